From an optimization exercise on the open Yosys and OpenROAD flow, aimed at small area and a short achievable clock period; shortcuts taken in it are not production practice.
RTL that was checked went through simulation tests only; none was proved equivalent to the original.
Runs are listed by start time; runs that overlapped did not see each other's results, and the first one shown may already differ from the original design.
The series may have gaps, and a smaller design here may also do less where the tests do not look.
No functional check of the RTL was part of runs 2 to 10, 13 to 16, 27 and 28.

## design.v

```verilog
`default_nettype none
module sync_fifo
#(
    parameter DATA_WIDTH = 8,
    parameter DATA_DEPTH = 64,
    parameter ADDR_WIDTH = 6
)
(
	input   wire                      clk,
	input   wire                      rst_n,
	input   wire  [DATA_WIDTH-1:0]    wr_data,
	input   wire                      rq,   
	input   wire                      wq,   
	output  reg   [DATA_WIDTH-1:0]    rd_data,
	output  wire                      full,
	output  wire                      empty
);
reg [DATA_WIDTH-1:0] fifo_mem [DATA_DEPTH-1:0];
reg[ADDR_WIDTH:0]  counter;  
reg[ADDR_WIDTH-1:0] rd_ptr;
reg[ADDR_WIDTH-1:0] wr_ptr;
wire wr_en;
wire rd_en;
assign   full  = (counter==DATA_DEPTH) ? 1'b1 : 1'b0;
assign   empty = (counter==0) ? 1'b1 : 1'b0;
assign   wr_en = wq && !full;
assign   rd_en = rq && !empty;
always @(posedge clk or negedge rst_n)
begin
	if(!rst_n)
		counter<=0;
	else if(wr_en && !rd_en)
		counter <= counter + 1;
	else if(rd_en && !wr_en)
		counter <= counter - 1;
	else
		counter <= counter;    
end
always @(posedge clk or negedge rst_n )
begin
	if(!rst_n) begin
		rd_data <= 0;
	end
	else if(rd_en)
		rd_data <= fifo_mem[rd_ptr];
end
always @(posedge clk)
begin
	if(wr_en)
		fifo_mem[wr_ptr] <= wr_data;
end
always @(posedge clk or negedge rst_n)
begin
	if(!rst_n)
        begin
            wr_ptr <= 0;
            rd_ptr <= 0;
        end
	else
        begin
            if(wr_en)
                wr_ptr <= wr_ptr + 1;
            if(rd_en)
                rd_ptr <= rd_ptr + 1;
        end
end
endmodule
`default_nettype wire
```

## run.sh

```bash
#!/bin/bash
# synth_recipe.tcl (not shown) runs the flow's synth.tcl, then flattens the netlist and writes it again
# the make line also repeats each setting of config.mk as NAME=value (left out here)
make -C /OpenROAD-flow-scripts/flow DESIGN_CONFIG=/design/flow/config.mk WORK_HOME=/design/flow/orfs CLKGATE_MAP_FILE= SYNTH_SCRIPT=/design/flow/synth_recipe.tcl finish
```

## config.mk

```make
export PLATFORM = sky130hd
export DESIGN_NAME = sync_fifo
export DESIGN_NICKNAME = sync_fifo
export VERILOG_FILES = /design/flow/design.v
export SDC_FILE = /design/flow/constraint.sdc
export NUM_CORES = 4
export LEC_CHECK = 0
export CAP_MARGIN = 20
export CORE_MARGIN = 2
export CORE_UTILIZATION = 40
export SLEW_MARGIN = 20
```

## constraint.sdc

```tcl
create_clock -name core_clock -period 4.0 [get_ports {clk}]
set_input_delay 0.8000 -clock core_clock [delete_from_list [all_inputs] [get_ports {clk}]]
set_output_delay 0.8000 -clock core_clock [all_outputs]
set_load 0.01 [all_outputs]
```

==> flow_metrics.py, run 1 <==
metrics = {
    "outcome": {
        "status": "finished clean",
    },
    "critical_path": {
        "end_kind": "flop",
        "critPathLaunchType": "flop",
        "rr_worst_depth": 11,
        "crit_arrival_ns": 3.91,
        "rr_startpoint": "counter[1]$_DFFE_PN0P_",
        "worstPathRequired_ns": 4.47,
        "r2r_slack_ns": 0.56,
        "cp_max_fo": 6,
        "crit_type": "flop to flop",
        "r2r-end": "counter[5]$_DFFE_PN0P_",
    },
    "global_routing": {
        "grt_start_max_net_pins": 45,
        "grt_pass1_wl_mm": 75.4,
        "grt_pass1_vias": 11415,
        "overflow": 0,
        "grt.total_usage": 0.184,
        "antenna_found_initial": 0,
    },
    "cts": {
        "ctsHtreeMaxLevel": 2,
        "insertion_delay_ns": 0.59,
        "clkTransAtPathRegs_ns": 0.06,
        "cts-root-buf": "clkbuf_16",
        "cts_buffers": 54,
        "postCtsSetupBuffers": 0,
        "cts_max_path_buffers": 3,
        "cts_hold_buf": 0,
        "post_cts_resized": 0,
        "cts_tree": "yes",
        "cts.sink_count": 539,
    },
    "route": {
        "drtIter0Drc": 909,
        "detail_route.vias_per_cell": 5.59,
        "drc": 0,
        "dr.pass1.iters": 5,
        "num_vias": 11152,
        "finalWirelength_mm": 50.6,
        "antenna_left": 0,
        "post_drt_wl_per_cell_um": 25.4,
    },
    "layout": {
        "mostFrequentLayoutCell": "edfxtp_1",
        "syn_to_final_growth_pct": 13.5,
        "final_cell_mix": "512 x edfxtp_1, 120 x mux2i_1, 106 x nor2_1",
        "drive_above_1_share": 0.175,
        "fin_nets": 1282,
        "stdcell_count": 1994,
        "antenna_cells": 0,
    },
    "floorplan": {
        "core.rowCount": 84,
        "dieHeight_um": 236,
        "dieArea_um2": 55700,
        "ioPinCount": 22,
        "core_area_um2": 52900,
        "die_w_um": 236,
        "start_util": 0.407,
    },
    "synthesis": {
        "synth_edf_count": 512,
        "ys_warn_count": 1,
        "muxShareOfSynthArea": 0.130,
        "post_synth_num_cell_types": 54,
        "synthesis.nets": 1192,
        "synth_flop_cell": "edfxtp_1",
        "async_flop_share": 0.0501,
        "synth_top_family_by_area": "multiplexers",
        "netlist_area_um2": 21500,
        "synthXorXnorAreaFrac": 0.00611,
        "synth_seq_cells": 539,
        "yosys.area_share.simple": 0.0482,
        "synth_fa_ha_area_frac": 0.00558,
        "synth_compound_area_frac": 0.0409,
        "postSynthAreaPerCell_um2": 18.4,
        "seq_area_frac_synth": 0.746,
        "synthCells": 1171,
    },
    "sta": {
        "whs_ns": 0.489,
        "slew_headroom": 0.286,
        "period_needed_ns": 3.44,
        "setup_viol": 0,
        "tns_ns": 0,
        "finClkSkew_ns": 0.0134,
        "tightest_slew_ns": 1.07,
        "fin_crit_sh": 0.861,
        "max_freq_ghz": 0.290,
        "rsz0062_at_grt": "false",
        "slew_viol_final": 0,
        "hold_violations": 0,
    },
    "min_path": {
        "holdPathStages": 2,
        "hp-start": "rd_data[4]$_DFFE_PN0P_",
        "hold_end": "rd_data[4]$_DFFE_PN0P_",
        "hold_class": "flop to flop",
    },
    "flow_run": {
        "cap_violations": 0,
    },
    "place": {
        "dp_hpwl_mm": 32.2,
        "io_buffers": 21,
        "dp.cells": 1893,
        "gp_congestion": 0.809,
    },
}
-- state kept, by name, indices dropped and copies added (netlist names) --
| name | flops |
|---|---|
| wr_ptr | 6 |
| rd_ptr | 6 |
| counter | 7 |
| rd_data | 8 |
| fifo_mem | 512 |
-- cells by family (layout without fill, tap and decap cells) --
group / count (synthesis) / count (layout)
compound gates: 122 / 122
xor+xnor: 15 / 15
fa+ha+maj: 9 / 9
buf+inv: 71 / 206
flops: 539 / 539
mux: 190 / 190
simple gates: 225 / 225
-- cell usage after synthesis, drive strengths merged, types with 3 or more instances --
master	number	area, um2
a21o	3	22.5
nand3b	4	33.8
nor2b	12	75.1
o22ai	22	138
mux2i	120	1200
o21ai	26	130
or3b	4	35.0
a311o	6	60.1
ha	8	100
clkbuf	11	41.3
dfrtp	27	676
nor2	106	398
and2	3	18.8
a211o	3	26.3
nor3	7	35.0
xor2	5	43.8
xnor2	10	87.6
edfxtp	512	15400
inv	6	22.5
a221oi	8	70.1
a31oi	8	50.1
nand2	46	175
nor4	19	125
nand3	13	65.1
mux4	68	1580
a211oi	18	135
o221ai	10	87.6
buf	54	428
a22o	10	87.6
-- how the worst max path moves through the flow --
stage                                start  depth (start not counted)                      to  slack, ns
floorplan           counter[1]$_DFFE_PN0P_                         12  counter[5]$_DFFE_PN0P_       0.63
global placement                        wq                         11  counter[5]$_DFFE_PN0P_       0.54
detailed placement                      wq                         11  counter[5]$_DFFE_PN0P_       0.54
CTS                 counter[1]$_DFFE_PN0P_                         11  counter[5]$_DFFE_PN0P_       0.56
global route        counter[1]$_DFFE_PN0P_                         11  counter[5]$_DFFE_PN0P_       0.28
finish              counter[1]$_DFFE_PN0P_                         11  counter[5]$_DFFE_PN0P_       0.56
-- routing by layer --
layer / GRT usage / vias to the layer above / wire (um)
met1: 0.265 / 5864 / 22800
met3: 0.0314 / 73 / 3000
met5: 0 / - / 0
li1: - / 4880 / -
met4: 0.0596 / 0 / 1320
met2: 0.286 / 335 / 23500
-- critical path: stages, from the launching register on --
cell and delay, ns:
dfrtp_1 0.43, or4_4 0.57, o41a_4 0.37, inv_1 0.12, ha_1 0.26, inv_1 0.17, ha_1 0.30, a21o_1 0.18
a21o_1 0.20, a21oi_1 0.22, nor4_1 0.06, or3b_2 0.45
-- through the flow --
step	util	worst slack, ns	instance area [um2]
2_1_floorplan	-	0.630	21500
3_3_place_gp	0.429	0.539	22700
3_5_place_dp	0.429	0.537	22700
4_1_cts	0.462	0.563	24400
5_1_grt	0.462	0.284	24400
6_report	0.462	0.555	24400
-- final cells by class --
| class | count | area [um2] |
|---|---|---|
| multi-input combinational | 561 | 4970 |
| inverter | 6 | 22.5 |
| clock buffer | 71 | 1480 |
| timing repair buffer | 99 | 781 |
| clock inverter | 30 | 238 |
| tap | 688 | 861 |
| fill | 4481 | 28500 |
| sequential | 539 | 16100 |
Power of run 1 is not shown: the default activity estimate is doubtful for this run.
==> inputs of run 2 (changes only) <==
==> design.v (replaced) <==
`default_nettype none
module sync_fifo
#(
    parameter DATA_WIDTH = 8,
    parameter DATA_DEPTH = 64,
    parameter ADDR_WIDTH = 6
)
(
	input   wire                      clk,
	input   wire                      rst_n,
	input   wire  [DATA_WIDTH-1:0]    wr_data,
	input   wire                      rq,   
	input   wire                      wq,   
	output  reg   [DATA_WIDTH-1:0]    rd_data,
	output  wire                      full,
	output  wire                      empty
);
reg [DATA_WIDTH-1:0] mem [DATA_DEPTH-1:0];
reg [ADDR_WIDTH-1:0] rd_ptr;
reg [ADDR_WIDTH-1:0] wr_ptr;
reg full_r;
reg empty_r;
assign full  = full_r;
assign empty = empty_r;
wire wr_en = wq & ~full_r;
wire rd_en = rq & ~empty_r;
wire [ADDR_WIDTH-1:0] rd_ptr_inc = rd_ptr + 1'b1;
wire [ADDR_WIDTH-1:0] wr_ptr_inc = wr_ptr + 1'b1;
wire one_left  = (rd_ptr_inc == wr_ptr);    
wire one_free  = (wr_ptr_inc == rd_ptr);    
always @(posedge clk or negedge rst_n)
begin
	if (!rst_n) begin
		rd_ptr  <= 0;
		wr_ptr  <= 0;
		full_r  <= 1'b0;
		empty_r <= 1'b1;
	end else begin
		if (wr_en)
			wr_ptr <= wr_ptr_inc;
		if (rd_en)
			rd_ptr <= rd_ptr_inc;
		empty_r <= ~wr_en & (empty_r | (rd_en & one_left));
		full_r  <= ~rd_en & (full_r | (wr_en & one_free));
	end
end
always @(posedge clk or negedge rst_n)
begin
	if (!rst_n)
		rd_data <= 0;
	else if (rd_en)
		rd_data <= mem[rd_ptr];
end
genvar i;
generate
	for (i = 0; i < DATA_DEPTH; i = i + 1) begin : row
		wire ld = (wr_ptr == i) & ~full_r;
		always @(posedge clk)
			mem[i] <= ({DATA_WIDTH{ld}} & wr_data) | ({DATA_WIDTH{~ld}} & mem[i]);
	end
endgenerate
endmodule
`default_nettype wire
--- a/config.mk
+++ b/config.mk
@@ -8,4 +8,5 @@
 export CAP_MARGIN = 20
 export CORE_MARGIN = 2
-export CORE_UTILIZATION = 40
+export CORE_UTILIZATION = 65
+export PLACE_DENSITY = 0.75
 export SLEW_MARGIN = 20
==> flow_metrics.py, run 2 <==
metrics = {
    "outcome": {
        "status": "finished clean",
    },
    "cts": {
        "cts_hold_buf": 0,
        "post_cts_resized": 0,
        "cts_tree": "yes",
        "postCtsSetupBuffers": 0,
        "cts_max_path_buffers": 3,
        "cts_buffers": 51,
        "ctsHtreeMaxLevel": 2,
        "clkTransAtPathRegs_ns": 0.06,
        "cts.sink_count": 534,
        "cts-root-buf": "clkbuf_16",
        "insertion_delay_ns": 0.59,
    },
    "synthesis": {
        "synthTopCellsByArea": "edfxtp_1 73%, a22oi_1 4.6%, dfrtp_1 2.5%",
        "synthesis.nets": 1347,
        "seq_area_frac_synth": 0.758,
        "yosysMostFrequentCell": "edfxtp_1",
        "ys_warn_count": 2,
        "postSynthAreaPerCell_um2": 15.8,
        "synthXorXnorAreaFrac": 0.0104,
        "synth_flop_cell": "edfxtp_1",
        "synth_top_family_by_area": "compound AO/OA/AOI/OAI gates",
        "synthCells": 1327,
        "muxShareOfSynthArea": 0.0140,
        "post_synth_num_cell_types": 71,
        "synth_seq_cells": 534,
        "netlist_area_um2": 21000,
        "synth_top_area_frac": 0.731,
        "async_flop_share": 0.0412,
        "yosys.area_share.simple": 0.0888,
        "synth_fa_ha_area_frac": 0.00476,
        "synth_edf_count": 512,
        "synth_compound_area_frac": 0.109,
        "synth_top_cell_by_area": "edfxtp_1",
        "yosys-top-cells-count": "512 x edfxtp_1, 139 x nor2_1, 130 x a22oi_1, 59 x nand2_1, 33 x nand4_1",
    },
    "layout": {
        "mostFrequentLayoutCell": "edfxtp_1",
        "fill_cells": 1919,
        "fin_nets": 1453,
        "antenna_cells": 0,
        "final_cell_mix": "512 x edfxtp_1, 136 x nor2_1, 130 x a22oi_1",
        "syn_to_final_growth_pct": 13.0,
        "stdcell_count": 1874,
        "drive_above_1_share": 0.144,
        "final_area_um2": 23700,
    },
    "critical_path": {
        "crit_arrival_ns": 4.24,
        "crit_type": "flop to flop",
        "path_delay_family": "simple AND/OR/NAND/NOR gates",
        "crit_buf_inv": 2,
        "max_stage_delay_ns": 0.76,
        "worstPathRequired_ns": 4.42,
        "critPathLaunchType": "flop",
        "cp_max_fo": 21,
        "slowest_stage": "nor4_1",
        "end_kind": "flop",
        "crit_chain": "inv_1 > ha_1 > buf_4 > nor3b_1 > and3_1 > a2111oi_2 > nand3_1 > or4_1 > nor4_1 > o21ai_0",
    },
    "floorplan": {
        "dieArea_um2": 33800,
        "die_w_um": 184,
        "core.rowCount": 65,
        "start_util": 0.663,
        "core_area_um2": 31700,
        "ioPinCount": 22,
        "dieHeight_um": 184,
    },
    "global_routing": {
        "overflow": 0,
        "antenna_found_initial": 0,
        "grt.total_usage": 0.412,
        "grt_start_max_net_pins": 49,
        "grt_util_met3": 0.108,
        "met2_usage": 0.604,
        "grt.met1_usage": 0.581,
        "grt_busiest_layer": "met2",
        "grt_pass1_wl_mm": 95.0,
        "grt_pass1_vias": 12969,
    },
    "route": {
        "drc": 0,
        "post_drt_wl_per_cell_um": 36.4,
        "antenna_left": 0,
        "detail_route.vias_per_cell": 7.43,
        "finalWirelength_mm": 68.2,
        "dr.pass1.iters": 6,
        "num_vias": 13916,
        "drtIter0Drc": 2704,
    },
    "flow_run": {
        "cap_violations": 0,
    },
    "sta": {
        "hold_violations": 0,
        "period_needed_ns": 3.82,
        "rsz0062_at_grt": "false",
        "setup_viol": 0,
        "fin_crit_sh": 0.954,
        "max_freq_ghz": 0.262,
        "tightest_slew_ns": 1.26,
        "slew_viol_final": 0,
        "tns_ns": 0,
        "slew_headroom": 0.154,
        "finClkSkew_ns": 0.0203,
    },
    "min_path": {
        "hold_class": "flop to flop",
    },
    "place": {
        "dp_hpwl_mm": 47.5,
        "io_buffers": 21,
        "gp_congestion": 1.03,
        "dp.cells": 1781,
        "dpl_cell_area_um2": 22100,
    },
}
run 2: cell count changes in the layout (fill, tap and decap cells not counted), moves of 16 or more:
cell	previous run	this run
nand4_1	2	33
o22ai_1	22	4
nor2_1	106	136
nand3_1	13	29
and3_1	1	19
mux2i_1	120	26
mux4_2	56	0
a22o_1	10	26
a22oi_1	2	130
run 2: kinds of logic (layout without fill, tap and decap cells):
family / after synthesis / in the layout
adders and majority gates: 8 / 8
buffers and inverters: 69 / 214
AOI/OAI and AO/OA: 291 / 291
muxes: 29 / 29
DFF: 534 / 534
and+or+nand+nor: 371 / 371
xor gates and xnor gates: 25 / 25
run 2: per-layer routing:
layer | up-vias | part of all wire
li1 | 5573 | -
met1 | 6816 | 0.35
met2 | 1295 | 0.44
met3 | 232 | 0.15
met4 | 0 | 0.060
met5 | - | 0
run 2: cell type report:
type / count / area, um2 / area share
clock buffers: 57 / 1300 / 0.0547
repair buffers: 113 / 865 / 0.0364
multi-input cells: 724 / 4780 / 0.201
inverters: 9 / 33.8 / 0.00142
flip-flops and latches: 534 / 15900 / 0.671
clock inverters: 35 / 334 / 0.0141
well taps: 402 / 503 / 0.0212
run 2: worst paths after layout:
kind                                              from                endpoint  slack, ns  cells after the start
worst min-delay path            rd_data[1]$_DFFE_PN0P_  rd_data[1]$_DFFE_PN0P_       0.50                      2
min in group asynchronous                        rst_n   rd_ptr[4]$_DFFE_PN0P_       0.55                      1
worst max-delay path             rd_ptr[0]$_DFFE_PN0P_  rd_data[4]$_DFFE_PN0P_       0.18                     10
worst min register to register  rd_data[1]$_DFFE_PN0P_  rd_data[1]$_DFFE_PN0P_       0.50                      2
worst max register to register   rd_ptr[0]$_DFFE_PN0P_  rd_data[4]$_DFFE_PN0P_       0.18                     10
max in group asynchronous                        rst_n       empty_r$_DFF_PN1_       2.77                      2
run 2: per-stage QoR:
stage / utilization / hold WS, ns / worst slack (ns)
after floorplan: - / 0.504 / 1.51
after global placement: 0.697 / 0.488 / 0.334
after detailed placement: 0.697 / 0.496 / 0.275
after CTS: 0.748 / 0.509 / 0.273
after global routing: 0.749 / 0.541 / 0.162
final: 0.749 / 0.502 / 0.182
run 2: tightest hold or removal path, cell delays in order, from the launching register on:
cell and delay [ns]:
dfrtp_1 0.34, a2bb2oi_1 0.07, o21ai_0 0.06
Power of run 2 is not shown: the default activity estimate is doubtful for this run.
==> inputs of run 3 (changes only) <==
--- a/config.mk
+++ b/config.mk
@@ -8,5 +8,4 @@
 export CAP_MARGIN = 20
 export CORE_MARGIN = 2
-export CORE_UTILIZATION = 65
-export PLACE_DENSITY = 0.75
+export CORE_UTILIZATION = 40
 export SLEW_MARGIN = 20
==> flow_metrics.py, run 3 <==
metrics = {
    "sta": {
        "slew_headroom": 0.0960,
        "fin_crit_sh": 0.933,
        "whs_ns": 0.157,
        "rsz0062_at_grt": "false",
        "hold_violations": 0,
        "tightest_slew_ns": 1.35,
        "setup_viol": 0,
        "tns_ns": 0,
        "max_freq_ghz": 0.268,
        "slew_viol_final": 0,
        "finClkSkew_ns": 0.0351,
        "period_needed_ns": 3.73,
    },
    "cts": {
        "cts_max_path_buffers": 3,
        "cts-root-buf": "clkbuf_16",
        "cts_buffers": 54,
        "cts.sink_count": 534,
        "insertion_delay_ns": 0.63,
        "clkTransAtPathRegs_ns": 0.07,
        "postCtsSetupBuffers": 0,
        "post_cts_resized": 0,
        "cts_hold_buf": 0,
        "ctsHtreeMaxLevel": 2,
        "cts_tree": "yes",
    },
    "route": {
        "dr.pass1.iters": 6,
        "drtIter0Drc": 2080,
        "detail_route.vias_per_cell": 6.28,
        "finalWirelength_mm": 73.6,
        "drc": 0,
        "num_vias": 13642,
        "antenna_left": 0,
        "post_drt_wl_per_cell_um": 33.9,
    },
    "synthesis": {
        "netlist_area_um2": 21000,
        "muxShareOfSynthArea": 0.0140,
        "post_synth_num_cell_types": 71,
        "synth_top_cell_by_area": "edfxtp_1",
        "synth_edf_count": 512,
        "synth_flop_cell": "edfxtp_1",
        "synth_compound_area_frac": 0.109,
        "synth_top_family_by_area": "compound AO/OA/AOI/OAI gates",
        "yosysMostFrequentCell": "edfxtp_1",
        "ys_warn_count": 2,
        "synth_fa_ha_area_frac": 0.00476,
        "synthTopCellsByArea": "edfxtp_1 73%, a22oi_1 4.6%, dfrtp_1 2.5%",
        "synthXorXnorAreaFrac": 0.0104,
        "synthCells": 1327,
        "yosys.area_share.simple": 0.0888,
        "synth_seq_cells": 534,
        "yosys-top-cells-count": "512 x edfxtp_1, 139 x nor2_1, 130 x a22oi_1, 59 x nand2_1, 33 x nand4_1",
        "postSynthAreaPerCell_um2": 15.8,
        "synth_top_area_frac": 0.731,
        "seq_area_frac_synth": 0.758,
        "async_flop_share": 0.0412,
        "synthesis.nets": 1347,
    },
    "place": {
        "dpl_cell_area_um2": 22500,
        "dp.cells": 2077,
        "gp_congestion": 1.03,
        "io_buffers": 21,
        "dp_hpwl_mm": 51.3,
    },
    "critical_path": {
        "crit_type": "flop to flop",
        "slowest_stage": "a2111oi_2",
        "worstPathRequired_ns": 4.49,
        "critPathLaunchType": "flop",
        "crit_chain": "buf_4 > or2_2 > nor2_1 > a2111oi_2 > nand3_1 > or4_1 > nor4_1 > o21ai_0",
        "crit_arrival_ns": 4.22,
        "cp_max_fo": 14,
        "end_kind": "flop",
        "max_stage_delay_ns": 0.62,
    },
    "global_routing": {
        "antenna_found_initial": 0,
        "grt.total_usage": 0.273,
        "grt_pass1_vias": 13037,
        "overflow": 0,
        "grt_pass1_wl_mm": 102,
        "grt_start_max_net_pins": 50,
    },
    "layout": {
        "fin_nets": 1465,
        "final_cell_mix": "512 x edfxtp_1, 132 x nor2_1, 130 x a22oi_1",
        "mostFrequentLayoutCell": "edfxtp_1",
        "antenna_cells": 0,
        "drive_above_1_share": 0.148,
        "stdcell_count": 2172,
        "syn_to_final_growth_pct": 15.0,
        "final_area_um2": 24200,
    },
    "floorplan": {
        "die_w_um": 233,
        "dieArea_um2": 54400,
        "core.rowCount": 84,
        "ioPinCount": 22,
        "core_area_um2": 52200,
        "start_util": 0.402,
        "dieHeight_um": 233,
    },
    "outcome": {
        "status": "finished clean",
    },
    "min_path": {
        "hold_class": "input pin to async pin",
    },
    "flow_run": {
        "cap_violations": 0,
    },
}
==> run 3: cell counts after synthesis <==
Identical to the previous run, type by type.
==> run 3: area by class of cell <==
cell class	count	area, um2
inverter	9	33.8
timing repair buffer	122	928
fill	4510	28100
clock inverter	29	210
sequential	534	15900
tap	688	861
clock buffer	66	1420
multi-input combinational	724	4790
==> run 3: worst paths after layout <==
kind / to / cells past startpoint / startpoint / slack [ns]
worst max-delay path: rd_data[4]$_DFFE_PN0P_ / 8 / rd_ptr[5]$_DFFE_PN0P_ / 0.27
worst min-delay path: rd_ptr[0]$_DFFE_PN0P_ / 1 / rst_n / 0.16
worst max register to register: rd_data[4]$_DFFE_PN0P_ / 8 / rd_ptr[5]$_DFFE_PN0P_ / 0.27
worst min register to register: rd_data[0]$_DFFE_PN0P_ / 2 / rd_data[0]$_DFFE_PN0P_ / 0.50
max in group asynchronous: rd_ptr[2]$_DFFE_PN0P_ / 1 / rst_n / 3.43
min in group core_clock: rd_data[0]$_DFFE_PN0P_ / 2 / rd_data[0]$_DFFE_PN0P_ / 0.50
==> run 3: through the flow <==
step                      setup slack (ns)  utilization
after CTS                            0.423        0.463
after detailed placement             0.441        0.431
after global routing                 0.302        0.463
final                                0.266        0.463
after global placement               0.430        0.431
after floorplan                       1.51            -
==> run 3: critical path, delay by kind of cell, from the launching register on <==
family                 cells  cell delay, ns
AND/OR/NAND/NOR            5            1.92
AO/OA/AOI/OAI              2            0.77
flip-flops                 1            0.59
buffers and inverters      1            0.29
==> run 3: cells by family after synthesis <==
group           Yosys count
flops                   534
buf+inv                  69
simple gates            371
fa+ha+maj                 8
compound gates          291
mux                      29
xor+xnor                 25
==> run 3: routing by layer <==
layer / track usage / up-vias / wire (um) / share of wire
met5: 0 / - / 0 / 0
met4: 0.150 / 0 / 4560 / 0.062
met3: 0.0670 / 209 / 8430 / 0.11
met2: 0.400 / 967 / 31800 / 0.43
met1: 0.373 / 6868 / 28800 / 0.39
li1: - / 5598 / - / -
Power of run 3 is not shown: the default activity estimate is doubtful for this run.
==> inputs of run 4 (changes only) <==
--- a/config.mk
+++ b/config.mk
@@ -8,4 +8,5 @@
 export CAP_MARGIN = 20
 export CORE_MARGIN = 2
-export CORE_UTILIZATION = 40
+export CORE_UTILIZATION = 60
+export SETUP_SLACK_MARGIN = 2.0
 export SLEW_MARGIN = 20
==> flow_metrics.py, run 4 <==
metrics = {
    "layout": {
        "fin_nets": 1529,
        "fill_cells": 2161,
        "seq_area_um2": 16000,
        "final_cell_mix": "512 x edfxtp_1, 131 x buf_4, 122 x a22oi_1",
        "drive_above_1_share": 0.285,
        "syn_to_final_growth_pct": 21.8,
        "mostFrequentLayoutCell": "edfxtp_1",
        "fin_util": 0.741,
        "antenna_cells": 0,
        "multiInputGateArea_um2": 5620,
    },
    "critical_path": {
        "cp_max_fo": 6,
        "rr_startpoint": "rd_ptr[0]$_DFFE_PN0P_",
        "end_kind": "flop",
        "crit_start": "rd_ptr[0]$_DFFE_PN0P_",
        "crit_arrival_ns": 3.48,
        "worstPathRequired_ns": 4.48,
        "critPathLaunchType": "flop",
        "crit_type": "flop to flop",
    },
    "synthesis": {
        "postSynthAreaPerCell_um2": 15.8,
        "synthesis.nets": 1347,
        "synth_top_cell_by_area": "edfxtp_1",
        "yosysMostFrequentCell": "edfxtp_1",
        "yosys-top-cells-count": "512 x edfxtp_1, 139 x nor2_1, 130 x a22oi_1, 59 x nand2_1, 33 x nand4_1",
        "seq_area_frac_synth": 0.758,
        "synth_edf_count": 512,
        "synth_top_area_frac": 0.731,
        "synth_flop_cell": "edfxtp_1",
        "synth_seq_cells": 534,
        "synthTopCellsByArea": "edfxtp_1 73%, a22oi_1 4.6%, dfrtp_1 2.5%",
        "async_flop_share": 0.0412,
        "post_synth_num_cell_types": 71,
        "ys_warn_count": 2,
        "netlist_area_um2": 21000,
        "synthCells": 1327,
    },
    "cts": {
        "clkTransAtPathRegs_ns": 0.07,
        "cts_max_path_buffers": 3,
        "ctsHtreeMaxLevel": 2,
        "cts_tree": "yes",
        "cts-root-buf": "clkbuf_16",
        "insertion_delay_ns": 0.62,
        "cts_hold_buf": 0,
        "cts_buffers": 51,
        "cts.sink_count": 534,
    },
    "place": {
        "io_buffers": 21,
        "dp_hpwl_mm": 51.2,
        "gp_congestion": 1.10,
    },
    "route": {
        "finalWirelength_mm": 76.2,
        "drtIter0Drc": 2458,
        "drc": 0,
        "dr.pass1.iters": 6,
        "detail_route.vias_per_cell": 7.20,
        "post_drt_wl_per_cell_um": 38.0,
        "antenna_left": 0,
        "num_vias": 14433,
    },
    "sta": {
        "setup_viol": 0,
        "hold_violations": 0,
        "rsz0062_at_grt": "true",
        "max_freq_ghz": 0.333,
        "slew_headroom": 0.257,
        "whs_ns": 0.232,
        "finClkSkew_ns": 0.0185,
        "tightest_slew_ns": 1.11,
        "period_needed_ns": 3.00,
        "slew_viol_final": 0,
        "fin_crit_sh": 0.750,
        "tns_ns": 0,
    },
    "floorplan": {
        "core_area_um2": 34500,
        "dieArea_um2": 36600,
        "ioPinCount": 22,
        "die_w_um": 191,
        "dieHeight_um": 191,
        "core.rowCount": 68,
        "start_util": 0.609,
    },
    "global_routing": {
        "grt.total_usage": 0.429,
        "grt_pass1_vias": 13693,
        "overflow": 0,
        "antenna_found_initial": 0,
        "grt_pass1_wl_mm": 105,
        "grt_start_max_net_pins": 52,
    },
    "outcome": {
        "status": "finished clean",
    },
    "min_path": {
        "hold_class": "input pin to async pin",
    },
    "flow_run": {
        "cap_violations": 0,
    },
}
==> run 4: cell counts after synthesis <==
No cell type changed its count.
==> run 4: routing by layer <==
metal / GRT usage / up-vias / wire [um]
met1: 0.581 / 7147 / 26500
met4: 0.241 / 0 / 5140
met3: 0.104 / 272 / 10400
met2: 0.644 / 1274 / 34200
met5: 0 / - / 0
li1: - / 5740 / -
==> run 4: logic make-up after synthesis <==
family | Yosys count | share of synthesized area
flip-flops | 534 | 0.758
AND/OR/NAND/NOR | 371 | 0.0888
AO/OA/AOI/OAI | 291 | 0.109
buffers and inverters | 69 | 0.0157
multiplexers | 29 | 0.0140
XOR/XNOR | 25 | 0.0104
adder cells (fa/ha/maj) | 8 | 0.00476
==> run 4: worst max-delay path: stages (launching register included) <==
cell and delay [ns]:
dfrtp_2 0.45, inv_2 0.09, ha_4 0.21, nor3b_2 0.20, and3_4 0.20, a2111oi_4 0.42, nand3_2 0.17, or4_4 0.58
nor4_4 0.45, o21ai_1 0.10
==> run 4: worst paths after layout <==
kind,end,slack [ns],cells past startpoint
worst max-delay path,rd_data[4]$_DFFE_PN0P_,1.00,9
max in group asynchronous,rd_ptr[3]$_DFFE_PN0P_,3.24,1
worst min-delay path,rd_data[6]$_DFFE_PN0P_,0.23,1
worst max register to register,rd_data[4]$_DFFE_PN0P_,1.00,9
min in group core_clock,rd_data[4]$_DFFE_PN0P_,0.50,2
worst min register to register,rd_data[4]$_DFFE_PN0P_,0.50,2
==> run 4: cell type report <==
type                       instances  share of cell area
sequential                       534               0.623
multi-input combinational        724               0.220
timing repair buffer             189              0.0665
clock buffer                      57              0.0507
tap                              455              0.0222
clock inverter                    36              0.0164
inverter                           9             0.00147
==> run 4: stage by stage <==
step | setup slack, ns | cell area [um2] | cells
3_3_place_gp | 0.239 | 22300 | 1831
2_1_floorplan | 1.65 | 21200 | 1327
6_report | 1.00 | 25600 | 2004
3_5_place_dp | 0.314 | 22300 | 1831
4_1_cts | 1.17 | 25200 | 1984
5_1_grt | 1.00 | 25600 | 2004
==> run 4: timing repair <==
action	4_1_cts	5_1_grt
resized for setup	208	57
buffers inserted	60	20
endpoints found under the setup margin	383	170
pin swaps	31	21
Power of run 4 is not shown: the default activity estimate is doubtful for this run.
==> inputs of run 5 (changes only) <==
--- a/design.v
+++ b/design.v
@@ -17,6 +17,7 @@
 );
 reg [DATA_WIDTH-1:0] mem [DATA_DEPTH-1:0];
-reg [ADDR_WIDTH-1:0] rd_ptr;
 reg [ADDR_WIDTH-1:0] wr_ptr;
+reg [7:0]            rd_lo;      
+reg [2:0]            rd_hi;      
 reg full_r;
 reg empty_r;
@@ -25,13 +26,14 @@
 wire wr_en = wq & ~full_r;
 wire rd_en = rq & ~empty_r;
-wire [ADDR_WIDTH-1:0] rd_ptr_inc = rd_ptr + 1'b1;
 wire [ADDR_WIDTH-1:0] wr_ptr_inc = wr_ptr + 1'b1;
-wire one_left  = (rd_ptr_inc == wr_ptr);    
-wire one_free  = (wr_ptr_inc == rd_ptr);    
+wire [ADDR_WIDTH-1:0] wr_ptr_dec = wr_ptr - 1'b1;
+wire one_left = rd_lo[wr_ptr_dec[2:0]] & (rd_hi == wr_ptr_dec[5:3]);
+wire one_free = rd_lo[wr_ptr_inc[2:0]] & (rd_hi == wr_ptr_inc[5:3]);
 always @(posedge clk or negedge rst_n)
 begin
 	if (!rst_n) begin
-		rd_ptr  <= 0;
 		wr_ptr  <= 0;
+		rd_lo   <= 8'b0000_0001;
+		rd_hi   <= 0;
 		full_r  <= 1'b0;
 		empty_r <= 1'b1;
@@ -39,9 +41,25 @@
 		if (wr_en)
 			wr_ptr <= wr_ptr_inc;
-		if (rd_en)
-			rd_ptr <= rd_ptr_inc;
+		if (rd_en) begin
+			rd_lo <= {rd_lo[6:0], rd_lo[7]};
+			if (rd_lo[7])
+				rd_hi <= rd_hi + 1'b1;
+		end
 		empty_r <= ~wr_en & (empty_r | (rd_en & one_left));
 		full_r  <= ~rd_en & (full_r | (wr_en & one_free));
 	end
+end
+reg [DATA_WIDTH-1:0] grp [7:0];
+reg [DATA_WIDTH-1:0] rd_next;
+integer j, k;
+always @(*) begin
+	for (j = 0; j < 8; j = j + 1) begin
+		grp[j] = {DATA_WIDTH{1'b0}};
+		for (k = 0; k < 8; k = k + 1)
+			grp[j] = grp[j] | ({DATA_WIDTH{rd_lo[k]}} & mem[8*j+k]);
+	end
+	rd_next = {DATA_WIDTH{1'b0}};
+	for (j = 0; j < 8; j = j + 1)
+		rd_next = rd_next | ({DATA_WIDTH{rd_hi == j}} & grp[j]);
 end
 always @(posedge clk or negedge rst_n)
@@ -50,12 +68,12 @@
 		rd_data <= 0;
 	else if (rd_en)
-		rd_data <= mem[rd_ptr];
+		rd_data <= rd_next;
 end
 genvar i;
 generate
 	for (i = 0; i < DATA_DEPTH; i = i + 1) begin : row
-		wire ld = (wr_ptr == i) & ~full_r;
 		always @(posedge clk)
-			mem[i] <= ({DATA_WIDTH{ld}} & wr_data) | ({DATA_WIDTH{~ld}} & mem[i]);
+			if ((wr_ptr == i) && !full_r)
+				mem[i] <= wr_data;
 	end
 endgenerate
==> flow_metrics.py, run 5 <==
metrics = {
    "outcome": {
        "status": "finished clean",
    },
    "floorplan": {
        "start_util": 0.606,
        "ioPinCount": 22,
        "dieHeight_um": 188,
        "dieArea_um2": 35300,
        "die_w_um": 188,
        "core.rowCount": 67,
        "core_area_um2": 33400,
    },
    "synthesis": {
        "synthesis.nets": 1199,
        "ys_warn_count": 3,
        "yosys-top-cells-count": "512 x edfxtp_1, 254 x a22oi_1, 76 x nor2_1, 48 x nand2_1, 42 x clkbuf_1",
        "synthCells": 1176,
        "synth_seq_cells": 539,
        "async_flop_share": 0.0501,
        "synth_top_area_frac": 0.758,
        "synth_top_cell_by_area": "edfxtp_1",
        "post_synth_num_cell_types": 46,
        "seq_area_frac_synth": 0.791,
        "synth_edf_count": 512,
        "yosysMostFrequentCell": "edfxtp_1",
        "synth_flop_cell": "edfxtp_1",
        "netlist_area_um2": 20300,
        "postSynthAreaPerCell_um2": 17.2,
        "synthTopCellsByArea": "edfxtp_1 76%, a22oi_1 9.4%, dfrtp_1 3.1%",
    },
    "cts": {
        "cts_max_path_buffers": 3,
        "cts_hold_buf": 0,
        "clkTransAtPathRegs_ns": 0.07,
        "ctsHtreeMaxLevel": 2,
        "cts_buffers": 52,
        "cts_tree": "yes",
        "cts-root-buf": "clkbuf_16",
        "insertion_delay_ns": 0.61,
        "cts.sink_count": 539,
    },
    "place": {
        "gp_congestion": 0.902,
        "io_buffers": 21,
        "dp_slack_ns": 1.31,
        "dp_hpwl_mm": 31.2,
    },
    "critical_path": {
        "crit_type": "flop to flop",
        "path_common_cell": "buf_12",
        "crit_chain": "buf_12 > buf_12 > a22oi_1 > nand4_1 > a221oi_2 > nor2_2 > o22a_1",
        "crit_start": "rd_lo[1]$_DFFE_PN0P_",
        "slowest_stage": "dfrtp_4",
        "worstPathRequired_ns": 4.48,
        "crit_end": "rd_data[1]$_DFFE_PN0P_",
        "max_stage_delay_ns": 0.57,
        "crit_arrival_ns": 2.64,
        "rr_startpoint": "rd_lo[1]$_DFFE_PN0P_",
        "r2r_slack_ns": 1.84,
        "cp_max_fo": 19,
        "r2r-end": "rd_data[1]$_DFFE_PN0P_",
        "critPathLaunchType": "flop",
        "end_kind": "flop",
        "rr_worst_depth": 7,
    },
    "global_routing": {
        "grt_start_max_net_pins": 65,
        "overflow": 0,
        "grt_pass1_vias": 11800,
        "grt_pass1_wl_mm": 81.8,
        "antenna_found_initial": 0,
        "grt.total_usage": 0.325,
    },
    "route": {
        "detail_route.vias_per_cell": 6.98,
        "dr.pass1.iters": 6,
        "drtIter0Drc": 1655,
        "post_drt_wl_per_cell_um": 33.0,
        "num_vias": 12584,
        "finalWirelength_mm": 59.5,
        "drc": 0,
        "antenna_left": 0,
    },
    "sta": {
        "fin_crit_sh": 0.541,
        "hold_violations": 0,
        "tightest_slew_ns": 1.02,
        "slew_viol_final": 0,
        "finClkSkew_ns": 0.0229,
        "setup_viol": 0,
        "rsz0062_at_grt": "true",
        "slew_headroom": 0.321,
        "max_freq_ghz": 0.462,
        "tns_ns": 0,
        "period_needed_ns": 2.16,
        "setup_slack_ns": 1.84,
    },
    "layout": {
        "fill_cells": 1834,
        "largest-register": "mem",
        "syn_to_final_growth_pct": 24.9,
        "antenna_cells": 0,
        "drive_above_1_share": 0.306,
        "final_cell_mix": "512 x edfxtp_1, 219 x a22oi_1, 64 x nor2_4, 64 x buf_12",
        "largest_registers": "mem: 512 flops, rd_data: 8 flops, rd_lo: 8 flops",
        "fin_nets": 1336,
        "multiInputGateArea_um2": 4770,
        "largest_reg_flops": 512,
        "mostFrequentLayoutCell": "edfxtp_1",
        "seq_area_um2": 16100,
    },
    "flow_run": {
        "cap_violations": 0,
    },
    "min_path": {
        "hold_class": "input pin to async pin",
    },
}
run 5: layout make-up:
| type | instances | area share |
|---|---|---|
| flip-flops and latches | 539 | 0.635 |
| repair buffers | 167 | 0.0897 |
| multi-input cells | 548 | 0.188 |
| well taps | 448 | 0.0221 |
| clock inverters | 30 | 0.00934 |
| clock buffers | 65 | 0.0542 |
| inverters | 5 | 0.000889 |
run 5: timing repair:
item | 4_1_cts | 5_1_grt
gates resized for setup | 239 | 89
setup buffers | 90 | 23
endpoints found under the setup margin | 531 | 491
cloned | 0 | 6
pin swaps | 60 | 44
run 5: cells by family after synthesis:
group | synth area share
AND/OR/NAND/NOR | 0.0423
flip-flops | 0.791
buffers and inverters | 0.0230
XOR/XNOR | 0.00648
multiplexers | 0.00654
AO/OA/AOI/OAI | 0.123
adder cells (fa/ha/maj) | 0.00679
run 5: metal layers:
| metal | vias to the layer above | global-route usage | share of wire | routed length (um) |
|---|---|---|---|---|
| met3 | 151 | 0.0530 | 0.11 | 6350 |
| met4 | 0 | 0.126 | 0.040 | 2400 |
| met1 | 6452 | 0.474 | 0.38 | 22800 |
| met5 | - | 0 | 0 | 0 |
| met2 | 870 | 0.500 | 0.47 | 27900 |
| li1 | 5111 | - | - | - |
run 5: worst min path at each step:
stage	slack (ns)	endpoint	cells past startpoint	start
6_report	0.58	wr_ptr[4]$_DFFE_PN0P_	2	rst_n
2_1_floorplan	0.50	full_r$_DFF_PN0_	0	rst_n
3_5_place_dp	0.57	empty_r$_DFF_PN1_	1	empty_r$_DFF_PN1_
3_3_place_gp	0.58	rd_data[1]$_DFFE_PN0P_	1	rd_data[1]$_DFFE_PN0P_
5_1_grt	0.61	rd_data[4]$_DFFE_PN0P_	1	rd_data[4]$_DFFE_PN0P_
4_1_cts	0.58	wr_ptr[4]$_DFFE_PN0P_	2	rst_n
run 5: critical path, delay by kind of cell (launching register included):
kind / cells / cell delay [ns]
flip-flops: 1 / 0.57
AO/OA/AOI/OAI: 3 / 0.77
AND/OR/NAND/NOR: 2 / 0.37
buffers and inverters: 2 / 0.31
run 5: through the flow:
step	hold slack (ns)	cell area [um2]	utilization	std cells
global route	0.609	25300	0.757	1802
finish	0.584	25300	0.757	1802
CTS	0.585	24500	0.732	1773
global placement	0.579	20800	0.622	1586
detailed placement	0.575	20800	0.623	1588
floorplan	0.504	20300	-	1176
Power of run 5 is not shown: the default activity estimate is doubtful for this run.
==> inputs of run 6 (changes only) <==
--- a/design.v
+++ b/design.v
@@ -18,6 +18,7 @@
 reg [DATA_WIDTH-1:0] mem [DATA_DEPTH-1:0];
 reg [ADDR_WIDTH-1:0] wr_ptr;
-reg [7:0]            rd_lo;      
-reg [2:0]            rd_hi;      
+reg [7:0]            rd_lo_a;
+reg [7:0]            rd_lo_b;
+reg [3:0]            rd_hi;
 reg full_r;
 reg empty_r;
@@ -26,14 +27,14 @@
 wire wr_en = wq & ~full_r;
 wire rd_en = rq & ~empty_r;
+wire [7:0] rd_lo = rd_lo_a | rd_lo_b;    
+wire       rd_p5 = |rd_lo_b;             
 wire [ADDR_WIDTH-1:0] wr_ptr_inc = wr_ptr + 1'b1;
 wire [ADDR_WIDTH-1:0] wr_ptr_dec = wr_ptr - 1'b1;
-wire one_left = rd_lo[wr_ptr_dec[2:0]] & (rd_hi == wr_ptr_dec[5:3]);
-wire one_free = rd_lo[wr_ptr_inc[2:0]] & (rd_hi == wr_ptr_inc[5:3]);
+wire one_left = rd_lo[wr_ptr_dec[2:0]] & rd_hi[wr_ptr_dec[4:3]] & (rd_p5 == wr_ptr_dec[5]);
+wire one_free = rd_lo[wr_ptr_inc[2:0]] & rd_hi[wr_ptr_inc[4:3]] & (rd_p5 == wr_ptr_inc[5]);
 always @(posedge clk or negedge rst_n)
 begin
 	if (!rst_n) begin
 		wr_ptr  <= 0;
-		rd_lo   <= 8'b0000_0001;
-		rd_hi   <= 0;
 		full_r  <= 1'b0;
 		empty_r <= 1'b1;
@@ -41,11 +42,28 @@
 		if (wr_en)
 			wr_ptr <= wr_ptr_inc;
-		if (rd_en) begin
-			rd_lo <= {rd_lo[6:0], rd_lo[7]};
-			if (rd_lo[7])
-				rd_hi <= rd_hi + 1'b1;
-		end
 		empty_r <= ~wr_en & (empty_r | (rd_en & one_left));
-		full_r  <= ~rd_en & (full_r | (wr_en & one_free));
+		full_r  <= ~rd_en & (full_r | (wr_en & ~empty_r & one_free));
+	end
+end
+reg [7:0] lo_n;
+reg [3:0] hi_n;
+reg       p5_n;
+always @(*) begin
+	if (empty_r) begin
+		lo_n = 8'd1 << wr_ptr[2:0];
+		hi_n = 4'd1 << wr_ptr[4:3];
+		p5_n = wr_ptr[5];
+	end else begin
+		lo_n = {rd_lo[6:0], rd_lo[7]};
+		hi_n = rd_lo[7] ? {rd_hi[2:0], rd_hi[3]} : rd_hi;
+		p5_n = rd_p5 ^ (rd_lo[7] & rd_hi[3]);
+	end
+end
+always @(posedge clk)
+begin
+	if (empty_r || rq) begin
+		rd_lo_a <= lo_n & {8{~p5_n}};
+		rd_lo_b <= lo_n & {8{p5_n}};
+		rd_hi   <= hi_n;
 	end
 end
@@ -57,9 +75,9 @@
 		grp[j] = {DATA_WIDTH{1'b0}};
 		for (k = 0; k < 8; k = k + 1)
-			grp[j] = grp[j] | ({DATA_WIDTH{rd_lo[k]}} & mem[8*j+k]);
+			grp[j] = grp[j] | ({DATA_WIDTH{(j < 4) ? rd_lo_a[k] : rd_lo_b[k]}} & mem[8*j+k]);
 	end
 	rd_next = {DATA_WIDTH{1'b0}};
-	for (j = 0; j < 8; j = j + 1)
-		rd_next = rd_next | ({DATA_WIDTH{rd_hi == j}} & grp[j]);
+	for (j = 0; j < 4; j = j + 1)
+		rd_next = rd_next | ({DATA_WIDTH{rd_hi[j]}} & (grp[j] | grp[j+4]));
 end
 always @(posedge clk or negedge rst_n)
==> flow_metrics.py, run 6 <==
metrics = {
    "synthesis": {
        "synth_flop_cell": "edfxtp_1",
        "synthTopCellsByArea": "edfxtp_1 78%, a221oi_1 5.5%, a22o_1 5.5%",
        "synth_top_area_frac": 0.777,
        "synthesis.nets": 1179,
        "synth_top_cell_by_area": "edfxtp_1",
        "post_synth_num_cell_types": 42,
        "synth_seq_cells": 548,
        "synth_fa_ha_area_frac": 0.00487,
        "ys_warn_count": 3,
        "synthCells": 1159,
        "synthXorXnorAreaFrac": 0.00505,
        "yosys.area_share.simple": 0.0425,
        "synth_top_family_by_area": "compound AO/OA/AOI/OAI gates",
        "async_flop_share": 0.0292,
        "postSynthAreaPerCell_um2": 17.7,
        "yosys-top-cells-count": "532 x edfxtp_1, 128 x a221oi_1, 128 x a22o_1, 104 x nor2_1, 59 x clkbuf_1",
        "muxShareOfSynthArea": 0.00816,
        "yosysMostFrequentCell": "edfxtp_1",
        "synth_edf_count": 532,
        "synth_compound_area_frac": 0.123,
        "netlist_area_um2": 20600,
        "seq_area_frac_synth": 0.797,
    },
    "sta": {
        "tns_ns": 0,
        "slew_headroom": 0.331,
        "finClkSkew_ns": 0.0160,
        "hold_violations": 0,
        "period_needed_ns": 2.23,
        "whs_ns": 0.567,
        "tightest_slew_ns": 1.00,
        "slew_viol_final": 0,
        "rsz0062_at_grt": "true",
        "max_freq_ghz": 0.449,
        "setup_viol": 0,
        "fin_crit_sh": 0.556,
    },
    "critical_path": {
        "r2r_slack_ns": 1.77,
        "rr_startpoint": "rd_lo_b[6]$_DFFE_PP_",
        "rr_worst_depth": 7,
        "crit_start": "rd_lo_b[6]$_DFFE_PP_",
        "critPathLaunchType": "flop",
        "cp_max_fo": 13,
        "crit_arrival_ns": 2.63,
        "crit_chain": "buf_4 > bufbuf_16 > a22o_1 > a221oi_2 > nand4_1 > a22oi_2 > a31oi_1",
        "r2r-end": "rd_data[4]$_DFFE_PN0P_",
        "slowest_stage": "edfxtp_1",
        "worstPathRequired_ns": 4.40,
        "max_stage_delay_ns": 0.47,
        "end_kind": "flop",
        "crit_type": "flop to flop",
    },
    "global_routing": {
        "antenna_found_initial": 1,
        "grt_pass1_wl_mm": 87.7,
        "grt.total_usage": 0.354,
        "overflow": 0,
        "grt_start_max_net_pins": 50,
        "grt_pass1_vias": 11996,
    },
    "cts": {
        "clkTransAtPathRegs_ns": 0.06,
        "cts_max_path_buffers": 3,
        "cts-root-buf": "clkbuf_16",
        "insertion_delay_ns": 0.58,
        "cts_buffers": 54,
        "cts_tree": "yes",
        "ctsHtreeMaxLevel": 2,
        "cts_hold_buf": 0,
        "cts.sink_count": 548,
    },
    "layout": {
        "largest_reg_flops": 512,
        "drive_above_1_share": 0.354,
        "fill_cells": 1806,
        "largest-register": "mem",
        "syn_to_final_growth_pct": 26.8,
        "final_cell_mix": "532 x edfxtp_1, 125 x a22o_1, 85 x buf_4",
        "mostFrequentLayoutCell": "edfxtp_1",
        "seq_area_um2": 16400,
        "stdcell_count": 1802,
        "antenna_cells": 0,
        "fin_nets": 1334,
        "multiInputGateArea_um2": 5180,
        "fin_util": 0.775,
    },
    "floorplan": {
        "ioPinCount": 22,
        "die_w_um": 189,
        "start_util": 0.611,
        "core_area_um2": 33600,
        "dieArea_um2": 35800,
        "dieHeight_um": 189,
        "core.rowCount": 67,
    },
    "route": {
        "num_vias": 12783,
        "antenna_left": 0,
        "dr.pass1.iters": 6,
        "detail_route.vias_per_cell": 7.09,
        "post_drt_wl_per_cell_um": 35.5,
        "drtIter0Drc": 1720,
        "finalWirelength_mm": 64.0,
        "drc": 0,
    },
    "min_path": {
        "hold_end": "rd_data[7]$_DFFE_PN0P_",
        "hold_class": "flop to flop",
        "hp-start": "rd_data[7]$_DFFE_PN0P_",
        "holdPathStages": 2,
    },
    "flow_run": {
        "cap_violations": 0,
    },
    "place": {
        "gp_congestion": 0.887,
        "dp.cells": 1579,
        "dp_hpwl_mm": 34.7,
        "io_buffers": 21,
    },
    "outcome": {
        "status": "finished clean",
    },
}
run 6: final cells by class:
cell class | instances | area share
multi-input combinational | 517 | 0.199
inverter | 8 | 0.00115
tap | 448 | 0.0215
clock inverter | 26 | 0.00668
timing repair buffer | 185 | 0.0860
sequential | 548 | 0.629
clock buffer | 70 | 0.0566
run 6: worst max-delay path by stage:
stage               slack, ns                     end  cells past startpoint
global route             1.75  rd_data[4]$_DFFE_PN0P_                      7
detailed placement       1.25    rd_lo_b[3]$_DFFE_PP_                      6
CTS                      1.84    mem[26][6]$_DFFE_PP_                      4
global placement         1.20        full_r$_DFF_PN0_                      4
finish                   1.77  rd_data[4]$_DFFE_PN0P_                      7
floorplan                1.91    mem[16][0]$_DFFE_PP_                      5
run 6: what timing repair did:
action / CTS / global route
buffers inserted: 74 / 43
cloned: 9 / 1
resized for setup: 320 / 71
endpoints found under the setup margin: 511 / 412
pin swaps: 58 / 52
endpoints found under the hold margin: 0 / 0
run 6: logic make-up after synthesis:
family / Yosys count
fa+ha+maj: 8
flops: 548
compound gates: 298
xor+xnor: 11
mux: 12
simple gates: 188
buf+inv: 94
run 6: per-stage QoR:
step | worst slack (ns) | cell area (um2)
detailed placement | 1.25 | 21200
floorplan | 1.91 | 20600
global route | 1.75 | 26100
finish | 1.77 | 26100
global placement | 1.20 | 21200
CTS | 1.84 | 25200
run 6: metal layers:
| layer | up-vias | GRT usage | wire [um] |
|---|---|---|---|
| met2 | 909 | 0.529 | 29200 |
| met4 | 0 | 0.0974 | 2420 |
| met1 | 6559 | 0.519 | 24300 |
| met5 | - | 0 | 0 |
| met3 | 166 | 0.0979 | 8050 |
| li1 | 5149 | - | - |
run 6: critical path: cells and delay by family (launching register included):
kind	cells	cell delay (ns)
AO/OA/AOI/OAI	4	0.91
flip-flops	1	0.47
buffers and inverters	2	0.51
AND/OR/NAND/NOR	1	0.16
Power of run 6 is not shown: the default activity estimate is doubtful for this run.
==> inputs of run 7 (changes only) <==
--- a/design.v
+++ b/design.v
@@ -22,5 +22,6 @@
 reg [3:0]            rd_hi;
 reg full_r;
-reg empty_r;
+reg nempty_r;                    
+wire empty_r = ~nempty_r;
 assign full  = full_r;
 assign empty = empty_r;
@@ -38,9 +39,9 @@
 		wr_ptr  <= 0;
 		full_r  <= 1'b0;
-		empty_r <= 1'b1;
+		nempty_r <= 1'b0;
 	end else begin
 		if (wr_en)
 			wr_ptr <= wr_ptr_inc;
-		empty_r <= ~wr_en & (empty_r | (rd_en & one_left));
+		nempty_r <= wr_en | (nempty_r & ~(rd_en & one_left));
 		full_r  <= ~rd_en & (full_r | (wr_en & ~empty_r & one_free));
 	end
@@ -54,17 +55,19 @@
 		hi_n = 4'd1 << wr_ptr[4:3];
 		p5_n = wr_ptr[5];
-	end else begin
+	end else if (rq) begin
 		lo_n = {rd_lo[6:0], rd_lo[7]};
 		hi_n = rd_lo[7] ? {rd_hi[2:0], rd_hi[3]} : rd_hi;
 		p5_n = rd_p5 ^ (rd_lo[7] & rd_hi[3]);
+	end else begin
+		lo_n = rd_lo;
+		hi_n = rd_hi;
+		p5_n = rd_p5;
 	end
 end
 always @(posedge clk)
 begin
-	if (empty_r || rq) begin
-		rd_lo_a <= lo_n & {8{~p5_n}};
-		rd_lo_b <= lo_n & {8{p5_n}};
-		rd_hi   <= hi_n;
-	end
+	rd_lo_a <= lo_n & {8{~p5_n}};
+	rd_lo_b <= lo_n & {8{p5_n}};
+	rd_hi   <= hi_n;
 end
 reg [DATA_WIDTH-1:0] grp [7:0];
--- a/config.mk
+++ b/config.mk
@@ -8,5 +8,7 @@
 export CAP_MARGIN = 20
 export CORE_MARGIN = 2
-export CORE_UTILIZATION = 60
-export SETUP_SLACK_MARGIN = 2.0
+export CORE_UTILIZATION = 70
+export CTS_CLUSTER_DIAMETER = 60
+export CTS_CLUSTER_SIZE = 30
+export SETUP_SLACK_MARGIN = 2.2
 export SLEW_MARGIN = 20
==> flow_metrics.py, run 7 <==
metrics = {
    "global_routing": {
        "grt_pass1_vias": 13082,
        "antenna_found_initial": 0,
        "grt_start_max_net_pins": 65,
        "overflow": 0,
        "grt_pass1_wl_mm": 91.4,
        "grt.total_usage": 0.426,
    },
    "sta": {
        "tightest_slew_ns": 1.06,
        "fin_crit_sh": 0.574,
        "setup_viol": 0,
        "rsz0062_at_grt": "true",
        "slew_headroom": 0.291,
        "hold_violations": 0,
        "max_freq_ghz": 0.435,
        "slew_viol_final": 0,
        "finClkSkew_ns": 0.0290,
        "tns_ns": 0,
        "period_needed_ns": 2.30,
    },
    "critical_path": {
        "cp_max_fo": 6,
        "end_kind": "flop",
        "rr_startpoint": "rd_lo_a[0]$_DFF_P_",
        "r2r-end": "rd_data[1]$_DFFE_PN0P_",
        "crit_arrival_ns": 2.69,
        "worstPathRequired_ns": 4.40,
        "r2r_slack_ns": 1.70,
        "rr_worst_depth": 7,
        "critPathLaunchType": "flop",
        "crit_type": "flop to flop",
    },
    "synthesis": {
        "yosys-top-cells-count": "516 x edfxtp_1, 128 x a221oi_1, 128 x a22o_1, 102 x nor2_1, 45 x buf_2",
        "synthXorXnorAreaFrac": 0.00514,
        "seq_area_frac_synth": 0.793,
        "synth_fa_ha_area_frac": 0.00428,
        "synth_edf_count": 516,
        "muxShareOfSynthArea": 0.00764,
        "yosys.area_share.simple": 0.0427,
        "postSynthAreaPerCell_um2": 17.5,
        "yosysMostFrequentCell": "edfxtp_1",
        "netlist_area_um2": 20500,
        "synth_top_family_by_area": "compound AO/OA/AOI/OAI gates",
        "ys_warn_count": 3,
        "synthCells": 1168,
        "synth_top_cell_by_area": "edfxtp_1",
        "synth_top_area_frac": 0.757,
        "synthTopCellsByArea": "edfxtp_1 76%, a221oi_1 5.5%, a22o_1 5.5%",
        "post_synth_num_cell_types": 39,
        "synth_flop_cell": "edfxtp_1",
        "async_flop_share": 0.0292,
        "synth_seq_cells": 548,
        "synthesis.nets": 1187,
        "synth_compound_area_frac": 0.127,
    },
    "route": {
        "antenna_left": 0,
        "drc": 0,
        "finalWirelength_mm": 73.2,
        "detail_route.vias_per_cell": 8.28,
        "num_vias": 14336,
        "post_drt_wl_per_cell_um": 42.3,
        "drtIter0Drc": 3036,
        "dr.pass1.iters": 7,
    },
    "cts": {
        "clkTransAtPathRegs_ns": 0.10,
        "insertion_delay_ns": 0.56,
        "cts_tree": "yes",
        "cts.sink_count": 548,
        "cts-root-buf": "clkbuf_16",
        "cts_max_path_buffers": 3,
        "ctsHtreeMaxLevel": 2,
        "cts_buffers": 36,
    },
    "flow_run": {
        "cap_violations": 0,
    },
    "layout": {
        "fin_nets": 1342,
        "final_cell_mix": "516 x edfxtp_1, 125 x a22o_1, 86 x buf_4",
        "fill_cells": 866,
        "largest-register": "mem",
        "largest_reg_flops": 512,
        "drive_above_1_share": 0.369,
        "antenna_cells": 0,
        "syn_to_final_growth_pct": 26.9,
        "mostFrequentLayoutCell": "edfxtp_1",
    },
    "floorplan": {
        "start_util": 0.711,
        "ioPinCount": 22,
        "core.rowCount": 62,
        "die_w_um": 175,
        "core_area_um2": 28800,
        "dieArea_um2": 30600,
        "dieHeight_um": 175,
    },
    "place": {
        "gp_congestion": 0.950,
        "dp_hpwl_mm": 32.4,
        "io_buffers": 21,
    },
    "outcome": {
        "status": "finished clean",
    },
    "min_path": {
        "hp-start": "rd_data[7]$_DFFE_PN0P_",
        "hold_class": "flop to flop",
        "holdPathStages": 2,
        "hold_end": "rd_data[7]$_DFFE_PN0P_",
    },
}
run 7: changes by cell type after synthesis, sizes merged, moves of 4 or more:
| cell | delta |
|---|---|
| clkbuf | -30 |
| buf | +28 |
| dfxtp | +16 |
| edfxtp | -16 |
| o21ai | +8 |
| a21oi | +7 |
| nand2 | +6 |
| a22oi | +4 |
| a31oi | -4 |
| nor3 | +4 |
| or2 | -4 |
run 7: worst max path at each step:
stage                          start                      to  slack, ns  cells after the start
6_report          rd_lo_a[0]$_DFF_P_  rd_data[1]$_DFFE_PN0P_       1.70                      7
2_1_floorplan  wr_ptr[3]$_DFFE_PN0P_    mem[24][0]$_DFFE_PP_       2.07                      5
5_1_grt           rd_lo_b[2]$_DFF_P_  rd_data[2]$_DFFE_PN0P_       1.77                      8
3_3_place_gp                      rq      rd_lo_a[1]$_DFF_P_       1.33                      6
3_5_place_dp                      rq      rd_lo_a[1]$_DFF_P_       1.29                      6
4_1_cts           nempty_r$_DFF_PN0_                   empty       1.98                      2
run 7: cell type report:
cell class / count / area, um2 / area share
clock buffer: 38 / 930 / 0.0358
clock inverter: 25 / 322 / 0.0124
inverter: 6 / 33.8 / 0.00130
multi-input combinational: 530 / 5370 / 0.207
sequential: 548 / 16300 / 0.627
tap: 384 / 480 / 0.0185
timing repair buffer: 201 / 2560 / 0.0984
run 7: metal layers:
metal	GRT usage	vias to the layer above	part of all wire
met5	0	-	0.00075
met4	0.170	2	0.083
met3	0.132	487	0.17
met2	0.649	1798	0.44
met1	0.585	6891	0.30
li1	-	5158	-
run 7: cells by family (layout without fill, tap and decap cells):
group,Yosys count,in the layout
buffers and inverters,90,270
adder cells (fa/ha/maj),7,7
flip-flops,548,548
AND/OR/NAND/NOR,189,189
multiplexers,10,10
AO/OA/AOI/OAI,312,312
XOR/XNOR,12,12
run 7: timing repair:
item / in CTS / in global routing
gates cloned: 5 / 1
buffers inserted: 114 / 28
pin swaps: 107 / 64
endpoints found under the hold margin: 0 / 0
hold buffers: 0 / 0
gates resized for setup: 321 / 79
setup endpoints to repair: 546 / 426
run 7: critical path, cell delays in order, from the launching register on:
cell      delay, ns
dfxtp_4        0.39
buf_12         0.16
buf_8          0.14
a22o_1         0.25
a221oi_2       0.34
nand4_1        0.41
a22oi_2        0.32
a31oi_1        0.13
run 7: per-stage QoR:
stage | hold WS (ns) | setup slack (ns) | utilization | std cells | area (um2)
floorplan | 0.504 | 2.07 | - | 1168 | 20600
global placement | 0.560 | 1.33 | 0.733 | 1521 | 21100
detailed placement | 0.562 | 1.29 | 0.733 | 1521 | 21100
CTS | 0.613 | 1.98 | 0.876 | 1703 | 25200
global route | 0.682 | 1.77 | 0.902 | 1732 | 26000
finish | 0.658 | 1.70 | 0.902 | 1732 | 26000
Power of run 7 is not shown: the default activity estimate is doubtful for this run.
==> inputs of run 8 (changes only) <==
--- a/config.mk
+++ b/config.mk
@@ -8,7 +8,5 @@
 export CAP_MARGIN = 20
 export CORE_MARGIN = 2
-export CORE_UTILIZATION = 70
-export CTS_CLUSTER_DIAMETER = 60
-export CTS_CLUSTER_SIZE = 30
+export CORE_UTILIZATION = 60
 export SETUP_SLACK_MARGIN = 2.2
 export SLEW_MARGIN = 20
==> flow_metrics.py, run 8 <==
metrics = {
    "floorplan": {
        "dieHeight_um": 189,
        "dieArea_um2": 35600,
        "core.rowCount": 67,
        "core_area_um2": 33500,
        "die_w_um": 189,
        "start_util": 0.610,
        "ioPinCount": 22,
    },
    "synthesis": {
        "postSynthAreaPerCell_um2": 17.5,
        "synth_flop_cell": "edfxtp_1",
        "synth_top_area_frac": 0.757,
        "synth_seq_cells": 548,
        "synth_edf_count": 516,
        "synthesis.nets": 1187,
        "seq_area_frac_synth": 0.793,
        "synthCells": 1168,
        "netlist_area_um2": 20500,
        "synthTopCellsByArea": "edfxtp_1 76%, a221oi_1 5.5%, a22o_1 5.5%",
        "async_flop_share": 0.0292,
        "synth_top_cell_by_area": "edfxtp_1",
        "yosys-top-cells-count": "516 x edfxtp_1, 128 x a221oi_1, 128 x a22o_1, 102 x nor2_1, 45 x buf_2",
        "post_synth_num_cell_types": 39,
        "ys_warn_count": 3,
        "yosysMostFrequentCell": "edfxtp_1",
    },
    "cts": {
        "cts_hold_buf": 0,
        "cts-root-buf": "clkbuf_16",
        "cts.sink_count": 548,
        "clkTransAtPathRegs_ns": 0.06,
        "cts_buffers": 52,
        "insertion_delay_ns": 0.59,
        "cts_tree": "yes",
        "cts_max_path_buffers": 3,
        "ctsHtreeMaxLevel": 2,
    },
    "place": {
        "dp.cells": 1587,
        "dp_hpwl_mm": 35.0,
        "dp_slack_ns": 1.48,
        "dpl_cell_area_um2": 21200,
        "io_buffers": 21,
        "gp_congestion": 0.970,
    },
    "layout": {
        "fill_cells": 1599,
        "largest-register": "mem",
        "drive_above_1_share": 0.391,
        "stdcell_count": 1859,
        "final_area_um2": 27000,
        "largest_reg_flops": 512,
        "final_cell_mix": "516 x edfxtp_1, 123 x a22o_1, 100 x buf_4",
        "fin_nets": 1392,
        "mostFrequentLayoutCell": "edfxtp_1",
        "syn_to_final_growth_pct": 31.9,
    },
    "sta": {
        "slew_headroom": 0.264,
        "fin_crit_sh": 0.537,
        "max_freq_ghz": 0.465,
        "finClkSkew_ns": 0.0166,
        "period_needed_ns": 2.15,
        "setup_viol": 0,
        "tns_ns": 0,
        "setup_slack_ns": 1.85,
        "hold_violations": 0,
        "slew_viol_final": 0,
        "tightest_slew_ns": 1.10,
        "rsz0062_at_grt": "true",
    },
    "critical_path": {
        "crit_start": "wq",
        "max_stage_delay_ns": 0.60,
        "crit_type": "input pin to flop",
        "critPathLaunchType": "input pin",
        "worstPathRequired_ns": 4.45,
        "r2r-end": "rd_data[6]$_DFFE_PN0P_",
        "rr_startpoint": "rd_lo_b[7]$_DFF_P_",
        "r2r_slack_ns": 1.91,
        "crit_arrival_ns": 2.60,
        "slowest_stage": "clkdlybuf4s50_1",
        "end_kind": "flop",
        "cp_max_fo": 9,
        "crit_chain": "clkdlybuf4s50_1 > nand2_1 > or3_1 > o32ai_1",
        "rr_worst_depth": 6,
        "crit_end": "full_r$_DFF_PN0_",
    },
    "route": {
        "dr.pass1.iters": 7,
        "drc": 0,
        "drtIter0Drc": 2184,
        "post_drt_wl_per_cell_um": 37.4,
        "antenna_left": 0,
        "detail_route.vias_per_cell": 7.31,
        "num_vias": 13587,
        "finalWirelength_mm": 69.6,
    },
    "global_routing": {
        "overflow": 0,
        "grt.met1_usage": 0.521,
        "grt_start_max_net_pins": 65,
        "antenna_found_initial": 1,
        "grt_pass1_vias": 12805,
        "grt_util_met3": 0.0812,
        "grt.total_usage": 0.381,
        "grt_busiest_layer": "met2",
        "met2_usage": 0.590,
        "grt_pass1_wl_mm": 94.2,
    },
    "min_path": {
        "hold_class": "flop to flop",
    },
    "outcome": {
        "status": "finished clean",
    },
    "flow_run": {
        "cap_violations": 0,
    },
}
==> run 8: repair_timing <==
item | CTS | global route
resized for setup | 365 | 67
setup endpoints to repair | 552 | 527
pin swaps | 115 | 56
gates cloned | 10 | 2
setup buffers | 133 | 35
==> run 8: layer usage <==
layer  vias up  share of wire  routed length (um)
met5         -              0                   0
met4         0          0.068                4730
met3       284           0.12                8580
met2      1142           0.46               31700
met1      6874           0.35               24600
li1       5287              -                   -
==> run 8: cell families after synthesis <==
family	count (synthesis)	synth area share
AOI/OAI and AO/OA	312	0.127
xor gates and xnor gates	12	0.00514
adders and majority gates	7	0.00428
buffers and inverters	90	0.0207
DFF	548	0.793
muxes	10	0.00764
and+or+nand+nor	189	0.0427
==> run 8: through the flow <==
stage / hold slack (ns) / utilization
2_1_floorplan: 0.504 / -
3_3_place_gp: 0.610 / 0.632
3_5_place_dp: 0.610 / 0.632
4_1_cts: 0.607 / 0.781
5_1_grt: 0.648 / 0.805
6_report: 0.637 / 0.805
==> run 8: worst max-delay path: cells and delay by family <==
| family | cells | cell delay (ns) |
|---|---|---|
| AND/OR/NAND/NOR | 2 | 0.83 |
| buffers and inverters | 1 | 0.60 |
| AO/OA/AOI/OAI | 1 | 0.36 |
==> run 8: layout make-up <==
type / count / area [um2] / area share
Clock buffer: 72 / 1440 / 0.0533
Timing Repair Buffer: 235 / 3160 / 0.117
Multi-Input combinational cell: 530 / 5430 / 0.201
Sequential cell: 548 / 16300 / 0.604
Inverter: 6 / 25.0 / 0.000927
Clock inverter: 19 / 86.3 / 0.00320
Antenna cell: 1 / 2.50 / 0.0000927
Tap cell: 448 / 561 / 0.0208
==> run 8: worst min-delay path by stage <==
stage	startpoint	endpoint	slack [ns]	depth (start not counted)
floorplan	rst_n	full_r$_DFF_PN0_	0.50	0
global placement	rd_data[1]$_DFFE_PN0P_	rd_data[1]$_DFFE_PN0P_	0.61	2
detailed placement	rd_data[7]$_DFFE_PN0P_	rd_data[7]$_DFFE_PN0P_	0.61	2
CTS	wr_ptr[4]$_DFFE_PN0P_	wr_ptr[4]$_DFFE_PN0P_	0.61	2
global route	wr_ptr[4]$_DFFE_PN0P_	wr_ptr[4]$_DFFE_PN0P_	0.65	2
finish	wr_ptr[4]$_DFFE_PN0P_	wr_ptr[4]$_DFFE_PN0P_	0.64	2
Power of run 8 is not shown: the default activity estimate is doubtful for this run.
==> inputs of run 9 (changes only) <==
==> design.v (replaced) <==
`default_nettype none
module sync_fifo
#(
    parameter DATA_WIDTH = 8,
    parameter DATA_DEPTH = 64,
    parameter ADDR_WIDTH = 6
)
(
	input   wire                      clk,
	input   wire                      rst_n,
	input   wire  [DATA_WIDTH-1:0]    wr_data,
	input   wire                      rq,   
	input   wire                      wq,   
	output  reg   [DATA_WIDTH-1:0]    rd_data,
	output  wire                      full,
	output  wire                      empty
);
reg [DATA_WIDTH-1:0] mem [DATA_DEPTH-1:0];
reg [ADDR_WIDTH-1:0] wr_ptr;
reg [7:0]            rd_lo;      
reg [7:0]            rd_hi;      
reg full_r;
reg nempty_r;
assign full  = full_r;
assign empty = ~nempty_r;
wire wr_en = wq & ~full_r;
wire rd_en = rq & nempty_r;
wire [ADDR_WIDTH-1:0] wr_ptr_inc = wr_ptr + 1'b1;
wire [ADDR_WIDTH-1:0] wr_ptr_dec = wr_ptr - 1'b1;
wire one_left = rd_lo[wr_ptr_dec[2:0]] & rd_hi[wr_ptr_dec[5:3]];
wire one_free = rd_lo[wr_ptr_inc[2:0]] & rd_hi[wr_ptr_inc[5:3]] & nempty_r;
always @(posedge clk or negedge rst_n)
begin
	if (!rst_n) begin
		wr_ptr   <= 0;
		full_r   <= 1'b0;
		nempty_r <= 1'b0;
	end else begin
		if (wr_en)
			wr_ptr <= wr_ptr_inc;
		full_r   <= ~rq & (full_r | (wq & one_free));
		nempty_r <= nempty_r ? ~(rq & ~wq & one_left) : wq;
	end
end
always @(posedge clk)
begin
	if (!nempty_r) begin
		rd_lo <= 8'd1 << wr_ptr[2:0];
		rd_hi <= 8'd1 << wr_ptr[5:3];
	end else if (rq) begin
		rd_lo <= {rd_lo[6:0], rd_lo[7]};
		if (rd_lo[7])
			rd_hi <= {rd_hi[6:0], rd_hi[7]};
	end
end
reg [DATA_WIDTH-1:0] rd_next;
integer r;
always @(*) begin
	rd_next = {DATA_WIDTH{1'b0}};
	for (r = 0; r < DATA_DEPTH; r = r + 1)
		rd_next = rd_next | ({DATA_WIDTH{rd_lo[r % 8] & rd_hi[r / 8]}} & mem[r]);
end
always @(posedge clk or negedge rst_n)
begin
	if (!rst_n)
		rd_data <= 0;
	else if (rd_en)
		rd_data <= rd_next;
end
genvar i;
generate
	for (i = 0; i < DATA_DEPTH; i = i + 1) begin : row
		always @(posedge clk)
			if ((wr_ptr == i) && !full_r)
				mem[i] <= wr_data;
	end
endgenerate
endmodule
`default_nettype wire
==> flow_metrics.py, run 9 <==
metrics = {
    "global_routing": {
        "antenna_found_initial": 3,
        "overflow": 0,
        "grt_pass1_wl_mm": 109,
        "grt.total_usage": 0.446,
        "grt_start_max_net_pins": 65,
        "grt_pass1_vias": 14119,
    },
    "sta": {
        "max_freq_ghz": 0.393,
        "fin_crit_sh": 0.637,
        "finClkSkew_ns": 0.0343,
        "period_needed_ns": 2.55,
        "tns_ns": 0,
        "hold_violations": 0,
        "tightest_slew_ns": 1.06,
        "whs_ns": 0.570,
        "slew_headroom": 0.295,
        "setup_viol": 0,
        "rsz0062_at_grt": "true",
        "slew_viol_final": 0,
    },
    "route": {
        "drc": 0,
        "post_drt_wl_per_cell_um": 39.2,
        "detail_route.vias_per_cell": 7.42,
        "drtIter0Drc": 3097,
        "finalWirelength_mm": 80.3,
        "num_vias": 15212,
        "antenna_left": 0,
        "dr.pass1.iters": 8,
    },
    "synthesis": {
        "synth_flop_cell": "edfxtp_1",
        "yosysMostFrequentCell": "edfxtp_1",
        "async_flop_share": 0.0294,
        "postSynthAreaPerCell_um2": 16.0,
        "ys_warn_count": 2,
        "yosys-top-cells-count": "528 x edfxtp_1, 145 x a22oi_1, 96 x nor2_1, 76 x nand3_1, 52 x clkbuf_1",
        "muxShareOfSynthArea": 0.00932,
        "synthXorXnorAreaFrac": 0.00418,
        "yosys.area_share.simple": 0.0638,
        "seq_area_frac_synth": 0.776,
        "synth_seq_cells": 544,
        "synth_top_cell_by_area": "edfxtp_1",
        "netlist_area_um2": 20900,
        "synth_fa_ha_area_frac": 0.00418,
        "synth_edf_count": 528,
        "synth_top_area_frac": 0.757,
        "synth_top_family_by_area": "compound AO/OA/AOI/OAI gates",
        "synthesis.nets": 1328,
        "synth_compound_area_frac": 0.121,
        "synthCells": 1309,
        "post_synth_num_cell_types": 55,
        "synthTopCellsByArea": "edfxtp_1 76%, a22oi_1 5.2%, dfrtp_1 1.9%",
    },
    "layout": {
        "final_area_um2": 27000,
        "mostFrequentLayoutCell": "edfxtp_1",
        "antenna_cells": 0,
        "fin_util": 0.783,
        "fin_nets": 1572,
        "largest_reg_flops": 512,
        "syn_to_final_growth_pct": 28.9,
        "largest-register": "mem",
        "final_cell_mix": "528 x edfxtp_1, 151 x buf_4, 143 x a22oi_1",
        "drive_above_1_share": 0.321,
    },
    "cts": {
        "cts-root-buf": "clkbuf_16",
        "cts_tree": "yes",
        "ctsHtreeMaxLevel": 2,
        "cts_buffers": 53,
        "cts_max_path_buffers": 3,
        "cts.sink_count": 544,
        "insertion_delay_ns": 0.62,
        "clkTransAtPathRegs_ns": 0.07,
    },
    "min_path": {
        "hold_class": "input pin to async pin",
    },
    "floorplan": {
        "dieHeight_um": 191,
        "core_area_um2": 34500,
        "die_w_um": 191,
        "start_util": 0.608,
        "ioPinCount": 22,
        "dieArea_um2": 36400,
        "core.rowCount": 68,
    },
    "critical_path": {
        "max_stage_delay_ns": 0.75,
        "end_kind": "flop",
        "slowest_stage": "a222oi_1",
        "crit_chain": "buf_6 > a222oi_1 > o22ai_2 > or4_1 > o22a_1",
        "critPathLaunchType": "flop",
        "crit_arrival_ns": 3.06,
        "worstPathRequired_ns": 4.51,
        "cp_max_fo": 21,
        "crit_type": "flop to flop",
    },
    "place": {
        "dpl_cell_area_um2": 22100,
        "gp_congestion": 0.989,
        "dp_hpwl_mm": 45.7,
        "io_buffers": 21,
    },
    "outcome": {
        "status": "finished clean",
    },
    "flow_run": {
        "cap_violations": 0,
    },
}
==> run 9: cell types whose count changed after synthesis, moves of 36 or more <==
cell	before	now
a221oi_1	128	4
a222oi_1	0	39
a22o_1	128	23
a22oi_1	20	145
buf_2	45	9
nand3_1	7	76
==> run 9: path summary, 6_finish.rpt <==
path                                        start                     end  slack [ns]  cells after the start
setup / recovery               rd_lo[6]$_DFFE_PP_  rd_data[3]$_DFFE_PN0P_        1.45                      5
hold / removal                              rst_n   wr_ptr[1]$_DFFE_PN0P_        0.57                      1
setup reg to reg               rd_lo[6]$_DFFE_PP_  rd_data[3]$_DFFE_PN0P_        1.45                      5
hold reg to reg            rd_data[5]$_DFFE_PN0P_  rd_data[5]$_DFFE_PN0P_        0.60                      2
max in group asynchronous                   rst_n  rd_data[4]$_DFFE_PN0P_        2.89                      2
min in group core_clock    rd_data[5]$_DFFE_PN0P_  rd_data[5]$_DFFE_PN0P_        0.60                      2
==> run 9: kinds of logic (layout without fill, tap and decap cells) <==
logic type      after synthesis  after routing
compound gates              338            338
simple gates                285            286
fa+ha+maj                     7              7
buf+inv                     111            395
xor+xnor                     10             10
mux                          14             14
flops                       544            544
==> run 9: final cells by class <==
type | count | area, um2
inverter | 18 | 93.8
sequential | 544 | 16300
tap | 455 | 569
timing repair buffer | 281 | 3170
multi-input combinational | 655 | 5230
fill | 1886 | 7480
clock buffer | 65 | 1410
clock inverter | 31 | 233
==> run 9: timing repair <==
item	in CTS	in global routing
hold endpoints to repair	0	0
setup buffers	172	29
gates cloned	5	0
setup endpoints to repair	543	477
pin swaps	82	37
hold buffers	0	0
resized for setup	201	50
==> run 9: stage by stage <==
step	setup WS [ns]	std cells
after floorplan	2.10	1309
after global placement	1.01	1746
after detailed placement	1.01	1746
after CTS	1.67	2019
after global routing	1.56	2049
final	1.45	2049
==> run 9: metal layers <==
metal,routed length [um],vias to the layer above,share of wire,GRT usage
met5,8,-,0.00010,0
met3,12800,345,0.16,0.122
met1,27000,7495,0.34,0.616
met4,5820,2,0.073,0.246
li1,-,5824,-,-
met2,34600,1546,0.43,0.647
==> run 9: worst max-delay path, delay by kind of cell (launching register included) <==
family	cells	cell delay [ns]
compound gates	3	1.24
simple gates	1	0.54
flops	1	0.44
buf+inv	1	0.22
Power of run 9 is not shown: the default activity estimate is doubtful for this run.
==> inputs of run 10 (changes only) <==
--- a/config.mk
+++ b/config.mk
@@ -9,4 +9,4 @@
 export CORE_MARGIN = 2
 export CORE_UTILIZATION = 60
-export SETUP_SLACK_MARGIN = 2.2
+export SETUP_SLACK_MARGIN = 1.9
 export SLEW_MARGIN = 20
==> flow_metrics.py, run 10 <==
metrics = {
    "outcome": {
        "status": "finished clean",
    },
    "floorplan": {
        "core_area_um2": 34500,
        "die_w_um": 191,
        "dieHeight_um": 191,
        "dieArea_um2": 36400,
        "core.rowCount": 68,
        "start_util": 0.608,
        "ioPinCount": 22,
    },
    "synthesis": {
        "seq_area_frac_synth": 0.776,
        "synth_seq_cells": 544,
        "ys_warn_count": 2,
        "yosys-top-cells-count": "528 x edfxtp_1, 145 x a22oi_1, 96 x nor2_1, 76 x nand3_1, 52 x clkbuf_1",
        "synth_top_cell_by_area": "edfxtp_1",
        "synthCells": 1309,
        "synth_flop_cell": "edfxtp_1",
        "async_flop_share": 0.0294,
        "synthTopCellsByArea": "edfxtp_1 76%, a22oi_1 5.2%, dfrtp_1 1.9%",
        "post_synth_num_cell_types": 55,
        "synth_edf_count": 528,
        "yosysMostFrequentCell": "edfxtp_1",
        "postSynthAreaPerCell_um2": 16.0,
        "synthesis.nets": 1328,
        "netlist_area_um2": 20900,
        "synth_top_area_frac": 0.757,
    },
    "layout": {
        "largest-register": "mem",
        "mostFrequentLayoutCell": "edfxtp_1",
        "fin_nets": 1494,
        "final_cell_mix": "528 x edfxtp_1, 149 x buf_4, 140 x a22oi_1",
        "largest_reg_flops": 512,
        "drive_above_1_share": 0.257,
        "syn_to_final_growth_pct": 19.9,
        "fill_cells": 2190,
    },
    "route": {
        "antenna_left": 0,
        "detail_route.vias_per_cell": 7.35,
        "drtIter0Drc": 2834,
        "finalWirelength_mm": 73.9,
        "post_drt_wl_per_cell_um": 37.5,
        "num_vias": 14480,
        "drc": 0,
        "dr.pass1.iters": 8,
    },
    "cts": {
        "cts_buffers": 53,
        "cts-root-buf": "clkbuf_16",
        "cts_max_path_buffers": 3,
        "cts.sink_count": 544,
        "cts_tree": "yes",
        "insertion_delay_ns": 0.60,
        "ctsHtreeMaxLevel": 2,
        "clkTransAtPathRegs_ns": 0.07,
    },
    "global_routing": {
        "grt.total_usage": 0.417,
        "met2_usage": 0.625,
        "grt_busiest_layer": "met2",
        "antenna_found_initial": 2,
        "grt_pass1_wl_mm": 103,
        "grt_start_max_net_pins": 55,
        "overflow": 0,
        "grt_util_met3": 0.120,
        "grt.met1_usage": 0.580,
        "grt_pass1_vias": 13453,
    },
    "sta": {
        "rsz0062_at_grt": "true",
        "period_needed_ns": 2.42,
        "hold_violations": 0,
        "slew_viol_final": 0,
        "fin_crit_sh": 0.604,
        "tightest_slew_ns": 1.18,
        "whs_ns": 0.609,
        "max_freq_ghz": 0.414,
        "slew_headroom": 0.215,
        "setup_viol": 0,
        "finClkSkew_ns": 0.0301,
        "tns_ns": 0,
    },
    "critical_path": {
        "cp_max_fo": 12,
        "worstPathRequired_ns": 4.49,
        "crit_arrival_ns": 2.91,
        "critPathLaunchType": "flop",
        "crit_type": "flop to flop",
        "path_delay_family": "compound AO/OA/AOI/OAI gates",
        "end_kind": "flop",
        "max_stage_delay_ns": 0.61,
        "rr_worst_depth": 5,
        "slowest_stage": "a222oi_1",
        "crit_chain": "buf_6 > a222oi_1 > o221ai_1 > or4_1 > o22a_1",
        "crit_buf_inv": 1,
        "cp.depth": 5,
    },
    "place": {
        "gp_congestion": 1.02,
        "dp_hpwl_mm": 46.7,
        "io_buffers": 21,
    },
    "flow_run": {
        "cap_violations": 0,
    },
    "min_path": {
        "holdPathStages": 1,
        "hold_class": "flop to flop",
    },
}
run 10: final cells by class:
cell class / count / area (um2) / area share
sequential: 544 / 16300 / 0.648
multi-input combinational: 654 / 4780 / 0.190
timing repair buffer: 204 / 1760 / 0.0700
clock buffer: 75 / 1470 / 0.0586
tap: 455 / 569 / 0.0227
clock inverter: 19 / 158 / 0.00628
inverter: 18 / 92.6 / 0.00369
antenna: 1 / 2.50 / 0.0000997
run 10: cells by family after synthesis:
family,Yosys count,share of synthesized area
AO/OA/AOI/OAI,338,0.121
adder cells (fa/ha/maj),7,0.00418
flip-flops,544,0.776
multiplexers,14,0.00932
XOR/XNOR,10,0.00418
AND/OR/NAND/NOR,285,0.0638
buffers and inverters,111,0.0213
run 10: through the flow:
stage          area, um2  instances  utilization  setup WS (ns)
3_5_place_dp       22200       1801        0.643           1.12
4_1_cts            24800       1955        0.720           1.65
2_1_floorplan      20900       1309            -           1.91
6_report           25100       1970        0.728           1.58
5_1_grt            25100       1970        0.728           1.56
3_3_place_gp       22200       1801        0.643           1.14
run 10: path summary, 6_finish.rpt:
path,startpoint,to,slack [ns]
worst min register to register,rd_data[3]$_DFFE_PN0P_,rd_data[3]$_DFFE_PN0P_,0.61
worst max-delay path,rd_lo[7]$_DFFE_PP_,rd_data[3]$_DFFE_PN0P_,1.58
min in group asynchronous,rst_n,rd_data[3]$_DFFE_PN0P_,0.82
max in group asynchronous,rst_n,wr_ptr[3]$_DFFE_PN0P_,2.35
worst min-delay path,rd_data[3]$_DFFE_PN0P_,rd_data[3]$_DFFE_PN0P_,0.61
worst max register to register,rd_lo[7]$_DFFE_PP_,rd_data[3]$_DFFE_PN0P_,1.58
run 10: worst reg2reg max path: cells and delay by family (launching register included):
family                 cells  cell delay, ns
AO/OA/AOI/OAI              3            1.01
AND/OR/NAND/NOR            1            0.57
flip-flops                 1            0.51
buffers and inverters      1            0.23
run 10: metal layers:
layer	vias to the layer above	part of all wire
met5	-	0
met4	0	0.057
met1	7138	0.34
met2	1410	0.44
met3	272	0.16
li1	5660	-
run 10: timing repair:
| item | CTS | global route |
|---|---|---|
| pin swaps | 34 | 23 |
| cloned | 1 | 0 |
| setup endpoints to repair | 456 | 103 |
| buffers inserted | 59 | 14 |
| resized for setup | 156 | 46 |
| hold buffers | 0 | 0 |
Power of run 10 is not shown: the default activity estimate is doubtful for this run.
==> inputs of run 11 (changes only) <==
--- a/design.v
+++ b/design.v
@@ -43,37 +43,141 @@
 	end
 end
+wire [7:0] rd_lo_nx;
+wire [7:0] rd_hi_nx;
+sync_fifo_rdptr u_rdptr (
+	.load(~nempty_r), .step(rq), .wr_ptr(wr_ptr),
+	.lo(rd_lo), .hi(rd_hi), .lo_nx(rd_lo_nx), .hi_nx(rd_hi_nx)
+);
 always @(posedge clk)
 begin
-	if (!nempty_r) begin
-		rd_lo <= 8'd1 << wr_ptr[2:0];
-		rd_hi <= 8'd1 << wr_ptr[5:3];
-	end else if (rq) begin
-		rd_lo <= {rd_lo[6:0], rd_lo[7]};
-		if (rd_lo[7])
-			rd_hi <= {rd_hi[6:0], rd_hi[7]};
+	rd_lo <= rd_lo_nx;
+	rd_hi <= rd_hi_nx;
+end
+wire [DATA_DEPTH-1:0] rsel_n;
+genvar r, b, g;
+generate
+	for (r = 0; r < DATA_DEPTH; r = r + 1) begin : rs
+		sync_fifo_nand2 u_sel (.a(rd_lo[r % 8]), .b(rd_hi[r / 8]), .y(rsel_n[r]));
 	end
-end
-reg [DATA_WIDTH-1:0] rd_next;
-integer r;
-always @(*) begin
-	rd_next = {DATA_WIDTH{1'b0}};
-	for (r = 0; r < DATA_DEPTH; r = r + 1)
-		rd_next = rd_next | ({DATA_WIDTH{rd_lo[r % 8] & rd_hi[r / 8]}} & mem[r]);
-end
+endgenerate
+wire [DATA_WIDTH-1:0] rd_mux;
+wire [DATA_WIDTH-1:0] rd_nx;
+generate
+	for (b = 0; b < DATA_WIDTH; b = b + 1) begin : rm
+		wire [31:0] t;
+		wire [15:0] u;
+		wire [3:0]  v;
+		for (g = 0; g < 32; g = g + 1) begin : l1
+			sync_fifo_oai22 u_t (.a1(rsel_n[2*g]), .a2(mem[2*g][b]), .b1(rsel_n[2*g+1]), .b2(mem[2*g+1][b]), .y(t[g]));
+		end
+		for (g = 0; g < 16; g = g + 1) begin : l2
+			sync_fifo_nor2 u_u (.a(t[2*g]), .b(t[2*g+1]), .y(u[g]));
+		end
+		for (g = 0; g < 4; g = g + 1) begin : l3
+			sync_fifo_nand4 u_v (.a(u[4*g]), .b(u[4*g+1]), .c(u[4*g+2]), .d(u[4*g+3]), .y(v[g]));
+		end
+		sync_fifo_nor4 u_w (.a(v[0]), .b(v[1]), .c(v[2]), .d(v[3]), .y(rd_mux[b]));
+		sync_fifo_mux2 u_m (.s(rd_en), .a0(rd_data[b]), .a1(rd_mux[b]), .x(rd_nx[b]));
+	end
+endgenerate
 always @(posedge clk or negedge rst_n)
 begin
 	if (!rst_n)
 		rd_data <= 0;
-	else if (rd_en)
-		rd_data <= rd_next;
+	else
+		rd_data <= rd_nx;
 end
-genvar i;
 generate
-	for (i = 0; i < DATA_DEPTH; i = i + 1) begin : row
+	for (r = 0; r < DATA_DEPTH; r = r + 1) begin : row
+		wire ld   = (wr_ptr == r) & ~full_r;
+		wire hold = ~ld;
+		wire [DATA_WIDTH-1:0] d;
+		for (b = 0; b < DATA_WIDTH; b = b + 1) begin : col
+			sync_fifo_ao22 u_ao (.a1(wr_data[b]), .a2(ld), .b1(mem[r][b]), .b2(hold), .x(d[b]));
+		end
 		always @(posedge clk)
-			if ((wr_ptr == i) && !full_r)
-				mem[i] <= wr_data;
+			mem[r] <= d;
 	end
 endgenerate
 endmodule
+module sync_fifo_rdptr (
+	input  wire       load,
+	input  wire       step,
+	input  wire [5:0] wr_ptr,
+	input  wire [7:0] lo,
+	input  wire [7:0] hi,
+	output reg  [7:0] lo_nx,
+	output reg  [7:0] hi_nx
+);
+always @(*) begin
+	if (load) begin
+		lo_nx = 8'd1 << wr_ptr[2:0];
+		hi_nx = 8'd1 << wr_ptr[5:3];
+	end else if (step) begin
+		lo_nx = {lo[6:0], lo[7]};
+		hi_nx = lo[7] ? {hi[6:0], hi[7]} : hi;
+	end else begin
+		lo_nx = lo;
+		hi_nx = hi;
+	end
+end
+endmodule
+module sync_fifo_ao22 (
+	input  wire a1,
+	input  wire a2,
+	input  wire b1,
+	input  wire b2,
+	output wire x
+);
+assign x = (a1 & a2) | (b1 & b2);
+endmodule
+module sync_fifo_oai22 (
+	input  wire a1,
+	input  wire a2,
+	input  wire b1,
+	input  wire b2,
+	output wire y
+);
+assign y = ~((a1 | a2) & (b1 | b2));
+endmodule
+module sync_fifo_nand4 (
+	input  wire a,
+	input  wire b,
+	input  wire c,
+	input  wire d,
+	output wire y
+);
+assign y = ~(a & b & c & d);
+endmodule
+module sync_fifo_nor2 (
+	input  wire a,
+	input  wire b,
+	output wire y
+);
+assign y = ~(a | b);
+endmodule
+module sync_fifo_nand2 (
+	input  wire a,
+	input  wire b,
+	output wire y
+);
+assign y = ~(a & b);
+endmodule
+module sync_fifo_nor4 (
+	input  wire a,
+	input  wire b,
+	input  wire c,
+	input  wire d,
+	output wire y
+);
+assign y = ~(a | b | c | d);
+endmodule
+module sync_fifo_mux2 (
+	input  wire s,
+	input  wire a0,
+	input  wire a1,
+	output wire x
+);
+assign x = s ? a1 : a0;
+endmodule
 `default_nettype wire
--- a/config.mk
+++ b/config.mk
@@ -9,4 +9,5 @@
 export CORE_MARGIN = 2
 export CORE_UTILIZATION = 60
-export SETUP_SLACK_MARGIN = 1.9
+export SETUP_SLACK_MARGIN = 2.3
 export SLEW_MARGIN = 20
+export SYNTH_HIERARCHICAL = 1
==> flow_metrics.py, run 11 <==
metrics = {
    "outcome": {
        "status": "finished clean",
    },
    "floorplan": {
        "core_area_um2": 32600,
        "start_util": 0.610,
        "ioPinCount": 22,
        "die_w_um": 186,
        "dieHeight_um": 186,
        "core.rowCount": 66,
        "dieArea_um2": 34600,
    },
    "sta": {
        "setup_viol": 0,
        "slew_viol_final": 0,
        "tightest_slew_ns": 1.01,
        "rsz0062_at_grt": "true",
        "hold_violations": 0,
        "period_needed_ns": 2.07,
        "slew_headroom": 0.323,
        "fin_crit_sh": 0.518,
        "max_freq_ghz": 0.483,
        "finClkSkew_ns": 0.0289,
        "tns_ns": 0,
    },
    "layout": {
        "final_cell_mix": "512 x a22o_1, 512 x dfxtp_1, 235 x o22ai_1",
        "fin_util": 0.826,
        "antenna_cells": 0,
        "largest-register": "mem",
        "drive_above_1_share": 0.297,
        "final_area_um2": 26900,
        "largest_reg_flops": 512,
        "fin_nets": 2118,
        "syn_to_final_growth_pct": 35.3,
    },
    "route": {
        "antenna_left": 0,
        "drc": 0,
        "finalWirelength_mm": 73.2,
        "drtIter0Drc": 2820,
        "dr.pass1.iters": 8,
        "detail_route.vias_per_cell": 7.24,
        "post_drt_wl_per_cell_um": 28.3,
        "num_vias": 18689,
    },
    "critical_path": {
        "worstPathRequired_ns": 4.51,
        "cp_max_fo": 14,
        "crit_type": "flop to flop",
        "crit_arrival_ns": 2.58,
        "end_kind": "flop",
        "critPathLaunchType": "flop",
    },
    "place": {
        "io_buffers": 21,
        "dp_hpwl_mm": 39.1,
        "gp_congestion": 0.943,
        "dpl_cell_area_um2": 20800,
    },
    "min_path": {
        "hold_class": "flop to flop",
    },
    "synthesis": {
        "synth_top_cell_by_area": "dfxtp_1",
        "synthesis.nets": 1851,
        "synth_flop_cell": "dfxtp_1",
        "netlist_area_um2": 19900,
        "yosysMostFrequentCell": "dfxtp_1",
        "synthTopCellsByArea": "dfxtp_1 53%, a22o_1 23%, o22ai_1 8.3%",
        "post_synth_num_cell_types": 46,
        "synth_edf_count": 0,
        "ys_warn_count": 10,
        "synth_top_area_frac": 0.531,
        "synth_seq_cells": 544,
        "yosys-top-cells-count": "528 x dfxtp_1, 512 x a22o_1, 263 x o22ai_1, 130 x nor2_1, 122 x nand2_1",
        "async_flop_share": 0.0294,
        "seq_area_frac_synth": 0.551,
        "synthCells": 1834,
        "postSynthAreaPerCell_um2": 10.9,
    },
    "global_routing": {
        "grt_pass1_vias": 16337,
        "overflow": 0,
        "grt_pass1_wl_mm": 100,
        "grt_start_max_net_pins": 65,
        "antenna_found_initial": 0,
        "grt.total_usage": 0.380,
    },
    "cts": {
        "ctsHtreeMaxLevel": 2,
        "cts-root-buf": "clkbuf_16",
        "cts_tree": "yes",
        "cts_max_path_buffers": 3,
        "cts.sink_count": 544,
        "clkTransAtPathRegs_ns": 0.08,
        "insertion_delay_ns": 0.59,
        "cts_buffers": 52,
    },
    "flow_run": {
        "cap_violations": 0,
    },
}
[run 11: changes by cell type after synthesis, sizes merged, moves of 54 or more]
cell and change:
inv +54, edfxtp -528, nand3 -56, a22o +489, o22ai +233, a22oi -146, dfxtp +528, nand2 +73
[run 11: stage by stage]
stage	std cells	hold slack [ns]	setup slack, ns
2_1_floorplan	1834	0.443	2.15
3_3_place_gp	2292	0.456	1.12
3_5_place_dp	2292	0.455	1.12
4_1_cts	2496	0.475	1.99
5_1_grt	2583	0.488	1.85
6_report	2583	0.474	1.93
[run 11: cells by family after synthesis]
family / synth area share
AO/OA/AOI/OAI: 0.314
XOR/XNOR: 0.00648
adder cells (fa/ha/maj): 0.00314
buffers and inverters: 0.0171
flip-flops: 0.551
multiplexers: 0.0246
AND/OR/NAND/NOR: 0.0836
[run 11: area by class of cell]
class	count	area [um2]
timing repair inverter	1	5.00
tap	442	553
inverter	67	470
timing repair buffer	210	2360
multi-input combinational	1225	10800
sequential	544	11100
fill	1743	5690
clock buffer	82	1520
clock inverter	12	163
[run 11: routing by layer]
| metal | global-route usage | up-vias | share of wire |
|---|---|---|---|
| met4 | 0.188 | 0 | 0.062 |
| met1 | 0.538 | 9140 | 0.39 |
| met2 | 0.556 | 1359 | 0.44 |
| met3 | 0.0734 | 292 | 0.12 |
| met5 | 0 | - | 0 |
| li1 | - | 7898 | - |
[run 11: repair_timing]
item | 4_1_cts | 5_1_grt
endpoints found under the setup margin | 536 | 522
hold buffers | 0 | 0
cloned | 2 | 21
pin swaps | 75 | 71
buffers inserted | 108 | 66
gates resized for setup | 441 | 234
[run 11: per-module statistics from Yosys (local to each module, per instance)]
| module | area, um2 | times used | flops+latches |
|---|---|---|---|
| sync_fifo | 12300 | 1 | 544 |
| sync_fifo_ao22 | 8.76 | 512 | 0 |
| sync_fifo_mux2 | 15.0 | 8 | 0 |
| sync_fifo_nand2 | 3.75 | 64 | 0 |
| sync_fifo_nand4 | 6.26 | 32 | 0 |
| sync_fifo_nor2 | 3.75 | 128 | 0 |
| sync_fifo_nor4 | 12.5 | 8 | 0 |
| sync_fifo_oai22 | 6.26 | 256 | 0 |
| sync_fifo_rdptr | 394 | 1 | 0 |
[run 11: path summary, 6_finish.rpt]
check / depth (start not counted) / slack, ns / to / start
max: 7 / 1.93 / nempty_r$_DFF_PN0_ / wr_ptr[3]$_DFFE_PN0P_
min: 1 / 0.47 / mem[33][0]$_DFF_P_ / mem[33][0]$_DFF_P_
max reg2reg: 7 / 1.93 / nempty_r$_DFF_PN0_ / wr_ptr[3]$_DFFE_PN0P_
min reg2reg: 1 / 0.47 / mem[33][0]$_DFF_P_ / mem[33][0]$_DFF_P_
max in group asynchronous: 1 / 2.50 / wr_ptr[0]$_DFFE_PN0P_ / rst_n
min in group asynchronous: 1 / 0.77 / rd_data[3]$_DFF_PN0_ / rst_n
[run 11: critical path, cell delays in order, from the launching register on]
cell	delay [ns]
dfrtp_4	0.54
nor2_4	0.17
buf_12	0.23
nand2_1	0.14
xor2_1	0.27
mux4_2	0.36
nor3_2	0.17
a211o_1	0.11
Power of run 11 is not shown: the default activity estimate is doubtful for this run.
==> inputs of run 12 (changes only) <==
--- a/config.mk
+++ b/config.mk
@@ -9,5 +9,5 @@
 export CORE_MARGIN = 2
 export CORE_UTILIZATION = 60
-export SETUP_SLACK_MARGIN = 2.3
+export SETUP_SLACK_MARGIN = 2.0
 export SLEW_MARGIN = 20
 export SYNTH_HIERARCHICAL = 1
==> flow_metrics.py, run 12 <==
metrics = {
    "floorplan": {
        "core.rowCount": 66,
        "start_util": 0.610,
        "dieArea_um2": 34600,
        "dieHeight_um": 186,
        "die_w_um": 186,
        "ioPinCount": 22,
        "core_area_um2": 32600,
    },
    "place": {
        "dp_hpwl_mm": 38.8,
        "io_buffers": 21,
        "dp_slack_ns": 1.23,
        "dpl_cell_area_um2": 20700,
        "gp_congestion": 0.914,
    },
    "global_routing": {
        "grt_start_max_net_pins": 65,
        "antenna_found_initial": 0,
        "grt.total_usage": 0.357,
        "grt_pass1_wl_mm": 94.5,
        "grt_pass1_vias": 15713,
        "overflow": 0,
    },
    "synthesis": {
        "synth_fa_ha_area_frac": 0.00314,
        "synthXorXnorAreaFrac": 0.00648,
        "muxShareOfSynthArea": 0.0246,
        "synth_top_area_frac": 0.531,
        "synth_seq_cells": 544,
        "yosys-top-cells-count": "528 x dfxtp_1, 512 x a22o_1, 263 x o22ai_1, 130 x nor2_1, 122 x nand2_1",
        "synthCells": 1834,
        "synth_flop_cell": "dfxtp_1",
        "seq_area_frac_synth": 0.551,
        "synth_top_cell_by_area": "dfxtp_1",
        "yosys.area_share.simple": 0.0836,
        "post_synth_num_cell_types": 46,
        "synth_edf_count": 0,
        "synth_compound_area_frac": 0.314,
        "yosysMostFrequentCell": "dfxtp_1",
        "async_flop_share": 0.0294,
        "netlist_area_um2": 19900,
        "ys_warn_count": 10,
        "synthTopCellsByArea": "dfxtp_1 53%, a22o_1 23%, o22ai_1 8.3%",
        "postSynthAreaPerCell_um2": 10.9,
        "synth_top_family_by_area": "compound AO/OA/AOI/OAI gates",
        "synthesis.nets": 1851,
    },
    "flow_run": {
        "cap_violations": 0,
    },
    "route": {
        "highest_layer": "met4",
        "post_drt_wl_per_cell_um": 25.8,
        "antenna_left": 0,
        "dr.pass1.iters": 7,
        "drc": 0,
        "wl_met1_mm": 26.7,
        "detail_route.vias_per_cell": 6.86,
        "wl_met2_mm": 27.3,
        "drtIter0Drc": 1971,
        "finalWirelength_mm": 62.4,
        "num_vias": 16612,
        "wl_met3_mm": 6.03,
    },
    "outcome": {
        "status": "finished clean",
    },
    "cts": {
        "cts_hold_buf": 0,
        "cts.sink_count": 544,
        "cts_max_path_buffers": 3,
        "clkTransAtPathRegs_ns": 0.06,
        "ctsHtreeMaxLevel": 2,
        "insertion_delay_ns": 0.59,
        "cts_tree": "yes",
        "cts_buffers": 52,
        "cts-root-buf": "clkbuf_16",
    },
    "sta": {
        "rsz0062_at_grt": "true",
        "setup_viol": 0,
        "finClkSkew_ns": 0.0275,
        "max_freq_ghz": 0.478,
        "fin_crit_sh": 0.523,
        "tightest_slew_ns": 1.04,
        "period_needed_ns": 2.09,
        "tns_ns": 0,
        "hold_violations": 0,
        "slew_headroom": 0.308,
        "slew_viol_final": 0,
        "setup_slack_ns": 1.91,
    },
    "critical_path": {
        "r2r_slack_ns": 1.91,
        "end_kind": "flop",
        "cp_max_fo": 9,
        "critPathLaunchType": "flop",
        "crit_arrival_ns": 2.61,
        "crit_type": "flop to flop",
        "worstPathRequired_ns": 4.51,
    },
    "layout": {
        "antenna_cells": 0,
        "largest-register": "mem",
        "final_area_um2": 23000,
        "fin_util": 0.707,
        "largest_reg_flops": 512,
        "fin_nets": 1951,
        "syn_to_final_growth_pct": 15.8,
        "drive_above_1_share": 0.173,
        "final_cell_mix": "512 x a22o_1, 512 x dfxtp_1, 263 x o22ai_1",
    },
    "min_path": {
        "hold_class": "flop to flop",
    },
}
run 12: cell counts after synthesis:
No cell type changed its count.
run 12: path summary, 6_finish.rpt:
path	start	endpoint	depth (start not counted)
max	wr_ptr[0]$_DFFE_PN0P_	mem[46][7]$_DFF_P_	6
min	mem[50][3]$_DFF_P_	mem[50][3]$_DFF_P_	1
max reg2reg	wr_ptr[0]$_DFFE_PN0P_	mem[46][7]$_DFF_P_	6
min reg2reg	mem[50][3]$_DFF_P_	mem[50][3]$_DFF_P_	1
max in group asynchronous	rst_n	wr_ptr[3]$_DFFE_PN0P_	1
min in group asynchronous	rst_n	rd_data[5]$_DFF_PN0_	1
run 12: per-module statistics from Yosys, one instance, submodules excluded:
module           copies in the design  cell area (um2)  flip-flops and latches
sync_fifo_nor4                      8             12.5                       0
sync_fifo_nand2                    64             3.75                       0
sync_fifo_mux2                      8             15.0                       0
sync_fifo                           1            12300                     544
sync_fifo_ao22                    512             8.76                       0
sync_fifo_oai22                   256             6.26                       0
sync_fifo_nand4                    32             6.26                       0
sync_fifo_rdptr                     1              394                       0
sync_fifo_nor2                    128             3.75                       0
run 12: area by class of cell:
class,instances,area (um2)
clock buffers,82,1580
flip-flops and latches,544,11000
multi-input cells,1205,8910
repair buffers,64,554
fillers,2470,9570
inverters,67,255
well taps,442,553
clock inverters,16,169
run 12: stage by stage:
| step | cells | hold slack (ns) |
|---|---|---|
| after floorplan | 1834 | 0.443 |
| after global placement | 2298 | 0.456 |
| after detailed placement | 2298 | 0.454 |
| after CTS | 2411 | 0.475 |
| after global routing | 2420 | 0.482 |
| final | 2420 | 0.474 |
run 12: worst max-delay path, cell delays in order, from the launching register on:
cell	delay (ns)
dfrtp_2	0.44
inv_1	0.20
ha_2	0.33
and3_2	0.40
nand2_1	0.28
inv_2	0.20
a22o_1	0.16
run 12: logic make-up after synthesis:
logic type / count (synthesis)
muxes: 37
buffers and inverters: 85
adders and majority gates: 5
DFF: 544
AOI/OAI and AO/OA: 795
and+or+nand+nor: 355
xor gates and xnor gates: 13
run 12: routing by layer:
metal,vias to the layer above,track usage
li1,7501,-
met1,8086,0.506
met2,874,0.542
met3,151,0.0680
met4,0,0.139
met5,-,0
run 12: what timing repair did:
action | in CTS | in global routing
setup buffers | 14 | 9
endpoints found under the hold margin | 0 | 0
endpoints found under the setup margin | 532 | 451
pin swaps | 6 | 8
resized for setup | 125 | 118
cloned | 1 | 0
Power of run 12 is not shown: the default activity estimate is doubtful for this run.
==> inputs of run 13 (changes only) <==
--- a/design.v
+++ b/design.v
@@ -23,5 +23,5 @@
 reg nempty_r;
 assign full  = full_r;
-assign empty = ~nempty_r;
+sync_fifo_inv u_empty (.a(nempty_r), .y(empty));
 wire wr_en = wq & ~full_r;
 wire rd_en = rq & nempty_r;
@@ -88,14 +88,34 @@
 		rd_data <= rd_nx;
 end
+wire [DATA_DEPTH-1:0] ld;
+wire [DATA_DEPTH-1:0] hold;
+sync_fifo_wdec u_wdec (.wr_ptr(wr_ptr), .full(full_r), .ld(ld), .hold(hold));
 generate
 	for (r = 0; r < DATA_DEPTH; r = r + 1) begin : row
-		wire ld   = (wr_ptr == r) & ~full_r;
-		wire hold = ~ld;
 		wire [DATA_WIDTH-1:0] d;
 		for (b = 0; b < DATA_WIDTH; b = b + 1) begin : col
-			sync_fifo_ao22 u_ao (.a1(wr_data[b]), .a2(ld), .b1(mem[r][b]), .b2(hold), .x(d[b]));
+			sync_fifo_ao22 u_ao (.a1(wr_data[b]), .a2(ld[r]), .b1(mem[r][b]), .b2(hold[r]), .x(d[b]));
 		end
 		always @(posedge clk)
 			mem[r] <= d;
+	end
+endgenerate
+endmodule
+module sync_fifo_wdec (
+	input  wire [5:0]  wr_ptr,
+	input  wire        full,
+	output wire [63:0] ld,
+	output wire [63:0] hold
+);
+wire [7:0] lo_n, hi_n;    
+genvar i;
+generate
+	for (i = 0; i < 8; i = i + 1) begin : pre
+		assign lo_n[i] = ~(wr_ptr[2:0] == i);
+		assign hi_n[i] = ~((wr_ptr[5:3] == i) & ~full);
+	end
+	for (i = 0; i < 64; i = i + 1) begin : dec
+		sync_fifo_nor2 u_ld (.a(lo_n[i % 8]), .b(hi_n[i / 8]), .y(ld[i]));
+		sync_fifo_inv  u_hd (.a(ld[i]), .y(hold[i]));
 	end
 endgenerate
@@ -157,4 +177,10 @@
 assign y = ~(a | b);
 endmodule
+module sync_fifo_inv (
+	input  wire a,
+	output wire y
+);
+assign y = ~a;
+endmodule
 module sync_fifo_nand2 (
 	input  wire a,
==> flow_metrics.py, run 13 <==
metrics = {
    "sta": {
        "rsz0062_at_grt": "true",
        "tightest_slew_ns": 1.01,
        "period_needed_ns": 2.10,
        "slew_viol_final": 0,
        "hold_violations": 0,
        "slew_headroom": 0.328,
        "setup_viol": 0,
        "max_freq_ghz": 0.476,
        "tns_ns": 0,
        "finClkSkew_ns": 0.0221,
        "fin_crit_sh": 0.525,
    },
    "cts": {
        "cts_tree": "yes",
        "insertion_delay_ns": 0.59,
        "cts_max_path_buffers": 3,
        "cts.sink_count": 544,
        "cts_buffers": 55,
        "ctsHtreeMaxLevel": 2,
        "cts-root-buf": "clkbuf_16",
        "clkTransAtPathRegs_ns": 0.06,
        "cts_hold_buf": 0,
    },
    "global_routing": {
        "overflow": 0,
        "grt_pass1_wl_mm": 92.4,
        "grt_pass1_vias": 15645,
        "grt_start_max_net_pins": 65,
        "antenna_found_initial": 0,
        "grt.total_usage": 0.348,
    },
    "synthesis": {
        "postSynthAreaPerCell_um2": 10.9,
        "synth_top_cell_by_area": "dfxtp_1",
        "synth_edf_count": 0,
        "seq_area_frac_synth": 0.553,
        "synth_flop_cell": "dfxtp_1",
        "ys_warn_count": 10,
        "synthesis.nets": 1829,
        "synth_seq_cells": 544,
        "yosys-top-cells-count": "528 x dfxtp_1, 512 x a22o_1, 263 x o22ai_1, 198 x nor2_1",
        "synthTopCellsByArea": "dfxtp_1 53%, a22o_1 23%, o22ai_1 8.3%",
        "yosysMostFrequentCell": "dfxtp_1",
        "synthCells": 1815,
        "netlist_area_um2": 19900,
        "post_synth_num_cell_types": 48,
        "async_flop_share": 0.0294,
        "synth_top_area_frac": 0.532,
    },
    "critical_path": {
        "cp_max_fo": 3,
        "r2r-end": "mem[38][4]$_DFF_P_",
        "crit_start": "full_r$_DFF_PN0_",
        "rr_startpoint": "full_r$_DFF_PN0_",
        "crit_arrival_ns": 1.30,
        "crit_end": "full",
        "crit_type": "flop to primary output",
        "rr_worst_depth": 6,
        "end_kind": "primary output",
        "worstPathRequired_ns": 3.20,
        "r2r_slack_ns": 1.92,
        "critPathLaunchType": "flop",
    },
    "flow_run": {
        "cap_violations": 0,
    },
    "floorplan": {
        "dieHeight_um": 186,
        "start_util": 0.610,
        "dieArea_um2": 34600,
        "ioPinCount": 22,
        "core.rowCount": 66,
        "die_w_um": 186,
        "core_area_um2": 32500,
    },
    "route": {
        "antenna_left": 0,
        "detail_route.vias_per_cell": 6.77,
        "num_vias": 17036,
        "finalWirelength_mm": 62.1,
        "dr.pass1.iters": 7,
        "drtIter0Drc": 1752,
        "post_drt_wl_per_cell_um": 24.7,
        "drc": 0,
    },
    "layout": {
        "drive_above_1_share": 0.194,
        "antenna_cells": 0,
        "final_cell_mix": "512 x a22o_1, 512 x dfxtp_1, 263 x o22ai_1",
        "syn_to_final_growth_pct": 22.2,
        "largest_reg_flops": 512,
        "largest-register": "mem",
        "fill_cells": 2259,
        "fin_nets": 2044,
    },
    "place": {
        "dp_hpwl_mm": 37.7,
        "io_buffers": 21,
        "gp_congestion": 0.946,
    },
    "min_path": {
        "hp-start": "mem[43][5]$_DFF_P_",
        "hold_class": "flop to flop",
    },
    "outcome": {
        "status": "finished clean",
    },
}
## run 13: cell count changes after synthesis, sizes merged, moves of 4 or more
cell	previous run	this run
nor3	5	1
nand3	21	6
nand2	123	70
nand3b	1	7
and2	11	1
nor2	131	198
clkbuf	10	0
## run 13: stage by stage
stage	instances	setup slack [ns]	utilization	instance area [um2]	hold slack, ns
global route	2516	1.88	0.745	24300	0.479
global placement	2301	1.20	0.639	20800	0.456
floorplan	1815	1.92	-	19900	0.443
finish	2516	1.90	0.745	24300	0.474
CTS	2444	1.91	0.721	23400	0.475
detailed placement	2301	1.10	0.639	20800	0.455
## run 13: area by class of cell
cell class	instances	area, um2	share of cell area
Inverter	69	297	0.0122
Clock inverter	18	269	0.0111
Multi-Input combinational cell	1194	9060	0.373
Clock buffer	83	1680	0.0694
Sequential cell	544	11000	0.455
Tap cell	442	553	0.0228
Timing Repair Buffer	166	1360	0.0560
## run 13: how the worst min path moves through the flow
stage	end	slack, ns	cells after the start
global route	mem[43][5]$_DFF_P_	0.48	1
global placement	mem[10][3]$_DFF_P_	0.46	1
finish	mem[43][5]$_DFF_P_	0.47	1
floorplan	mem[0][0]$_DFF_P_	0.44	1
detailed placement	mem[56][2]$_DFF_P_	0.45	1
CTS	mem[38][6]$_DFF_P_	0.48	1
## run 13: modules after synthesis (local to each module, per instance), a selection
| module | flip-flops and latches | cells inside | cell area, um2 | copies in the design |
|---|---|---|---|---|
| sync_fifo_wdec | 0 | 16 | 140 | 1 |
| sync_fifo_rdptr | 0 | 50 | 394 | 1 |
| sync_fifo_nand4 | 0 | 1 | 6.26 | 32 |
| sync_fifo_oai22 | 0 | 1 | 6.26 | 256 |
| sync_fifo_mux2 | 0 | 1 | 15.0 | 8 |
| sync_fifo_nand2 | 0 | 1 | 3.75 | 64 |
| sync_fifo_inv | 0 | 1 | 3.75 | 65 |
## run 13: per-layer routing
metal,GRT usage,up-vias,share of wire
met3,0.0610,171,0.092
met4,0.151,0,0.043
met2,0.531,962,0.44
li1,-,7701,-
met5,0,-,0
met1,0.484,8202,0.43
## run 13: logic make-up after synthesis
group,share of synthesized area
buf+inv,0.0166
flops,0.553
xor+xnor,0.00662
simple gates,0.0836
mux,0.0246
fa+ha+maj,0.00126
compound gates,0.315
## run 13: critical path: stages (launching register included)
cell	delay, ns
dfrtp_2	0.44
buf_4	0.15
buf_6	0.12
## run 13: repair_timing
action | in CTS | in global routing
setup endpoints to repair | 532 | 416
setup buffers | 42 | 72
pin swaps | 23 | 31
gates cloned | 0 | 0
endpoints found under the hold margin | 0 | 0
resized for setup | 170 | 72
Power of run 13 is not shown: the default activity estimate is doubtful for this run.
==> inputs of run 14 (changes only) <==
==> flow/run.sh (new file) <==
#!/bin/bash
# Layout flow: the standard ORFS flow, with the port buffers made of
# sky130_fd_sc_hd__buf_4 cells instead of the default choice.
# All tool output goes to logs in this folder (standard.log, orfs/logs/).
set -euo pipefail
bash standard.sh "BUFFER_PORTS_ARGS=-buffer_cell sky130_fd_sc_hd__buf_4" finish > standard.log 2>&1
==> standard.sh (new file) <==
#!/bin/bash
# synth_recipe.tcl (not shown) runs the flow's synth.tcl, then flattens the netlist and writes it again
# the make line also repeats each setting of config.mk as NAME=value (left out here)
make -C /OpenROAD-flow-scripts/flow DESIGN_CONFIG=/design/flow/config.mk WORK_HOME=/design/flow/orfs CLKGATE_MAP_FILE= SYNTH_SCRIPT=/design/flow/synth_recipe.tcl "${@:-finish}"
removed: run.sh
==> flow_metrics.py, run 14 <==
metrics = {
    "outcome": {
        "status": "finished clean",
    },
    "synthesis": {
        "netlist_area_um2": 19900,
        "synthesis.nets": 1829,
        "synth_top_cell_by_area": "dfxtp_1",
        "seq_area_frac_synth": 0.553,
        "synthTopCellsByArea": "dfxtp_1 53%, a22o_1 23%, o22ai_1 8.3%",
        "post_synth_num_cell_types": 48,
        "synth_seq_cells": 544,
        "synth_flop_cell": "dfxtp_1",
        "async_flop_share": 0.0294,
        "ys_warn_count": 10,
        "synthCells": 1815,
        "synth_top_area_frac": 0.532,
        "postSynthAreaPerCell_um2": 10.9,
        "synth_edf_count": 0,
        "yosys-top-cells-count": "528 x dfxtp_1, 512 x a22o_1, 263 x o22ai_1, 198 x nor2_1",
        "yosysMostFrequentCell": "dfxtp_1",
    },
    "route": {
        "wl_met3_mm": 6.13,
        "drc": 0,
        "highest_layer": "met4",
        "wl_met1_mm": 27.2,
        "detail_route.vias_per_cell": 6.90,
        "antenna_left": 0,
        "finalWirelength_mm": 62.7,
        "post_drt_wl_per_cell_um": 25.1,
        "dr.pass1.iters": 6,
        "drtIter0Drc": 2304,
        "wl_met2_mm": 26.7,
        "num_vias": 17213,
    },
    "critical_path": {
        "crit_buf_inv": 2,
        "crit_type": "flop to primary output",
        "critPathLaunchType": "flop",
        "crit_arrival_ns": 1.29,
        "slowest_stage": "dfrtp_2",
        "end_kind": "primary output",
        "worstPathRequired_ns": 3.20,
        "max_stage_delay_ns": 0.45,
        "cp_max_fo": 4,
        "crit_chain": "buf_6 > buf_6",
        "path_delay_family": "flip-flops",
        "path_common_cell": "buf_6",
    },
    "sta": {
        "tightest_slew_ns": 1.09,
        "max_freq_ghz": 0.479,
        "period_needed_ns": 2.09,
        "setup_viol": 0,
        "fin_crit_sh": 0.521,
        "rsz0062_at_grt": "true",
        "hold_violations": 0,
        "tns_ns": 0,
        "finClkSkew_ns": 0.0139,
        "slew_headroom": 0.275,
        "slew_viol_final": 0,
    },
    "cts": {
        "cts.sink_count": 544,
        "cts-root-buf": "clkbuf_16",
        "cts_max_path_buffers": 3,
        "ctsHtreeMaxLevel": 2,
        "clkTransAtPathRegs_ns": 0.06,
        "cts_buffers": 54,
        "cts_tree": "yes",
        "insertion_delay_ns": 0.60,
    },
    "layout": {
        "drive_above_1_share": 0.203,
        "syn_to_final_growth_pct": 21.7,
        "antenna_cells": 0,
        "seq_area_um2": 11000,
        "largest-register": "mem",
        "fill_cells": 2295,
        "multiInputGateArea_um2": 9230,
        "largest_reg_flops": 512,
        "final_cell_mix": "512 x a22o_1, 512 x dfxtp_1, 262 x o22ai_1",
        "fin_nets": 2021,
    },
    "global_routing": {
        "grt_start_max_net_pins": 65,
        "grt_pass1_wl_mm": 92.7,
        "grt_pass1_vias": 15497,
        "overflow": 0,
        "grt.total_usage": 0.354,
        "antenna_found_initial": 0,
    },
    "place": {
        "io_buffers": 21,
        "dp_hpwl_mm": 36.2,
        "gp_congestion": 0.878,
    },
    "flow_run": {
        "cap_violations": 0,
    },
    "floorplan": {
        "core_area_um2": 32500,
        "start_util": 0.610,
        "dieHeight_um": 186,
        "ioPinCount": 22,
        "die_w_um": 186,
        "dieArea_um2": 34600,
        "core.rowCount": 66,
    },
    "min_path": {
        "hold_class": "input pin to async pin",
    },
}
==> run 14: logic make-up (layout without fill, tap and decap cells) <==
family | count (synthesis) | after routing | share of synthesized area
AOI/OAI and AO/OA | 793 | 793 | 0.315
DFF | 544 | 544 | 0.553
and+or+nand+nor | 349 | 349 | 0.0836
buffers and inverters | 77 | 313 | 0.0166
muxes | 38 | 38 | 0.0246
xor gates and xnor gates | 12 | 12 | 0.00662
adders and majority gates | 2 | 2 | 0.00126
==> run 14: area by class of cell <==
| cell class | instances | area share |
|---|---|---|
| clock buffers | 77 | 0.0667 |
| clock inverters | 23 | 0.0105 |
| inverters | 69 | 0.0113 |
| multi-input cells | 1194 | 0.382 |
| flip-flops and latches | 544 | 0.457 |
| well taps | 442 | 0.0229 |
| repair buffers | 144 | 0.0500 |
==> run 14: path summary, 6_finish.rpt <==
kind / cells after the start / from / slack, ns / endpoint
max: 2 / full_r$_DFF_PN0_ / 1.91 / full
min in group core_clock: 1 / mem[23][4]$_DFF_P_ / 0.47 / mem[23][4]$_DFF_P_
min reg2reg: 1 / mem[23][4]$_DFF_P_ / 0.47 / mem[23][4]$_DFF_P_
max reg2reg: 7 / full_r$_DFF_PN0_ / 1.96 / mem[2][3]$_DFF_P_
min: 1 / rst_n / 0.06 / rd_data[5]$_DFF_PN0_
max in group asynchronous: 1 / rst_n / 3.70 / wr_ptr[2]$_DFFE_PN0P_
==> run 14: layer usage <==
metal / vias to the layer above / global-route usage
li1: 7665 / -
met1: 8364 / 0.515
met2: 1010 / 0.517
met3: 174 / 0.0501
met4: 0 / 0.170
met5: - / 0
==> run 14: what timing repair did <==
| action | CTS | global route |
|---|---|---|
| setup endpoints to repair | 524 | 404 |
| hold buffers | 0 | 0 |
| pin swaps | 34 | 30 |
| buffers inserted | 46 | 69 |
| endpoints found under the hold margin | 0 | 0 |
| gates resized for setup | 167 | 80 |
==> run 14: metrics by stage <==
| step | setup slack [ns] | cell area (um2) | utilization | hold WS (ns) | instances |
|---|---|---|---|---|---|
| 3_3_place_gp | 1.15 | 20600 | 0.632 | 0.456 | 2278 |
| 5_1_grt | 1.88 | 24200 | 0.742 | 0.0641 | 2493 |
| 3_5_place_dp | 1.11 | 20600 | 0.632 | 0.455 | 2278 |
| 2_1_floorplan | 1.92 | 19900 | - | 0.443 | 1815 |
| 4_1_cts | 1.96 | 23400 | 0.718 | 0.0579 | 2424 |
| 6_report | 1.91 | 24200 | 0.742 | 0.0632 | 2493 |
==> run 14: per-module statistics from Yosys, one instance, submodules excluded, a selection <==
module | cells inside | copies in the design
sync_fifo_ao22 | 1 | 512
sync_fifo_nor4 | 1 | 8
sync_fifo_rdptr | 50 | 1
sync_fifo_oai22 | 1 | 256
sync_fifo | 612 | 1
sync_fifo_inv | 1 | 65
sync_fifo_wdec | 16 | 1
Power of run 14 is not shown: the default activity estimate is doubtful for this run.
==> inputs of run 15 (changes only) <==
--- a/design.v
+++ b/design.v
@@ -17,28 +17,52 @@
 );
 reg [DATA_WIDTH-1:0] mem [DATA_DEPTH-1:0];
-reg [ADDR_WIDTH-1:0] wr_ptr;
+reg [7:0]            wr_lo;      
+reg [7:0]            wr_hi;      
 reg [7:0]            rd_lo;      
 reg [7:0]            rd_hi;      
-reg full_r;
-reg nempty_r;
-assign full  = full_r;
-sync_fifo_inv u_empty (.a(nempty_r), .y(empty));
+reg full_r;                      
+reg nempty_r;                    
+reg full_o;                      
+reg nempty_o;                    
+assign full = full_o;
+sync_fifo_inv u_empty (.a(nempty_o), .y(empty));
 wire wr_en = wq & ~full_r;
 wire rd_en = rq & nempty_r;
-wire [ADDR_WIDTH-1:0] wr_ptr_inc = wr_ptr + 1'b1;
-wire [ADDR_WIDTH-1:0] wr_ptr_dec = wr_ptr - 1'b1;
-wire one_left = rd_lo[wr_ptr_dec[2:0]] & rd_hi[wr_ptr_dec[5:3]];
-wire one_free = rd_lo[wr_ptr_inc[2:0]] & rd_hi[wr_ptr_inc[5:3]] & nempty_r;
+wire [7:0] wr_hi_dec = wr_lo[0] ? {wr_hi[0], wr_hi[7:1]} : wr_hi;
+wire [7:0] wr_hi_inc = wr_lo[7] ? {wr_hi[6:0], wr_hi[7]} : wr_hi;
+wire one_left = (|(rd_lo & {wr_lo[0], wr_lo[7:1]})) & (|(rd_hi & wr_hi_dec));
+wire one_free = (|(rd_lo & {wr_lo[6:0], wr_lo[7]})) & (|(rd_hi & wr_hi_inc)) & nempty_r;
 always @(posedge clk or negedge rst_n)
 begin
 	if (!rst_n) begin
-		wr_ptr   <= 0;
+		wr_lo <= 8'd1;
+		wr_hi <= 8'd1;
+	end else if (wr_en) begin
+		wr_lo <= {wr_lo[6:0], wr_lo[7]};
+		if (wr_lo[7])
+			wr_hi <= {wr_hi[6:0], wr_hi[7]};
+	end
+end
+wire full_nx, nempty_nx, full_o_nx, nempty_o_nx;
+sync_fifo_flags u_flags (
+	.rq(rq), .wq(wq), .full(full_r), .nempty(nempty_r), .one_left(one_left), .one_free(one_free),
+	.full_nx(full_nx), .nempty_nx(nempty_nx)
+);
+sync_fifo_flags u_flags_o (
+	.rq(rq), .wq(wq), .full(full_r), .nempty(nempty_r), .one_left(one_left), .one_free(one_free),
+	.full_nx(full_o_nx), .nempty_nx(nempty_o_nx)
+);
+always @(posedge clk or negedge rst_n)
+begin
+	if (!rst_n) begin
 		full_r   <= 1'b0;
 		nempty_r <= 1'b0;
+		full_o   <= 1'b0;
+		nempty_o <= 1'b0;
 	end else begin
-		if (wr_en)
-			wr_ptr <= wr_ptr_inc;
-		full_r   <= ~rq & (full_r | (wq & one_free));
-		nempty_r <= nempty_r ? ~(rq & ~wq & one_left) : wq;
+		full_r   <= full_nx;
+		nempty_r <= nempty_nx;
+		full_o   <= full_o_nx;
+		nempty_o <= nempty_o_nx;
 	end
 end
@@ -46,5 +70,5 @@
 wire [7:0] rd_hi_nx;
 sync_fifo_rdptr u_rdptr (
-	.load(~nempty_r), .step(rq), .wr_ptr(wr_ptr),
+	.load(~nempty_r), .step(rq), .wr_lo(wr_lo), .wr_hi(wr_hi),
 	.lo(rd_lo), .hi(rd_hi), .lo_nx(rd_lo_nx), .hi_nx(rd_hi_nx)
 );
@@ -90,5 +114,5 @@
 wire [DATA_DEPTH-1:0] ld;
 wire [DATA_DEPTH-1:0] hold;
-sync_fifo_wdec u_wdec (.wr_ptr(wr_ptr), .full(full_r), .ld(ld), .hold(hold));
+sync_fifo_wdec u_wdec (.wr_lo(wr_lo), .wr_hi(wr_hi), .full(full_r), .ld(ld), .hold(hold));
 generate
 	for (r = 0; r < DATA_DEPTH; r = r + 1) begin : row
@@ -102,6 +126,20 @@
 endgenerate
 endmodule
+module sync_fifo_flags (
+	input  wire rq,
+	input  wire wq,
+	input  wire full,
+	input  wire nempty,
+	input  wire one_left,
+	input  wire one_free,
+	output wire full_nx,
+	output wire nempty_nx
+);
+assign full_nx   = ~rq & (full | (wq & one_free));
+assign nempty_nx = nempty ? ~(rq & ~wq & one_left) : wq;
+endmodule
 module sync_fifo_wdec (
-	input  wire [5:0]  wr_ptr,
+	input  wire [7:0]  wr_lo,
+	input  wire [7:0]  wr_hi,
 	input  wire        full,
 	output wire [63:0] ld,
@@ -112,6 +150,6 @@
 generate
 	for (i = 0; i < 8; i = i + 1) begin : pre
-		assign lo_n[i] = ~(wr_ptr[2:0] == i);
-		assign hi_n[i] = ~((wr_ptr[5:3] == i) & ~full);
+		assign lo_n[i] = ~wr_lo[i];
+		assign hi_n[i] = ~(wr_hi[i] & ~full);
 	end
 	for (i = 0; i < 64; i = i + 1) begin : dec
@@ -124,5 +162,6 @@
 	input  wire       load,
 	input  wire       step,
-	input  wire [5:0] wr_ptr,
+	input  wire [7:0] wr_lo,
+	input  wire [7:0] wr_hi,
 	input  wire [7:0] lo,
 	input  wire [7:0] hi,
@@ -132,6 +171,6 @@
 always @(*) begin
 	if (load) begin
-		lo_nx = 8'd1 << wr_ptr[2:0];
-		hi_nx = 8'd1 << wr_ptr[5:3];
+		lo_nx = wr_lo;
+		hi_nx = wr_hi;
 	end else if (step) begin
 		lo_nx = {lo[6:0], lo[7]};
==> run.sh (new file) <==
#!/bin/bash
# synth_recipe.tcl (not shown) runs the flow's synth.tcl, then flattens the netlist and writes it again
# the make line also repeats each setting of config.mk as NAME=value (left out here)
make -C /OpenROAD-flow-scripts/flow DESIGN_CONFIG=/design/flow/config.mk WORK_HOME=/design/flow/orfs CLKGATE_MAP_FILE= SYNTH_SCRIPT=/design/flow/synth_recipe.tcl finish
removed: flow/run.sh
removed: standard.sh
==> flow_metrics.py, run 15 <==
metrics = {
    "floorplan": {
        "core.rowCount": 66,
        "dieHeight_um": 187,
        "start_util": 0.614,
        "dieArea_um2": 34900,
        "core_area_um2": 32700,
        "ioPinCount": 22,
        "die_w_um": 187,
    },
    "sta": {
        "slew_viol_final": 0,
        "slew_headroom": 0.267,
        "tightest_slew_ns": 1.10,
        "hold_violations": 0,
        "period_needed_ns": 2.06,
        "finClkSkew_ns": 0.0251,
        "fin_crit_sh": 0.516,
        "max_freq_ghz": 0.484,
        "rsz0062_at_grt": "true",
        "setup_viol": 0,
        "tns_ns": 0,
    },
    "cts": {
        "cts.sink_count": 556,
        "cts_buffers": 55,
        "clkTransAtPathRegs_ns": 0.06,
        "ctsHtreeMaxLevel": 2,
        "insertion_delay_ns": 0.62,
        "cts-root-buf": "clkbuf_16",
        "cts_tree": "yes",
        "cts_max_path_buffers": 3,
    },
    "critical_path": {
        "r2r_slack_ns": 1.94,
        "slowest_stage": "inv_1",
        "critPathLaunchType": "flop",
        "crit_type": "flop to flop",
        "rr_worst_depth": 4,
        "crit_chain": "inv_1 > nor2_2 > inv_1 > a22o_1",
        "worstPathRequired_ns": 4.48,
        "cp_max_fo": 9,
        "path_common_cell": "inv_1",
        "r2r-end": "mem[27][2]$_DFF_P_",
        "max_stage_delay_ns": 0.52,
        "rr_startpoint": "wr_lo[3]$_DFFE_PN0P_",
        "end_kind": "flop",
        "crit_arrival_ns": 2.55,
    },
    "global_routing": {
        "grt_pass1_wl_mm": 96.6,
        "grt_pass1_vias": 15782,
        "grt_start_max_net_pins": 65,
        "grt_util_met3": 0.0576,
        "overflow": 0,
        "grt_busiest_layer": "met2",
        "met2_usage": 0.541,
        "antenna_found_initial": 0,
        "grt.met1_usage": 0.496,
        "grt.total_usage": 0.355,
    },
    "place": {
        "io_buffers": 21,
        "gp_congestion": 0.942,
        "dp_hpwl_mm": 39.5,
    },
    "synthesis": {
        "yosysMostFrequentCell": "dfxtp_1",
        "synthTopCellsByArea": "dfxtp_1 53%, a22o_1 22%, o22ai_1 8.0%",
        "synth_edf_count": 0,
        "netlist_area_um2": 20100,
        "synthesis.nets": 1854,
        "synth_seq_cells": 556,
        "synthCells": 1842,
        "async_flop_share": 0.0504,
        "post_synth_num_cell_types": 37,
        "postSynthAreaPerCell_um2": 10.9,
        "synth_flop_cell": "dfxtp_1",
        "ys_warn_count": 10,
        "seq_area_frac_synth": 0.562,
        "synth_top_cell_by_area": "dfxtp_1",
        "yosys-top-cells-count": "528 x dfxtp_1, 513 x a22o_1, 256 x o22ai_1, 195 x nor2_1, 87 x nand2_1",
        "synth_top_area_frac": 0.527,
    },
    "layout": {
        "mostFrequentLayoutCell": "dfxtp_1",
        "largest-register": "mem",
        "syn_to_final_growth_pct": 15.8,
        "largest_reg_flops": 512,
        "final_cell_mix": "514 x dfxtp_1, 513 x a22o_1, 256 x o22ai_1",
        "fill_cells": 2454,
        "multiInputGateArea_um2": 8830,
        "antenna_cells": 0,
        "seq_area_um2": 11300,
        "fin_nets": 1948,
        "drive_above_1_share": 0.148,
    },
    "min_path": {
        "hp-start": "mem[46][7]$_DFF_P_",
        "hold_class": "flop to flop",
        "hold_end": "mem[46][7]$_DFF_P_",
        "holdPathStages": 1,
    },
    "flow_run": {
        "cap_violations": 0,
    },
    "outcome": {
        "status": "finished clean",
    },
    "route": {
        "detail_route.vias_per_cell": 6.97,
        "dr.pass1.iters": 6,
        "antenna_left": 0,
        "drtIter0Drc": 2029,
        "finalWirelength_mm": 63.6,
        "post_drt_wl_per_cell_um": 26.3,
        "num_vias": 16887,
        "drc": 0,
    },
}
==> run 15: cell count changes after synthesis, sizes merged, moves of 8 or more <==
cell / before / now
mux2: 10 / 27
nand2: 70 / 87
mux2i: 23 / 9
nand2b: 4 / 17
dfrtp: 16 / 26
a22oi: 1 / 9
o211ai: 0 / 8
o22ai: 264 / 256
==> run 15: final cells by class <==
type | count | share of cell area
Inverter | 74 | 0.0128
Tap cell | 442 | 0.0238
Timing Repair Buffer | 48 | 0.0169
Sequential cell | 556 | 0.486
Clock buffer | 85 | 0.0727
Multi-Input combinational cell | 1201 | 0.380
Clock inverter | 16 | 0.00748
==> run 15: how the worst max path moves through the flow <==
| stage | start | end | slack [ns] |
|---|---|---|---|
| floorplan | rq | rd_data[0]$_DFF_PN0_ | 2.38 |
| global placement | rq | rd_data[1]$_DFF_PN0_ | 1.48 |
| detailed placement | rq | rd_data[6]$_DFF_PN0_ | 1.48 |
| CTS | rd_data[0]$_DFF_PN0_ | rd_data[0] | 1.85 |
| global route | full_r$_DFF_PN0_ | mem[38][3]$_DFF_P_ | 1.90 |
| finish | wr_lo[3]$_DFFE_PN0P_ | mem[27][2]$_DFF_P_ | 1.94 |
==> run 15: per-stage QoR <==
| step | cell area (um2) | instances | hold WS, ns | utilization | setup slack (ns) |
|---|---|---|---|---|---|
| final | 23200 | 2422 | 0.471 | 0.711 | 1.94 |
| after global placement | 20900 | 2309 | 0.455 | 0.638 | 1.48 |
| after detailed placement | 20900 | 2309 | 0.457 | 0.638 | 1.48 |
| after floorplan | 20100 | 1842 | 0.443 | - | 2.38 |
| after global routing | 23200 | 2422 | 0.480 | 0.711 | 1.90 |
| after CTS | 22900 | 2417 | 0.475 | 0.701 | 1.85 |
==> run 15: worst max-delay path, delay by kind of cell, from the launching register on <==
family          cells  cell delay, ns
buf+inv             2            0.76
simple gates        1            0.51
flops               1            0.45
compound gates      1            0.23
==> run 15: timing repair <==
item	4_1_cts	5_1_grt
endpoints found under the setup margin	513	405
gates resized for setup	118	66
pin swaps	0	1
hold buffers	0	0
setup buffers	7	5
==> run 15: cell families (layout without fill, tap and decap cells) <==
family,after synthesis,in the layout,share of synthesized area
AOI/OAI and AO/OA,810,810,0.320
DFF,556,556,0.562
and+or+nand+nor,355,355,0.0794
buffers and inverters,85,223,0.0175
muxes,36,36,0.0211
==> run 15: per-layer routing <==
layer / wire length, um / part of all wire / up-vias
li1: - / - / 7505
met1: 26800 / 0.42 / 8189
met2: 27800 / 0.44 / 1013
met3: 6010 / 0.094 / 180
met4: 3010 / 0.047 / 0
met5: 0 / 0 / -
==> run 15: Yosys stat by module (local to each module, per instance), excerpt <==
module,flip-flops and latches,cells,times used,area (um2)
sync_fifo_flags,0,4,2,20.0
sync_fifo_nand2,0,1,64,3.75
sync_fifo,556,616,1,11800
sync_fifo_nand4,0,1,32,6.26
sync_fifo_rdptr,0,65,1,468
sync_fifo_ao22,0,1,512,8.76
sync_fifo_wdec,0,16,1,80.1
Power of run 15 is not shown: the default activity estimate is doubtful for this run.
==> inputs of run 16 (changes only) <==
--- a/config.mk
+++ b/config.mk
@@ -9,4 +9,7 @@
 export CORE_MARGIN = 2
 export CORE_UTILIZATION = 60
+export CTS_BUF_LIST = sky130_fd_sc_hd__clkbuf_8
+export CTS_CLUSTER_DIAMETER = 60
+export CTS_CLUSTER_SIZE = 20
 export SETUP_SLACK_MARGIN = 2.0
 export SLEW_MARGIN = 20
==> flow_metrics.py, run 16 <==
metrics = {
    "outcome": {
        "status": "finished clean",
    },
    "synthesis": {
        "muxShareOfSynthArea": 0.0211,
        "ys_warn_count": 10,
        "synthXorXnorAreaFrac": 0,
        "yosys-top-cells-count": "528 x dfxtp_1, 513 x a22o_1, 256 x o22ai_1, 195 x nor2_1, 87 x nand2_1",
        "synth_compound_area_frac": 0.320,
        "synth_top_area_frac": 0.527,
        "yosysMostFrequentCell": "dfxtp_1",
        "netlist_area_um2": 20100,
        "synth_edf_count": 0,
        "seq_area_frac_synth": 0.562,
        "post_synth_num_cell_types": 37,
        "synth_top_cell_by_area": "dfxtp_1",
        "synth_top_family_by_area": "compound AO/OA/AOI/OAI gates",
        "synth_flop_cell": "dfxtp_1",
        "synth_fa_ha_area_frac": 0,
        "async_flop_share": 0.0504,
        "synth_seq_cells": 556,
        "yosys.area_share.simple": 0.0794,
        "synthTopCellsByArea": "dfxtp_1 53%, a22o_1 22%, o22ai_1 8.0%",
        "synthesis.nets": 1854,
        "postSynthAreaPerCell_um2": 10.9,
        "synthCells": 1842,
    },
    "sta": {
        "slew_viol_final": 0,
        "tns_ns": 0,
        "whs_ns": 0.486,
        "setup_viol": 0,
        "finClkSkew_ns": 0.0425,
        "rsz0062_at_grt": "true",
        "setup_slack_ns": 1.96,
        "tightest_slew_ns": 1.06,
        "fin_crit_sh": 0.510,
        "period_needed_ns": 2.04,
        "slew_headroom": 0.292,
        "max_freq_ghz": 0.491,
        "hold_violations": 0,
    },
    "layout": {
        "drive_above_1_share": 0.140,
        "largest_reg_flops": 512,
        "final_cell_mix": "514 x dfxtp_1, 513 x a22o_1, 256 x o22ai_1",
        "multiInputGateArea_um2": 8830,
        "fin_nets": 1938,
        "fill_cells": 2580,
        "antenna_cells": 0,
        "largest-register": "mem",
        "mostFrequentLayoutCell": "dfxtp_1",
        "seq_area_um2": 11300,
        "syn_to_final_growth_pct": 10.6,
    },
    "route": {
        "antenna_left": 0,
        "num_vias": 16608,
        "detail_route.vias_per_cell": 6.96,
        "dr.pass1.iters": 6,
        "drc": 0,
        "post_drt_wl_per_cell_um": 26.2,
        "drtIter0Drc": 1992,
        "finalWirelength_mm": 62.5,
    },
    "cts": {
        "cts_max_path_buffers": 3,
        "cts_tree": "yes",
        "cts-root-buf": "clkbuf_8",
        "insertion_delay_ns": 0.62,
        "cts_buffers": 37,
        "ctsHtreeMaxLevel": 2,
        "cts_hold_buf": 0,
        "cts.sink_count": 556,
        "clkTransAtPathRegs_ns": 0.12,
    },
    "floorplan": {
        "dieArea_um2": 34900,
        "die_w_um": 187,
        "ioPinCount": 22,
        "core_area_um2": 32700,
        "dieHeight_um": 187,
        "start_util": 0.614,
        "core.rowCount": 66,
    },
    "critical_path": {
        "crit_buf_inv": 2,
        "crit_chain": "inv_1 > nor2_2 > inv_1 > a22o_1",
        "path_common_cell": "inv_1",
        "crit_type": "flop to flop",
        "path_delay_family": "buffers and inverters",
        "critPathLaunchType": "flop",
        "slowest_stage": "nor2_2",
        "cp_max_fo": 9,
        "end_kind": "flop",
        "crit_arrival_ns": 2.53,
        "worstPathRequired_ns": 4.49,
        "max_stage_delay_ns": 0.49,
    },
    "min_path": {
        "hold_class": "flop to flop",
    },
    "global_routing": {
        "grt_pass1_wl_mm": 94.5,
        "grt_pass1_vias": 15503,
        "antenna_found_initial": 0,
        "grt.total_usage": 0.345,
        "overflow": 0,
        "grt_start_max_net_pins": 65,
    },
    "place": {
        "dp_slack_ns": 1.48,
        "dp_hpwl_mm": 39.5,
        "gp_congestion": 0.942,
        "io_buffers": 21,
    },
    "flow_run": {
        "cap_violations": 0,
    },
}
run 16: timing repair:
action | in CTS | in global routing
pin swaps | 0 | 3
setup endpoints to repair | 524 | 474
setup buffers | 8 | 12
resized for setup | 109 | 84
run 16: final timing paths:
check / startpoint / endpoint / slack (ns) / cells past startpoint
max: wr_lo[3]$_DFFE_PN0P_ / mem[43][3]$_DFF_P_ / 1.96 / 4
min: mem[46][7]$_DFF_P_ / mem[46][7]$_DFF_P_ / 0.49 / 1
max reg2reg: wr_lo[3]$_DFFE_PN0P_ / mem[43][3]$_DFF_P_ / 1.96 / 4
min reg2reg: mem[46][7]$_DFF_P_ / mem[46][7]$_DFF_P_ / 0.49 / 1
max in group asynchronous: rst_n / wr_lo[0]$_DFFE_PN1P_ / 3.09 / 2
min in group asynchronous: rst_n / wr_hi[7]$_DFFE_PN0P_ / 0.58 / 2
run 16: worst reg2reg max path, delay by kind of cell, from the launching register on:
kind                   cells  cell delay (ns)
buffers and inverters      2             0.72
AND/OR/NAND/NOR            1             0.50
flip-flops                 1             0.47
AO/OA/AOI/OAI              1             0.24
run 16: cell families (layout without fill, tap and decap cells):
logic type,Yosys count,after routing
AOI/OAI and AO/OA,810,810
buffers and inverters,85,188
DFF,556,556
muxes,36,36
and+or+nand+nor,355,355
run 16: Yosys stat by module (local to each module, per instance), a selection:
module / cells inside / times used / flip-flops and latches
sync_fifo: 616 / 1 / 556
sync_fifo_ao22: 1 / 512 / 0
sync_fifo_flags: 4 / 2 / 0
sync_fifo_inv: 1 / 65 / 0
sync_fifo_mux2: 1 / 8 / 0
sync_fifo_nand4: 1 / 32 / 0
sync_fifo_nor2: 1 / 192 / 0
sync_fifo_nor4: 1 / 8 / 0
sync_fifo_oai22: 1 / 256 / 0
sync_fifo_rdptr: 65 / 1 / 0
sync_fifo_wdec: 16 / 1 / 0
run 16: per-layer routing:
metal	GRT usage	wire (um)	vias to the layer above
li1	-	-	7455
met1	0.482	26100	8024
met2	0.531	27900	969
met3	0.0565	5920	160
met4	0.153	2650	0
met5	0	0	-
run 16: area by class of cell:
type	count	area share
clock buffers	39	0.0242
clock inverters	19	0.00772
inverters	74	0.0137
multi-input cells	1201	0.398
flip-flops and latches	556	0.509
well taps	442	0.0249
repair buffers	56	0.0223
run 16: metrics by stage:
stage | instance area, um2 | instances | utilization
6_report | 22200 | 2387 | 0.679
2_1_floorplan | 20100 | 1842 | -
5_1_grt | 22200 | 2387 | 0.679
3_5_place_dp | 20900 | 2309 | 0.638
3_3_place_gp | 20900 | 2309 | 0.638
4_1_cts | 21700 | 2375 | 0.665
Power of run 16 is not shown: the default activity estimate is doubtful for this run.
==> inputs of run 17 (changes only) <==
--- a/design.v
+++ b/design.v
@@ -17,5 +17,5 @@
 );
 reg [DATA_WIDTH-1:0] mem [DATA_DEPTH-1:0];
-reg [7:0]            wr_lo;      
+reg [7:0]            wr_lo_n;    
 reg [7:0]            wr_hi;      
 reg [7:0]            rd_lo;      
@@ -29,4 +29,5 @@
 wire wr_en = wq & ~full_r;
 wire rd_en = rq & nempty_r;
+wire [7:0] wr_lo = ~wr_lo_n;
 wire [7:0] wr_hi_dec = wr_lo[0] ? {wr_hi[0], wr_hi[7:1]} : wr_hi;
 wire [7:0] wr_hi_inc = wr_lo[7] ? {wr_hi[6:0], wr_hi[7]} : wr_hi;
@@ -36,8 +37,8 @@
 begin
 	if (!rst_n) begin
-		wr_lo <= 8'd1;
-		wr_hi <= 8'd1;
+		wr_lo_n <= 8'b1111_1110;
+		wr_hi   <= 8'd1;
 	end else if (wr_en) begin
-		wr_lo <= {wr_lo[6:0], wr_lo[7]};
+		wr_lo_n <= {wr_lo_n[6:0], wr_lo_n[7]};
 		if (wr_lo[7])
 			wr_hi <= {wr_hi[6:0], wr_hi[7]};
@@ -114,5 +115,5 @@
 wire [DATA_DEPTH-1:0] ld;
 wire [DATA_DEPTH-1:0] hold;
-sync_fifo_wdec u_wdec (.wr_lo(wr_lo), .wr_hi(wr_hi), .full(full_r), .ld(ld), .hold(hold));
+sync_fifo_wdec u_wdec (.wr_lo_n(wr_lo_n), .wr_hi(wr_hi), .full(full_r), .ld(ld), .hold(hold));
 generate
 	for (r = 0; r < DATA_DEPTH; r = r + 1) begin : row
@@ -140,5 +141,5 @@
 endmodule
 module sync_fifo_wdec (
-	input  wire [7:0]  wr_lo,
+	input  wire [7:0]  wr_lo_n,
 	input  wire [7:0]  wr_hi,
 	input  wire        full,
@@ -146,14 +147,13 @@
 	output wire [63:0] hold
 );
-wire [7:0] lo_n, hi_n;    
+wire [7:0] hi_n;    
 genvar i;
 generate
 	for (i = 0; i < 8; i = i + 1) begin : pre
-		assign lo_n[i] = ~wr_lo[i];
 		assign hi_n[i] = ~(wr_hi[i] & ~full);
 	end
 	for (i = 0; i < 64; i = i + 1) begin : dec
-		sync_fifo_nor2 u_ld (.a(lo_n[i % 8]), .b(hi_n[i / 8]), .y(ld[i]));
-		sync_fifo_inv  u_hd (.a(ld[i]), .y(hold[i]));
+		sync_fifo_nor2 u_ld (.a(wr_lo_n[i % 8]), .b(hi_n[i / 8]), .y(ld[i]));
+		sync_fifo_or2  u_hd (.a(wr_lo_n[i % 8]), .b(hi_n[i / 8]), .x(hold[i]));
 	end
 endgenerate
@@ -222,4 +222,11 @@
 assign y = ~a;
 endmodule
+module sync_fifo_or2 (
+	input  wire a,
+	input  wire b,
+	output wire x
+);
+assign x = a | b;
+endmodule
 module sync_fifo_nand2 (
 	input  wire a,
--- a/config.mk
+++ b/config.mk
@@ -9,5 +9,5 @@
 export CORE_MARGIN = 2
 export CORE_UTILIZATION = 60
-export CTS_BUF_LIST = sky130_fd_sc_hd__clkbuf_8
+export CTS_BUF_LIST = sky130_fd_sc_hd__clkbuf_8 sky130_fd_sc_hd__clkbuf_16
 export CTS_CLUSTER_DIAMETER = 60
 export CTS_CLUSTER_SIZE = 20
==> flow_metrics.py, run 17 <==
metrics = {
    "outcome": {
        "status": "finished clean",
    },
    "layout": {
        "antenna_cells": 0,
        "fin_nets": 1940,
        "syn_to_final_growth_pct": 10.1,
        "largest_reg_flops": 512,
        "final_area_um2": 22300,
        "largest-register": "mem",
        "mostFrequentLayoutCell": "a22o_1",
        "stdcell_count": 2393,
        "fill_cells": 2654,
        "final_cell_mix": "513 x a22o_1, 512 x dfxtp_1, 264 x o22ai_1",
        "drive_above_1_share": 0.0977,
    },
    "sta": {
        "fin_crit_sh": 0.499,
        "tightest_slew_ns": 1.02,
        "slew_headroom": 0.319,
        "period_needed_ns": 2.00,
        "finClkSkew_ns": 0.0205,
        "tns_ns": 0,
        "slew_viol_final": 0,
        "max_freq_ghz": 0.501,
        "hold_violations": 0,
        "rsz0062_at_grt": "true",
        "setup_viol": 0,
    },
    "synthesis": {
        "seq_area_frac_synth": 0.557,
        "muxShareOfSynthArea": 0.0178,
        "synth_top_area_frac": 0.522,
        "synth_seq_cells": 556,
        "yosys.area_share.simple": 0.0990,
        "netlist_area_um2": 20300,
        "synth_top_cell_by_area": "dfxtp_1",
        "synth_top_family_by_area": "compound AO/OA/AOI/OAI gates",
        "synthCells": 1860,
        "synth_fa_ha_area_frac": 0,
        "post_synth_num_cell_types": 35,
        "synthesis.nets": 1872,
        "async_flop_share": 0.0504,
        "yosys-top-cells-count": "528 x dfxtp_1, 513 x a22o_1, 264 x o22ai_1, 194 x nor2_1, 94 x nand2_1",
        "synth_flop_cell": "dfxtp_1",
        "yosysMostFrequentCell": "dfxtp_1",
        "postSynthAreaPerCell_um2": 10.9,
        "synthTopCellsByArea": "dfxtp_1 52%, a22o_1 22%, o22ai_1 8.2%",
        "ys_warn_count": 10,
        "synthXorXnorAreaFrac": 0,
        "synth_compound_area_frac": 0.319,
        "synth_edf_count": 0,
    },
    "route": {
        "num_vias": 16698,
        "post_drt_wl_per_cell_um": 25.7,
        "drc": 0,
        "dr.pass1.iters": 6,
        "drtIter0Drc": 1939,
        "antenna_left": 0,
        "finalWirelength_mm": 61.5,
        "detail_route.vias_per_cell": 6.98,
    },
    "global_routing": {
        "grt_pass1_wl_mm": 94.1,
        "grt_pass1_vias": 15416,
        "overflow": 0,
        "grt.total_usage": 0.340,
        "grt_start_max_net_pins": 65,
        "antenna_found_initial": 0,
    },
    "cts": {
        "cts_buffers": 37,
        "clkTransAtPathRegs_ns": 0.08,
        "cts-root-buf": "clkbuf_16",
        "cts_hold_buf": 0,
        "insertion_delay_ns": 0.55,
        "cts_tree": "yes",
        "cts_max_path_buffers": 3,
        "ctsHtreeMaxLevel": 2,
        "cts.sink_count": 556,
    },
    "floorplan": {
        "start_util": 0.607,
        "dieArea_um2": 35300,
        "core_area_um2": 33400,
        "die_w_um": 188,
        "ioPinCount": 22,
        "core.rowCount": 67,
        "dieHeight_um": 188,
    },
    "min_path": {
        "hold_class": "input pin to async pin",
    },
    "place": {
        "dp_hpwl_mm": 39.0,
        "io_buffers": 21,
        "gp_congestion": 0.900,
        "dpl_cell_area_um2": 21100,
        "dp.cells": 2334,
    },
    "critical_path": {
        "critPathLaunchType": "flop",
        "worstPathRequired_ns": 4.48,
        "end_kind": "flop",
        "crit_arrival_ns": 2.48,
        "crit_type": "flop to flop",
        "cp_max_fo": 16,
    },
    "flow_run": {
        "cap_violations": 0,
    },
}
[run 17: final timing paths]
path / from / end / slack, ns / cells after the start
min: rst_n / nempty_o$_DFF_PN0_ / 0.24 / 1
max: full_r$_DFF_PN0_ / mem[0][5]$_DFF_P_ / 2.00 / 3
min reg2reg: mem[36][1]$_DFF_P_ / mem[36][1]$_DFF_P_ / 0.48 / 1
max in group asynchronous: rst_n / wr_lo_n[5]$_DFFE_PN1P_ / 3.16 / 2
max reg2reg: full_r$_DFF_PN0_ / mem[0][5]$_DFF_P_ / 2.00 / 3
min in group core_clock: mem[36][1]$_DFF_P_ / mem[36][1]$_DFF_P_ / 0.48 / 1
[run 17: worst max-delay path, stage by stage (launching register included)]
cell      delay (ns)
dfrtp_1         0.52
nand2b_1        0.55
nor2_1          0.60
a22o_1          0.24
[run 17: layout make-up]
type | instances | area [um2] | area share
multi-input cells | 1273 | 8890 | 0.398
inverters | 18 | 67.6 | 0.00303
well taps | 448 | 561 | 0.0251
repair buffers | 42 | 310 | 0.0139
clock inverters | 15 | 133 | 0.00595
flip-flops and latches | 556 | 11400 | 0.509
clock buffers | 41 | 992 | 0.0445
[run 17: timing repair]
action                                  in CTS  in global routing
setup buffers                                3                  0
endpoints found under the setup margin      26                385
pin swaps                                    1                  4
gates cloned                                 0                  0
gates resized for setup                     68                 35
[run 17: kinds of logic after synthesis]
logic type | count (synthesis)
AO/OA/AOI/OAI | 818
flip-flops | 556
AND/OR/NAND/NOR | 425
buffers and inverters | 31
multiplexers | 30
[run 17: modules after synthesis (local to each module, per instance), excerpt]
module,copies in the design,cells,flip-flops and latches
sync_fifo_rdptr,1,65,0
sync_fifo_nand2,64,1,0
sync_fifo_oai22,256,1,0
sync_fifo_wdec,1,8,0
sync_fifo_nor2,192,1,0
sync_fifo,1,642,556
sync_fifo_flags,2,4,0
sync_fifo_ao22,512,1,0
sync_fifo_mux2,8,1,0
sync_fifo_nor4,8,1,0
sync_fifo_or2,64,1,0
[run 17: through the flow]
step	setup WS, ns	hold slack [ns]	utilization
2_1_floorplan	2.20	0.443	-
3_3_place_gp	1.43	0.456	0.631
3_5_place_dp	1.42	0.454	0.631
4_1_cts	1.95	0.242	0.666
5_1_grt	1.92	0.256	0.668
6_report	2.00	0.235	0.668
[run 17: layer usage]
layer,vias to the layer above,part of all wire,track usage
met2,855,0.44,0.525
li1,7552,-,-
met1,8145,0.45,0.496
met5,-,0,0
met4,0,0.037,0.118
met3,146,0.077,0.0393
Power of run 17 is not shown: the default activity estimate is doubtful for this run.
==> inputs of run 18 (changes only) <==
--- a/config.mk
+++ b/config.mk
@@ -9,7 +9,7 @@
 export CORE_MARGIN = 2
 export CORE_UTILIZATION = 60
-export CTS_BUF_LIST = sky130_fd_sc_hd__clkbuf_8 sky130_fd_sc_hd__clkbuf_16
-export CTS_CLUSTER_DIAMETER = 60
-export CTS_CLUSTER_SIZE = 20
+export CTS_BUF_LIST = sky130_fd_sc_hd__clkbuf_8
+export CTS_CLUSTER_DIAMETER = 50
+export CTS_CLUSTER_SIZE = 16
 export SETUP_SLACK_MARGIN = 2.0
 export SLEW_MARGIN = 20
==> flow_metrics.py, run 18 <==
metrics = {
    "place": {
        "dp_hpwl_mm": 39.0,
        "gp_congestion": 0.900,
        "io_buffers": 21,
        "dp.cells": 2334,
    },
    "global_routing": {
        "antenna_found_initial": 1,
        "overflow": 0,
        "grt_start_max_net_pins": 65,
        "grt_pass1_vias": 15510,
        "grt_pass1_wl_mm": 93.7,
        "grt.total_usage": 0.340,
    },
    "sta": {
        "tightest_slew_ns": 1.02,
        "rsz0062_at_grt": "true",
        "hold_violations": 0,
        "tns_ns": 0,
        "slew_viol_final": 0,
        "fin_crit_sh": 0.519,
        "setup_viol": 0,
        "slew_headroom": 0.322,
        "max_freq_ghz": 0.481,
        "finClkSkew_ns": 0.0407,
        "period_needed_ns": 2.08,
    },
    "layout": {
        "antenna_cells": 0,
        "largest-register": "mem",
        "stdcell_count": 2415,
        "drive_above_1_share": 0.107,
        "final_cell_mix": "513 x a22o_1, 512 x dfxtp_1, 264 x o22ai_1",
        "mostFrequentLayoutCell": "a22o_1",
        "fill_cells": 2701,
        "syn_to_final_growth_pct": 9.03,
        "fin_nets": 1948,
        "largest_reg_flops": 512,
    },
    "synthesis": {
        "synthCells": 1860,
        "synth_flop_cell": "dfxtp_1",
        "seq_area_frac_synth": 0.557,
        "synth_edf_count": 0,
        "async_flop_share": 0.0504,
        "synth_top_area_frac": 0.522,
        "synth_seq_cells": 556,
        "netlist_area_um2": 20300,
        "yosys-top-cells-count": "528 x dfxtp_1, 513 x a22o_1, 264 x o22ai_1, 194 x nor2_1, 94 x nand2_1",
        "synth_top_cell_by_area": "dfxtp_1",
        "synthesis.nets": 1872,
        "yosysMostFrequentCell": "dfxtp_1",
        "postSynthAreaPerCell_um2": 10.9,
        "ys_warn_count": 10,
        "synthTopCellsByArea": "dfxtp_1 52%, a22o_1 22%, o22ai_1 8.2%",
        "post_synth_num_cell_types": 35,
    },
    "critical_path": {
        "rr_startpoint": "rd_lo[2]$_DFF_P_",
        "worstPathRequired_ns": 3.20,
        "crit_start": "rd_data[3]$_DFF_PN0_",
        "crit_chain": "buf_6",
        "slowest_stage": "dfrtp_2",
        "rr_worst_depth": 6,
        "cp_max_fo": 2,
        "crit_buf_inv": 1,
        "path_delay_family": "flip-flops",
        "crit_type": "flop to primary output",
        "max_stage_delay_ns": 0.49,
        "crit_arrival_ns": 1.28,
        "critPathLaunchType": "flop",
        "cp.depth": 1,
        "end_kind": "primary output",
    },
    "route": {
        "dr.pass1.iters": 6,
        "drtIter0Drc": 1889,
        "finalWirelength_mm": 61.3,
        "detail_route.vias_per_cell": 6.91,
        "drc": 0,
        "num_vias": 16699,
        "post_drt_wl_per_cell_um": 25.4,
        "antenna_left": 0,
    },
    "cts": {
        "ctsHtreeMaxLevel": 2,
        "cts_tree": "yes",
        "cts_hold_buf": 0,
        "insertion_delay_ns": 0.66,
        "cts_buffers": 45,
        "clkTransAtPathRegs_ns": 0.10,
        "cts-root-buf": "clkbuf_8",
        "cts_max_path_buffers": 3,
        "cts.sink_count": 556,
    },
    "floorplan": {
        "core_area_um2": 33400,
        "dieArea_um2": 35300,
        "ioPinCount": 22,
        "die_w_um": 188,
        "dieHeight_um": 188,
        "core.rowCount": 67,
        "start_util": 0.607,
    },
    "flow_run": {
        "cap_violations": 0,
    },
    "min_path": {
        "hold_class": "input pin to async pin",
    },
    "outcome": {
        "status": "finished clean",
    },
}
run 18: cell counts after synthesis:
Identical to the previous run, type by type.
run 18: worst paths after layout:
path                       slack, ns                      to
max                             1.92              rd_data[3]
min                             0.12        full_r$_DFF_PN0_
max reg2reg                     2.01    rd_data[5]$_DFF_PN0_
min reg2reg                     0.48      mem[15][0]$_DFF_P_
max in group asynchronous       3.25  wr_lo_n[6]$_DFFE_PN1P_
min in group core_clock         0.48      mem[15][0]$_DFF_P_
run 18: stage by stage:
step	setup WS [ns]	hold slack [ns]	utilization	instance area (um2)
2_1_floorplan	2.20	0.443	-	20300
3_3_place_gp	1.43	0.456	0.631	21100
3_5_place_dp	1.42	0.454	0.631	21100
4_1_cts	1.78	0.105	0.658	22000
5_1_grt	1.89	0.128	0.662	22100
6_report	1.92	0.121	0.662	22100
run 18: modules after synthesis, one instance, submodules excluded:
module / cells / flops+latches
sync_fifo_rdptr: 65 / 0
sync_fifo_wdec: 8 / 0
sync_fifo_oai22: 1 / 0
sync_fifo_mux2: 1 / 0
sync_fifo_flags: 4 / 0
sync_fifo: 642 / 556
sync_fifo_or2: 1 / 0
sync_fifo_nand2: 1 / 0
sync_fifo_nor4: 1 / 0
sync_fifo_inv: 1 / 0
sync_fifo_ao22: 1 / 0
sync_fifo_nand4: 1 / 0
sync_fifo_nor2: 1 / 0
run 18: layout make-up:
type | count | area (um2) | share of cell area
Clock buffer | 51 | 702 | 0.0318
Clock inverter | 27 | 173 | 0.00782
Inverter | 18 | 67.6 | 0.00306
Multi-Input combinational cell | 1273 | 8900 | 0.403
Sequential cell | 556 | 11300 | 0.514
Tap cell | 448 | 561 | 0.0254
Timing Repair Buffer | 42 | 343 | 0.0155
run 18: timing repair:
action	CTS	global route
pin swaps	0	2
resized for setup	69	43
hold endpoints to repair	0	0
setup endpoints to repair	22	454
buffers inserted	1	2
run 18: layer usage:
| layer | part of all wire | routed length [um] | GRT usage |
|---|---|---|---|
| met5 | 0 | 0 | 0 |
| met2 | 0.43 | 26600 | 0.523 |
| met1 | 0.45 | 27500 | 0.496 |
| met3 | 0.078 | 4770 | 0.0391 |
| met4 | 0.038 | 2320 | 0.123 |
run 18: logic make-up after synthesis:
logic type / after synthesis / share of synthesized area
buffers and inverters: 31 / 0.00784
AND/OR/NAND/NOR: 425 / 0.0990
flip-flops: 556 / 0.557
AO/OA/AOI/OAI: 818 / 0.319
multiplexers: 30 / 0.0178
Power of run 18 is not shown: the default activity estimate is doubtful for this run.
==> inputs of run 19 (changes only) <==
--- a/config.mk
+++ b/config.mk
@@ -12,5 +12,5 @@
 export CTS_CLUSTER_DIAMETER = 50
 export CTS_CLUSTER_SIZE = 16
-export SETUP_SLACK_MARGIN = 2.0
+export SETUP_SLACK_MARGIN = 2.25
 export SLEW_MARGIN = 20
 export SYNTH_HIERARCHICAL = 1
==> flow_metrics.py, run 19 <==
metrics = {
    "floorplan": {
        "start_util": 0.607,
        "dieArea_um2": 35300,
        "dieHeight_um": 188,
        "ioPinCount": 22,
        "core_area_um2": 33400,
        "die_w_um": 188,
        "core.rowCount": 67,
    },
    "sta": {
        "slew_headroom": 0.280,
        "hold_violations": 0,
        "max_freq_ghz": 0.482,
        "setup_viol": 0,
        "finClkSkew_ns": 0.0258,
        "tns_ns": 0,
        "rsz0062_at_grt": "true",
        "period_needed_ns": 2.08,
        "tightest_slew_ns": 1.08,
        "fin_crit_sh": 0.519,
        "slew_viol_final": 0,
    },
    "route": {
        "antenna_left": 0,
        "detail_route.vias_per_cell": 7.17,
        "dr.pass1.iters": 6,
        "finalWirelength_mm": 70.4,
        "drtIter0Drc": 2385,
        "post_drt_wl_per_cell_um": 28.2,
        "num_vias": 17916,
        "drc": 0,
    },
    "global_routing": {
        "overflow": 0,
        "grt_start_max_net_pins": 65,
        "grt_pass1_wl_mm": 101,
        "grt.total_usage": 0.371,
        "antenna_found_initial": 1,
        "grt_pass1_vias": 16002,
    },
    "cts": {
        "insertion_delay_ns": 0.67,
        "clkTransAtPathRegs_ns": 0.10,
        "cts_buffers": 47,
        "cts_hold_buf": 0,
        "cts-root-buf": "clkbuf_8",
        "cts_max_path_buffers": 3,
        "cts_tree": "yes",
        "ctsHtreeMaxLevel": 2,
        "cts.sink_count": 556,
    },
    "synthesis": {
        "synthesis.nets": 1872,
        "synth_flop_cell": "dfxtp_1",
        "post_synth_num_cell_types": 35,
        "synth_seq_cells": 556,
        "postSynthAreaPerCell_um2": 10.9,
        "synthCells": 1860,
        "synth_top_area_frac": 0.522,
        "async_flop_share": 0.0504,
        "synthTopCellsByArea": "dfxtp_1 52%, a22o_1 22%, o22ai_1 8.2%",
        "netlist_area_um2": 20300,
        "ys_warn_count": 10,
        "synth_edf_count": 0,
        "yosysMostFrequentCell": "dfxtp_1",
        "yosys-top-cells-count": "528 x dfxtp_1, 513 x a22o_1, 264 x o22ai_1, 194 x nor2_1, 94 x nand2_1",
        "synth_top_cell_by_area": "dfxtp_1",
        "seq_area_frac_synth": 0.557,
    },
    "layout": {
        "seq_area_um2": 11400,
        "mostFrequentLayoutCell": "a22o_1",
        "largest-register": "mem",
        "fill_cells": 2421,
        "multiInputGateArea_um2": 9960,
        "drive_above_1_share": 0.209,
        "final_cell_mix": "513 x a22o_1, 512 x dfxtp_1, 229 x o22ai_1",
        "largest_reg_flops": 512,
        "fin_nets": 2030,
        "syn_to_final_growth_pct": 19.7,
    },
    "critical_path": {
        "critPathLaunchType": "flop",
        "slowest_stage": "dfrtp_2",
        "worstPathRequired_ns": 3.20,
        "max_stage_delay_ns": 0.48,
        "end_kind": "primary output",
        "crit_type": "flop to primary output",
        "cp_max_fo": 2,
        "r2r_slack_ns": 2.13,
        "crit_arrival_ns": 1.28,
        "crit_buf_inv": 1,
        "path_delay_family": "flip-flops",
        "crit_chain": "buf_6",
    },
    "outcome": {
        "status": "finished clean",
    },
    "place": {
        "io_buffers": 21,
        "gp_congestion": 0.967,
        "dp_hpwl_mm": 41.1,
    },
    "flow_run": {
        "cap_violations": 0,
    },
    "min_path": {
        "hold_class": "input pin to async pin",
    },
}
run 19: cell counts after synthesis:
Identical to the previous run, type by type.
run 19: final cells by class:
type / instances / share of cell area
Multi-Input combinational cell: 1273 / 0.411
Clock buffer: 52 / 0.0295
Clock inverter: 27 / 0.0120
Antenna cell: 4 / 0.000413
Inverter: 18 / 0.00294
Timing Repair Buffer: 121 / 0.0517
Sequential cell: 556 / 0.469
Tap cell: 448 / 0.0231
Timing Repair inverter: 1 / 0.000310
run 19: cell families after synthesis:
logic type / count (synthesis) / synth area share
AOI/OAI and AO/OA: 818 / 0.319
buffers and inverters: 31 / 0.00784
DFF: 556 / 0.557
muxes: 30 / 0.0178
and+or+nand+nor: 425 / 0.0990
run 19: metal layers:
metal  GRT usage  vias up  part of all wire
met5           0        -                 0
met3      0.0786      275              0.11
met2       0.551     1247              0.42
met1       0.526     8636              0.41
li1            -     7758                 -
met4       0.157        0             0.055
run 19: repair_timing:
item | 4_1_cts | 5_1_grt
endpoints found under the setup margin | 542 | 479
gates resized for setup | 183 | 191
setup buffers | 33 | 51
gates cloned | 0 | 1
pin swaps | 27 | 80
run 19: modules after synthesis, one instance, submodules excluded:
| module | cell area, um2 | copies in the design | flops+latches | cells |
|---|---|---|---|---|
| sync_fifo_flags | 20.0 | 2 | 0 | 4 |
| sync_fifo_rdptr | 468 | 1 | 0 | 65 |
| sync_fifo_nand2 | 3.75 | 64 | 0 | 1 |
| sync_fifo_nor4 | 12.5 | 8 | 0 | 1 |
| sync_fifo_nand4 | 6.26 | 32 | 0 | 1 |
| sync_fifo_oai22 | 6.26 | 256 | 0 | 1 |
| sync_fifo_wdec | 50.0 | 1 | 0 | 8 |
| sync_fifo_inv | 3.75 | 1 | 0 | 1 |
| sync_fifo_nor2 | 3.75 | 192 | 0 | 1 |
| sync_fifo | 11800 | 1 | 556 | 642 |
| sync_fifo_mux2 | 15.0 | 8 | 0 | 1 |
| sync_fifo_or2 | 6.26 | 64 | 0 | 1 |
| sync_fifo_ao22 | 8.76 | 512 | 0 | 1 |
run 19: per-stage QoR:
step	area, um2	worst slack (ns)	util	cells	hold slack, ns
global route	24200	1.90	0.726	2497	0.152
floorplan	20300	2.25	-	1860	0.443
global placement	21100	1.53	0.632	2332	0.456
CTS	22800	1.91	0.683	2444	0.123
finish	24200	1.92	0.727	2500	0.129
detailed placement	21100	1.57	0.632	2332	0.454
run 19: worst paths after layout:
path	start	cells past startpoint	endpoint
setup / recovery	rd_data[4]$_DFF_PN0_	1	rd_data[4]
hold / removal	rst_n	1	wr_hi[1]$_DFFE_PN0P_
setup reg to reg	rd_lo[5]$_DFF_P_	7	rd_data[5]$_DFF_PN0_
hold reg to reg	mem[15][6]$_DFF_P_	1	mem[15][6]$_DFF_P_
max in group asynchronous	rst_n	2	wr_lo_n[6]$_DFFE_PN1P_
min in group core_clock	wq	2	nempty_r$_DFF_PN0_
Power of run 19 is not shown: the default activity estimate is doubtful for this run.
==> inputs of run 20 (changes only) <==
--- a/design.v
+++ b/design.v
@@ -92,5 +92,7 @@
 		wire [31:0] t;
 		wire [15:0] u;
-		wire [3:0]  v;
+		wire [7:0]  v;
+		wire [3:0]  w;
+		wire [1:0]  x;
 		for (g = 0; g < 32; g = g + 1) begin : l1
 			sync_fifo_oai22 u_t (.a1(rsel_n[2*g]), .a2(mem[2*g][b]), .b1(rsel_n[2*g+1]), .b2(mem[2*g+1][b]), .y(t[g]));
@@ -99,8 +101,14 @@
 			sync_fifo_nor2 u_u (.a(t[2*g]), .b(t[2*g+1]), .y(u[g]));
 		end
-		for (g = 0; g < 4; g = g + 1) begin : l3
-			sync_fifo_nand4 u_v (.a(u[4*g]), .b(u[4*g+1]), .c(u[4*g+2]), .d(u[4*g+3]), .y(v[g]));
-		end
-		sync_fifo_nor4 u_w (.a(v[0]), .b(v[1]), .c(v[2]), .d(v[3]), .y(rd_mux[b]));
+		for (g = 0; g < 8; g = g + 1) begin : l3
+			sync_fifo_nand2 u_v (.a(u[2*g]), .b(u[2*g+1]), .y(v[g]));
+		end
+		for (g = 0; g < 4; g = g + 1) begin : l4
+			sync_fifo_nor2 u_w (.a(v[2*g]), .b(v[2*g+1]), .y(w[g]));
+		end
+		for (g = 0; g < 2; g = g + 1) begin : l5
+			sync_fifo_nand2 u_x (.a(w[2*g]), .b(w[2*g+1]), .y(x[g]));
+		end
+		sync_fifo_nor2 u_y (.a(x[0]), .b(x[1]), .y(rd_mux[b]));
 		sync_fifo_mux2 u_m (.s(rd_en), .a0(rd_data[b]), .a1(rd_mux[b]), .x(rd_nx[b]));
 	end
==> flow/run.sh (new file) <==
#!/bin/bash
# Layout flow: the standard ORFS flow (standard.sh, standard synthesis
# unchanged), with two changes:
#  - the port buffers are sky130_fd_sc_hd__buf_4 cells;
#  - after global routing, one more setup repair pass (flow/extra_repair.tcl).
# All tool output goes to standard.log and to ORFS's logs under orfs/logs/.
set -euo pipefail
here=$(pwd)
bash standard.sh "BUFFER_PORTS_ARGS=-buffer_cell sky130_fd_sc_hd__buf_4" \
  "POST_GLOBAL_ROUTE_TCL=$here/flow/extra_repair.tcl" finish > standard.log 2>&1
==> flow/extra_repair.tcl (new file) <==
# Sourced by ORFS at the end of global routing (POST_GLOBAL_ROUTE_TCL):
# one more setup repair pass on global-route parasitics, as the standard
# global_route.tcl does, then re-legalize and re-route the changed nets.
estimate_parasitics -global_routing
puts "extra repair: worst slack before [worst_slack -max]"
repair_timing -setup -setup_margin $::env(SETUP_SLACK_MARGIN) -verbose
global_route -start_incremental
detailed_placement
global_route -end_incremental
estimate_parasitics -global_routing
puts "extra repair: worst slack after [worst_slack -max]"
==> standard.sh (new file) <==
#!/bin/bash
# synth_recipe.tcl (not shown) runs the flow's synth.tcl, then flattens the netlist and writes it again
# the make line also repeats each setting of config.mk as NAME=value (left out here)
make -C /OpenROAD-flow-scripts/flow DESIGN_CONFIG=/design/flow/config.mk WORK_HOME=/design/flow/orfs CLKGATE_MAP_FILE= SYNTH_SCRIPT=/design/flow/synth_recipe.tcl "${@:-finish}"
--- a/config.mk
+++ b/config.mk
@@ -12,5 +12,5 @@
 export CTS_CLUSTER_DIAMETER = 50
 export CTS_CLUSTER_SIZE = 16
-export SETUP_SLACK_MARGIN = 2.25
+export SETUP_SLACK_MARGIN = 2.0
 export SLEW_MARGIN = 20
 export SYNTH_HIERARCHICAL = 1
removed: run.sh
==> flow_metrics.py, run 20 <==
metrics = {
    "layout": {
        "largest-register": "mem",
        "fin_util": 0.668,
        "mostFrequentLayoutCell": "a22o_1",
        "largest_reg_flops": 512,
        "drive_above_1_share": 0.0992,
        "fin_nets": 2029,
        "final_cell_mix": "513 x a22o_1, 512 x dfxtp_1, 264 x o22ai_1",
        "antenna_cells": 0,
        "syn_to_final_growth_pct": 9.74,
    },
    "place": {
        "dp_slack_ns": 1.51,
        "gp_congestion": 0.900,
        "dp_hpwl_mm": 37.6,
        "io_buffers": 21,
    },
    "sta": {
        "fin_crit_sh": 0.516,
        "whs_ns": 0.0587,
        "period_needed_ns": 2.06,
        "hold_violations": 0,
        "slew_headroom": 0.302,
        "setup_slack_ns": 1.94,
        "tightest_slew_ns": 1.05,
        "tns_ns": 0,
        "slew_viol_final": 0,
        "max_freq_ghz": 0.485,
        "finClkSkew_ns": 0.0394,
        "setup_viol": 0,
    },
    "global_routing": {
        "grt_pass1_wl_mm": 95.7,
        "antenna_found_initial": 2,
        "grt_start_max_net_pins": 65,
        "overflow": 0,
        "grt_pass1_vias": 16200,
        "grt.total_usage": 0.345,
    },
    "route": {
        "drc": 0,
        "dr.pass1.iters": 8,
        "detail_route.vias_per_cell": 6.88,
        "drtIter0Drc": 2037,
        "post_drt_wl_per_cell_um": 25.6,
        "finalWirelength_mm": 63.8,
        "num_vias": 17153,
        "antenna_left": 0,
    },
    "cts": {
        "cts_tree": "yes",
        "cts-root-buf": "clkbuf_8",
        "postCtsSetupBuffers": 9,
        "ctsHtreeMaxLevel": 2,
        "cts_max_path_buffers": 3,
        "cts.sink_count": 556,
        "cts_buffers": 46,
        "cts_hold_buf": 0,
        "insertion_delay_ns": 0.65,
        "post_cts_resized": 37,
        "clkTransAtPathRegs_ns": 0.11,
    },
    "floorplan": {
        "dieArea_um2": 35500,
        "start_util": 0.609,
        "core_area_um2": 33500,
        "die_w_um": 188,
        "dieHeight_um": 188,
        "ioPinCount": 22,
        "core.rowCount": 67,
    },
    "synthesis": {
        "yosysMostFrequentCell": "dfxtp_1",
        "synth_flop_cell": "dfxtp_1",
        "synthesis.nets": 1952,
        "synth_seq_cells": 556,
        "synthCells": 1940,
        "synth_top_cell_by_area": "dfxtp_1",
        "ys_warn_count": 10,
        "post_synth_num_cell_types": 33,
        "synth_edf_count": 0,
        "postSynthAreaPerCell_um2": 10.5,
        "yosys-top-cells-count": "528 x dfxtp_1, 513 x a22o_1, 264 x o22ai_1, 234 x nor2_1, 174 x nand2_1",
        "synth_top_area_frac": 0.518,
        "synthTopCellsByArea": "dfxtp_1 52%, a22o_1 22%, o22ai_1 8.1%",
        "netlist_area_um2": 20400,
        "async_flop_share": 0.0504,
        "seq_area_frac_synth": 0.553,
    },
    "critical_path": {
        "crit_buf_inv": 1,
        "slowest_stage": "dfrtp_1",
        "path_delay_family": "flip-flops",
        "crit_type": "flop to primary output",
        "crit_arrival_ns": 1.26,
        "worstPathRequired_ns": 3.20,
        "crit_chain": "buf_6",
        "critPathLaunchType": "flop",
        "cp_max_fo": 2,
        "rr_worst_depth": 8,
        "r2r-end": "rd_data[4]$_DFF_PN0_",
        "r2r_slack_ns": 1.99,
        "rr_startpoint": "rd_lo[5]$_DFF_P_",
        "end_kind": "primary output",
        "max_stage_delay_ns": 0.46,
        "cp.depth": 1,
    },
    "flow_run": {
        "cap_violations": 0,
    },
    "outcome": {
        "status": "finished clean",
    },
    "min_path": {
        "hold_class": "input pin to async pin",
    },
}
-- run 20: cell types whose count changed in the layout (fill, tap and decap cells not counted), sizes merged, moves of 2 or more --
cell / change
inv: +3
nand2: +80
nand4: -32
nor4: -8
nor2: +40
diode: -4
clkbuf: +2
buf: -80
clkinv: -5
-- run 20: logic make-up (layout without fill, tap and decap cells) --
kind of cell / count (synthesis) / after routing / synth area share
AND/OR/NAND/NOR: 505 / 505 / 0.106
flip-flops: 556 / 556 / 0.553
multiplexers: 30 / 30 / 0.0177
buffers and inverters: 31 / 137 / 0.00778
AO/OA/AOI/OAI: 818 / 818 / 0.316
-- run 20: metal layers --
| layer | GRT usage | up-vias | share of wire |
|---|---|---|---|
| met5 | 0 | - | 0 |
| met4 | 0.157 | 0 | 0.039 |
| met3 | 0.0611 | 157 | 0.11 |
| met2 | 0.504 | 1037 | 0.43 |
| met1 | 0.498 | 8240 | 0.43 |
| li1 | - | 7719 | - |
-- run 20: per-stage QoR --
step	std cells	cell area [um2]
2_1_floorplan	1940	20400
3_3_place_gp	2399	21100
3_5_place_dp	2399	21100
4_1_cts	2485	22200
6_report	2494	22400
-- run 20: how the worst max path moves through the flow --
| stage | from | to |
|---|---|---|
| floorplan | wq | wr_hi[1]$_DFFE_PN0P_ |
| global placement | rd_lo[4]$_DFF_P_ | rd_data[2]$_DFF_PN0_ |
| detailed placement | rd_lo[4]$_DFF_P_ | rd_data[4]$_DFF_PN0_ |
| CTS | rd_data[6]$_DFF_PN0_ | rd_data[6] |
| finish | rd_data[7]$_DFF_PN0_ | rd_data[7] |
-- run 20: cell type report --
type,instances,area [um2]
inverters,18,67.6
flip-flops and latches,556,11400
clock inverters,26,256
well taps,448,561
multi-input cells,1353,9050
fillers,2659,11100
clock buffers,51,702
repair buffers,42,409
-- run 20: Yosys stat by module, one instance, submodules excluded, excerpt --
module | area (um2) | flip-flops and latches | cells
sync_fifo_wdec | 50.0 | 0 | 8
sync_fifo_ao22 | 8.76 | 0 | 1
sync_fifo_inv | 3.75 | 0 | 1
sync_fifo_mux2 | 15.0 | 0 | 1
sync_fifo_nand2 | 3.75 | 0 | 1
sync_fifo_flags | 20.0 | 0 | 4
sync_fifo_or2 | 6.26 | 0 | 1
sync_fifo_nor2 | 3.75 | 0 | 1
sync_fifo | 11800 | 556 | 642
sync_fifo_oai22 | 6.26 | 0 | 1
Power of run 20 is not shown: the default activity estimate is doubtful for this run.
==> inputs of run 21 (changes only) <==
==> run.sh (new file) <==
#!/bin/bash
# synth_recipe.tcl (not shown) runs the flow's synth.tcl, then flattens the netlist and writes it again
# the make line also repeats each setting of config.mk as NAME=value (left out here)
make -C /OpenROAD-flow-scripts/flow DESIGN_CONFIG=/design/flow/config.mk WORK_HOME=/design/flow/orfs CLKGATE_MAP_FILE= SYNTH_SCRIPT=/design/flow/synth_recipe.tcl finish
removed: flow/run.sh
removed: flow/extra_repair.tcl
removed: standard.sh
==> flow_metrics.py, run 21 <==
metrics = {
    "cts": {
        "clkTransAtPathRegs_ns": 0.10,
        "cts.sink_count": 556,
        "cts_buffers": 47,
        "cts-root-buf": "clkbuf_8",
        "cts_tree": "yes",
        "cts_max_path_buffers": 3,
        "insertion_delay_ns": 0.64,
        "ctsHtreeMaxLevel": 2,
        "cts_hold_buf": 0,
    },
    "layout": {
        "syn_to_final_growth_pct": 9.89,
        "seq_area_um2": 11400,
        "largest-register": "mem",
        "mostFrequentLayoutCell": "a22o_1",
        "final_cell_mix": "513 x a22o_1, 512 x dfxtp_1, 264 x o22ai_1",
        "multiInputGateArea_um2": 9050,
        "fill_cells": 2694,
        "antenna_cells": 0,
        "drive_above_1_share": 0.104,
        "largest_reg_flops": 512,
        "fin_nets": 2045,
    },
    "route": {
        "detail_route.vias_per_cell": 6.76,
        "num_vias": 16970,
        "antenna_left": 0,
        "finalWirelength_mm": 60.7,
        "drc": 0,
        "dr.pass1.iters": 7,
        "post_drt_wl_per_cell_um": 24.2,
        "drtIter0Drc": 1684,
    },
    "synthesis": {
        "synthesis.nets": 1952,
        "synth_edf_count": 0,
        "synth_top_cell_by_area": "dfxtp_1",
        "postSynthAreaPerCell_um2": 10.5,
        "synthTopCellsByArea": "dfxtp_1 52%, a22o_1 22%, o22ai_1 8.1%",
        "synth_flop_cell": "dfxtp_1",
        "seq_area_frac_synth": 0.553,
        "synth_seq_cells": 556,
        "synth_top_area_frac": 0.518,
        "synthCells": 1940,
        "async_flop_share": 0.0504,
        "yosysMostFrequentCell": "dfxtp_1",
        "netlist_area_um2": 20400,
        "yosys-top-cells-count": "528 x dfxtp_1, 513 x a22o_1, 264 x o22ai_1, 234 x nor2_1, 174 x nand2_1",
        "ys_warn_count": 10,
        "post_synth_num_cell_types": 33,
    },
    "critical_path": {
        "rr_startpoint": "rd_lo[4]$_DFF_P_",
        "crit_type": "flop to primary output",
        "crit_chain": "buf_2",
        "path_delay_family": "flip-flops",
        "critPathLaunchType": "flop",
        "crit_buf_inv": 1,
        "worstPathRequired_ns": 3.20,
        "slowest_stage": "dfrtp_1",
        "max_stage_delay_ns": 0.46,
        "cp_max_fo": 2,
        "crit_arrival_ns": 1.26,
        "crit_start": "rd_data[6]$_DFF_PN0_",
        "end_kind": "primary output",
    },
    "place": {
        "dp_hpwl_mm": 37.8,
        "io_buffers": 21,
        "gp_congestion": 0.881,
    },
    "sta": {
        "setup_viol": 0,
        "tightest_slew_ns": 1.03,
        "finClkSkew_ns": 0.0306,
        "tns_ns": 0,
        "fin_crit_sh": 0.514,
        "period_needed_ns": 2.06,
        "slew_viol_final": 0,
        "max_freq_ghz": 0.486,
        "rsz0062_at_grt": "true",
        "hold_violations": 0,
        "slew_headroom": 0.315,
    },
    "flow_run": {
        "cap_violations": 0,
    },
    "min_path": {
        "hold_class": "input pin to async pin",
    },
    "global_routing": {
        "grt.total_usage": 0.334,
        "grt_pass1_wl_mm": 93.2,
        "overflow": 0,
        "grt_pass1_vias": 15903,
        "antenna_found_initial": 0,
        "grt_start_max_net_pins": 65,
    },
    "floorplan": {
        "dieArea_um2": 35500,
        "dieHeight_um": 188,
        "start_util": 0.609,
        "core_area_um2": 33500,
        "core.rowCount": 67,
        "ioPinCount": 22,
        "die_w_um": 188,
    },
    "outcome": {
        "status": "finished clean",
    },
}
-- run 21: changes by cell type in the layout (fill, tap and decap cells not counted), moves of 3 or more --
cell,change
clkinv_2,+4
buf_2,+16
inv_6,+3
clkinv_4,-4
clkbuf_16,-3
buf_4,+6
buf_6,-8
-- run 21: logic make-up (layout without fill, tap and decap cells) --
kind of cell,after synthesis,in the layout,synth area share
AOI/OAI and AO/OA,818,818,0.316
DFF,556,556,0.553
and+or+nand+nor,505,505,0.106
buffers and inverters,31,155,0.00778
muxes,30,30,0.0177
-- run 21: layout make-up --
type                       instances  share of cell area
sequential                       556               0.506
multi-input combinational       1353               0.403
clock buffer                      51              0.0313
tap                              448              0.0250
timing repair buffer              57              0.0189
clock inverter                    29              0.0123
inverter                          18             0.00301
-- run 21: routing by layer --
layer / wire [um] / track usage / vias up
met3: 5560 / 0.0555 / 143
li1: - / - / 7772
met5: 0 / 0 / -
met4: 2220 / 0.123 / 0
met1: 26900 / 0.483 / 8161
met2: 26000 / 0.502 / 894
-- run 21: metrics by stage --
stage	setup slack, ns	util	instance area (um2)	std cells	hold WS, ns
floorplan	2.20	-	20400	1940	0.443
global placement	1.43	0.632	21200	2414	0.456
detailed placement	1.42	0.632	21200	2414	0.454
CTS	1.93	0.664	22300	2504	0.150
global route	1.92	0.669	22400	2512	0.179
finish	1.94	0.669	22400	2512	0.166
-- run 21: final timing paths --
path                            cells past startpoint  slack (ns)                      to
worst max-delay path                                1        1.94              rd_data[6]
worst min-delay path                                1        0.17      nempty_o$_DFF_PN0_
worst max register to register                      8        1.99    rd_data[5]$_DFF_PN0_
worst min register to register                      1        0.48      mem[59][1]$_DFF_P_
max in group asynchronous                           2        3.22  wr_lo_n[3]$_DFFE_PN1P_
min in group core_clock                             1        0.48      mem[59][1]$_DFF_P_
-- run 21: what timing repair did --
action / 4_1_cts / 5_1_grt
setup endpoints to repair: 27 / 449
resized for setup: 68 / 40
buffers inserted: 10 / 8
-- run 21: per-module statistics from Yosys (local to each module, per instance) --
| module | cells | area, um2 |
|---|---|---|
| sync_fifo_inv | 1 | 3.75 |
| sync_fifo_flags | 4 | 20.0 |
| sync_fifo_nand2 | 1 | 3.75 |
| sync_fifo_ao22 | 1 | 8.76 |
| sync_fifo_wdec | 8 | 50.0 |
| sync_fifo_rdptr | 65 | 468 |
| sync_fifo | 642 | 11800 |
| sync_fifo_oai22 | 1 | 6.26 |
| sync_fifo_nor2 | 1 | 3.75 |
| sync_fifo_mux2 | 1 | 15.0 |
| sync_fifo_or2 | 1 | 6.26 |
Power of run 21 is not shown: the default activity estimate is doubtful for this run.
==> inputs of run 22 (changes only) <==
==> flow/run.sh (new file) <==
#!/bin/bash
# Layout flow: the standard ORFS flow (standard.sh, standard synthesis
# unchanged), with two changes:
#  - the port buffers are sky130_fd_sc_hd__buf_4 cells;
#  - after global routing, one more setup repair pass (flow/extra_repair.tcl).
# All tool output goes to standard.log and to ORFS's logs under orfs/logs/.
set -euo pipefail
here=$(pwd)
bash standard.sh "BUFFER_PORTS_ARGS=-buffer_cell sky130_fd_sc_hd__buf_4" \
  "POST_GLOBAL_ROUTE_TCL=$here/flow/extra_repair.tcl" finish > standard.log 2>&1
==> flow/extra_repair.tcl (new file) <==
# Sourced by ORFS at the end of global routing (POST_GLOBAL_ROUTE_TCL):
# one more setup repair pass on global-route parasitics, as the standard
# global_route.tcl does, then re-legalize and re-route the changed nets.
estimate_parasitics -global_routing
puts "extra repair: worst slack before [worst_slack -max]"
repair_timing -setup -setup_margin $::env(SETUP_SLACK_MARGIN) -verbose
global_route -start_incremental
detailed_placement
global_route -end_incremental
estimate_parasitics -global_routing
puts "extra repair: worst slack after [worst_slack -max]"
==> standard.sh (new file) <==
#!/bin/bash
# synth_recipe.tcl (not shown) runs the flow's synth.tcl, then flattens the netlist and writes it again
# the make line also repeats each setting of config.mk as NAME=value (left out here)
make -C /OpenROAD-flow-scripts/flow DESIGN_CONFIG=/design/flow/config.mk WORK_HOME=/design/flow/orfs CLKGATE_MAP_FILE= SYNTH_SCRIPT=/design/flow/synth_recipe.tcl "${@:-finish}"
--- a/config.mk
+++ b/config.mk
@@ -9,7 +9,7 @@
 export CORE_MARGIN = 2
 export CORE_UTILIZATION = 60
-export CTS_BUF_LIST = sky130_fd_sc_hd__clkbuf_8
-export CTS_CLUSTER_DIAMETER = 50
-export CTS_CLUSTER_SIZE = 16
+export CTS_BUF_LIST = sky130_fd_sc_hd__clkbuf_16
+export CTS_CLUSTER_DIAMETER = 70
+export CTS_CLUSTER_SIZE = 36
 export SETUP_SLACK_MARGIN = 2.0
 export SLEW_MARGIN = 20
removed: run.sh
==> flow_metrics.py, run 22 <==
metrics = {
    "sta": {
        "max_freq_ghz": 0.494,
        "setup_slack_ns": 1.97,
        "setup_viol": 0,
        "hold_violations": 0,
        "slew_headroom": 0.286,
        "tightest_slew_ns": 1.07,
        "whs_ns": 0.169,
        "finClkSkew_ns": 0.0232,
        "slew_viol_final": 0,
        "fin_crit_sh": 0.506,
        "tns_ns": 0,
        "period_needed_ns": 2.03,
    },
    "synthesis": {
        "synthesis.nets": 1952,
        "async_flop_share": 0.0504,
        "synthCells": 1940,
        "synthTopCellsByArea": "dfxtp_1 52%, a22o_1 22%, o22ai_1 8.1%",
        "synthXorXnorAreaFrac": 0,
        "muxShareOfSynthArea": 0.0177,
        "synth_top_family_by_area": "compound AO/OA/AOI/OAI gates",
        "post_synth_num_cell_types": 33,
        "synth_flop_cell": "dfxtp_1",
        "synth_fa_ha_area_frac": 0,
        "yosys.area_share.simple": 0.106,
        "synth_compound_area_frac": 0.316,
        "yosysMostFrequentCell": "dfxtp_1",
        "synth_edf_count": 0,
        "synth_top_area_frac": 0.518,
        "synth_seq_cells": 556,
        "ys_warn_count": 10,
        "yosys-top-cells-count": "528 x dfxtp_1, 513 x a22o_1, 264 x o22ai_1, 234 x nor2_1, 174 x nand2_1",
        "netlist_area_um2": 20400,
        "postSynthAreaPerCell_um2": 10.5,
        "seq_area_frac_synth": 0.553,
        "synth_top_cell_by_area": "dfxtp_1",
    },
    "cts": {
        "postCtsSetupBuffers": 1,
        "cts_tree": "yes",
        "cts_hold_buf": 0,
        "cts-root-buf": "clkbuf_16",
        "post_cts_resized": 26,
        "cts_buffers": 36,
        "clkTransAtPathRegs_ns": 0.09,
        "cts_max_path_buffers": 3,
        "cts.sink_count": 556,
        "insertion_delay_ns": 0.56,
        "ctsHtreeMaxLevel": 2,
    },
    "floorplan": {
        "dieArea_um2": 35500,
        "ioPinCount": 22,
        "core_area_um2": 33500,
        "die_w_um": 188,
        "start_util": 0.609,
        "dieHeight_um": 188,
        "core.rowCount": 67,
    },
    "global_routing": {
        "grt_start_max_net_pins": 65,
        "met2_usage": 0.507,
        "antenna_found_initial": 1,
        "grt.total_usage": 0.343,
        "grt_pass1_vias": 16164,
        "grt_util_met3": 0.0503,
        "grt_busiest_layer": "met2",
        "grt.met1_usage": 0.504,
        "grt_pass1_wl_mm": 95.9,
        "overflow": 0,
    },
    "critical_path": {
        "r2r_slack_ns": 1.97,
        "worstPathRequired_ns": 4.48,
        "critPathLaunchType": "flop",
        "slowest_stage": "nand2b_1",
        "cp_max_fo": 16,
        "end_kind": "flop",
        "path_delay_family": "simple AND/OR/NAND/NOR gates",
        "crit_type": "flop to flop",
        "crit_buf_inv": 0,
        "max_stage_delay_ns": 0.59,
        "crit_arrival_ns": 2.51,
        "crit_chain": "nand2b_1 > nor2_1 > a22o_1",
    },
    "route": {
        "drtIter0Drc": 2015,
        "num_vias": 17108,
        "drc": 0,
        "detail_route.vias_per_cell": 6.91,
        "post_drt_wl_per_cell_um": 25.6,
        "dr.pass1.iters": 8,
        "finalWirelength_mm": 63.3,
        "antenna_left": 0,
    },
    "min_path": {
        "hold_class": "input pin to async pin",
    },
    "place": {
        "dp_slack_ns": 1.51,
        "dp_hpwl_mm": 37.6,
        "io_buffers": 21,
        "gp_congestion": 0.900,
    },
    "layout": {
        "syn_to_final_growth_pct": 10.5,
        "largest-register": "mem",
        "mostFrequentLayoutCell": "a22o_1",
        "largest_reg_flops": 512,
        "fin_nets": 2011,
        "final_cell_mix": "513 x a22o_1, 512 x dfxtp_1, 264 x o22ai_1",
        "drive_above_1_share": 0.0938,
    },
    "flow_run": {
        "cap_violations": 0,
    },
    "outcome": {
        "status": "finished clean",
    },
}
==> run 22: cell counts after synthesis <==
Identical to the previous run, type by type.
==> run 22: per-module statistics from Yosys (local to each module, per instance) <==
| module | flops+latches | times used | area, um2 | cells inside |
|---|---|---|---|---|
| sync_fifo_or2 | 0 | 64 | 6.26 | 1 |
| sync_fifo_mux2 | 0 | 8 | 15.0 | 1 |
| sync_fifo_wdec | 0 | 1 | 50.0 | 8 |
| sync_fifo | 556 | 1 | 11800 | 642 |
| sync_fifo_rdptr | 0 | 1 | 468 | 65 |
| sync_fifo_inv | 0 | 1 | 3.75 | 1 |
| sync_fifo_nor2 | 0 | 232 | 3.75 | 1 |
| sync_fifo_nand2 | 0 | 144 | 3.75 | 1 |
| sync_fifo_oai22 | 0 | 256 | 6.26 | 1 |
| sync_fifo_flags | 0 | 2 | 20.0 | 4 |
| sync_fifo_ao22 | 0 | 512 | 8.76 | 1 |
==> run 22: cell type report <==
type,instances,area [um2]
inverter,18,67.6
tap,448,561
sequential,556,11300
multi-input combinational,1353,9070
clock buffer,38,951
clock inverter,26,278
antenna,2,5.00
timing repair buffer,34,287
fill,2618,11000
==> run 22: metrics by stage <==
| stage | instances | utilization | cell area, um2 |
|---|---|---|---|
| 6_report | 2475 | 0.673 | 22600 |
| 2_1_floorplan | 1940 | - | 20400 |
| 3_5_place_dp | 2399 | 0.628 | 21100 |
| 3_3_place_gp | 2399 | 0.628 | 21100 |
| 4_1_cts | 2464 | 0.667 | 22400 |
==> run 22: logic make-up after synthesis <==
kind of cell / Yosys count
AO/OA/AOI/OAI: 818
buffers and inverters: 31
flip-flops: 556
multiplexers: 30
AND/OR/NAND/NOR: 505
==> run 22: path summary, 6_finish.rpt <==
| kind | depth (start not counted) | end | from |
|---|---|---|---|
| worst min register to register | 1 | mem[61][2]$_DFF_P_ | mem[61][2]$_DFF_P_ |
| min in group core_clock | 1 | mem[61][2]$_DFF_P_ | mem[61][2]$_DFF_P_ |
| worst max-delay path | 3 | mem[2][2]$_DFF_P_ | full_r$_DFF_PN0_ |
| worst max register to register | 3 | mem[2][2]$_DFF_P_ | full_r$_DFF_PN0_ |
| worst min-delay path | 1 | rd_data[2]$_DFF_PN0_ | rst_n |
| max in group asynchronous | 1 | wr_lo_n[3]$_DFFE_PN1P_ | rst_n |
==> run 22: metal layers <==
layer,part of all wire,vias up
li1,-,7696
met1,0.43,8299
met2,0.43,958
met3,0.10,155
met4,0.041,0
met5,0,-
==> run 22: worst reg2reg max path, delay by kind of cell, from the launching register on <==
family | cells | cell delay (ns)
DFF | 1 | 0.55
AOI/OAI and AO/OA | 1 | 0.25
and+or+nand+nor | 2 | 1.18
Power of run 22 is not shown: the default activity estimate is doubtful for this run.
==> inputs of run 23 (changes only) <==
--- a/config.mk
+++ b/config.mk
@@ -8,8 +8,8 @@
 export CAP_MARGIN = 20
 export CORE_MARGIN = 2
-export CORE_UTILIZATION = 60
+export CORE_UTILIZATION = 70
 export CTS_BUF_LIST = sky130_fd_sc_hd__clkbuf_16
-export CTS_CLUSTER_DIAMETER = 70
-export CTS_CLUSTER_SIZE = 36
+export CTS_CLUSTER_DIAMETER = 100
+export CTS_CLUSTER_SIZE = 28
 export SETUP_SLACK_MARGIN = 2.0
 export SLEW_MARGIN = 20
==> flow_metrics.py, run 23 <==
metrics = {
    "outcome": {
        "status": "finished clean",
    },
    "flow_run": {
        "cap_violations": 0,
    },
    "cts": {
        "cts.sink_count": 556,
        "post_cts_resized": 24,
        "cts_buffers": 23,
        "cts_tree": "yes",
        "ctsHtreeMaxLevel": 1,
        "clkTransAtPathRegs_ns": 0.11,
        "cts_max_path_buffers": 3,
        "cts_hold_buf": 0,
        "insertion_delay_ns": 0.58,
        "postCtsSetupBuffers": 1,
        "cts-root-buf": "clkbuf_16",
    },
    "sta": {
        "tns_ns": 0,
        "tightest_slew_ns": 1.07,
        "hold_violations": 0,
        "period_needed_ns": 2.02,
        "finClkSkew_ns": 0.0153,
        "slew_viol_final": 0,
        "slew_headroom": 0.286,
        "whs_ns": 0.139,
        "setup_viol": 0,
        "max_freq_ghz": 0.495,
        "fin_crit_sh": 0.505,
    },
    "synthesis": {
        "synth_flop_cell": "dfxtp_1",
        "synthesis.nets": 1952,
        "yosysMostFrequentCell": "dfxtp_1",
        "post_synth_num_cell_types": 33,
        "synth_seq_cells": 556,
        "synth_top_area_frac": 0.518,
        "synth_edf_count": 0,
        "netlist_area_um2": 20400,
        "synthCells": 1940,
        "synth_top_cell_by_area": "dfxtp_1",
        "yosys-top-cells-count": "528 x dfxtp_1, 513 x a22o_1, 264 x o22ai_1, 234 x nor2_1, 174 x nand2_1",
        "postSynthAreaPerCell_um2": 10.5,
        "seq_area_frac_synth": 0.553,
        "async_flop_share": 0.0504,
        "synthTopCellsByArea": "dfxtp_1 52%, a22o_1 22%, o22ai_1 8.1%",
        "ys_warn_count": 10,
    },
    "global_routing": {
        "overflow": 0,
        "grt.total_usage": 0.389,
        "grt_start_max_net_pins": 65,
        "grt_pass1_vias": 16194,
        "antenna_found_initial": 1,
        "grt_pass1_wl_mm": 94.0,
    },
    "layout": {
        "syn_to_final_growth_pct": 7.06,
        "mostFrequentLayoutCell": "a22o_1",
        "final_cell_mix": "513 x a22o_1, 512 x dfxtp_1, 264 x o22ai_1",
        "fill_cells": 2013,
        "fin_nets": 1994,
        "largest-register": "mem",
        "drive_above_1_share": 0.0790,
        "antenna_cells": 0,
        "largest_reg_flops": 512,
    },
    "critical_path": {
        "rr_startpoint": "full_r$_DFF_PN0_",
        "critPathLaunchType": "flop",
        "path_delay_family": "flip-flops",
        "max_stage_delay_ns": 0.49,
        "end_kind": "primary output",
        "crit_start": "rd_data[6]$_DFF_PN0_",
        "worstPathRequired_ns": 3.20,
        "cp_max_fo": 2,
        "crit_buf_inv": 1,
        "crit_chain": "buf_6",
        "slowest_stage": "dfrtp_2",
        "crit_type": "flop to primary output",
        "crit_arrival_ns": 1.22,
    },
    "min_path": {
        "hold_class": "input pin to async pin",
    },
    "route": {
        "num_vias": 17292,
        "finalWirelength_mm": 61.7,
        "drc": 0,
        "drtIter0Drc": 2502,
        "post_drt_wl_per_cell_um": 26.0,
        "dr.pass1.iters": 5,
        "antenna_left": 0,
        "detail_route.vias_per_cell": 7.29,
    },
    "floorplan": {
        "core.rowCount": 62,
        "dieArea_um2": 30500,
        "die_w_um": 175,
        "core_area_um2": 28700,
        "start_util": 0.711,
        "ioPinCount": 22,
        "dieHeight_um": 175,
    },
    "place": {
        "dp_hpwl_mm": 36.9,
        "gp_congestion": 0.931,
        "io_buffers": 21,
    },
}
## run 23: area by class of cell
cell class	count	area [um2]	area share
Sequential cell	556	11400	0.520
Multi-Input combinational cell	1353	9080	0.415
Clock buffer	23	576	0.0263
Tap cell	384	480	0.0220
Timing Repair Buffer	30	236	0.0108
Inverter	18	67.6	0.00309
Clock inverter	8	61.3	0.00281
## run 23: cell families after synthesis
group	count (synthesis)	share of synthesized area
flops	556	0.553
compound gates	818	0.316
mux	30	0.0177
buf+inv	31	0.00778
simple gates	505	0.106
## run 23: final timing paths
kind | to | slack [ns] | cells after the start
max in group asynchronous | wr_lo_n[0]$_DFFE_PN0P_ | 3.52 | 1
hold reg to reg | mem[37][7]$_DFF_P_ | 0.48 | 1
setup reg to reg | mem[58][5]$_DFF_P_ | 2.02 | 3
setup / recovery | rd_data[6] | 1.98 | 1
min in group core_clock | nempty_r$_DFF_PN0_ | 0.45 | 2
hold / removal | rd_data[4]$_DFF_PN0_ | 0.14 | 1
## run 23: layer usage
layer / track usage / up-vias / routed length, um
li1: - / 7648 / -
met1: 0.560 / 8337 / 25500
met2: 0.584 / 1138 / 26800
met5: 0 / - / 0
met3: 0.0664 / 169 / 6830
met4: 0.162 / 0 / 2580
## run 23: stage by stage
step / instance area, um2 / util / setup slack [ns] / instances
2_1_floorplan: 20400 / - / 2.20 / 1940
3_3_place_gp: 21000 / 0.731 / 1.61 / 2334
3_5_place_dp: 21000 / 0.731 / 1.61 / 2334
4_1_cts: 21700 / 0.755 / 1.90 / 2366
6_report: 21900 / 0.761 / 1.98 / 2372
## run 23: Yosys stat by module (local to each module, per instance), excerpt
module	cells	copies in the design	cell area (um2)
sync_fifo_ao22	1	512	8.76
sync_fifo_nor2	1	232	3.75
sync_fifo_or2	1	64	6.26
sync_fifo_oai22	1	256	6.26
sync_fifo_flags	4	2	20.0
sync_fifo_wdec	8	1	50.0
Power of run 23 is not shown: the default activity estimate is doubtful for this run.
==> inputs of run 24 (changes only) <==
==> run.sh (new file) <==
#!/bin/bash
# synth_recipe.tcl (not shown) runs the flow's synth.tcl, then flattens the netlist and writes it again
# the make line also repeats each setting of config.mk as NAME=value (left out here)
make -C /OpenROAD-flow-scripts/flow DESIGN_CONFIG=/design/flow/config.mk WORK_HOME=/design/flow/orfs CLKGATE_MAP_FILE= SYNTH_SCRIPT=/design/flow/synth_recipe.tcl finish
--- a/config.mk
+++ b/config.mk
@@ -8,5 +8,5 @@
 export CAP_MARGIN = 20
 export CORE_MARGIN = 2
-export CORE_UTILIZATION = 70
+export CORE_UTILIZATION = 60
 export CTS_BUF_LIST = sky130_fd_sc_hd__clkbuf_16
 export CTS_CLUSTER_DIAMETER = 100
removed: flow/run.sh
removed: flow/extra_repair.tcl
removed: standard.sh
==> flow_metrics.py, run 24 <==
metrics = {
    "layout": {
        "fill_cells": 2747,
        "largest-register": "mem",
        "syn_to_final_growth_pct": 7.97,
        "drive_above_1_share": 0.0796,
        "final_area_um2": 22000,
        "largest_reg_flops": 512,
        "final_cell_mix": "513 x a22o_1, 512 x dfxtp_1, 264 x o22ai_1",
        "mostFrequentLayoutCell": "a22o_1",
        "fin_nets": 2016,
    },
    "critical_path": {
        "crit_type": "flop to flop",
        "crit_chain": "nand2_1 > o22ai_1 > nor2_1 > nand2_1 > nor2_1 > nand2_1 > nor2_1 > mux2_4",
        "cp_max_fo": 11,
        "rr_startpoint": "rd_lo[6]$_DFF_P_",
        "crit_start": "rd_lo[6]$_DFF_P_",
        "crit_arrival_ns": 2.51,
        "path_delay_family": "simple AND/OR/NAND/NOR gates",
        "end_kind": "flop",
        "slowest_stage": "dfxtp_4",
        "worstPathRequired_ns": 4.51,
        "critPathLaunchType": "flop",
        "max_stage_delay_ns": 0.47,
        "crit_buf_inv": 0,
    },
    "synthesis": {
        "synth_seq_cells": 556,
        "synth_top_area_frac": 0.518,
        "synthCells": 1940,
        "postSynthAreaPerCell_um2": 10.5,
        "synth_top_family_by_area": "compound AO/OA/AOI/OAI gates",
        "synthesis.nets": 1952,
        "seq_area_frac_synth": 0.553,
        "yosys-top-cells-count": "528 x dfxtp_1, 513 x a22o_1, 264 x o22ai_1, 234 x nor2_1, 174 x nand2_1",
        "synth_top_cell_by_area": "dfxtp_1",
        "async_flop_share": 0.0504,
        "post_synth_num_cell_types": 33,
        "synthTopCellsByArea": "dfxtp_1 52%, a22o_1 22%, o22ai_1 8.1%",
        "yosysMostFrequentCell": "dfxtp_1",
        "synthXorXnorAreaFrac": 0,
        "synth_flop_cell": "dfxtp_1",
        "yosys.area_share.simple": 0.106,
        "ys_warn_count": 10,
        "muxShareOfSynthArea": 0.0177,
        "synth_edf_count": 0,
        "netlist_area_um2": 20400,
        "synth_fa_ha_area_frac": 0,
        "synth_compound_area_frac": 0.316,
    },
    "cts": {
        "ctsHtreeMaxLevel": 1,
        "clkTransAtPathRegs_ns": 0.11,
        "cts_hold_buf": 0,
        "cts_tree": "yes",
        "insertion_delay_ns": 0.57,
        "cts.sink_count": 556,
        "cts-root-buf": "clkbuf_16",
        "cts_max_path_buffers": 3,
        "cts_buffers": 23,
    },
    "sta": {
        "slew_viol_final": 0,
        "whs_ns": 0.227,
        "rsz0062_at_grt": "true",
        "slew_headroom": 0.300,
        "setup_slack_ns": 2.00,
        "tightest_slew_ns": 1.05,
        "tns_ns": 0,
        "hold_violations": 0,
        "fin_crit_sh": 0.500,
        "finClkSkew_ns": 0.0216,
        "max_freq_ghz": 0.500,
        "period_needed_ns": 2.00,
        "setup_viol": 0,
    },
    "place": {
        "gp_congestion": 0.881,
        "dp_hpwl_mm": 37.8,
        "dp_slack_ns": 1.42,
        "dpl_cell_area_um2": 21200,
        "io_buffers": 21,
    },
    "global_routing": {
        "grt.met1_usage": 0.486,
        "antenna_found_initial": 0,
        "grt_pass1_vias": 15665,
        "met2_usage": 0.494,
        "grt_util_met3": 0.0436,
        "grt_busiest_layer": "met2",
        "overflow": 0,
        "grt_start_max_net_pins": 65,
        "grt.total_usage": 0.329,
        "grt_pass1_wl_mm": 92.4,
    },
    "route": {
        "drc": 0,
        "dr.pass1.iters": 5,
        "antenna_left": 0,
        "post_drt_wl_per_cell_um": 24.6,
        "finalWirelength_mm": 60.5,
        "num_vias": 16903,
        "detail_route.vias_per_cell": 6.88,
        "drtIter0Drc": 1994,
    },
    "floorplan": {
        "start_util": 0.609,
        "ioPinCount": 22,
        "core.rowCount": 67,
        "dieHeight_um": 188,
        "core_area_um2": 33500,
        "die_w_um": 188,
        "dieArea_um2": 35500,
    },
    "flow_run": {
        "cap_violations": 0,
    },
    "min_path": {
        "hold_class": "input pin to async pin",
    },
    "outcome": {
        "status": "finished clean",
    },
}
==> run 24: timing repair <==
action / in CTS / in global routing
buffers inserted: 9 / 4
endpoints found under the setup margin: 22 / 409
gates resized for setup: 66 / 37
==> run 24: final timing paths <==
check                      slack [ns]  cells past startpoint                endpoint
min in group core_clock          0.48                      1      mem[35][1]$_DFF_P_
min                              0.23                      1    rd_data[7]$_DFF_PN0_
max in group asynchronous        3.17                      2  wr_lo_n[6]$_DFFE_PN1P_
max reg2reg                      2.00                      8    rd_data[5]$_DFF_PN0_
min reg2reg                      0.48                      1      mem[35][1]$_DFF_P_
max                              2.00                      8    rd_data[5]$_DFF_PN0_
==> run 24: area by class of cell <==
class	instances	area [um2]	share of cell area
clock inverters	7	52.6	0.00238
clock buffers	23	576	0.0261
well taps	448	561	0.0254
multi-input cells	1353	9040	0.410
repair buffers	52	380	0.0173
diodes	1	2.50	0.000114
flip-flops and latches	556	11400	0.515
inverters	18	67.6	0.00307
==> run 24: metrics by stage <==
| step | cells | util |
|---|---|---|
| floorplan | 1940 | - |
| global placement | 2414 | 0.632 |
| detailed placement | 2414 | 0.632 |
| CTS | 2453 | 0.653 |
| global route | 2457 | 0.657 |
| finish | 2458 | 0.657 |
==> run 24: per-module statistics from Yosys (local to each module, per instance) <==
module / flip-flops and latches / times used
sync_fifo_wdec: 0 / 1
sync_fifo_or2: 0 / 64
sync_fifo_oai22: 0 / 256
sync_fifo_inv: 0 / 1
sync_fifo_nor2: 0 / 232
sync_fifo: 556 / 1
sync_fifo_flags: 0 / 2
sync_fifo_ao22: 0 / 512
sync_fifo_mux2: 0 / 8
sync_fifo_nand2: 0 / 144
sync_fifo_rdptr: 0 / 1
==> run 24: cell families (layout without fill, tap and decap cells) <==
logic type,after synthesis,in the layout
AO/OA/AOI/OAI,818,818
buffers and inverters,31,100
flip-flops,556,556
multiplexers,30,30
other,0,1
AND/OR/NAND/NOR,505,505
==> run 24: routing by layer <==
layer  part of all wire  wire [um]
met1               0.44      26800
met2               0.43      25800
met3              0.090       5430
met4              0.040       2410
met5                  0          0
Power of run 24 is not shown: the default activity estimate is doubtful for this run.
==> inputs of run 25 (changes only) <==
==> flow/run.sh (new file) <==
#!/bin/bash
# Layout flow: the standard ORFS flow (standard.sh, standard synthesis
# unchanged), with two changes:
#  - the port buffers are sky130_fd_sc_hd__buf_4 cells;
#  - after global routing, one more setup repair pass (flow/extra_repair.tcl).
# All tool output goes to standard.log and to ORFS's logs under orfs/logs/.
set -euo pipefail
here=$(pwd)
bash standard.sh "BUFFER_PORTS_ARGS=-buffer_cell sky130_fd_sc_hd__buf_4" \
  "POST_GLOBAL_ROUTE_TCL=$here/flow/extra_repair.tcl" finish > standard.log 2>&1
==> flow/extra_repair.tcl (new file) <==
# Sourced by ORFS at the end of global routing (POST_GLOBAL_ROUTE_TCL):
# one more setup repair pass on global-route parasitics, as the standard
# global_route.tcl does, then re-legalize and re-route the changed nets.
estimate_parasitics -global_routing
puts "extra repair: worst slack before [worst_slack -max]"
repair_timing -setup -setup_margin $::env(SETUP_SLACK_MARGIN) -verbose
global_route -start_incremental
detailed_placement
global_route -end_incremental
estimate_parasitics -global_routing
puts "extra repair: worst slack after [worst_slack -max]"
==> standard.sh (new file) <==
#!/bin/bash
# synth_recipe.tcl (not shown) runs the flow's synth.tcl, then flattens the netlist and writes it again
# the make line also repeats each setting of config.mk as NAME=value (left out here)
make -C /OpenROAD-flow-scripts/flow DESIGN_CONFIG=/design/flow/config.mk WORK_HOME=/design/flow/orfs CLKGATE_MAP_FILE= SYNTH_SCRIPT=/design/flow/synth_recipe.tcl "${@:-finish}"
removed: run.sh
==> flow_metrics.py, run 25 <==
metrics = {
    "global_routing": {
        "grt_pass1_wl_mm": 94.7,
        "grt_start_max_net_pins": 65,
        "grt_pass1_vias": 15973,
        "antenna_found_initial": 2,
        "grt.total_usage": 0.338,
        "overflow": 0,
    },
    "synthesis": {
        "synth_top_area_frac": 0.518,
        "postSynthAreaPerCell_um2": 10.5,
        "seq_area_frac_synth": 0.553,
        "synth_seq_cells": 556,
        "synthTopCellsByArea": "dfxtp_1 52%, a22o_1 22%, o22ai_1 8.1%",
        "post_synth_num_cell_types": 33,
        "async_flop_share": 0.0504,
        "synth_flop_cell": "dfxtp_1",
        "synthCells": 1940,
        "yosys-top-cells-count": "528 x dfxtp_1, 513 x a22o_1, 264 x o22ai_1, 234 x nor2_1, 174 x nand2_1",
        "yosysMostFrequentCell": "dfxtp_1",
        "synth_top_cell_by_area": "dfxtp_1",
        "ys_warn_count": 10,
        "synth_edf_count": 0,
        "netlist_area_um2": 20400,
        "synthesis.nets": 1952,
    },
    "critical_path": {
        "rr_worst_depth": 8,
        "crit_chain": "buf_6",
        "critPathLaunchType": "flop",
        "cp.depth": 1,
        "slowest_stage": "dfrtp_1",
        "worstPathRequired_ns": 3.20,
        "cp_max_fo": 2,
        "crit_type": "flop to primary output",
        "end_kind": "primary output",
        "crit_buf_inv": 1,
        "crit_start": "rd_data[7]$_DFF_PN0_",
        "rr_startpoint": "rd_lo[2]$_DFF_P_",
        "crit_arrival_ns": 1.19,
        "path_delay_family": "flip-flops",
        "max_stage_delay_ns": 0.47,
    },
    "sta": {
        "slew_viol_final": 0,
        "whs_ns": 0.138,
        "period_needed_ns": 1.99,
        "hold_violations": 0,
        "fin_crit_sh": 0.497,
        "max_freq_ghz": 0.503,
        "tns_ns": 0,
        "slew_headroom": 0.298,
        "setup_viol": 0,
        "finClkSkew_ns": 0.0157,
        "tightest_slew_ns": 1.05,
    },
    "place": {
        "dp.cells": 2399,
        "gp_congestion": 0.900,
        "dp_hpwl_mm": 37.6,
        "io_buffers": 21,
    },
    "cts": {
        "insertion_delay_ns": 0.57,
        "clkTransAtPathRegs_ns": 0.11,
        "cts_tree": "yes",
        "cts-root-buf": "clkbuf_16",
        "cts_buffers": 23,
        "post_cts_resized": 22,
        "cts_hold_buf": 0,
        "cts.sink_count": 556,
        "ctsHtreeMaxLevel": 1,
        "postCtsSetupBuffers": 4,
        "cts_max_path_buffers": 3,
    },
    "flow_run": {
        "cap_violations": 0,
    },
    "layout": {
        "antenna_cells": 0,
        "syn_to_final_growth_pct": 7.96,
        "largest_reg_flops": 512,
        "largest-register": "mem",
        "fin_util": 0.657,
        "multiInputGateArea_um2": 9090,
        "drive_above_1_share": 0.0837,
        "seq_area_um2": 11400,
        "fin_nets": 2003,
        "fill_cells": 2706,
        "stdcell_count": 2444,
        "mostFrequentLayoutCell": "a22o_1",
        "final_cell_mix": "513 x a22o_1, 512 x dfxtp_1, 264 x o22ai_1",
    },
    "floorplan": {
        "dieArea_um2": 35500,
        "die_w_um": 188,
        "start_util": 0.609,
        "ioPinCount": 22,
        "core.rowCount": 67,
        "dieHeight_um": 188,
        "core_area_um2": 33500,
    },
    "route": {
        "drc": 0,
        "dr.pass1.iters": 5,
        "antenna_left": 0,
        "finalWirelength_mm": 63.0,
        "drtIter0Drc": 2039,
        "detail_route.vias_per_cell": 6.95,
        "num_vias": 16984,
        "post_drt_wl_per_cell_um": 25.8,
    },
    "outcome": {
        "status": "finished clean",
    },
    "min_path": {
        "hold_class": "input pin to async pin",
    },
}
[run 25: cell types whose count changed in the layout (fill, tap and decap cells not counted), moves of 2 or more]
| cell | before | now |
|---|---|---|
| and2_2 | 2 | 0 |
| nand2b_1 | 11 | 8 |
| buf_6 | 0 | 4 |
| and2_1 | 0 | 2 |
| buf_4 | 28 | 32 |
| nor2_1 | 216 | 204 |
| nor2_2 | 18 | 30 |
| clkdlybuf4s50_1 | 2 | 0 |
| buf_12 | 2 | 0 |
| nand2b_2 | 5 | 8 |
| buf_2 | 19 | 0 |
| nand2_2 | 3 | 8 |
| nand2_1 | 171 | 166 |
[run 25: path summary, 6_finish.rpt]
kind,end,slack (ns)
max in group asynchronous,wr_lo_n[7]$_DFFE_PN1P_,3.54
min in group core_clock,nempty_r$_DFF_PN0_,0.46
min,rd_data[2]$_DFF_PN0_,0.14
min reg2reg,mem[20][7]$_DFF_P_,0.48
max,rd_data[7],2.01
max reg2reg,rd_data[2]$_DFF_PN0_,2.01
[run 25: metrics by stage]
stage	cell area, um2	setup WS (ns)
after CTS	21800	1.93
after detailed placement	21100	1.51
after floorplan	20400	2.20
final	22000	2.01
after global placement	21100	1.55
[run 25: modules after synthesis, one instance, submodules excluded, a selection]
module | times used | flip-flops and latches | cells inside
sync_fifo_or2 | 64 | 0 | 1
sync_fifo_flags | 2 | 0 | 4
sync_fifo_oai22 | 256 | 0 | 1
sync_fifo_rdptr | 1 | 0 | 65
sync_fifo_inv | 1 | 0 | 1
sync_fifo | 1 | 556 | 642
sync_fifo_nand2 | 144 | 0 | 1
sync_fifo_mux2 | 8 | 0 | 1
sync_fifo_wdec | 1 | 0 | 8
sync_fifo_ao22 | 512 | 0 | 1
[run 25: cell families after synthesis]
logic type | after synthesis | synth area share
AO/OA/AOI/OAI | 818 | 0.316
flip-flops | 556 | 0.553
AND/OR/NAND/NOR | 505 | 0.106
buffers and inverters | 31 | 0.00778
multiplexers | 30 | 0.0177
[run 25: routing by layer]
metal	routed length, um	vias up	track usage
met5	12	-	0
met4	2550	2	0.134
met3	6140	154	0.0501
met2	26900	975	0.505
met1	27400	8204	0.493
li1	-	7649	-
[run 25: worst reg2reg max path: stages, from the launching register on]
cell and delay [ns]:
dfxtp_4 0.47, nand2_1 0.30, o22ai_1 0.15, nor2_1 0.18
nand2_1 0.08, nor2_1 0.33, nand2_1 0.16, nor2_1 0.12
mux2_4 0.15
[run 25: layout make-up]
class	instances	area share
inverters	18	0.00307
repair buffers	39	0.0154
clock inverters	7	0.00238
multi-input cells	1353	0.412
clock buffers	23	0.0261
flip-flops and latches	556	0.515
well taps	448	0.0254
Power of run 25 is not shown: the default activity estimate is doubtful for this run.
==> inputs of run 26 (changes only) <==
==> run.sh (new file) <==
#!/bin/bash
# synth_recipe.tcl (not shown) runs the flow's synth.tcl, then flattens the netlist and writes it again
# the make line also repeats each setting of config.mk as NAME=value (left out here)
make -C /OpenROAD-flow-scripts/flow DESIGN_CONFIG=/design/flow/config.mk WORK_HOME=/design/flow/orfs CLKGATE_MAP_FILE= SYNTH_SCRIPT=/design/flow/synth_recipe.tcl finish
--- a/config.mk
+++ b/config.mk
@@ -8,5 +8,5 @@
 export CAP_MARGIN = 20
 export CORE_MARGIN = 2
-export CORE_UTILIZATION = 60
+export CORE_UTILIZATION = 70
 export CTS_BUF_LIST = sky130_fd_sc_hd__clkbuf_16
 export CTS_CLUSTER_DIAMETER = 100
removed: flow/run.sh
removed: flow/extra_repair.tcl
removed: standard.sh
==> flow_metrics.py, run 26 <==
metrics = {
    "outcome": {
        "status": "finished clean",
    },
    "layout": {
        "fill_cells": 2023,
        "final_cell_mix": "513 x a22o_1, 512 x dfxtp_1, 263 x o22ai_1",
        "drive_above_1_share": 0.0756,
        "mostFrequentLayoutCell": "a22o_1",
        "syn_to_final_growth_pct": 7.42,
        "fin_nets": 2018,
        "largest-register": "mem",
        "stdcell_count": 2395,
        "largest_reg_flops": 512,
    },
    "floorplan": {
        "ioPinCount": 22,
        "die_w_um": 175,
        "start_util": 0.711,
        "dieArea_um2": 30500,
        "dieHeight_um": 175,
        "core_area_um2": 28700,
        "core.rowCount": 62,
    },
    "critical_path": {
        "r2r-end": "mem[39][4]$_DFF_P_",
        "rr_startpoint": "full_r$_DFF_PN0_",
        "crit_type": "flop to flop",
        "cp_max_fo": 16,
        "cp.depth": 3,
        "max_stage_delay_ns": 0.58,
        "slowest_stage": "nand2b_1",
        "r2r_slack_ns": 1.99,
        "end_kind": "flop",
        "path_delay_family": "simple AND/OR/NAND/NOR gates",
        "crit_chain": "nand2b_1 > nor2_1 > a22o_1",
        "crit_buf_inv": 0,
        "rr_worst_depth": 3,
        "worstPathRequired_ns": 4.50,
        "critPathLaunchType": "flop",
        "crit_arrival_ns": 2.51,
    },
    "route": {
        "drc": 0,
        "detail_route.vias_per_cell": 7.16,
        "post_drt_wl_per_cell_um": 24.9,
        "drtIter0Drc": 2369,
        "finalWirelength_mm": 59.7,
        "dr.pass1.iters": 6,
        "antenna_left": 0,
        "num_vias": 17138,
    },
    "cts": {
        "cts.sink_count": 556,
        "clkTransAtPathRegs_ns": 0.11,
        "ctsHtreeMaxLevel": 1,
        "cts_buffers": 23,
        "insertion_delay_ns": 0.57,
        "cts_tree": "yes",
        "cts_hold_buf": 0,
        "cts-root-buf": "clkbuf_16",
        "cts_max_path_buffers": 3,
    },
    "flow_run": {
        "cap_violations": 0,
    },
    "synthesis": {
        "ys_warn_count": 10,
        "muxShareOfSynthArea": 0.0177,
        "synth_flop_cell": "dfxtp_1",
        "yosysMostFrequentCell": "dfxtp_1",
        "synth_fa_ha_area_frac": 0,
        "synth_seq_cells": 556,
        "synth_top_cell_by_area": "dfxtp_1",
        "seq_area_frac_synth": 0.553,
        "synth_compound_area_frac": 0.316,
        "synthTopCellsByArea": "dfxtp_1 52%, a22o_1 22%, o22ai_1 8.1%",
        "async_flop_share": 0.0504,
        "yosys-top-cells-count": "528 x dfxtp_1, 513 x a22o_1, 264 x o22ai_1, 234 x nor2_1, 174 x nand2_1",
        "synth_top_area_frac": 0.518,
        "yosys.area_share.simple": 0.106,
        "synth_edf_count": 0,
        "postSynthAreaPerCell_um2": 10.5,
        "netlist_area_um2": 20400,
        "synthesis.nets": 1952,
        "synth_top_family_by_area": "compound AO/OA/AOI/OAI gates",
        "synthXorXnorAreaFrac": 0,
        "post_synth_num_cell_types": 33,
        "synthCells": 1940,
    },
    "place": {
        "dp_slack_ns": 1.44,
        "dp.cells": 2349,
        "gp_congestion": 0.937,
        "dp_hpwl_mm": 37.1,
        "io_buffers": 21,
    },
    "global_routing": {
        "grt_pass1_vias": 16191,
        "antenna_found_initial": 2,
        "grt_start_max_net_pins": 65,
        "grt.total_usage": 0.378,
        "overflow": 0,
        "grt_pass1_wl_mm": 91.5,
    },
    "sta": {
        "hold_violations": 0,
        "rsz0062_at_grt": "true",
        "whs_ns": 0.219,
        "tns_ns": 0,
        "finClkSkew_ns": 0.0186,
        "fin_crit_sh": 0.502,
        "period_needed_ns": 2.01,
        "setup_slack_ns": 1.99,
        "tightest_slew_ns": 1.12,
        "slew_headroom": 0.251,
        "slew_viol_final": 0,
        "setup_viol": 0,
        "max_freq_ghz": 0.498,
    },
    "min_path": {
        "hold_class": "input pin to async pin",
    },
}
[run 26: layer usage]
layer | global-route usage | up-vias | share of wire
met1 | 0.542 | 8184 | 0.42
met5 | 0 | - | 0.00022
met4 | 0.164 | 2 | 0.047
li1 | - | 7694 | -
met3 | 0.0587 | 183 | 0.10
met2 | 0.570 | 1075 | 0.43
[run 26: repair_timing]
action | in CTS | in global routing
resized for setup | 58 | 33
setup buffers | 9 | 7
endpoints found under the setup margin | 22 | 220
endpoints found under the hold margin | 0 | 0
[run 26: cells by family after synthesis]
logic type             Yosys count
muxes                           30
DFF                            556
and+or+nand+nor                505
buffers and inverters           31
AOI/OAI and AO/OA              818
[run 26: final cells by class]
cell class / instances / area (um2) / area share
diodes: 1 / 2.50 / 0.000114
clock buffers: 23 / 576 / 0.0262
clock inverters: 6 / 48.8 / 0.00223
inverters: 18 / 67.6 / 0.00308
multi-input cells: 1353 / 9020 / 0.411
flip-flops and latches: 556 / 11300 / 0.518
well taps: 384 / 480 / 0.0219
repair buffers: 54 / 385 / 0.0176
[run 26: worst max path at each step]
stage / to / slack [ns] / start
2_1_floorplan: wr_hi[1]$_DFFE_PN0P_ / 2.20 / wq
3_3_place_gp: wr_hi[4]$_DFFE_PN0P_ / 1.50 / wq
3_5_place_dp: wr_hi[6]$_DFFE_PN0P_ / 1.44 / wq
4_1_cts: rd_data[7] / 1.93 / rd_data[7]$_DFF_PN0_
5_1_grt: mem[26][1]$_DFF_P_ / 1.94 / full_r$_DFF_PN0_
6_report: mem[39][4]$_DFF_P_ / 1.99 / full_r$_DFF_PN0_
[run 26: worst register-to-register path: cells and delay by family (launching register included)]
| kind | cells | cell delay (ns) |
|---|---|---|
| AND/OR/NAND/NOR | 2 | 1.16 |
| flip-flops | 1 | 0.55 |
| AO/OA/AOI/OAI | 1 | 0.24 |
[run 26: Yosys stat by module, one instance, submodules excluded]
module | flip-flops and latches | copies in the design | cells inside
sync_fifo | 556 | 1 | 642
sync_fifo_inv | 0 | 1 | 1
sync_fifo_or2 | 0 | 64 | 1
sync_fifo_wdec | 0 | 1 | 8
sync_fifo_oai22 | 0 | 256 | 1
sync_fifo_rdptr | 0 | 1 | 65
sync_fifo_nor2 | 0 | 232 | 1
sync_fifo_flags | 0 | 2 | 4
sync_fifo_mux2 | 0 | 8 | 1
sync_fifo_ao22 | 0 | 512 | 1
sync_fifo_nand2 | 0 | 144 | 1
[run 26: per-stage QoR]
stage,util,area [um2]
after global routing,0.764,21900
after detailed placement,0.735,21100
after global placement,0.735,21100
after floorplan,-,20400
after CTS,0.759,21800
final,0.764,21900
Power of run 26 is not shown: the default activity estimate is doubtful for this run.
==> inputs of run 27 (changes only) <==
--- a/design.v
+++ b/design.v
@@ -163,5 +163,5 @@
 	for (i = 0; i < 64; i = i + 1) begin : dec
 		sync_fifo_nor2 u_ld (.a(wr_lo_n[i % 8]), .b(hi_n[i / 8]), .y(ld[i]));
-		sync_fifo_or2  u_hd (.a(wr_lo_n[i % 8]), .b(hi_n[i / 8]), .x(hold[i]));
+		sync_fifo_inv  u_hd (.a(ld[i]), .y(hold[i]));
 	end
 endgenerate
@@ -230,11 +230,4 @@
 assign y = ~a;
 endmodule
-module sync_fifo_or2 (
-	input  wire a,
-	input  wire b,
-	output wire x
-);
-assign x = a | b;
-endmodule
 module sync_fifo_nand2 (
 	input  wire a,
==> flow/run.sh (new file) <==
#!/bin/bash
# Layout flow: the standard ORFS flow (standard.sh, standard synthesis
# unchanged), with two changes:
#  - the port buffers are sky130_fd_sc_hd__buf_4 cells;
#  - after global routing, one more setup repair pass (flow/extra_repair.tcl).
# All tool output goes to standard.log and to ORFS's logs under orfs/logs/.
set -euo pipefail
here=$(pwd)
bash standard.sh "BUFFER_PORTS_ARGS=-buffer_cell sky130_fd_sc_hd__buf_4" \
  "POST_GLOBAL_ROUTE_TCL=$here/flow/extra_repair.tcl" finish > standard.log 2>&1
==> flow/extra_repair.tcl (new file) <==
# Sourced by ORFS at the end of global routing (POST_GLOBAL_ROUTE_TCL):
# one more setup repair pass on global-route parasitics, as the standard
# global_route.tcl does, then re-legalize and re-route the changed nets.
estimate_parasitics -global_routing
puts "extra repair: worst slack before [worst_slack -max]"
repair_timing -setup -setup_margin $::env(SETUP_SLACK_MARGIN) -verbose
global_route -start_incremental
detailed_placement
global_route -end_incremental
estimate_parasitics -global_routing
puts "extra repair: worst slack after [worst_slack -max]"
==> standard.sh (new file) <==
#!/bin/bash
# synth_recipe.tcl (not shown) runs the flow's synth.tcl, then flattens the netlist and writes it again
# the make line also repeats each setting of config.mk as NAME=value (left out here)
make -C /OpenROAD-flow-scripts/flow DESIGN_CONFIG=/design/flow/config.mk WORK_HOME=/design/flow/orfs CLKGATE_MAP_FILE= SYNTH_SCRIPT=/design/flow/synth_recipe.tcl "${@:-finish}"
--- a/config.mk
+++ b/config.mk
@@ -8,5 +8,5 @@
 export CAP_MARGIN = 20
 export CORE_MARGIN = 2
-export CORE_UTILIZATION = 70
+export CORE_UTILIZATION = 60
 export CTS_BUF_LIST = sky130_fd_sc_hd__clkbuf_16
 export CTS_CLUSTER_DIAMETER = 100
removed: run.sh
==> flow_metrics.py, run 27 <==
metrics = {
    "outcome": {
        "status": "finished clean",
    },
    "place": {
        "gp_congestion": 0.944,
        "dp_hpwl_mm": 37.4,
        "io_buffers": 21,
    },
    "floorplan": {
        "ioPinCount": 22,
        "core_area_um2": 33400,
        "dieArea_um2": 35200,
        "start_util": 0.607,
        "die_w_um": 188,
        "core.rowCount": 67,
        "dieHeight_um": 188,
    },
    "layout": {
        "largest_reg_flops": 512,
        "mostFrequentLayoutCell": "a22o_1",
        "antenna_cells": 0,
        "fin_nets": 1999,
        "largest-register": "mem",
        "final_cell_mix": "513 x a22o_1, 512 x dfxtp_1, 264 x o22ai_1",
        "fill_cells": 2772,
        "drive_above_1_share": 0.101,
        "syn_to_final_growth_pct": 9.53,
    },
    "sta": {
        "slew_headroom": 0.295,
        "finClkSkew_ns": 0.0274,
        "slew_viol_final": 0,
        "fin_crit_sh": 0.500,
        "setup_viol": 0,
        "max_freq_ghz": 0.500,
        "hold_violations": 0,
        "tightest_slew_ns": 1.06,
        "tns_ns": 0,
        "period_needed_ns": 2.00,
    },
    "synthesis": {
        "post_synth_num_cell_types": 32,
        "netlist_area_um2": 20300,
        "synth_top_area_frac": 0.522,
        "synth_edf_count": 0,
        "async_flop_share": 0.0504,
        "synth_flop_cell": "dfxtp_1",
        "synthesis.nets": 1952,
        "synth_seq_cells": 556,
        "synthCells": 1940,
        "synthTopCellsByArea": "dfxtp_1 52%, a22o_1 22%, o22ai_1 8.2%",
        "yosys-top-cells-count": "528 x dfxtp_1, 513 x a22o_1, 264 x o22ai_1, 234 x nor2_1, 174 x nand2_1",
        "yosysMostFrequentCell": "dfxtp_1",
        "ys_warn_count": 10,
        "synth_top_cell_by_area": "dfxtp_1",
        "seq_area_frac_synth": 0.557,
        "postSynthAreaPerCell_um2": 10.4,
    },
    "critical_path": {
        "end_kind": "flop",
        "rr_startpoint": "full_r$_DFF_PN0_",
        "crit_arrival_ns": 2.46,
        "rr_worst_depth": 4,
        "r2r-end": "mem[37][7]$_DFF_P_",
        "r2r_slack_ns": 2.00,
        "worstPathRequired_ns": 4.46,
        "cp_max_fo": 11,
        "crit_type": "flop to flop",
        "critPathLaunchType": "flop",
    },
    "route": {
        "antenna_left": 0,
        "num_vias": 16617,
        "dr.pass1.iters": 5,
        "finalWirelength_mm": 61.2,
        "detail_route.vias_per_cell": 6.81,
        "drc": 0,
        "drtIter0Drc": 1766,
        "post_drt_wl_per_cell_um": 25.1,
    },
    "global_routing": {
        "grt_pass1_wl_mm": 92.7,
        "antenna_found_initial": 1,
        "grt_pass1_vias": 15690,
        "grt.total_usage": 0.335,
        "grt_start_max_net_pins": 65,
        "overflow": 0,
    },
    "cts": {
        "cts_max_path_buffers": 3,
        "ctsHtreeMaxLevel": 1,
        "cts_tree": "yes",
        "clkTransAtPathRegs_ns": 0.11,
        "cts_buffers": 23,
        "post_cts_resized": 61,
        "postCtsSetupBuffers": 2,
        "insertion_delay_ns": 0.59,
        "cts_hold_buf": 0,
        "cts.sink_count": 556,
        "cts-root-buf": "clkbuf_16",
    },
    "min_path": {
        "hold_class": "input pin to async pin",
    },
    "flow_run": {
        "cap_violations": 0,
    },
}
run 27: changes by cell type in the layout (fill, tap and decap cells not counted), sizes merged:
cell,before,now
buf,51,35
diode,1,0
clkbuf,24,23
inv,23,87
or2,64,0
clkdlybuf4s50,2,0
run 27: logic make-up after synthesis:
logic type	after synthesis	share of synthesized area
flops	556	0.557
simple gates	441	0.0867
compound gates	818	0.319
buf+inv	95	0.0197
mux	30	0.0179
run 27: cell type report:
cell class | instances | area (um2) | share of cell area
Sequential cell | 556 | 11400 | 0.512
Timing Repair Buffer | 35 | 293 | 0.0132
Clock inverter | 6 | 53.8 | 0.00243
Tap cell | 448 | 561 | 0.0253
Clock buffer | 23 | 576 | 0.0259
Multi-Input combinational cell | 1289 | 9040 | 0.408
Inverter | 82 | 308 | 0.0139
run 27: worst max-delay path: stages, from the launching register on:
cell      delay [ns]
dfrtp_1         0.54
nand2b_2        0.46
nor2_2          0.42
inv_1           0.23
a22o_1          0.23
run 27: worst max path at each step:
stage	startpoint	to	slack, ns	depth (start not counted)
4_1_cts	full_r$_DFF_PN0_	mem[13][2]$_DFF_P_	1.81	4
3_3_place_gp	rd_lo[5]$_DFF_P_	rd_data[1]$_DFF_PN0_	1.53	8
6_report	full_r$_DFF_PN0_	mem[37][7]$_DFF_P_	2.00	4
2_1_floorplan	wq	wr_hi[1]$_DFFE_PN0P_	2.20	5
3_5_place_dp	rd_lo[4]$_DFF_P_	rd_data[1]$_DFF_PN0_	1.53	8
run 27: modules after synthesis (local to each module, per instance), a selection:
module           copies in the design  cell area [um2]  cells
sync_fifo_nor2                    232             3.75      1
sync_fifo_wdec                      1             50.0      8
sync_fifo_oai22                   256             6.26      1
sync_fifo_mux2                      8             15.0      1
sync_fifo_inv                      65             3.75      1
sync_fifo_nand2                   144             3.75      1
sync_fifo                           1            11800    642
sync_fifo_rdptr                     1              468     65
run 27: metal layers:
layer	part of all wire	global-route usage	vias up	wire, um
met5	0.00018	0	-	11
met4	0.033	0.122	2	2020
met3	0.087	0.0498	134	5340
met2	0.43	0.505	833	26500
met1	0.45	0.492	8069	27300
li1	-	-	7579	-
run 27: metrics by stage:
step / util / cells / hold WS (ns) / area, um2 / setup slack [ns]
2_1_floorplan: - / 1940 / 0.443 / 20300 / 2.20
3_3_place_gp: 0.626 / 2398 / 0.456 / 20900 / 1.53
4_1_cts: 0.650 / 2429 / 0.120 / 21700 / 1.81
6_report: 0.665 / 2439 / 0.123 / 22200 / 2.00
3_5_place_dp: 0.626 / 2398 / 0.455 / 20900 / 1.53
Power of run 27 is not shown: the default activity estimate is doubtful for this run.
==> inputs of run 28 (changes only) <==
==> run.sh (new file) <==
#!/bin/bash
# synth_recipe.tcl (not shown) runs the flow's synth.tcl, then flattens the netlist and writes it again
# the make line also repeats each setting of config.mk as NAME=value (left out here)
make -C /OpenROAD-flow-scripts/flow DESIGN_CONFIG=/design/flow/config.mk WORK_HOME=/design/flow/orfs CLKGATE_MAP_FILE= SYNTH_SCRIPT=/design/flow/synth_recipe.tcl finish
removed: flow/run.sh
removed: flow/extra_repair.tcl
removed: standard.sh
==> flow_metrics.py, run 28 <==
metrics = {
    "critical_path": {
        "crit_type": "flop to flop",
        "cp_max_fo": 11,
        "rr_startpoint": "full_r$_DFF_PN0_",
        "critPathLaunchType": "flop",
        "crit_end": "mem[22][6]$_DFF_P_",
        "crit_start": "full_r$_DFF_PN0_",
        "r2r-end": "mem[22][6]$_DFF_P_",
        "end_kind": "flop",
        "worstPathRequired_ns": 4.46,
        "r2r_slack_ns": 1.93,
        "crit_arrival_ns": 2.53,
        "rr_worst_depth": 4,
    },
    "route": {
        "post_drt_wl_per_cell_um": 24.6,
        "finalWirelength_mm": 60.3,
        "drc": 0,
        "drtIter0Drc": 2099,
        "antenna_left": 0,
        "num_vias": 16664,
        "dr.pass1.iters": 5,
        "detail_route.vias_per_cell": 6.80,
    },
    "global_routing": {
        "grt_start_max_net_pins": 65,
        "overflow": 0,
        "antenna_found_initial": 1,
        "grt.total_usage": 0.333,
        "grt_pass1_wl_mm": 92.3,
        "grt_pass1_vias": 15437,
    },
    "synthesis": {
        "yosys-top-cells-count": "528 x dfxtp_1, 513 x a22o_1, 264 x o22ai_1, 234 x nor2_1, 174 x nand2_1",
        "synth_top_area_frac": 0.522,
        "async_flop_share": 0.0504,
        "synth_top_cell_by_area": "dfxtp_1",
        "seq_area_frac_synth": 0.557,
        "yosysMostFrequentCell": "dfxtp_1",
        "synthCells": 1940,
        "ys_warn_count": 10,
        "synth_edf_count": 0,
        "post_synth_num_cell_types": 32,
        "netlist_area_um2": 20300,
        "synth_seq_cells": 556,
        "synthesis.nets": 1952,
        "synth_flop_cell": "dfxtp_1",
        "postSynthAreaPerCell_um2": 10.4,
        "synthTopCellsByArea": "dfxtp_1 52%, a22o_1 22%, o22ai_1 8.2%",
    },
    "floorplan": {
        "start_util": 0.607,
        "core.rowCount": 67,
        "core_area_um2": 33400,
        "die_w_um": 188,
        "dieHeight_um": 188,
        "ioPinCount": 22,
        "dieArea_um2": 35200,
    },
    "layout": {
        "largest-register": "mem",
        "fill_cells": 2791,
        "final_cell_mix": "513 x a22o_1, 512 x dfxtp_1, 264 x o22ai_1",
        "fin_nets": 2010,
        "drive_above_1_share": 0.101,
        "seq_area_um2": 11400,
        "antenna_cells": 0,
        "mostFrequentLayoutCell": "a22o_1",
        "largest_reg_flops": 512,
        "syn_to_final_growth_pct": 8.90,
        "multiInputGateArea_um2": 8920,
    },
    "cts": {
        "insertion_delay_ns": 0.56,
        "cts_max_path_buffers": 3,
        "cts_buffers": 23,
        "cts_hold_buf": 0,
        "cts_tree": "yes",
        "clkTransAtPathRegs_ns": 0.11,
        "cts.sink_count": 556,
        "ctsHtreeMaxLevel": 1,
        "cts-root-buf": "clkbuf_16",
    },
    "min_path": {
        "hold_class": "input pin to async pin",
    },
    "sta": {
        "hold_violations": 0,
        "max_freq_ghz": 0.482,
        "setup_viol": 0,
        "finClkSkew_ns": 0.0126,
        "rsz0062_at_grt": "true",
        "fin_crit_sh": 0.519,
        "tightest_slew_ns": 1.06,
        "period_needed_ns": 2.07,
        "slew_headroom": 0.296,
        "tns_ns": 0,
        "slew_viol_final": 0,
    },
    "flow_run": {
        "cap_violations": 0,
    },
    "place": {
        "io_buffers": 21,
        "dp_hpwl_mm": 38.5,
        "gp_congestion": 0.897,
    },
    "outcome": {
        "status": "finished clean",
    },
}
[run 28: metal layers]
layer  vias up  global-route usage  share of wire
li1       7592                   -              -
met5         -                   0        0.00018
met1      8070               0.491           0.45
met3       117              0.0518          0.088
met2       883               0.500           0.43
met4         2               0.111          0.034
[run 28: worst min-delay path by stage]
stage                        from                    to  cells after the start
2_1_floorplan   mem[0][0]$_DFF_P_     mem[0][0]$_DFF_P_                      1
3_3_place_gp   mem[32][6]$_DFF_P_    mem[32][6]$_DFF_P_                      1
3_5_place_dp   mem[44][4]$_DFF_P_    mem[44][4]$_DFF_P_                      1
4_1_cts        mem[34][7]$_DFF_P_    mem[34][7]$_DFF_P_                      1
5_1_grt                     rst_n  rd_data[5]$_DFF_PN0_                      1
6_report                    rst_n  rd_data[5]$_DFF_PN0_                      1
[run 28: Yosys stat by module (local to each module, per instance), excerpt]
module | cells | flip-flops and latches | copies in the design | area [um2]
sync_fifo_nand2 | 1 | 0 | 144 | 3.75
sync_fifo_wdec | 8 | 0 | 1 | 50.0
sync_fifo_ao22 | 1 | 0 | 512 | 8.76
sync_fifo_nor2 | 1 | 0 | 232 | 3.75
sync_fifo_inv | 1 | 0 | 65 | 3.75
sync_fifo_mux2 | 1 | 0 | 8 | 15.0
sync_fifo_flags | 4 | 0 | 2 | 20.0
sync_fifo_oai22 | 1 | 0 | 256 | 6.26
[run 28: through the flow]
step | hold WS [ns] | cells | utilization | instance area (um2) | worst slack, ns
after global routing | 0.242 | 2450 | 0.661 | 22100 | 1.84
after CTS | 0.486 | 2447 | 0.652 | 21800 | 1.83
final | 0.212 | 2450 | 0.661 | 22100 | 1.93
after floorplan | 0.443 | 1940 | - | 20300 | 2.20
after detailed placement | 0.455 | 2414 | 0.630 | 21000 | 1.44
after global placement | 0.456 | 2414 | 0.630 | 21000 | 1.48
[run 28: worst max-delay path, cell delays in order (launching register included)]
cell and delay (ns):
dfrtp_1 0.54, nand2b_1 0.48, nor2_2 0.47, inv_1 0.24
a22o_1 0.23
[run 28: layout make-up]
type / instances / share of cell area
Sequential cell: 556 / 0.515
Inverter: 82 / 0.0140
Clock buffer: 23 / 0.0261
Clock inverter: 6 / 0.00108
Timing Repair Buffer: 46 / 0.0140
Tap cell: 448 / 0.0254
Multi-Input combinational cell: 1289 / 0.405
[run 28: logic make-up (layout without fill, tap and decap cells)]
kind of cell / after synthesis / count (layout) / synth area share
compound gates: 818 / 818 / 0.319
simple gates: 441 / 441 / 0.0867
mux: 30 / 30 / 0.0179
buf+inv: 95 / 157 / 0.0197
flops: 556 / 556 / 0.557
[run 28: repair_timing]
| item | CTS | global route |
|---|---|---|
| gates cloned | 0 | 0 |
| setup endpoints to repair | 507 | 533 |
| buffers inserted | 4 | 3 |
| pin swaps | 0 | 0 |
| resized for setup | 103 | 80 |
Power of run 28 is not shown: the default activity estimate is doubtful for this run.

[re-timing with driven ports]
In the flow no input, the clock included, has a driving cell. The finished layouts below were timed again as built, in two steps. Step 1, drivers: a clkbuf_16 drives clk and a buf_2 each remaining input, both assumed. Step 2 also shifts input and output timing later by t, the mid clock arrival at the registers, as if the neighbouring blocks saw the same clock. a / b / c = no drivers / after step 1 / after step 2; a / b = the first two.
| run | t, ns | setup slack, ns | worst setup path at the end | worst register clock-pin slew, ns | worst data-port slew with drivers (ns) |
|---|---|---|---|---|---|
| run 1 | 0.649 | 0.555 / 0.555 / 0.490 | input to register | 0.06 / 0.06 | 0.04 |
| run 2 | 0.627 | 0.182 / 0.182 / 0.182 | register to register | 0.07 / 0.07 | 0.03 |
| run 3 | 0.672 | 0.266 / 0.266 / 0.266 | register to register | 0.07 / 0.07 | 0.03 |
| run 4 | 0.665 | 1.000 / 1.000 / 1.000 | register to register | 0.07 / 0.07 | 0.03 |
| run 5 | 0.652 | 1.838 / 1.838 / 1.403 | input to register | 0.07 / 0.07 | 0.03 |
| run 6 | 0.624 | 1.775 / 1.775 / 1.419 | input to register | 0.07 / 0.07 | 0.03 |
| run 7 | 0.597 | 1.703 / 1.703 / 1.435 | input to register | 0.10 / 0.10 | 0.03 |
| run 8 | 0.637 | 1.851 / 1.873 / 1.248 | input to register | 0.07 / 0.07 | 0.09 |
| run 9 | 0.663 | 1.454 / 1.454 / 1.200 | input to register | 0.07 / 0.07 | 0.03 |
| run 10 | 0.643 | 1.585 / 1.585 / 1.214 | input to register | 0.07 / 0.07 | 0.03 |
| run 11 | 0.625 | 1.930 / 1.929 / 1.658 | input to register | 0.08 / 0.08 | 0.03 |
| run 12 | 0.634 | 1.909 / 1.886 / 1.418 | input to register | 0.07 / 0.07 | 0.03 |
| run 13 | 0.631 | 1.899 / 1.849 / 1.430 | input to register | 0.06 / 0.06 | 0.06 |
| run 14 | 0.649 | 1.914 / 1.857 / 1.823 | input to register | 0.06 / 0.06 | 0.07 |
| run 15 | 0.653 | 1.936 / 1.936 / 1.434 | input to register | 0.07 / 0.07 | 0.03 |
| run 16 | 0.644 | 1.961 / 1.949 / 1.430 | input to register | 0.12 / 0.12 | 0.04 |
| run 17 | 0.597 | 2.005 / 1.972 / 1.582 | input to register | 0.09 / 0.09 | 0.03 |
| run 18 | 0.688 | 1.922 / 1.873 / 1.415 | input to register | 0.10 / 0.10 | 0.03 |
| run 19 | 0.703 | 1.925 / 1.874 / 1.712 | input to register | 0.11 / 0.11 | 0.10 |
| run 20 | 0.687 | 1.937 / 1.883 / 1.783 | input to register | 0.11 / 0.11 | 0.08 |
| run 21 | 0.673 | 1.943 / 1.891 / 1.427 | input to register | 0.10 / 0.10 | 0.07 |
| run 22 | 0.599 | 1.975 / 1.966 / 1.735 | input to register | 0.09 / 0.09 | 0.08 |
| run 23 | 0.626 | 1.980 / 1.926 / 1.718 | input to register | 0.11 / 0.11 | 0.08 |
| run 24 | 0.615 | 1.999 / 1.965 / 1.525 | input to register | 0.11 / 0.11 | 0.08 |
| run 25 | 0.618 | 2.013 / 1.959 / 1.761 | input to register | 0.11 / 0.11 | 0.07 |
| run 26 | 0.611 | 1.992 / 1.963 / 1.506 | input to register | 0.11 / 0.11 | 0.06 |
| run 27 | 0.629 | 1.999 / 1.946 / 1.826 | input to register | 0.11 / 0.11 | 0.10 |
| run 28 | 0.609 | 1.925 / 1.925 / 1.517 | input to register | 0.11 / 0.11 | 0.09 |
After both steps setup and hold are still met in every run listed. For run 8, which loses most, drivers alone change the setup slack by +0.022 ns; drivers and shift together by -0.603 ns.
